Background: an optimization exercise with open tools, aiming at small area and a short achievable clock period. Do not read the settings as production practice. At most, simulation tests tie the RTL to the original design; equivalence was not proved. The runs stand in the order in which they began. Some may have run side by side, so a run need not build on the results above it, and the first need not be the original design. The series may have gaps, and a smaller design here may also do less where the tests do not look. For runs 2, 9, 10 and 15, only the layout was checked, not whether the RTL still works. Power is estimated from default activity; no workload was simulated.

==> design.v <==
`timescale 1ns/1ns
module bc_pe(
  input         clock,
  input         reset,
  input  [7:0]  io_ho_input,
  input  [31:0] io_ve_input,
  input         io_input_valid,
  input         io_iormac,
  output [31:0] io_ve_out,
  output [7:0]  io_ho_out
);
  reg [31:0] mac;  
  reg [7:0] ho_reg;  
  reg [31:0] ve_reg;  
  wire [39:0] _mac_T = $signed(io_ho_input) * $signed(io_ve_input);  
  wire [39:0] _GEN_1 = {{8{mac[31]}},mac};  
  wire [39:0] _mac_T_3 = $signed(_GEN_1) + $signed(_mac_T);  
  wire [32:0] _mac_T_4 = {{1{mac[31]}},mac};  
  wire [31:0] _mac_T_6 = _mac_T_4[31:0];  
  wire [39:0] _GEN_0 = io_input_valid ? $signed(_mac_T_3) : $signed({{8{_mac_T_6[31]}},_mac_T_6});  
  wire [39:0] _GEN_2 = reset ? $signed(40'sh0) : $signed(_GEN_0);  
  assign io_ve_out = io_iormac ? $signed(ve_reg) : $signed(mac);  
  assign io_ho_out = ho_reg;  
  always @(posedge clock) begin
    mac <= _GEN_2[31:0];  
    if (reset) begin  
      ho_reg <= 8'sh0;  
    end else begin
      ho_reg <= io_ho_input;  
    end
    if (reset) begin  
      ve_reg <= 32'sh0;  
    end else begin
      ve_reg <= io_ve_input;  
    end
  end
endmodule
module bc_mmul(
  input         clock,
  input         reset,
  input  [7:0]  io_x_input_0,
  input  [7:0]  io_x_input_1,
  input  [7:0]  io_x_input_2,
  input  [7:0]  io_x_input_3,
  input  [7:0]  io_w_input_0,
  input  [7:0]  io_w_input_1,
  input  [7:0]  io_w_input_2,
  input  [7:0]  io_w_input_3,
  input         io_input_valid_0,
  input         io_input_valid_1,
  input         io_input_valid_2,
  input         io_input_valid_3,
  input         io_input_valid_4,
  input         io_input_valid_5,
  input         io_input_valid_6,
  input         io_input_valid_7,
  input         io_input_valid_8,
  input         io_input_valid_9,
  input         io_input_valid_10,
  input         io_input_valid_11,
  input         io_input_valid_12,
  input         io_input_valid_13,
  input         io_input_valid_14,
  input         io_input_valid_15,
  input         io_iormac_0,
  input         io_iormac_1,
  input         io_iormac_2,
  input         io_iormac_3,
  input         io_iormac_4,
  input         io_iormac_5,
  input         io_iormac_6,
  input         io_iormac_7,
  input         io_iormac_8,
  input         io_iormac_9,
  input         io_iormac_10,
  input         io_iormac_11,
  input         io_iormac_12,
  input         io_iormac_13,
  input         io_iormac_14,
  input         io_iormac_15,
  output [31:0] io_out_0,
  output [31:0] io_out_1,
  output [31:0] io_out_2,
  output [31:0] io_out_3
);
  wire  bc_pe_clock;  
  wire  bc_pe_reset;  
  wire [7:0] bc_pe_io_ho_input;  
  wire [31:0] bc_pe_io_ve_input;  
  wire  bc_pe_io_input_valid;  
  wire  bc_pe_io_iormac;  
  wire [31:0] bc_pe_io_ve_out;  
  wire [7:0] bc_pe_io_ho_out;  
  wire  bc_pe_1_clock;  
  wire  bc_pe_1_reset;  
  wire [7:0] bc_pe_1_io_ho_input;  
  wire [31:0] bc_pe_1_io_ve_input;  
  wire  bc_pe_1_io_input_valid;  
  wire  bc_pe_1_io_iormac;  
  wire [31:0] bc_pe_1_io_ve_out;  
  wire [7:0] bc_pe_1_io_ho_out;  
  wire  bc_pe_2_clock;  
  wire  bc_pe_2_reset;  
  wire [7:0] bc_pe_2_io_ho_input;  
  wire [31:0] bc_pe_2_io_ve_input;  
  wire  bc_pe_2_io_input_valid;  
  wire  bc_pe_2_io_iormac;  
  wire [31:0] bc_pe_2_io_ve_out;  
  wire [7:0] bc_pe_2_io_ho_out;  
  wire  bc_pe_3_clock;  
  wire  bc_pe_3_reset;  
  wire [7:0] bc_pe_3_io_ho_input;  
  wire [31:0] bc_pe_3_io_ve_input;  
  wire  bc_pe_3_io_input_valid;  
  wire  bc_pe_3_io_iormac;  
  wire [31:0] bc_pe_3_io_ve_out;  
  wire [7:0] bc_pe_3_io_ho_out;  
  wire  bc_pe_4_clock;  
  wire  bc_pe_4_reset;  
  wire [7:0] bc_pe_4_io_ho_input;  
  wire [31:0] bc_pe_4_io_ve_input;  
  wire  bc_pe_4_io_input_valid;  
  wire  bc_pe_4_io_iormac;  
  wire [31:0] bc_pe_4_io_ve_out;  
  wire [7:0] bc_pe_4_io_ho_out;  
  wire  bc_pe_5_clock;  
  wire  bc_pe_5_reset;  
  wire [7:0] bc_pe_5_io_ho_input;  
  wire [31:0] bc_pe_5_io_ve_input;  
  wire  bc_pe_5_io_input_valid;  
  wire  bc_pe_5_io_iormac;  
  wire [31:0] bc_pe_5_io_ve_out;  
  wire [7:0] bc_pe_5_io_ho_out;  
  wire  bc_pe_6_clock;  
  wire  bc_pe_6_reset;  
  wire [7:0] bc_pe_6_io_ho_input;  
  wire [31:0] bc_pe_6_io_ve_input;  
  wire  bc_pe_6_io_input_valid;  
  wire  bc_pe_6_io_iormac;  
  wire [31:0] bc_pe_6_io_ve_out;  
  wire [7:0] bc_pe_6_io_ho_out;  
  wire  bc_pe_7_clock;  
  wire  bc_pe_7_reset;  
  wire [7:0] bc_pe_7_io_ho_input;  
  wire [31:0] bc_pe_7_io_ve_input;  
  wire  bc_pe_7_io_input_valid;  
  wire  bc_pe_7_io_iormac;  
  wire [31:0] bc_pe_7_io_ve_out;  
  wire [7:0] bc_pe_7_io_ho_out;  
  wire  bc_pe_8_clock;  
  wire  bc_pe_8_reset;  
  wire [7:0] bc_pe_8_io_ho_input;  
  wire [31:0] bc_pe_8_io_ve_input;  
  wire  bc_pe_8_io_input_valid;  
  wire  bc_pe_8_io_iormac;  
  wire [31:0] bc_pe_8_io_ve_out;  
  wire [7:0] bc_pe_8_io_ho_out;  
  wire  bc_pe_9_clock;  
  wire  bc_pe_9_reset;  
  wire [7:0] bc_pe_9_io_ho_input;  
  wire [31:0] bc_pe_9_io_ve_input;  
  wire  bc_pe_9_io_input_valid;  
  wire  bc_pe_9_io_iormac;  
  wire [31:0] bc_pe_9_io_ve_out;  
  wire [7:0] bc_pe_9_io_ho_out;  
  wire  bc_pe_10_clock;  
  wire  bc_pe_10_reset;  
  wire [7:0] bc_pe_10_io_ho_input;  
  wire [31:0] bc_pe_10_io_ve_input;  
  wire  bc_pe_10_io_input_valid;  
  wire  bc_pe_10_io_iormac;  
  wire [31:0] bc_pe_10_io_ve_out;  
  wire [7:0] bc_pe_10_io_ho_out;  
  wire  bc_pe_11_clock;  
  wire  bc_pe_11_reset;  
  wire [7:0] bc_pe_11_io_ho_input;  
  wire [31:0] bc_pe_11_io_ve_input;  
  wire  bc_pe_11_io_input_valid;  
  wire  bc_pe_11_io_iormac;  
  wire [31:0] bc_pe_11_io_ve_out;  
  wire [7:0] bc_pe_11_io_ho_out;  
  wire  bc_pe_12_clock;  
  wire  bc_pe_12_reset;  
  wire [7:0] bc_pe_12_io_ho_input;  
  wire [31:0] bc_pe_12_io_ve_input;  
  wire  bc_pe_12_io_input_valid;  
  wire  bc_pe_12_io_iormac;  
  wire [31:0] bc_pe_12_io_ve_out;  
  wire [7:0] bc_pe_12_io_ho_out;  
  wire  bc_pe_13_clock;  
  wire  bc_pe_13_reset;  
  wire [7:0] bc_pe_13_io_ho_input;  
  wire [31:0] bc_pe_13_io_ve_input;  
  wire  bc_pe_13_io_input_valid;  
  wire  bc_pe_13_io_iormac;  
  wire [31:0] bc_pe_13_io_ve_out;  
  wire [7:0] bc_pe_13_io_ho_out;  
  wire  bc_pe_14_clock;  
  wire  bc_pe_14_reset;  
  wire [7:0] bc_pe_14_io_ho_input;  
  wire [31:0] bc_pe_14_io_ve_input;  
  wire  bc_pe_14_io_input_valid;  
  wire  bc_pe_14_io_iormac;  
  wire [31:0] bc_pe_14_io_ve_out;  
  wire [7:0] bc_pe_14_io_ho_out;  
  wire  bc_pe_15_clock;  
  wire  bc_pe_15_reset;  
  wire [7:0] bc_pe_15_io_ho_input;  
  wire [31:0] bc_pe_15_io_ve_input;  
  wire  bc_pe_15_io_input_valid;  
  wire  bc_pe_15_io_iormac;  
  wire [31:0] bc_pe_15_io_ve_out;  
  wire [7:0] bc_pe_15_io_ho_out;  
  bc_pe bc_pe (  
    .clock(bc_pe_clock),
    .reset(bc_pe_reset),
    .io_ho_input(bc_pe_io_ho_input),
    .io_ve_input(bc_pe_io_ve_input),
    .io_input_valid(bc_pe_io_input_valid),
    .io_iormac(bc_pe_io_iormac),
    .io_ve_out(bc_pe_io_ve_out),
    .io_ho_out(bc_pe_io_ho_out)
  );
  bc_pe bc_pe_1 (  
    .clock(bc_pe_1_clock),
    .reset(bc_pe_1_reset),
    .io_ho_input(bc_pe_1_io_ho_input),
    .io_ve_input(bc_pe_1_io_ve_input),
    .io_input_valid(bc_pe_1_io_input_valid),
    .io_iormac(bc_pe_1_io_iormac),
    .io_ve_out(bc_pe_1_io_ve_out),
    .io_ho_out(bc_pe_1_io_ho_out)
  );
  bc_pe bc_pe_2 (  
    .clock(bc_pe_2_clock),
    .reset(bc_pe_2_reset),
    .io_ho_input(bc_pe_2_io_ho_input),
    .io_ve_input(bc_pe_2_io_ve_input),
    .io_input_valid(bc_pe_2_io_input_valid),
    .io_iormac(bc_pe_2_io_iormac),
    .io_ve_out(bc_pe_2_io_ve_out),
    .io_ho_out(bc_pe_2_io_ho_out)
  );
  bc_pe bc_pe_3 (  
    .clock(bc_pe_3_clock),
    .reset(bc_pe_3_reset),
    .io_ho_input(bc_pe_3_io_ho_input),
    .io_ve_input(bc_pe_3_io_ve_input),
    .io_input_valid(bc_pe_3_io_input_valid),
    .io_iormac(bc_pe_3_io_iormac),
    .io_ve_out(bc_pe_3_io_ve_out),
    .io_ho_out(bc_pe_3_io_ho_out)
  );
  bc_pe bc_pe_4 (  
    .clock(bc_pe_4_clock),
    .reset(bc_pe_4_reset),
    .io_ho_input(bc_pe_4_io_ho_input),
    .io_ve_input(bc_pe_4_io_ve_input),
    .io_input_valid(bc_pe_4_io_input_valid),
    .io_iormac(bc_pe_4_io_iormac),
    .io_ve_out(bc_pe_4_io_ve_out),
    .io_ho_out(bc_pe_4_io_ho_out)
  );
  bc_pe bc_pe_5 (  
    .clock(bc_pe_5_clock),
    .reset(bc_pe_5_reset),
    .io_ho_input(bc_pe_5_io_ho_input),
    .io_ve_input(bc_pe_5_io_ve_input),
    .io_input_valid(bc_pe_5_io_input_valid),
    .io_iormac(bc_pe_5_io_iormac),
    .io_ve_out(bc_pe_5_io_ve_out),
    .io_ho_out(bc_pe_5_io_ho_out)
  );
  bc_pe bc_pe_6 (  
    .clock(bc_pe_6_clock),
    .reset(bc_pe_6_reset),
    .io_ho_input(bc_pe_6_io_ho_input),
    .io_ve_input(bc_pe_6_io_ve_input),
    .io_input_valid(bc_pe_6_io_input_valid),
    .io_iormac(bc_pe_6_io_iormac),
    .io_ve_out(bc_pe_6_io_ve_out),
    .io_ho_out(bc_pe_6_io_ho_out)
  );
  bc_pe bc_pe_7 (  
    .clock(bc_pe_7_clock),
    .reset(bc_pe_7_reset),
    .io_ho_input(bc_pe_7_io_ho_input),
    .io_ve_input(bc_pe_7_io_ve_input),
    .io_input_valid(bc_pe_7_io_input_valid),
    .io_iormac(bc_pe_7_io_iormac),
    .io_ve_out(bc_pe_7_io_ve_out),
    .io_ho_out(bc_pe_7_io_ho_out)
  );
  bc_pe bc_pe_8 (  
    .clock(bc_pe_8_clock),
    .reset(bc_pe_8_reset),
    .io_ho_input(bc_pe_8_io_ho_input),
    .io_ve_input(bc_pe_8_io_ve_input),
    .io_input_valid(bc_pe_8_io_input_valid),
    .io_iormac(bc_pe_8_io_iormac),
    .io_ve_out(bc_pe_8_io_ve_out),
    .io_ho_out(bc_pe_8_io_ho_out)
  );
  bc_pe bc_pe_9 (  
    .clock(bc_pe_9_clock),
    .reset(bc_pe_9_reset),
    .io_ho_input(bc_pe_9_io_ho_input),
    .io_ve_input(bc_pe_9_io_ve_input),
    .io_input_valid(bc_pe_9_io_input_valid),
    .io_iormac(bc_pe_9_io_iormac),
    .io_ve_out(bc_pe_9_io_ve_out),
    .io_ho_out(bc_pe_9_io_ho_out)
  );
  bc_pe bc_pe_10 (  
    .clock(bc_pe_10_clock),
    .reset(bc_pe_10_reset),
    .io_ho_input(bc_pe_10_io_ho_input),
    .io_ve_input(bc_pe_10_io_ve_input),
    .io_input_valid(bc_pe_10_io_input_valid),
    .io_iormac(bc_pe_10_io_iormac),
    .io_ve_out(bc_pe_10_io_ve_out),
    .io_ho_out(bc_pe_10_io_ho_out)
  );
  bc_pe bc_pe_11 (  
    .clock(bc_pe_11_clock),
    .reset(bc_pe_11_reset),
    .io_ho_input(bc_pe_11_io_ho_input),
    .io_ve_input(bc_pe_11_io_ve_input),
    .io_input_valid(bc_pe_11_io_input_valid),
    .io_iormac(bc_pe_11_io_iormac),
    .io_ve_out(bc_pe_11_io_ve_out),
    .io_ho_out(bc_pe_11_io_ho_out)
  );
  bc_pe bc_pe_12 (  
    .clock(bc_pe_12_clock),
    .reset(bc_pe_12_reset),
    .io_ho_input(bc_pe_12_io_ho_input),
    .io_ve_input(bc_pe_12_io_ve_input),
    .io_input_valid(bc_pe_12_io_input_valid),
    .io_iormac(bc_pe_12_io_iormac),
    .io_ve_out(bc_pe_12_io_ve_out),
    .io_ho_out(bc_pe_12_io_ho_out)
  );
  bc_pe bc_pe_13 (  
    .clock(bc_pe_13_clock),
    .reset(bc_pe_13_reset),
    .io_ho_input(bc_pe_13_io_ho_input),
    .io_ve_input(bc_pe_13_io_ve_input),
    .io_input_valid(bc_pe_13_io_input_valid),
    .io_iormac(bc_pe_13_io_iormac),
    .io_ve_out(bc_pe_13_io_ve_out),
    .io_ho_out(bc_pe_13_io_ho_out)
  );
  bc_pe bc_pe_14 (  
    .clock(bc_pe_14_clock),
    .reset(bc_pe_14_reset),
    .io_ho_input(bc_pe_14_io_ho_input),
    .io_ve_input(bc_pe_14_io_ve_input),
    .io_input_valid(bc_pe_14_io_input_valid),
    .io_iormac(bc_pe_14_io_iormac),
    .io_ve_out(bc_pe_14_io_ve_out),
    .io_ho_out(bc_pe_14_io_ho_out)
  );
  bc_pe bc_pe_15 (  
    .clock(bc_pe_15_clock),
    .reset(bc_pe_15_reset),
    .io_ho_input(bc_pe_15_io_ho_input),
    .io_ve_input(bc_pe_15_io_ve_input),
    .io_input_valid(bc_pe_15_io_input_valid),
    .io_iormac(bc_pe_15_io_iormac),
    .io_ve_out(bc_pe_15_io_ve_out),
    .io_ho_out(bc_pe_15_io_ho_out)
  );
  assign io_out_0 = bc_pe_12_io_ve_out;  
  assign io_out_1 = bc_pe_13_io_ve_out;  
  assign io_out_2 = bc_pe_14_io_ve_out;  
  assign io_out_3 = bc_pe_15_io_ve_out;  
  assign bc_pe_clock = clock;
  assign bc_pe_reset = reset;
  assign bc_pe_io_ho_input = io_x_input_0;  
  assign bc_pe_io_ve_input = {{24{io_w_input_0[7]}},io_w_input_0};  
  assign bc_pe_io_input_valid = io_input_valid_0;  
  assign bc_pe_io_iormac = io_iormac_0;  
  assign bc_pe_1_clock = clock;
  assign bc_pe_1_reset = reset;
  assign bc_pe_1_io_ho_input = bc_pe_io_ho_out;  
  assign bc_pe_1_io_ve_input = {{24{io_w_input_1[7]}},io_w_input_1};  
  assign bc_pe_1_io_input_valid = io_input_valid_1;  
  assign bc_pe_1_io_iormac = io_iormac_1;  
  assign bc_pe_2_clock = clock;
  assign bc_pe_2_reset = reset;
  assign bc_pe_2_io_ho_input = bc_pe_1_io_ho_out;  
  assign bc_pe_2_io_ve_input = {{24{io_w_input_2[7]}},io_w_input_2};  
  assign bc_pe_2_io_input_valid = io_input_valid_2;  
  assign bc_pe_2_io_iormac = io_iormac_2;  
  assign bc_pe_3_clock = clock;
  assign bc_pe_3_reset = reset;
  assign bc_pe_3_io_ho_input = bc_pe_2_io_ho_out;  
  assign bc_pe_3_io_ve_input = {{24{io_w_input_3[7]}},io_w_input_3};  
  assign bc_pe_3_io_input_valid = io_input_valid_3;  
  assign bc_pe_3_io_iormac = io_iormac_3;  
  assign bc_pe_4_clock = clock;
  assign bc_pe_4_reset = reset;
  assign bc_pe_4_io_ho_input = io_x_input_1;  
  assign bc_pe_4_io_ve_input = bc_pe_io_ve_out;  
  assign bc_pe_4_io_input_valid = io_input_valid_4;  
  assign bc_pe_4_io_iormac = io_iormac_4;  
  assign bc_pe_5_clock = clock;
  assign bc_pe_5_reset = reset;
  assign bc_pe_5_io_ho_input = bc_pe_4_io_ho_out;  
  assign bc_pe_5_io_ve_input = bc_pe_1_io_ve_out;  
  assign bc_pe_5_io_input_valid = io_input_valid_5;  
  assign bc_pe_5_io_iormac = io_iormac_5;  
  assign bc_pe_6_clock = clock;
  assign bc_pe_6_reset = reset;
  assign bc_pe_6_io_ho_input = bc_pe_5_io_ho_out;  
  assign bc_pe_6_io_ve_input = bc_pe_2_io_ve_out;  
  assign bc_pe_6_io_input_valid = io_input_valid_6;  
  assign bc_pe_6_io_iormac = io_iormac_6;  
  assign bc_pe_7_clock = clock;
  assign bc_pe_7_reset = reset;
  assign bc_pe_7_io_ho_input = bc_pe_6_io_ho_out;  
  assign bc_pe_7_io_ve_input = bc_pe_3_io_ve_out;  
  assign bc_pe_7_io_input_valid = io_input_valid_7;  
  assign bc_pe_7_io_iormac = io_iormac_7;  
  assign bc_pe_8_clock = clock;
  assign bc_pe_8_reset = reset;
  assign bc_pe_8_io_ho_input = io_x_input_2;  
  assign bc_pe_8_io_ve_input = bc_pe_4_io_ve_out;  
  assign bc_pe_8_io_input_valid = io_input_valid_8;  
  assign bc_pe_8_io_iormac = io_iormac_8;  
  assign bc_pe_9_clock = clock;
  assign bc_pe_9_reset = reset;
  assign bc_pe_9_io_ho_input = bc_pe_8_io_ho_out;  
  assign bc_pe_9_io_ve_input = bc_pe_5_io_ve_out;  
  assign bc_pe_9_io_input_valid = io_input_valid_9;  
  assign bc_pe_9_io_iormac = io_iormac_9;  
  assign bc_pe_10_clock = clock;
  assign bc_pe_10_reset = reset;
  assign bc_pe_10_io_ho_input = bc_pe_9_io_ho_out;  
  assign bc_pe_10_io_ve_input = bc_pe_6_io_ve_out;  
  assign bc_pe_10_io_input_valid = io_input_valid_10;  
  assign bc_pe_10_io_iormac = io_iormac_10;  
  assign bc_pe_11_clock = clock;
  assign bc_pe_11_reset = reset;
  assign bc_pe_11_io_ho_input = bc_pe_10_io_ho_out;  
  assign bc_pe_11_io_ve_input = bc_pe_7_io_ve_out;  
  assign bc_pe_11_io_input_valid = io_input_valid_11;  
  assign bc_pe_11_io_iormac = io_iormac_11;  
  assign bc_pe_12_clock = clock;
  assign bc_pe_12_reset = reset;
  assign bc_pe_12_io_ho_input = io_x_input_3;  
  assign bc_pe_12_io_ve_input = bc_pe_8_io_ve_out;  
  assign bc_pe_12_io_input_valid = io_input_valid_12;  
  assign bc_pe_12_io_iormac = io_iormac_12;  
  assign bc_pe_13_clock = clock;
  assign bc_pe_13_reset = reset;
  assign bc_pe_13_io_ho_input = bc_pe_12_io_ho_out;  
  assign bc_pe_13_io_ve_input = bc_pe_9_io_ve_out;  
  assign bc_pe_13_io_input_valid = io_input_valid_13;  
  assign bc_pe_13_io_iormac = io_iormac_13;  
  assign bc_pe_14_clock = clock;
  assign bc_pe_14_reset = reset;
  assign bc_pe_14_io_ho_input = bc_pe_13_io_ho_out;  
  assign bc_pe_14_io_ve_input = bc_pe_10_io_ve_out;  
  assign bc_pe_14_io_input_valid = io_input_valid_14;  
  assign bc_pe_14_io_iormac = io_iormac_14;  
  assign bc_pe_15_clock = clock;
  assign bc_pe_15_reset = reset;
  assign bc_pe_15_io_ho_input = bc_pe_14_io_ho_out;  
  assign bc_pe_15_io_ve_input = bc_pe_11_io_ve_out;  
  assign bc_pe_15_io_input_valid = io_input_valid_15;  
  assign bc_pe_15_io_iormac = io_iormac_15;  
endmodule
module demux4to1(
  input        io_in,
  input  [1:0] io_sel,
  output       io_out0,
  output       io_out1,
  output       io_out2,
  output       io_out3
);
  assign io_out0 = io_sel == 2'h0 & io_in;  
  assign io_out1 = io_sel == 2'h1 & io_in;  
  assign io_out2 = io_sel == 2'h2 & io_in;  
  assign io_out3 = io_sel == 2'h3 & io_in;  
endmodule
module regfile(
  input          clock,
  input          reset,
  input  [31:0] io_din,
  input  [4:0]   io_addrs,
  input          io_en,
  input          io_load,
  output [31:0] io_regout
);
  reg [31:0] buffer_0;  
  reg [31:0] buffer_1;  
  reg [31:0] buffer_2;  
  reg [31:0] buffer_3;  
  reg [31:0] buffer_4;  
  reg [31:0] buffer_5;  
  reg [31:0] buffer_6;  
  reg [31:0] buffer_7;  
  reg [31:0] buffer_8;  
  reg [31:0] buffer_9;  
  reg [31:0] buffer_10;  
  reg [31:0] buffer_11;  
  reg [31:0] buffer_12;  
  reg [31:0] buffer_13;  
  reg [31:0] buffer_14;  
  reg [31:0] buffer_15;  
  reg [31:0] buffer_16;  
  reg [31:0] buffer_17;  
  reg [31:0] buffer_18;  
  reg [31:0] buffer_19;  
  reg [31:0] buffer_20;  
  reg [31:0] buffer_21;  
  reg [31:0] buffer_22;  
  reg [31:0] buffer_23;  
  reg [31:0] buffer_24;  
  reg [31:0] buffer_25;  
  reg [31:0] buffer_26;  
  reg [31:0] buffer_27;  
  reg [31:0] buffer_28;  
  reg [31:0] buffer_29;  
  reg [31:0] buffer_30;  
  reg [31:0] buffer_31;  
  wire [31:0] _GEN_33 = 5'h1 == io_addrs ? buffer_1 : buffer_0;  
  wire [31:0] _GEN_34 = 5'h2 == io_addrs ? buffer_2 : _GEN_33;  
  wire [31:0] _GEN_35 = 5'h3 == io_addrs ? buffer_3 : _GEN_34;  
  wire [31:0] _GEN_36 = 5'h4 == io_addrs ? buffer_4 : _GEN_35;  
  wire [31:0] _GEN_37 = 5'h5 == io_addrs ? buffer_5 : _GEN_36;  
  wire [31:0] _GEN_38 = 5'h6 == io_addrs ? buffer_6 : _GEN_37;  
  wire [31:0] _GEN_39 = 5'h7 == io_addrs ? buffer_7 : _GEN_38;  
  wire [31:0] _GEN_40 = 5'h8 == io_addrs ? buffer_8 : _GEN_39;  
  wire [31:0] _GEN_41 = 5'h9 == io_addrs ? buffer_9 : _GEN_40;  
  wire [31:0] _GEN_42 = 5'ha == io_addrs ? buffer_10 : _GEN_41;  
  wire [31:0] _GEN_43 = 5'hb == io_addrs ? buffer_11 : _GEN_42;  
  wire [31:0] _GEN_44 = 5'hc == io_addrs ? buffer_12 : _GEN_43;  
  wire [31:0] _GEN_45 = 5'hd == io_addrs ? buffer_13 : _GEN_44;  
  wire [31:0] _GEN_46 = 5'he == io_addrs ? buffer_14 : _GEN_45;  
  wire [31:0] _GEN_47 = 5'hf == io_addrs ? buffer_15 : _GEN_46;  
  wire [31:0] _GEN_48 = 5'h10 == io_addrs ? buffer_16 : _GEN_47;  
  wire [31:0] _GEN_49 = 5'h11 == io_addrs ? buffer_17 : _GEN_48;  
  wire [31:0] _GEN_50 = 5'h12 == io_addrs ? buffer_18 : _GEN_49;  
  wire [31:0] _GEN_51 = 5'h13 == io_addrs ? buffer_19 : _GEN_50;  
  wire [31:0] _GEN_52 = 5'h14 == io_addrs ? buffer_20 : _GEN_51;  
  wire [31:0] _GEN_53 = 5'h15 == io_addrs ? buffer_21 : _GEN_52;  
  wire [31:0] _GEN_54 = 5'h16 == io_addrs ? buffer_22 : _GEN_53;  
  wire [31:0] _GEN_55 = 5'h17 == io_addrs ? buffer_23 : _GEN_54;  
  wire [31:0] _GEN_56 = 5'h18 == io_addrs ? buffer_24 : _GEN_55;  
  wire [31:0] _GEN_57 = 5'h19 == io_addrs ? buffer_25 : _GEN_56;  
  wire [31:0] _GEN_58 = 5'h1a == io_addrs ? buffer_26 : _GEN_57;  
  wire [31:0] _GEN_59 = 5'h1b == io_addrs ? buffer_27 : _GEN_58;  
  wire [31:0] _GEN_60 = 5'h1c == io_addrs ? buffer_28 : _GEN_59;  
  wire [31:0] _GEN_61 = 5'h1d == io_addrs ? buffer_29 : _GEN_60;  
  wire [31:0] _GEN_62 = 5'h1e == io_addrs ? buffer_30 : _GEN_61;  
  wire [31:0] _GEN_63 = 5'h1f == io_addrs ? buffer_31 : _GEN_62;  
  assign io_regout = ~io_load & io_en ? _GEN_63 : 32'h0;  
  always @(posedge clock) begin
    if (reset) begin  
      buffer_0 <= 32'h0;  
    end else if (io_load & io_en) begin  
      if (5'h0 == io_addrs) begin  
        buffer_0 <= io_din;  
      end
    end
    if (reset) begin  
      buffer_1 <= 32'h0;  
    end else if (io_load & io_en) begin  
      if (5'h1 == io_addrs) begin  
        buffer_1 <= io_din;  
      end
    end
    if (reset) begin  
      buffer_2 <= 32'h0;  
    end else if (io_load & io_en) begin  
      if (5'h2 == io_addrs) begin  
        buffer_2 <= io_din;  
      end
    end
    if (reset) begin  
      buffer_3 <= 32'h0;  
    end else if (io_load & io_en) begin  
      if (5'h3 == io_addrs) begin  
        buffer_3 <= io_din;  
      end
    end
    if (reset) begin  
      buffer_4 <= 32'h0;  
    end else if (io_load & io_en) begin  
      if (5'h4 == io_addrs) begin  
        buffer_4 <= io_din;  
      end
    end
    if (reset) begin  
      buffer_5 <= 32'h0;  
    end else if (io_load & io_en) begin  
      if (5'h5 == io_addrs) begin  
        buffer_5 <= io_din;  
      end
    end
    if (reset) begin  
      buffer_6 <= 32'h0;  
    end else if (io_load & io_en) begin  
      if (5'h6 == io_addrs) begin  
        buffer_6 <= io_din;  
      end
    end
    if (reset) begin  
      buffer_7 <= 32'h0;  
    end else if (io_load & io_en) begin  
      if (5'h7 == io_addrs) begin  
        buffer_7 <= io_din;  
      end
    end
    if (reset) begin  
      buffer_8 <= 32'h0;  
    end else if (io_load & io_en) begin  
      if (5'h8 == io_addrs) begin  
        buffer_8 <= io_din;  
      end
    end
    if (reset) begin  
      buffer_9 <= 32'h0;  
    end else if (io_load & io_en) begin  
      if (5'h9 == io_addrs) begin  
        buffer_9 <= io_din;  
      end
    end
    if (reset) begin  
      buffer_10 <= 32'h0;  
    end else if (io_load & io_en) begin  
      if (5'ha == io_addrs) begin  
        buffer_10 <= io_din;  
      end
    end
    if (reset) begin  
      buffer_11 <= 32'h0;  
    end else if (io_load & io_en) begin  
      if (5'hb == io_addrs) begin  
        buffer_11 <= io_din;  
      end
    end
    if (reset) begin  
      buffer_12 <= 32'h0;  
    end else if (io_load & io_en) begin  
      if (5'hc == io_addrs) begin  
        buffer_12 <= io_din;  
      end
    end
    if (reset) begin  
      buffer_13 <= 32'h0;  
    end else if (io_load & io_en) begin  
      if (5'hd == io_addrs) begin  
        buffer_13 <= io_din;  
      end
    end
    if (reset) begin  
      buffer_14 <= 32'h0;  
    end else if (io_load & io_en) begin  
      if (5'he == io_addrs) begin  
        buffer_14 <= io_din;  
      end
    end
    if (reset) begin  
      buffer_15 <= 32'h0;  
    end else if (io_load & io_en) begin  
      if (5'hf == io_addrs) begin  
        buffer_15 <= io_din;  
      end
    end
    if (reset) begin  
      buffer_16 <= 32'h0;  
    end else if (io_load & io_en) begin  
      if (5'h10 == io_addrs) begin  
        buffer_16 <= io_din;  
      end
    end
    if (reset) begin  
      buffer_17 <= 32'h0;  
    end else if (io_load & io_en) begin  
      if (5'h11 == io_addrs) begin  
        buffer_17 <= io_din;  
      end
    end
    if (reset) begin  
      buffer_18 <= 32'h0;  
    end else if (io_load & io_en) begin  
      if (5'h12 == io_addrs) begin  
        buffer_18 <= io_din;  
      end
    end
    if (reset) begin  
      buffer_19 <= 32'h0;  
    end else if (io_load & io_en) begin  
      if (5'h13 == io_addrs) begin  
        buffer_19 <= io_din;  
      end
    end
    if (reset) begin  
      buffer_20 <= 32'h0;  
    end else if (io_load & io_en) begin  
      if (5'h14 == io_addrs) begin  
        buffer_20 <= io_din;  
      end
    end
    if (reset) begin  
      buffer_21 <= 32'h0;  
    end else if (io_load & io_en) begin  
      if (5'h15 == io_addrs) begin  
        buffer_21 <= io_din;  
      end
    end
    if (reset) begin  
      buffer_22 <= 32'h0;  
    end else if (io_load & io_en) begin  
      if (5'h16 == io_addrs) begin  
        buffer_22 <= io_din;  
      end
    end
    if (reset) begin  
      buffer_23 <= 32'h0;  
    end else if (io_load & io_en) begin  
      if (5'h17 == io_addrs) begin  
        buffer_23 <= io_din;  
      end
    end
    if (reset) begin  
      buffer_24 <= 32'h0;  
    end else if (io_load & io_en) begin  
      if (5'h18 == io_addrs) begin  
        buffer_24 <= io_din;  
      end
    end
    if (reset) begin  
      buffer_25 <= 32'h0;  
    end else if (io_load & io_en) begin  
      if (5'h19 == io_addrs) begin  
        buffer_25 <= io_din;  
      end
    end
    if (reset) begin  
      buffer_26 <= 32'h0;  
    end else if (io_load & io_en) begin  
      if (5'h1a == io_addrs) begin  
        buffer_26 <= io_din;  
      end
    end
    if (reset) begin  
      buffer_27 <= 32'h0;  
    end else if (io_load & io_en) begin  
      if (5'h1b == io_addrs) begin  
        buffer_27 <= io_din;  
      end
    end
    if (reset) begin  
      buffer_28 <= 32'h0;  
    end else if (io_load & io_en) begin  
      if (5'h1c == io_addrs) begin  
        buffer_28 <= io_din;  
      end
    end
    if (reset) begin  
      buffer_29 <= 32'h0;  
    end else if (io_load & io_en) begin  
      if (5'h1d == io_addrs) begin  
        buffer_29 <= io_din;  
      end
    end
    if (reset) begin  
      buffer_30 <= 32'h0;  
    end else if (io_load & io_en) begin  
      if (5'h1e == io_addrs) begin  
        buffer_30 <= io_din;  
      end
    end
    if (reset) begin  
      buffer_31 <= 32'h0;  
    end else if (io_load & io_en) begin  
      if (5'h1f == io_addrs) begin  
        buffer_31 <= io_din;  
      end
    end
  end
endmodule
module regfile_4(
  input         clock,
  input         reset,
  input  [31:0] io_din,
  input  [4:0]  io_addrs,
  input         io_en,
  input         io_load,
  output [31:0] io_regout
);
  reg [31:0] buffer_0;  
  reg [31:0] buffer_1;  
  reg [31:0] buffer_2;  
  reg [31:0] buffer_3;  
  reg [31:0] buffer_4;  
  reg [31:0] buffer_5;  
  reg [31:0] buffer_6;  
  reg [31:0] buffer_7;  
  reg [31:0] buffer_8;  
  reg [31:0] buffer_9;  
  reg [31:0] buffer_10;  
  reg [31:0] buffer_11;  
  reg [31:0] buffer_12;  
  reg [31:0] buffer_13;  
  reg [31:0] buffer_14;  
  reg [31:0] buffer_15;  
  reg [31:0] buffer_16;  
  reg [31:0] buffer_17;  
  reg [31:0] buffer_18;  
  reg [31:0] buffer_19;  
  reg [31:0] buffer_20;  
  reg [31:0] buffer_21;  
  reg [31:0] buffer_22;  
  reg [31:0] buffer_23;  
  reg [31:0] buffer_24;  
  reg [31:0] buffer_25;  
  reg [31:0] buffer_26;  
  reg [31:0] buffer_27;  
  reg [31:0] buffer_28;  
  reg [31:0] buffer_29;  
  reg [31:0] buffer_30;  
  reg [31:0] buffer_31;  
  wire [31:0] _GEN_33 = 5'h1 == io_addrs ? buffer_1 : buffer_0;  
  wire [31:0] _GEN_34 = 5'h2 == io_addrs ? buffer_2 : _GEN_33;  
  wire [31:0] _GEN_35 = 5'h3 == io_addrs ? buffer_3 : _GEN_34;  
  wire [31:0] _GEN_36 = 5'h4 == io_addrs ? buffer_4 : _GEN_35;  
  wire [31:0] _GEN_37 = 5'h5 == io_addrs ? buffer_5 : _GEN_36;  
  wire [31:0] _GEN_38 = 5'h6 == io_addrs ? buffer_6 : _GEN_37;  
  wire [31:0] _GEN_39 = 5'h7 == io_addrs ? buffer_7 : _GEN_38;  
  wire [31:0] _GEN_40 = 5'h8 == io_addrs ? buffer_8 : _GEN_39;  
  wire [31:0] _GEN_41 = 5'h9 == io_addrs ? buffer_9 : _GEN_40;  
  wire [31:0] _GEN_42 = 5'ha == io_addrs ? buffer_10 : _GEN_41;  
  wire [31:0] _GEN_43 = 5'hb == io_addrs ? buffer_11 : _GEN_42;  
  wire [31:0] _GEN_44 = 5'hc == io_addrs ? buffer_12 : _GEN_43;  
  wire [31:0] _GEN_45 = 5'hd == io_addrs ? buffer_13 : _GEN_44;  
  wire [31:0] _GEN_46 = 5'he == io_addrs ? buffer_14 : _GEN_45;  
  wire [31:0] _GEN_47 = 5'hf == io_addrs ? buffer_15 : _GEN_46;  
  wire [31:0] _GEN_48 = 5'h10 == io_addrs ? buffer_16 : _GEN_47;  
  wire [31:0] _GEN_49 = 5'h11 == io_addrs ? buffer_17 : _GEN_48;  
  wire [31:0] _GEN_50 = 5'h12 == io_addrs ? buffer_18 : _GEN_49;  
  wire [31:0] _GEN_51 = 5'h13 == io_addrs ? buffer_19 : _GEN_50;  
  wire [31:0] _GEN_52 = 5'h14 == io_addrs ? buffer_20 : _GEN_51;  
  wire [31:0] _GEN_53 = 5'h15 == io_addrs ? buffer_21 : _GEN_52;  
  wire [31:0] _GEN_54 = 5'h16 == io_addrs ? buffer_22 : _GEN_53;  
  wire [31:0] _GEN_55 = 5'h17 == io_addrs ? buffer_23 : _GEN_54;  
  wire [31:0] _GEN_56 = 5'h18 == io_addrs ? buffer_24 : _GEN_55;  
  wire [31:0] _GEN_57 = 5'h19 == io_addrs ? buffer_25 : _GEN_56;  
  wire [31:0] _GEN_58 = 5'h1a == io_addrs ? buffer_26 : _GEN_57;  
  wire [31:0] _GEN_59 = 5'h1b == io_addrs ? buffer_27 : _GEN_58;  
  wire [31:0] _GEN_60 = 5'h1c == io_addrs ? buffer_28 : _GEN_59;  
  wire [31:0] _GEN_61 = 5'h1d == io_addrs ? buffer_29 : _GEN_60;  
  wire [31:0] _GEN_62 = 5'h1e == io_addrs ? buffer_30 : _GEN_61;  
  wire [31:0] _GEN_63 = 5'h1f == io_addrs ? buffer_31 : _GEN_62;  
  assign io_regout = ~io_load & io_en ? _GEN_63 : 32'h0;  
  always @(posedge clock) begin
    if (reset) begin  
      buffer_0 <= 32'h0;  
    end else if (io_load & io_en) begin  
      if (5'h0 == io_addrs) begin  
        buffer_0 <= io_din;  
      end
    end
    if (reset) begin  
      buffer_1 <= 32'h0;  
    end else if (io_load & io_en) begin  
      if (5'h1 == io_addrs) begin  
        buffer_1 <= io_din;  
      end
    end
    if (reset) begin  
      buffer_2 <= 32'h0;  
    end else if (io_load & io_en) begin  
      if (5'h2 == io_addrs) begin  
        buffer_2 <= io_din;  
      end
    end
    if (reset) begin  
      buffer_3 <= 32'h0;  
    end else if (io_load & io_en) begin  
      if (5'h3 == io_addrs) begin  
        buffer_3 <= io_din;  
      end
    end
    if (reset) begin  
      buffer_4 <= 32'h0;  
    end else if (io_load & io_en) begin  
      if (5'h4 == io_addrs) begin  
        buffer_4 <= io_din;  
      end
    end
    if (reset) begin  
      buffer_5 <= 32'h0;  
    end else if (io_load & io_en) begin  
      if (5'h5 == io_addrs) begin  
        buffer_5 <= io_din;  
      end
    end
    if (reset) begin  
      buffer_6 <= 32'h0;  
    end else if (io_load & io_en) begin  
      if (5'h6 == io_addrs) begin  
        buffer_6 <= io_din;  
      end
    end
    if (reset) begin  
      buffer_7 <= 32'h0;  
    end else if (io_load & io_en) begin  
      if (5'h7 == io_addrs) begin  
        buffer_7 <= io_din;  
      end
    end
    if (reset) begin  
      buffer_8 <= 32'h0;  
    end else if (io_load & io_en) begin  
      if (5'h8 == io_addrs) begin  
        buffer_8 <= io_din;  
      end
    end
    if (reset) begin  
      buffer_9 <= 32'h0;  
    end else if (io_load & io_en) begin  
      if (5'h9 == io_addrs) begin  
        buffer_9 <= io_din;  
      end
    end
    if (reset) begin  
      buffer_10 <= 32'h0;  
    end else if (io_load & io_en) begin  
      if (5'ha == io_addrs) begin  
        buffer_10 <= io_din;  
      end
    end
    if (reset) begin  
      buffer_11 <= 32'h0;  
    end else if (io_load & io_en) begin  
      if (5'hb == io_addrs) begin  
        buffer_11 <= io_din;  
      end
    end
    if (reset) begin  
      buffer_12 <= 32'h0;  
    end else if (io_load & io_en) begin  
      if (5'hc == io_addrs) begin  
        buffer_12 <= io_din;  
      end
    end
    if (reset) begin  
      buffer_13 <= 32'h0;  
    end else if (io_load & io_en) begin  
      if (5'hd == io_addrs) begin  
        buffer_13 <= io_din;  
      end
    end
    if (reset) begin  
      buffer_14 <= 32'h0;  
    end else if (io_load & io_en) begin  
      if (5'he == io_addrs) begin  
        buffer_14 <= io_din;  
      end
    end
    if (reset) begin  
      buffer_15 <= 32'h0;  
    end else if (io_load & io_en) begin  
      if (5'hf == io_addrs) begin  
        buffer_15 <= io_din;  
      end
    end
    if (reset) begin  
      buffer_16 <= 32'h0;  
    end else if (io_load & io_en) begin  
      if (5'h10 == io_addrs) begin  
        buffer_16 <= io_din;  
      end
    end
    if (reset) begin  
      buffer_17 <= 32'h0;  
    end else if (io_load & io_en) begin  
      if (5'h11 == io_addrs) begin  
        buffer_17 <= io_din;  
      end
    end
    if (reset) begin  
      buffer_18 <= 32'h0;  
    end else if (io_load & io_en) begin  
      if (5'h12 == io_addrs) begin  
        buffer_18 <= io_din;  
      end
    end
    if (reset) begin  
      buffer_19 <= 32'h0;  
    end else if (io_load & io_en) begin  
      if (5'h13 == io_addrs) begin  
        buffer_19 <= io_din;  
      end
    end
    if (reset) begin  
      buffer_20 <= 32'h0;  
    end else if (io_load & io_en) begin  
      if (5'h14 == io_addrs) begin  
        buffer_20 <= io_din;  
      end
    end
    if (reset) begin  
      buffer_21 <= 32'h0;  
    end else if (io_load & io_en) begin  
      if (5'h15 == io_addrs) begin  
        buffer_21 <= io_din;  
      end
    end
    if (reset) begin  
      buffer_22 <= 32'h0;  
    end else if (io_load & io_en) begin  
      if (5'h16 == io_addrs) begin  
        buffer_22 <= io_din;  
      end
    end
    if (reset) begin  
      buffer_23 <= 32'h0;  
    end else if (io_load & io_en) begin  
      if (5'h17 == io_addrs) begin  
        buffer_23 <= io_din;  
      end
    end
    if (reset) begin  
      buffer_24 <= 32'h0;  
    end else if (io_load & io_en) begin  
      if (5'h18 == io_addrs) begin  
        buffer_24 <= io_din;  
      end
    end
    if (reset) begin  
      buffer_25 <= 32'h0;  
    end else if (io_load & io_en) begin  
      if (5'h19 == io_addrs) begin  
        buffer_25 <= io_din;  
      end
    end
    if (reset) begin  
      buffer_26 <= 32'h0;  
    end else if (io_load & io_en) begin  
      if (5'h1a == io_addrs) begin  
        buffer_26 <= io_din;  
      end
    end
    if (reset) begin  
      buffer_27 <= 32'h0;  
    end else if (io_load & io_en) begin  
      if (5'h1b == io_addrs) begin  
        buffer_27 <= io_din;  
      end
    end
    if (reset) begin  
      buffer_28 <= 32'h0;  
    end else if (io_load & io_en) begin  
      if (5'h1c == io_addrs) begin  
        buffer_28 <= io_din;  
      end
    end
    if (reset) begin  
      buffer_29 <= 32'h0;  
    end else if (io_load & io_en) begin  
      if (5'h1d == io_addrs) begin  
        buffer_29 <= io_din;  
      end
    end
    if (reset) begin  
      buffer_30 <= 32'h0;  
    end else if (io_load & io_en) begin  
      if (5'h1e == io_addrs) begin  
        buffer_30 <= io_din;  
      end
    end
    if (reset) begin  
      buffer_31 <= 32'h0;  
    end else if (io_load & io_en) begin  
      if (5'h1f == io_addrs) begin  
        buffer_31 <= io_din;  
      end
    end
  end
endmodule
module top_2dsys(
  input          clock,
  input          reset,
  input  [127:0] io_in,
  input          io_rw_co,
  input          io_ping_pong_wr,
  input          io_ping_pong_rd,
  input          io_wr_input,
  output         io_wr_ready,
  input          io_start,
  input          io_iormac,
  output         io_sys_busy,
  input          io_rd_output,
  output         io_rd_ready,
  output [127:0] io_out
);
  wire  bc_mmul_clock;  
  wire  bc_mmul_reset;  
  wire [7:0] bc_mmul_io_x_input_0;  
  wire [7:0] bc_mmul_io_x_input_1;  
  wire [7:0] bc_mmul_io_x_input_2;  
  wire [7:0] bc_mmul_io_x_input_3;  
  wire [7:0] bc_mmul_io_w_input_0;  
  wire [7:0] bc_mmul_io_w_input_1;  
  wire [7:0] bc_mmul_io_w_input_2;  
  wire [7:0] bc_mmul_io_w_input_3;  
  wire  bc_mmul_io_input_valid_0;  
  wire  bc_mmul_io_input_valid_1;  
  wire  bc_mmul_io_input_valid_2;  
  wire  bc_mmul_io_input_valid_3;  
  wire  bc_mmul_io_input_valid_4;  
  wire  bc_mmul_io_input_valid_5;  
  wire  bc_mmul_io_input_valid_6;  
  wire  bc_mmul_io_input_valid_7;  
  wire  bc_mmul_io_input_valid_8;  
  wire  bc_mmul_io_input_valid_9;  
  wire  bc_mmul_io_input_valid_10;  
  wire  bc_mmul_io_input_valid_11;  
  wire  bc_mmul_io_input_valid_12;  
  wire  bc_mmul_io_input_valid_13;  
  wire  bc_mmul_io_input_valid_14;  
  wire  bc_mmul_io_input_valid_15;  
  wire  bc_mmul_io_iormac_0;  
  wire  bc_mmul_io_iormac_1;  
  wire  bc_mmul_io_iormac_2;  
  wire  bc_mmul_io_iormac_3;  
  wire  bc_mmul_io_iormac_4;  
  wire  bc_mmul_io_iormac_5;  
  wire  bc_mmul_io_iormac_6;  
  wire  bc_mmul_io_iormac_7;  
  wire  bc_mmul_io_iormac_8;  
  wire  bc_mmul_io_iormac_9;  
  wire  bc_mmul_io_iormac_10;  
  wire  bc_mmul_io_iormac_11;  
  wire  bc_mmul_io_iormac_12;  
  wire  bc_mmul_io_iormac_13;  
  wire  bc_mmul_io_iormac_14;  
  wire  bc_mmul_io_iormac_15;  
  wire [31:0] bc_mmul_io_out_0;  
  wire [31:0] bc_mmul_io_out_1;  
  wire [31:0] bc_mmul_io_out_2;  
  wire [31:0] bc_mmul_io_out_3;  
  wire  demux4to1_io_in;  
  wire [1:0] demux4to1_io_sel;  
  wire  demux4to1_io_out0;  
  wire  demux4to1_io_out1;  
  wire  demux4to1_io_out2;  
  wire  demux4to1_io_out3;  
  wire  regfile_clock;  
  wire  regfile_reset;  
  wire [31:0] regfile_io_din;  
  wire [4:0] regfile_io_addrs;  
  wire  regfile_io_en;  
  wire  regfile_io_load;  
  wire [31:0] regfile_io_regout;  
  wire  regfile_1_clock;  
  wire  regfile_1_reset;  
  wire [31:0] regfile_1_io_din;  
  wire [4:0] regfile_1_io_addrs;  
  wire  regfile_1_io_en;  
  wire  regfile_1_io_load;  
  wire [31:0] regfile_1_io_regout;  
  wire  regfile_2_clock;  
  wire  regfile_2_reset;  
  wire [31:0] regfile_2_io_din;  
  wire [4:0] regfile_2_io_addrs;  
  wire  regfile_2_io_en;  
  wire  regfile_2_io_load;  
  wire [31:0] regfile_2_io_regout;  
  wire  regfile_3_clock;  
  wire  regfile_3_reset;  
  wire [31:0] regfile_3_io_din;  
  wire [4:0] regfile_3_io_addrs;  
  wire  regfile_3_io_en;  
  wire  regfile_3_io_load;  
  wire [31:0] regfile_3_io_regout;  
  wire  regfile_4_clock;  
  wire  regfile_4_reset;  
  wire [31:0] regfile_4_io_din;  
  wire [4:0] regfile_4_io_addrs;  
  wire  regfile_4_io_en;  
  wire  regfile_4_io_load;  
  wire [31:0] regfile_4_io_regout;  
  wire  regfile_5_clock;  
  wire  regfile_5_reset;  
  wire [31:0] regfile_5_io_din;  
  wire [4:0] regfile_5_io_addrs;  
  wire  regfile_5_io_en;  
  wire  regfile_5_io_load;  
  wire [31:0] regfile_5_io_regout;  
  wire  regfile_6_clock;  
  wire  regfile_6_reset;  
  wire [31:0] regfile_6_io_din;  
  wire [4:0] regfile_6_io_addrs;  
  wire  regfile_6_io_en;  
  wire  regfile_6_io_load;  
  wire [31:0] regfile_6_io_regout;  
  wire  regfile_7_clock;  
  wire  regfile_7_reset;  
  wire [31:0] regfile_7_io_din;  
  wire [4:0] regfile_7_io_addrs;  
  wire  regfile_7_io_en;  
  wire  regfile_7_io_load;  
  wire [31:0] regfile_7_io_regout;  
  reg  wr_fsm;  
  reg [1:0] matmul_fsm;  
  reg  rd_fsm;  
  reg [4:0] addr_count_wr;  
  reg [4:0] addr_count_rd;  
  reg [4:0] addr_count_out;  
  reg  reg_en;  
  reg  reg_load;  
  reg [1:0] demux_sel;  
  reg [31:0] x_input;  
  reg [31:0] w_input;  
  reg  iormac_reg_0;  
  reg  iormac_reg_1;  
  reg  iormac_reg_2;  
  reg  shiftRegister_0;  
  reg  shiftRegister_1;  
  reg  shiftRegister_2;  
  reg  shiftRegister_3;  
  reg  shiftRegister_4;  
  reg  shiftRegister_5;  
  reg  shiftRegister_6;  
  wire  _T = matmul_fsm == 2'h0;  
  wire [7:0] _T_34 = x_input[7:0];  
  wire [7:0] _T_38 = x_input[15:8];  
  wire [7:0] _T_42 = x_input[23:16];  
  wire [7:0] _T_46 = x_input[31:24];  
  wire [7:0] _T_50 = w_input[7:0];  
  wire [7:0] _T_54 = w_input[15:8];  
  wire [7:0] _T_58 = w_input[23:16];  
  wire [7:0] _T_62 = w_input[31:24];  
  wire  _io_rd_ready_T = ~rd_fsm;  
  wire  _io_wr_ready_T = ~wr_fsm;  
  wire [31:0] reg_out_1_regout = regfile_5_io_regout;  
  wire [31:0] reg_out_0_regout = regfile_4_io_regout;  
  wire [63:0] io_out_lo = {reg_out_1_regout,reg_out_0_regout};  
  wire [31:0] reg_out_3_regout = regfile_7_io_regout;  
  wire [31:0] reg_out_2_regout = regfile_6_io_regout;  
  wire [63:0] io_out_hi = {reg_out_3_regout,reg_out_2_regout};  
  wire  _GEN_0 = io_ping_pong_wr ? 1'h0 : 1'h1;  
  wire  _T_103 = io_wr_input & ~io_rw_co;  
  wire [1:0] _GEN_1 = io_ping_pong_wr ? 2'h2 : 2'h3;  
  wire  _GEN_4 = io_wr_input & io_rw_co | _T_103;  
  wire [4:0] _addr_count_wr_T_1 = addr_count_wr + 5'h1;  
  wire  _GEN_7 = io_wr_input & reg_load;  
  wire  _GEN_11 = _io_wr_ready_T | reg_en;  
  wire [4:0] _addr_count_rd_T_1 = addr_count_rd + 5'h1;  
  wire [4:0] _GEN_16 = io_start ? _addr_count_rd_T_1 : 5'h0;  
  wire [1:0] _matmul_fsm_T_1 = ~iormac_reg_2 ? 2'h3 : 2'h2;  
  wire [1:0] _GEN_20 = addr_count_rd >= 5'h3 ? 2'h0 : matmul_fsm;  
  wire [4:0] _GEN_21 = 2'h3 == matmul_fsm ? _addr_count_rd_T_1 : addr_count_rd;  
  wire [1:0] _GEN_22 = 2'h3 == matmul_fsm ? _GEN_20 : matmul_fsm;  
  wire  _GEN_29 = io_rd_output | rd_fsm;  
  wire [4:0] _addr_count_out_T_1 = addr_count_out + 5'h1;  
  bc_mmul bc_mmul (  
    .clock(bc_mmul_clock),
    .reset(bc_mmul_reset),
    .io_x_input_0(bc_mmul_io_x_input_0),
    .io_x_input_1(bc_mmul_io_x_input_1),
    .io_x_input_2(bc_mmul_io_x_input_2),
    .io_x_input_3(bc_mmul_io_x_input_3),
    .io_w_input_0(bc_mmul_io_w_input_0),
    .io_w_input_1(bc_mmul_io_w_input_1),
    .io_w_input_2(bc_mmul_io_w_input_2),
    .io_w_input_3(bc_mmul_io_w_input_3),
    .io_input_valid_0(bc_mmul_io_input_valid_0),
    .io_input_valid_1(bc_mmul_io_input_valid_1),
    .io_input_valid_2(bc_mmul_io_input_valid_2),
    .io_input_valid_3(bc_mmul_io_input_valid_3),
    .io_input_valid_4(bc_mmul_io_input_valid_4),
    .io_input_valid_5(bc_mmul_io_input_valid_5),
    .io_input_valid_6(bc_mmul_io_input_valid_6),
    .io_input_valid_7(bc_mmul_io_input_valid_7),
    .io_input_valid_8(bc_mmul_io_input_valid_8),
    .io_input_valid_9(bc_mmul_io_input_valid_9),
    .io_input_valid_10(bc_mmul_io_input_valid_10),
    .io_input_valid_11(bc_mmul_io_input_valid_11),
    .io_input_valid_12(bc_mmul_io_input_valid_12),
    .io_input_valid_13(bc_mmul_io_input_valid_13),
    .io_input_valid_14(bc_mmul_io_input_valid_14),
    .io_input_valid_15(bc_mmul_io_input_valid_15),
    .io_iormac_0(bc_mmul_io_iormac_0),
    .io_iormac_1(bc_mmul_io_iormac_1),
    .io_iormac_2(bc_mmul_io_iormac_2),
    .io_iormac_3(bc_mmul_io_iormac_3),
    .io_iormac_4(bc_mmul_io_iormac_4),
    .io_iormac_5(bc_mmul_io_iormac_5),
    .io_iormac_6(bc_mmul_io_iormac_6),
    .io_iormac_7(bc_mmul_io_iormac_7),
    .io_iormac_8(bc_mmul_io_iormac_8),
    .io_iormac_9(bc_mmul_io_iormac_9),
    .io_iormac_10(bc_mmul_io_iormac_10),
    .io_iormac_11(bc_mmul_io_iormac_11),
    .io_iormac_12(bc_mmul_io_iormac_12),
    .io_iormac_13(bc_mmul_io_iormac_13),
    .io_iormac_14(bc_mmul_io_iormac_14),
    .io_iormac_15(bc_mmul_io_iormac_15),
    .io_out_0(bc_mmul_io_out_0),
    .io_out_1(bc_mmul_io_out_1),
    .io_out_2(bc_mmul_io_out_2),
    .io_out_3(bc_mmul_io_out_3)
  );
  demux4to1 demux4to1 (  
    .io_in(demux4to1_io_in),
    .io_sel(demux4to1_io_sel),
    .io_out0(demux4to1_io_out0),
    .io_out1(demux4to1_io_out1),
    .io_out2(demux4to1_io_out2),
    .io_out3(demux4to1_io_out3)
  );
  regfile regfile (  
    .clock(regfile_clock),
    .reset(regfile_reset),
    .io_din(regfile_io_din),
    .io_addrs(regfile_io_addrs),
    .io_en(regfile_io_en),
    .io_load(regfile_io_load),
    .io_regout(regfile_io_regout)
  );
  regfile regfile_1 (  
    .clock(regfile_1_clock),
    .reset(regfile_1_reset),
    .io_din(regfile_1_io_din),
    .io_addrs(regfile_1_io_addrs),
    .io_en(regfile_1_io_en),
    .io_load(regfile_1_io_load),
    .io_regout(regfile_1_io_regout)
  );
  regfile regfile_2 (  
    .clock(regfile_2_clock),
    .reset(regfile_2_reset),
    .io_din(regfile_2_io_din),
    .io_addrs(regfile_2_io_addrs),
    .io_en(regfile_2_io_en),
    .io_load(regfile_2_io_load),
    .io_regout(regfile_2_io_regout)
  );
  regfile regfile_3 (  
    .clock(regfile_3_clock),
    .reset(regfile_3_reset),
    .io_din(regfile_3_io_din),
    .io_addrs(regfile_3_io_addrs),
    .io_en(regfile_3_io_en),
    .io_load(regfile_3_io_load),
    .io_regout(regfile_3_io_regout)
  );
  regfile_4 regfile_4 (  
    .clock(regfile_4_clock),
    .reset(regfile_4_reset),
    .io_din(regfile_4_io_din),
    .io_addrs(regfile_4_io_addrs),
    .io_en(regfile_4_io_en),
    .io_load(regfile_4_io_load),
    .io_regout(regfile_4_io_regout)
  );
  regfile_4 regfile_5 (  
    .clock(regfile_5_clock),
    .reset(regfile_5_reset),
    .io_din(regfile_5_io_din),
    .io_addrs(regfile_5_io_addrs),
    .io_en(regfile_5_io_en),
    .io_load(regfile_5_io_load),
    .io_regout(regfile_5_io_regout)
  );
  regfile_4 regfile_6 (  
    .clock(regfile_6_clock),
    .reset(regfile_6_reset),
    .io_din(regfile_6_io_din),
    .io_addrs(regfile_6_io_addrs),
    .io_en(regfile_6_io_en),
    .io_load(regfile_6_io_load),
    .io_regout(regfile_6_io_regout)
  );
  regfile_4 regfile_7 (  
    .clock(regfile_7_clock),
    .reset(regfile_7_reset),
    .io_din(regfile_7_io_din),
    .io_addrs(regfile_7_io_addrs),
    .io_en(regfile_7_io_en),
    .io_load(regfile_7_io_load),
    .io_regout(regfile_7_io_regout)
  );
  assign io_wr_ready = ~wr_fsm ? 1'h0 : 1'h1;  
  assign io_sys_busy = _T ? 1'h0 : 1'h1;  
  assign io_rd_ready = ~rd_fsm ? 1'h0 : 1'h1;  
  assign io_out = {io_out_hi,io_out_lo};  
  assign bc_mmul_clock = clock;
  assign bc_mmul_reset = reset;
  assign bc_mmul_io_x_input_0 = _T ? $signed(8'sh0) : $signed(_T_34);  
  assign bc_mmul_io_x_input_1 = _T ? $signed(8'sh0) : $signed(_T_38);  
  assign bc_mmul_io_x_input_2 = _T ? $signed(8'sh0) : $signed(_T_42);  
  assign bc_mmul_io_x_input_3 = _T ? $signed(8'sh0) : $signed(_T_46);  
  assign bc_mmul_io_w_input_0 = _T ? $signed(8'sh0) : $signed(_T_50);  
  assign bc_mmul_io_w_input_1 = _T ? $signed(8'sh0) : $signed(_T_54);  
  assign bc_mmul_io_w_input_2 = _T ? $signed(8'sh0) : $signed(_T_58);  
  assign bc_mmul_io_w_input_3 = _T ? $signed(8'sh0) : $signed(_T_62);  
  assign bc_mmul_io_input_valid_0 = matmul_fsm == 2'h0 ? 1'h0 : io_start;  
  assign bc_mmul_io_input_valid_1 = matmul_fsm == 2'h0 ? 1'h0 : io_start;  
  assign bc_mmul_io_input_valid_2 = matmul_fsm == 2'h0 ? 1'h0 : io_start;  
  assign bc_mmul_io_input_valid_3 = matmul_fsm == 2'h0 ? 1'h0 : io_start;  
  assign bc_mmul_io_input_valid_4 = matmul_fsm == 2'h0 ? 1'h0 : io_start;  
  assign bc_mmul_io_input_valid_5 = matmul_fsm == 2'h0 ? 1'h0 : io_start;  
  assign bc_mmul_io_input_valid_6 = matmul_fsm == 2'h0 ? 1'h0 : io_start;  
  assign bc_mmul_io_input_valid_7 = matmul_fsm == 2'h0 ? 1'h0 : io_start;  
  assign bc_mmul_io_input_valid_8 = matmul_fsm == 2'h0 ? 1'h0 : io_start;  
  assign bc_mmul_io_input_valid_9 = matmul_fsm == 2'h0 ? 1'h0 : io_start;  
  assign bc_mmul_io_input_valid_10 = matmul_fsm == 2'h0 ? 1'h0 : io_start;  
  assign bc_mmul_io_input_valid_11 = matmul_fsm == 2'h0 ? 1'h0 : io_start;  
  assign bc_mmul_io_input_valid_12 = matmul_fsm == 2'h0 ? 1'h0 : io_start;  
  assign bc_mmul_io_input_valid_13 = matmul_fsm == 2'h0 ? 1'h0 : io_start;  
  assign bc_mmul_io_input_valid_14 = matmul_fsm == 2'h0 ? 1'h0 : io_start;  
  assign bc_mmul_io_input_valid_15 = matmul_fsm == 2'h0 ? 1'h0 : io_start;  
  assign bc_mmul_io_iormac_0 = io_iormac ? io_iormac : shiftRegister_0;  
  assign bc_mmul_io_iormac_1 = io_iormac ? io_iormac : shiftRegister_0;  
  assign bc_mmul_io_iormac_2 = io_iormac ? io_iormac : shiftRegister_0;  
  assign bc_mmul_io_iormac_3 = io_iormac ? io_iormac : shiftRegister_0;  
  assign bc_mmul_io_iormac_4 = io_iormac ? io_iormac : shiftRegister_2;  
  assign bc_mmul_io_iormac_5 = io_iormac ? io_iormac : shiftRegister_2;  
  assign bc_mmul_io_iormac_6 = io_iormac ? io_iormac : shiftRegister_2;  
  assign bc_mmul_io_iormac_7 = io_iormac ? io_iormac : shiftRegister_2;  
  assign bc_mmul_io_iormac_8 = io_iormac ? io_iormac : shiftRegister_4;  
  assign bc_mmul_io_iormac_9 = io_iormac ? io_iormac : shiftRegister_4;  
  assign bc_mmul_io_iormac_10 = io_iormac ? io_iormac : shiftRegister_4;  
  assign bc_mmul_io_iormac_11 = io_iormac ? io_iormac : shiftRegister_4;  
  assign bc_mmul_io_iormac_12 = io_iormac ? io_iormac : shiftRegister_6;  
  assign bc_mmul_io_iormac_13 = io_iormac ? io_iormac : shiftRegister_6;  
  assign bc_mmul_io_iormac_14 = io_iormac ? io_iormac : shiftRegister_6;  
  assign bc_mmul_io_iormac_15 = io_iormac ? io_iormac : shiftRegister_6;  
  assign demux4to1_io_in = reg_load;  
  assign demux4to1_io_sel = demux_sel;  
  assign regfile_clock = clock;
  assign regfile_reset = reset;
  assign regfile_io_din = io_in[31:0];  
  assign regfile_io_addrs = demux_sel == 2'h0 & io_wr_ready ? addr_count_wr : addr_count_rd;  
  assign regfile_io_en = reg_en;  
  assign regfile_io_load = demux4to1_io_out0;  
  assign regfile_1_clock = clock;
  assign regfile_1_reset = reset;
  assign regfile_1_io_din = io_in[31:0];  
  assign regfile_1_io_addrs = demux_sel == 2'h2 & io_wr_ready ? addr_count_wr : addr_count_rd;  
  assign regfile_1_io_en = reg_en;  
  assign regfile_1_io_load = demux4to1_io_out2;  
  assign regfile_2_clock = clock;
  assign regfile_2_reset = reset;
  assign regfile_2_io_din = io_in[31:0];  
  assign regfile_2_io_addrs = demux_sel == 2'h1 & io_wr_ready ? addr_count_wr : addr_count_rd;  
  assign regfile_2_io_en = reg_en;  
  assign regfile_2_io_load = demux4to1_io_out1;  
  assign regfile_3_clock = clock;
  assign regfile_3_reset = reset;
  assign regfile_3_io_din = io_in[31:0];  
  assign regfile_3_io_addrs = demux_sel == 2'h3 & io_wr_ready ? addr_count_wr : addr_count_rd;  
  assign regfile_3_io_en = reg_en;  
  assign regfile_3_io_load = demux4to1_io_out3;  
  assign regfile_4_clock = clock;
  assign regfile_4_reset = reset;
  assign regfile_4_io_din = bc_mmul_io_out_0;  
  assign regfile_4_io_addrs = rd_fsm ? addr_count_out : addr_count_rd;  
  assign regfile_4_io_en = reg_en;  
  assign regfile_4_io_load = matmul_fsm == 2'h3;  
  assign regfile_5_clock = clock;
  assign regfile_5_reset = reset;
  assign regfile_5_io_din = bc_mmul_io_out_1;  
  assign regfile_5_io_addrs = rd_fsm ? addr_count_out : addr_count_rd;  
  assign regfile_5_io_en = reg_en;  
  assign regfile_5_io_load = matmul_fsm == 2'h3;  
  assign regfile_6_clock = clock;
  assign regfile_6_reset = reset;
  assign regfile_6_io_din = bc_mmul_io_out_2;  
  assign regfile_6_io_addrs = rd_fsm ? addr_count_out : addr_count_rd;  
  assign regfile_6_io_en = reg_en;  
  assign regfile_6_io_load = matmul_fsm == 2'h3;  
  assign regfile_7_clock = clock;
  assign regfile_7_reset = reset;
  assign regfile_7_io_din = bc_mmul_io_out_3;  
  assign regfile_7_io_addrs = rd_fsm ? addr_count_out : addr_count_rd;  
  assign regfile_7_io_en = reg_en;  
  assign regfile_7_io_load = matmul_fsm == 2'h3;  
  always @(posedge clock) begin
    if (reset) begin  
      wr_fsm <= 1'h0;  
    end else if (_io_wr_ready_T) begin  
      wr_fsm <= _GEN_4;
    end else if (wr_fsm) begin  
      wr_fsm <= io_wr_input;
    end
    if (reset) begin  
      matmul_fsm <= 2'h0;  
    end else if (2'h0 == matmul_fsm) begin  
      if (io_start) begin  
        matmul_fsm <= 2'h1;  
      end
    end else if (2'h1 == matmul_fsm) begin  
      if (!(io_start)) begin  
        matmul_fsm <= 2'h2;  
      end
    end else if (2'h2 == matmul_fsm) begin  
      matmul_fsm <= _matmul_fsm_T_1;  
    end else begin
      matmul_fsm <= _GEN_22;
    end
    if (reset) begin  
      rd_fsm <= 1'h0;  
    end else if (_io_rd_ready_T) begin  
      rd_fsm <= _GEN_29;
    end else if (rd_fsm) begin  
      if (addr_count_out >= 5'h3) begin  
        rd_fsm <= 1'h0;  
      end
    end
    if (reset) begin  
      addr_count_wr <= 5'h0;  
    end else if (_io_wr_ready_T) begin  
      addr_count_wr <= 5'h0;  
    end else if (wr_fsm) begin  
      addr_count_wr <= _addr_count_wr_T_1;  
    end
    if (reset) begin  
      addr_count_rd <= 5'h0;  
    end else if (2'h0 == matmul_fsm) begin  
      addr_count_rd <= _GEN_16;
    end else if (2'h1 == matmul_fsm) begin  
      addr_count_rd <= _GEN_16;
    end else if (!(2'h2 == matmul_fsm)) begin  
      addr_count_rd <= _GEN_21;
    end
    if (reset) begin  
      addr_count_out <= 5'h0;  
    end else if (_io_rd_ready_T) begin  
      addr_count_out <= 5'h0;  
    end else if (rd_fsm) begin  
      if (addr_count_out >= 5'h3) begin  
        addr_count_out <= 5'h0;  
      end else begin
        addr_count_out <= _addr_count_out_T_1;  
      end
    end
    if (reset) begin  
      reg_en <= 1'h0;  
    end else begin
      reg_en <= _GEN_11;
    end
    if (reset) begin  
      reg_load <= 1'h0;  
    end else if (_io_wr_ready_T) begin  
      reg_load <= _GEN_4;
    end else if (wr_fsm) begin  
      reg_load <= _GEN_7;
    end
    if (reset) begin  
      demux_sel <= 2'h2;  
    end else if (_io_wr_ready_T) begin  
      if (io_wr_input & io_rw_co) begin  
        demux_sel <= {{1'd0}, _GEN_0};
      end else if (io_wr_input & ~io_rw_co) begin  
        demux_sel <= _GEN_1;
      end
    end
    if (reset) begin  
      x_input <= 32'h0;  
    end else if (io_ping_pong_rd) begin  
      x_input <= regfile_io_regout;
    end else begin
      x_input <= regfile_2_io_regout;
    end
    if (reset) begin  
      w_input <= 32'h0;  
    end else if (io_ping_pong_rd) begin  
      w_input <= regfile_1_io_regout;
    end else begin
      w_input <= regfile_3_io_regout;
    end
    iormac_reg_0 <= reset | io_iormac;  
    iormac_reg_1 <= reset | iormac_reg_0;  
    iormac_reg_2 <= reset | iormac_reg_1;  
    shiftRegister_0 <= reset | io_iormac;  
    shiftRegister_1 <= reset | shiftRegister_0;  
    shiftRegister_2 <= reset | shiftRegister_1;  
    shiftRegister_3 <= reset | shiftRegister_2;  
    shiftRegister_4 <= reset | shiftRegister_3;  
    shiftRegister_5 <= reset | shiftRegister_4;  
    shiftRegister_6 <= reset | shiftRegister_5;  
  end
endmodule
==> run.sh <==
#!/bin/bash
# synth_recipe.tcl (not shown) runs the flow's synth.tcl, then flattens the netlist and writes it again
# the make line also repeats each setting of config.mk as NAME=value (left out here)
make -C /OpenROAD-flow-scripts/flow DESIGN_CONFIG=/design/flow/config.mk WORK_HOME=/design/flow/orfs CLKGATE_MAP_FILE= SYNTH_SCRIPT=/design/flow/synth_recipe.tcl finish
==> config.mk <==
export PLATFORM = sky130hd
export DESIGN_NAME = top_2dsys
export DESIGN_NICKNAME = top_2dsys
export VERILOG_FILES = /design/flow/design.v
export SDC_FILE = /design/flow/constraint.sdc
export NUM_CORES = 8
export LEC_CHECK = 0
export CAP_MARGIN = 20
export CORE_MARGIN = 2
export CORE_UTILIZATION = 45
export SLEW_MARGIN = 30
==> constraint.sdc <==
create_clock -name core_clock -period 12.0 [get_ports {clock}]
set_input_delay 2.4000 -clock core_clock [delete_from_list [all_inputs] [get_ports {clock}]]
set_output_delay 2.4000 -clock core_clock [all_outputs]
set_load 0.01 [all_outputs]
==> flow_metrics.py, run 1 <==
metrics = {
    "clocking": {
        "cts-resized-gates": 0,
        "clockBufferDepth": 6,
        "htreeDepth": 7,
        "post_cts_buffers": 0,
        "holdBufCountCts": 0,
        "cts_tree": "built",
        "clk_pin_slew_ns": 0.07,
        "cts.sinks": 9310,
        "cts-root-buf": "clkbuf_16",
        "insertion_delay_ns": 1.27,
        "cts_inserted_buffers": 1118,
    },
    "floorplanning": {
        "dieArea_um2": 1100000,
        "io_pins": 268,
        "core_um2": 1090000,
        "die_h_um": 1050,
        "start_util_pct": 45.1,
        "num_rows": 384,
        "chipWidth_um": 1050,
    },
    "critical_path": {
        "cp-end-kind": "output port",
        "path_max_fanout": 33,
        "cp.arrival_ns": 7.99,
        "required_ns": 9.60,
        "path_class": "reg -> out",
        "start_kind": "register",
        "reg2regPathDepth": 24,
    },
    "finish": {
        "drive_gt1_share_pct": 6.82,
        "fillCellCount": 105393,
        "regArea_um2": 186000,
        "multi_input_area_um2": 277000,
        "fin_nets": 61478,
        "fin_cells": 72853,
        "synthToLayoutAreaGrowth_pct": 10.4,
    },
    "place": {
        "dpl.hpwl_um": 1130000,
        "dpl.cell_count": 70772,
        "io_buffers": 171,
        "place_congestion": 0.903,
    },
    "power": {
        "fin_total_pwr_w": 0.0725,
        "power_density_nw_per_um2": 133,
        "ir_drop_v": 0.000133,
        "p_leak_nw": 195,
    },
    "detailed_routing": {
        "vias": 427431,
        "drc": 0,
        "viasPerCell": 5.87,
        "drt_pass1_iterations": 10,
        "wirelength_um": 1810000,
        "drt-wirelength-per-cell_um": 24.8,
        "drtIter0Drc": 47196,
        "ant_nets": 0,
    },
    "synth": {
        "syn_area_per_cell_um2": 8.17,
        "synth_most_common_cell": "nand2_1",
        "seq_area_frac_synth_pct": 37.9,
        "netlist_area_um2": 492000,
        "ys_warn_count": 4,
        "yosysUniqueCellTypes": 121,
        "synthArstFlopShare_pct": 0,
        "synth_edf_count": 0,
        "ys_top_cells_by_area": "dfxtp_1, fa_1, nand2_1, a211oi_1, a21oi_1",
        "yosys_most_used_dff": "dfxtp_1",
        "synth_seq_cells": 9310,
        "yosys.area.top_type_share_pct": 37.9,
        "syn_inst": 60228,
        "yosys-top-cells-count": "nand2_1, dfxtp_1, nor2_1, a21oi_1, a211oi_1",
        "yosys.area.top_type": "dfxtp_1",
    },
    "global_route": {
        "grt_pass1_vias": 405972,
        "grt_pass1_wl_um": 2690000,
        "grt_overflow": 0,
        "grt_max_degree": 219,
        "antenna_found_initial": 90,
        "grt_use_total_pct": 31.5,
    },
    "timing": {
        "fmaxAchievable_mhz": 96.3,
        "drv_slew": 0,
        "slew_headroom_pct": 19.0,
        "finalSetupViolCount": 0,
        "rsz0062_at_grt": "no",
        "skew_ns": 0.102,
        "hold_viol_final": 0,
        "finalCriticalPeriod_ns": 10.39,
        "worstMarginPinSlew_ns": 1.21,
        "period_share_pct": 86.6,
        "setup_tns_ns": 0,
    },
    "flow_run": {
        "drv_cap": 0,
    },
    "run_status": {
        "status": "no timing/DRC/antenna violations",
    },
    "min_path": {
        "hp-class": "reg -> reg",
        "hold_path_depth": 1,
    },
}
==> cell type report <==
cell class	instances	area share, %
sequential	9310	34.3
multi-input combinational	42338	50.9
inverter	3262	2.25
clock inverter	258	0.531
tap	14475	3.33
clock buffer	1598	5.96
antenna	181	0.0833
timing repair buffer	1431	2.59
==> power by group <==
| part | internal (W) | switching, W | leakage, nW | total, W |
|---|---|---|---|---|
| Sequential | 0.0310 | 0.000170 | 75.0 | 0.0312 |
| Combinational | 0.00192 | 0.00586 | 103 | 0.00778 |
| Clock | 0.0198 | 0.0137 | 17.4 | 0.0336 |
| Total | 0.0528 | 0.0197 | 195 | 0.0725 |
==> per-layer routing <==
metal | vias up | wire length, um | GRT usage, %
li1 | 198392 | - | -
met1 | 207182 | 756000 | 42.5
met2 | 17983 | 800000 | 49.5
met3 | 3824 | 151000 | 5.19
met4 | 50 | 99000 | 15.1
met5 | - | 357 | 0
==> worst max-delay path: stages, from the launching register on <==
cell,delay (ns)
dfxtp_1,0.63
buf_4,0.37
nor3b_1,0.45
or2_0,0.61
nand2_1,0.34
nor2_4,0.84
buf_4,0.71
buf_4,0.50
nand2_1,0.10
a31oi_1,0.19
a211oi_1,0.08
o2111ai_1,0.31
a22o_1,0.18
a21oi_1,0.10
o21ai_1,0.58
clkdlybuf4s50_1,0.71
==> final timing paths <==
check                   from                      end  slack (ns)
min reg2reg  shiftRegister_5          shiftRegister_6        0.41
max                   rd_fsm              io_out[115]        1.61
max reg2reg    matmul_fsm[0]  bc_mmul.bc_pe_1.mac[28]        3.69
min          shiftRegister_5          shiftRegister_6        0.41
==> logic make-up after synthesis <==
logic type | Yosys count | synth area share (%)
xor gates and xnor gates | 576 | 1.03
adders and majority gates | 3880 | 14.1
DFF | 9310 | 37.9
other | 1 | 0.000762
buffers and inverters | 8582 | 6.70
AOI/OAI and AO/OA | 15596 | 20.5
and+or+nand+nor | 21249 | 17.6
muxes | 1034 | 2.18
==> layout by cell type (no fill, tap or decap), drive strengths merged, types with 94 or more instances in the layout <==
cell type | Yosys | final
nand2 | 12279 | 12279
or3 | 229 | 229
nor4 | 112 | 112
a21oi | 5842 | 5842
buf | 775 | 1292
nand2b | 136 | 136
a222oi | 142 | 142
o21a | 94 | 94
ha | 1088 | 1088
mux2i | 777 | 777
a221oi | 317 | 317
dfxtp | 9310 | 9310
clkinv | 0 | 153
a221o | 174 | 174
a22o | 325 | 325
mux2 | 257 | 257
fa | 2792 | 2792
a211oi | 4556 | 4556
clkdlybuf4s50 | 0 | 138
nand3 | 305 | 305
clkbuf | 4545 | 1599
o221ai | 258 | 258
or2 | 179 | 179
diode | 0 | 181
xnor2 | 417 | 417
nor2 | 6209 | 6209
o21ai | 1070 | 1070
xor2 | 157 | 157
o2111ai | 159 | 159
a22oi | 443 | 443
o211ai | 245 | 245
inv | 3262 | 3292
a31oi | 373 | 373
o22ai | 832 | 832
a21o | 243 | 243
nor3 | 263 | 263
and2 | 957 | 957
nor2b | 303 | 303
==> stage by stage <==
step           setup WS [ns]  instance area (um2)  hold slack, ns  util (%)
6_report                1.61               543000           0.406      49.8
5_1_grt                 1.52               543000           0.424      49.8
3_3_place_gp            1.11               505000           0.393      46.2
4_1_cts                 1.73               542000           0.414      49.6
2_1_floorplan           2.32               492000           0.389         -
3_5_place_dp            1.05               507000           0.403      46.4
==> inputs of run 2 (changes only) <==
==> design.v (replaced) <==
`timescale 1ns/1ns
module top_2dsys(
  input          clock,
  input          reset,
  input  [127:0] io_in,
  input          io_rw_co,
  input          io_ping_pong_wr,
  input          io_ping_pong_rd,
  input          io_wr_input,
  output         io_wr_ready,
  input          io_start,
  input          io_iormac,
  output         io_sys_busy,
  input          io_rd_output,
  output         io_rd_ready,
  output [127:0] io_out
);
  reg rst_q;
  always @(posedge clock) rst_q <= reset;
  reg        wr_fsm;
  reg  [1:0] wsel;    
  reg        we_q;
  reg  [4:0] wa;
  reg [31:0] wd;
  always @(posedge clock) begin
    wr_fsm <= ~reset & io_wr_input;
    if (~wr_fsm & io_wr_input) wsel <= {~io_rw_co, ~io_ping_pong_wr};
    we_q <= ~reset & wr_fsm;
    wa   <= we_q ? wa + 5'd1 : 5'd0;
    wd   <= io_in[31:0];
  end
  wire [6:0]    widx = {wsel, wa};
  wire [4095:0] mem;
  reg  [127:0]  vb;
  genvar g;
  generate
    for (g = 0; g < 128; g = g + 1) begin : word
      reg [31:0] d;
      always @(posedge clock)
        if (we_q && widx == g) d <= wd;
      assign mem[32*g +: 32] = d;
    end
  endgenerate
  always @(posedge clock)
    if (rst_q) vb <= 128'd0;
    else if (we_q) vb[widx] <= 1'b1;
  reg  [1:0] fsm;     
  reg        busy;
  reg  [2:0] im;
  reg  [1:0] dc;
  reg        b_q;
  reg [31:0] rsel;
  reg  [1:0] fsm_n;
  always @* begin
    fsm_n = fsm;
    case (fsm)
      2'd0: if (io_start) fsm_n = 2'd1;
      2'd1: if (!io_start) fsm_n = 2'd2;
      2'd2: if (!im[2]) fsm_n = 2'd3;
      2'd3: if (dc == 2'd3) fsm_n = 2'd0;
    endcase
    if (reset) fsm_n = 2'd0;
  end
  wire comp = fsm == 2'd1;
  always @(posedge clock) begin
    fsm  <= fsm_n;
    busy <= fsm_n != 2'd0;
    im   <= {im[1:0], io_iormac} | {3{reset}};
    dc   <= (fsm == 2'd3) ? dc + 2'd1 : 2'd0;
    if (fsm == 2'd0) b_q <= io_ping_pong_rd;
    rsel <= comp ? {rsel[30:0], rsel[31]} : 32'd1;
  end
  reg [31:0] xrd, wrd;
  reg        xv, wv;
  integer i;
  always @* begin
    xrd = 32'd0; wrd = 32'd0; xv = 1'b0; wv = 1'b0;
    for (i = 0; i < 32; i = i + 1) begin
      xrd = xrd | ({32{rsel[i] &  b_q}} & mem[32*i +: 32])
                | ({32{rsel[i] & ~b_q}} & mem[32*(32+i) +: 32]);
      wrd = wrd | ({32{rsel[i] &  b_q}} & mem[32*(64+i) +: 32])
                | ({32{rsel[i] & ~b_q}} & mem[32*(96+i) +: 32]);
      xv  = xv | (rsel[i] & (b_q ? vb[i] : vb[32+i]));
      wv  = wv | (rsel[i] & (b_q ? vb[64+i] : vb[96+i]));
    end
  end
  reg [31:0] xr, wr;
  reg        fx, fw, v1;
  always @(posedge clock) begin
    xr <= xrd;
    wr <= wrd;
    fx <= ~reset & comp & xv;
    fw <= ~reset & comp & wv;
    v1 <= ~reset & comp & io_start;
  end
  reg [7:0] xd [0:3][1:3];
  reg [7:0] wdl [0:3][1:3];
  reg [3:1] fxd, fwd;
  integer r, c;
  always @(posedge clock) begin
    for (r = 0; r < 4; r = r + 1) begin
      xd[r][1] <= xr[8*r +: 8];
      xd[r][2] <= xd[r][1];
      xd[r][3] <= xd[r][2];
      wdl[r][1] <= wr[8*r +: 8];
      wdl[r][2] <= wdl[r][1];
      wdl[r][3] <= wdl[r][2];
    end
    fxd <= reset ? 3'd0 : {fxd[2:1], fx};
    fwd <= reset ? 3'd0 : {fwd[2:1], fw};
  end
  wire [3:0] fxa = {fxd, fx};
  wire [3:0] fwa = {fwd, fw};
  wire [511:0] accs;
  genvar gr, gc;
  generate
    for (gr = 0; gr < 4; gr = gr + 1) begin : row
      for (gc = 0; gc < 4; gc = gc + 1) begin : col
        wire [7:0] xo = (gc == 0) ? xr[8*gr +: 8] : xd[gr][gc];
        wire [7:0] wo = (gr == 0) ? wr[8*gc +: 8] : wdl[gc][gr];
        wire       en = v1 & fxa[gc] & fwa[gr];
        wire [7:0] xg = en ? xo : 8'd0;
        reg [17:0] pp [0:7];
        integer i, j;
        always @* begin
          for (i = 0; i < 8; i = i + 1) begin
            pp[i] = 18'd0;
            for (j = 0; j < 8; j = j + 1)
              pp[i][i+j] = ((i == 7) ^ (j == 7)) ? ~(xg[i] & wo[j]) : (xg[i] & wo[j]);
          end
        end
        reg  [15:0] lo, hi;
        reg   [1:0] cq;    
        wire [17:0] t = {2'b00, lo} + pp[0] + pp[1] + pp[2] + pp[3]
                        + pp[4] + pp[5] + pp[6] + pp[7] + 18'h38100;
        always @(posedge clock) begin
          lo <= rst_q ? 16'd0 : t[15:0];
          cq <= t[17:16];
          hi <= rst_q ? 16'd0 : hi + {{14{cq[1]}}, cq};
        end
        wire [31:0] acc = {hi, lo};
        assign accs[128*gr + 32*gc +: 32] = acc;
      end
    end
  endgenerate
  reg         rd_fsm;
  reg   [1:0] aco;
  reg [127:0] out_q;
  wire  [1:0] nrow = rd_fsm ? aco + 2'd1 : 2'd0;
  always @(posedge clock) begin
    if (reset) begin
      rd_fsm <= 1'b0;
      aco    <= 2'd0;
    end else if (!rd_fsm) begin
      rd_fsm <= io_rd_output;
      aco    <= 2'd0;
    end else if (aco == 2'd3) begin
      rd_fsm <= 1'b0;
      aco    <= 2'd0;
    end else begin
      aco    <= aco + 2'd1;
    end
    out_q <= rst_q ? 128'd0 : accs[128*nrow +: 128];
  end
  assign io_wr_ready = wr_fsm;
  assign io_sys_busy = busy;
  assign io_rd_ready = rd_fsm;
  assign io_out      = out_q;
endmodule
==> flow_metrics.py, run 2 <==
metrics = {
    "run_status": {
        "status": "no timing/DRC/antenna violations",
    },
    "critical_path": {
        "path_delay_family": "adder cells",
        "startpoint": "v1",
        "reg2regPathDepth": 17,
        "path_class": "reg -> reg",
        "required_ns": 12.92,
        "cp-end-kind": "register",
        "r2r-start": "v1",
        "cp_slowest_cell": "dfxtp_1",
        "cp.arrival_ns": 7.31,
        "path_cells": "and3_1, buf_4, and2_1, nand2_1, fa_1, fa_1, fa_1, inv_1, fa_1, ha_1, o21a_1, a21oi_1, o21ai_0, and4_1, a2111oi_2, a21oi_1, xor2_1",
        "crit_end": "row[1].col[0].cq[1]",
        "r2r_end": "row[1].col[0].cq[1]",
        "reg2reg_slack_ns": 5.61,
        "crit_top_cell": "fa_1",
        "start_kind": "register",
        "cp_slowest_stage_delay_ns": 0.75,
        "path_depth": 17,
        "path_max_fanout": 60,
        "crit_buf_inv": 2,
    },
    "finish": {
        "largest_registers": "word.d (4096), row.col.hi (256), row.col.lo (256)",
        "drive_gt1_share_pct": 8.95,
        "finalCoreUtilization_pct": 51.1,
        "multi_input_area_um2": 76900,
        "fillCellCount": 42710,
        "final_common_cell": "edfxtp_1",
        "fin_nets": 18488,
        "synthToLayoutAreaGrowth_pct": 12.9,
        "fin_cells": 23857,
        "top_register": "word.d",
        "regArea_um2": 146000,
        "final_cell_mix": "edfxtp_1, dfxtp_1, inv_1, a22oi_1, ha_1",
        "largest_reg_flops": 4096,
    },
    "clocking": {
        "insertion_delay_ns": 1.12,
        "cts-resized-gates": 0,
        "post_cts_buffers": 0,
        "cts.sinks": 5247,
        "clockBufferDepth": 4,
        "cts_tree": "built",
        "cts-root-buf": "clkbuf_16",
        "htreeDepth": 6,
        "holdBufCountCts": 0,
        "clk_pin_slew_ns": 0.06,
        "cts_inserted_buffers": 561,
    },
    "global_route": {
        "grt_overflow": 0,
        "grt_max_degree": 158,
        "antenna_found_initial": 59,
        "grt_pass1_vias": 145933,
        "grt_use_total_pct": 29.9,
        "grt_pass1_wl_um": 1100000,
    },
    "detailed_routing": {
        "vias": 152011,
        "drt-wirelength-per-cell_um": 32.9,
        "drtIter0Drc": 22348,
        "drc": 0,
        "viasPerCell": 6.37,
        "wirelength_um": 786000,
        "drt_pass1_iterations": 10,
        "ant_nets": 0,
    },
    "timing": {
        "fmaxAchievable_mhz": 156,
        "worstMarginPinSlew_ns": 1.30,
        "fin_ws_ns": 5.61,
        "finalCriticalPeriod_ns": 6.39,
        "slew_headroom_pct": 12.6,
        "setup_tns_ns": 0,
        "drv_slew": 0,
        "finalSetupViolCount": 0,
        "skew_ns": 0.106,
        "rsz0062_at_grt": "no",
        "period_share_pct": 53.3,
        "hold_viol_final": 0,
    },
    "floorplanning": {
        "io_pins": 268,
        "start_util_pct": 45.3,
        "num_rows": 261,
        "dieArea_um2": 514000,
        "core_um2": 506000,
        "die_h_um": 717,
        "chipWidth_um": 717,
    },
    "min_path": {
        "worstHoldStart": "im[1]",
        "hp-class": "reg -> reg",
    },
    "synth": {
        "yosys.area.top_type_share_pct": 53.8,
        "yosys-top-cells-count": "edfxtp_1, dfxtp_1, inv_1, a22oi_1, ha_1",
        "synthArstFlopShare_pct": 0,
        "syn_area_per_cell_um2": 14.0,
        "netlist_area_um2": 229000,
        "synth_edf_count": 4099,
        "yosys_most_used_dff": "edfxtp_1",
        "synth_most_common_cell": "edfxtp_1",
        "synth_seq_cells": 5247,
        "seq_area_frac_synth_pct": 63.8,
        "yosys.area.top_type": "edfxtp_1",
        "syn_inst": 16388,
        "ys_warn_count": 19,
        "ys_top_cells_by_area": "edfxtp_1, dfxtp_1, fa_1, ha_1, a22oi_1",
        "yosysUniqueCellTypes": 77,
    },
    "place": {
        "place_congestion": 0.844,
        "io_buffers": 171,
        "dpl.hpwl_um": 452000,
        "dpl.cell_count": 22803,
        "dp_slack_ns": 5.57,
    },
    "power": {
        "ir_drop_v": 0.000198,
        "power_density_nw_per_um2": 185,
        "p_leak_nw": 94.2,
    },
    "flow_run": {
        "drv_cap": 0,
    },
}
==> run 2: cell count changes after synthesis, sizes merged, moves of 890 or more <==
cell    change
fa       -1976
dfxtp    -8162
nor2     -5408
clkbuf   -3911
edfxtp   +4099
a21oi    -5224
nand2   -11627
inv      -2206
a211oi   -4305
and2      -890
==> run 2: worst min-delay path by stage <==
stage	endpoint	slack [ns]	depth (start not counted)
2_1_floorplan	xd[0][6]	0.35	0
3_3_place_gp	im[1]	0.39	1
3_5_place_dp	im[2]	0.39	1
4_1_cts	im[2]	0.41	1
5_1_grt	im[2]	0.41	1
6_report	im[2]	0.41	1
==> run 2: area by class of cell <==
cell class	instances	area share (%)
diodes	42	0.0407
clock inverters	260	0.895
flip-flops and latches	5247	56.6
clock buffers	748	5.94
inverters	1056	1.53
well taps	6706	3.25
repair buffers	551	1.97
multi-input cells	9247	29.8
==> run 2: cells by family after synthesis <==
family                   Yosys count  share of synthesized area (%)
adder cells (fa/ha/maj)         1687                           11.9
buffers and inverters           1894                           3.12
flip-flops                      5247                           63.8
XOR/XNOR                         341                           1.32
AND/OR/NAND/NOR                 3596                           7.98
multiplexers                      67                          0.328
AO/OA/AOI/OAI                   3556                           11.5
==> run 2: metal layers <==
metal | up-vias | share of wire [%] | global-route usage (%)
met4 | 34 | 4.5 | 11.3
met1 | 77329 | 37 | 39.6
met3 | 1900 | 12 | 6.81
li1 | 62963 | - | -
met2 | 9785 | 46 | 48.2
met5 | - | 0.027 | 0
==> run 2: worst reg2reg max path, delay by kind of cell, from the launching register on <==
kind | cells | cell delay [ns]
AOI/OAI and AO/OA | 5 | 1.23
adders and majority gates | 5 | 2.28
xor gates and xnor gates | 1 | 0.46
buffers and inverters | 2 | 0.46
DFF | 1 | 0.75
and+or+nand+nor | 4 | 1.09
==> run 2: through the flow <==
| stage | area [um2] | hold slack (ns) | power, W |
|---|---|---|---|
| global placement | 240000 | 0.392 | 0.0311 |
| floorplan | 229000 | 0.348 | 0.0287 |
| detailed placement | 241000 | 0.395 | 0.0312 |
| CTS | 258000 | 0.408 | 0.0480 |
| finish | 258000 | 0.406 | 0.0479 |
| global route | 258000 | 0.413 | 0.0501 |
==> run 2: report_power, final <==
part / internal (W) / leakage, nW / total, W / switching (W)
logic: 0.00432 / 39.2 / 0.00962 / 0.00530
registers: 0.0204 / 46.3 / 0.0213 / 0.000952
clock network: 0.00959 / 8.62 / 0.0170 / 0.00739
==> inputs of run 3 (changes only) <==
==> design.v (replaced) <==
`timescale 1ns/1ns
module top_2dsys(
  input          clock,
  input          reset,
  input  [127:0] io_in,
  input          io_rw_co,
  input          io_ping_pong_wr,
  input          io_ping_pong_rd,
  input          io_wr_input,
  output         io_wr_ready,
  input          io_start,
  input          io_iormac,
  output         io_sys_busy,
  input          io_rd_output,
  output         io_rd_ready,
  output [127:0] io_out
);
  reg rst_q;
  always @(posedge clock) rst_q <= reset;
  reg        wr_rdy, wr_idle;
  reg  [1:0] wsel;    
  reg  [4:0] waddr;
  wire       wr_fsm = ~wr_idle;
  always @(posedge clock) begin
    wr_rdy  <= ~reset & io_wr_input;
    wr_idle <= reset | ~io_wr_input;
    if (wr_idle & io_wr_input) wsel <= {~io_rw_co, ~io_ping_pong_wr};
    waddr   <= wr_fsm ? waddr + 5'd1 : 5'd0;
  end
  wire  [6:0]   widx = {wsel, waddr};
  wire [31:0]   din  = rst_q ? 32'd0 : io_in[31:0];
  wire [4095:0] mem;
  genvar g;
  generate
    for (g = 0; g < 128; g = g + 1) begin : word
      reg [31:0] d;
      always @(posedge clock)
        if (rst_q | (wr_fsm & (widx == g))) d <= din;
      assign mem[32*g +: 32] = d;
    end
  endgenerate
  reg  [1:0] fsm;     
  reg        busy;
  reg  [2:0] im;
  reg  [1:0] dc;
  reg [31:0] selp, selq;    
  reg  [1:0] fsm_n;
  always @* begin
    fsm_n = fsm;
    case (fsm)
      2'd0: if (io_start) fsm_n = 2'd1;
      2'd1: if (!io_start) fsm_n = 2'd2;
      2'd2: if (!im[2]) fsm_n = 2'd3;
      2'd3: if (dc == 2'd3) fsm_n = 2'd0;
    endcase
    if (reset) fsm_n = 2'd0;
  end
  wire comp = fsm == 2'd1;
  always @(posedge clock) begin
    fsm  <= fsm_n;
    busy <= fsm_n != 2'd0;
    im   <= {im[1:0], io_iormac} | {3{reset}};
    dc   <= (fsm == 2'd3) ? dc + 2'd1 : 2'd0;
    if (comp) begin
      selp <= {selp[30:0], selp[31]};
      selq <= {selq[30:0], selq[31]};
    end else begin
      selp <= {31'd0,  io_ping_pong_rd};
      selq <= {31'd0, ~io_ping_pong_rd};
    end
  end
  reg [31:0] xrd, wrd;
  integer i;
  always @* begin
    xrd = 32'd0;
    wrd = 32'd0;
    for (i = 0; i < 32; i = i + 1) begin
      xrd = xrd | ({32{selp[i]}} & mem[32*i +: 32])
                | ({32{selq[i]}} & mem[32*(32+i) +: 32]);
      wrd = wrd | ({32{selp[i]}} & mem[32*(64+i) +: 32])
                | ({32{selq[i]}} & mem[32*(96+i) +: 32]);
    end
  end
  wire [47:0] wrdg;
  genvar gb;
  generate
    for (gb = 0; gb < 4; gb = gb + 1) begin : benc
      booth_enc enc (.w(wrd[8*gb +: 8]), .dg(wrdg[12*gb +: 12]));
    end
  endgenerate
  wire       go   = ~reset & comp & io_start;
  wire       kill = reset | (comp & ~io_start);
  reg [31:0] xr;
  reg [47:0] wr;
  reg  [7:0] xd [0:3][1:3];
  reg [11:0] wdl [0:3][1:3];
  integer r;
  always @(posedge clock) begin
    xr <= go ? xrd : 32'd0;
    wr <= go ? wrdg : 48'd0;
    for (r = 0; r < 4; r = r + 1) begin
      xd[r][1]  <= kill ? 8'd0 : xr[8*r +: 8];
      xd[r][2]  <= kill ? 8'd0 : xd[r][1];
      xd[r][3]  <= kill ? 8'd0 : xd[r][2];
      wdl[r][1] <= kill ? 12'd0 : wr[12*r +: 12];
      wdl[r][2] <= kill ? 12'd0 : wdl[r][1];
      wdl[r][3] <= kill ? 12'd0 : wdl[r][2];
    end
  end
  wire [511:0] accs;
  genvar gr, gc;
  generate
    for (gr = 0; gr < 4; gr = gr + 1) begin : row
      for (gc = 0; gc < 4; gc = gc + 1) begin : col
        wire [7:0] xo = (gc == 0) ? xr[8*gr +: 8] : xd[gr][gc];
        wire [11:0] wo = (gr == 0) ? wr[12*gc +: 12] : wdl[gc][gr];
        reg  [15:0] lo, hi;
        reg   [2:0] pc;    
        reg   [1:0] cq;    
        wire  [2:0] pco;
        wire [17:0] t;     
        pe_mac mac (.x(xo), .dg(wo), .lo(lo), .pc(pc), .pco(pco), .t(t));
        always @(posedge clock) begin
          lo <= reset ? 16'd0 : t[15:0];
          pc <= reset ? 3'd0 : pco;
          cq <= reset ? 2'd0 : t[17:16];
          hi <= reset ? 16'd0 : hi + {{14{cq[1]}}, cq};
        end
        assign accs[128*gr + 32*gc +: 32] = {hi, lo};
      end
    end
  endgenerate
  reg         rd_rdy, rd_idle;
  reg   [1:0] aco;
  reg [127:0] out_q;
  wire        rd_fsm = ~rd_idle;
  wire  [1:0] nrow = rd_fsm ? aco + 2'd1 : 2'd0;
  wire        rd_n = ~reset & (rd_fsm ? (aco != 2'd3) : io_rd_output);
  always @(posedge clock) begin
    rd_rdy  <= rd_n;
    rd_idle <= ~(~reset & (rd_fsm ? (aco != 2'd3) : io_rd_output));
    aco     <= (reset | ~rd_fsm | (aco == 2'd3)) ? 2'd0 : aco + 2'd1;
    out_q   <= accs[128*nrow +: 128];
  end
  assign io_wr_ready = wr_rdy;
  assign io_sys_busy = busy;
  assign io_rd_ready = rd_rdy;
  assign io_out      = out_q;
endmodule
module pe_mac(
  input  [7:0]  x,
  input  [11:0] dg,
  input  [15:0] lo,
  input  [2:0]  pc,
  output [2:0]  pco,
  output [17:0] t
);
  wire [8:0] xe = {x[7], x};
  wire one0 = dg[0], two0 = dg[1], neg0 = dg[2];
  wire b_0_0 = (one0 & xe[0]) ^ neg0;
  wire b_0_1 = ((one0 & xe[1]) | (two0 & xe[0])) ^ neg0;
  wire b_0_2 = ((one0 & xe[2]) | (two0 & xe[1])) ^ neg0;
  wire b_0_3 = ((one0 & xe[3]) | (two0 & xe[2])) ^ neg0;
  wire b_0_4 = ((one0 & xe[4]) | (two0 & xe[3])) ^ neg0;
  wire b_0_5 = ((one0 & xe[5]) | (two0 & xe[4])) ^ neg0;
  wire b_0_6 = ((one0 & xe[6]) | (two0 & xe[5])) ^ neg0;
  wire b_0_7 = ((one0 & xe[7]) | (two0 & xe[6])) ^ neg0;
  wire b_0_8 = ((one0 & xe[8]) | (two0 & xe[7])) ^ neg0;
  wire one1 = dg[3], two1 = dg[4], neg1 = dg[5];
  wire b_1_0 = (one1 & xe[0]) ^ neg1;
  wire b_1_1 = ((one1 & xe[1]) | (two1 & xe[0])) ^ neg1;
  wire b_1_2 = ((one1 & xe[2]) | (two1 & xe[1])) ^ neg1;
  wire b_1_3 = ((one1 & xe[3]) | (two1 & xe[2])) ^ neg1;
  wire b_1_4 = ((one1 & xe[4]) | (two1 & xe[3])) ^ neg1;
  wire b_1_5 = ((one1 & xe[5]) | (two1 & xe[4])) ^ neg1;
  wire b_1_6 = ((one1 & xe[6]) | (two1 & xe[5])) ^ neg1;
  wire b_1_7 = ((one1 & xe[7]) | (two1 & xe[6])) ^ neg1;
  wire b_1_8 = ((one1 & xe[8]) | (two1 & xe[7])) ^ neg1;
  wire one2 = dg[6], two2 = dg[7], neg2 = dg[8];
  wire b_2_0 = (one2 & xe[0]) ^ neg2;
  wire b_2_1 = ((one2 & xe[1]) | (two2 & xe[0])) ^ neg2;
  wire b_2_2 = ((one2 & xe[2]) | (two2 & xe[1])) ^ neg2;
  wire b_2_3 = ((one2 & xe[3]) | (two2 & xe[2])) ^ neg2;
  wire b_2_4 = ((one2 & xe[4]) | (two2 & xe[3])) ^ neg2;
  wire b_2_5 = ((one2 & xe[5]) | (two2 & xe[4])) ^ neg2;
  wire b_2_6 = ((one2 & xe[6]) | (two2 & xe[5])) ^ neg2;
  wire b_2_7 = ((one2 & xe[7]) | (two2 & xe[6])) ^ neg2;
  wire b_2_8 = ((one2 & xe[8]) | (two2 & xe[7])) ^ neg2;
  wire one3 = dg[9], two3 = dg[10], neg3 = dg[11];
  wire b_3_0 = (one3 & xe[0]) ^ neg3;
  wire b_3_1 = ((one3 & xe[1]) | (two3 & xe[0])) ^ neg3;
  wire b_3_2 = ((one3 & xe[2]) | (two3 & xe[1])) ^ neg3;
  wire b_3_3 = ((one3 & xe[3]) | (two3 & xe[2])) ^ neg3;
  wire b_3_4 = ((one3 & xe[4]) | (two3 & xe[3])) ^ neg3;
  wire b_3_5 = ((one3 & xe[5]) | (two3 & xe[4])) ^ neg3;
  wire b_3_6 = ((one3 & xe[6]) | (two3 & xe[5])) ^ neg3;
  wire b_3_7 = ((one3 & xe[7]) | (two3 & xe[6])) ^ neg3;
  wire b_3_8 = ((one3 & xe[8]) | (two3 & xe[7])) ^ neg3;
  wire ss12 = ~b_0_8 ^ ~b_1_8 ^ ~b_2_8;
  wire sc12 = (~b_0_8 & ~b_1_8) | (~b_0_8 & ~b_2_8) | (~b_1_8 & ~b_2_8);
  wire s1 = lo[4] ^ pc[0] ^ neg2;
  wire c2 = (lo[4] & pc[0]) | (lo[4] & neg2) | (pc[0] & neg2);
  wire s3 = lo[5] ^ b_0_5;
  wire c4 = lo[5] & b_0_5;
  wire s5 = lo[6] ^ neg3 ^ b_0_6;
  wire c6 = (lo[6] & neg3) | (lo[6] & b_0_6) | (neg3 & b_0_6);
  wire s7 = b_1_4 ^ b_2_2;
  wire c8 = b_1_4 & b_2_2;
  wire s9 = lo[7] ^ b_0_7 ^ b_1_5;
  wire c10 = (lo[7] & b_0_7) | (lo[7] & b_1_5) | (b_0_7 & b_1_5);
  wire s11 = b_2_3 ^ b_3_1;
  wire c12 = b_2_3 & b_3_1;
  wire s13 = lo[8] ^ pc[1] ^ b_0_8;
  wire c14 = (lo[8] & pc[1]) | (lo[8] & b_0_8) | (pc[1] & b_0_8);
  wire s15 = b_1_6 ^ b_2_4 ^ b_3_2;
  wire c16 = (b_1_6 & b_2_4) | (b_1_6 & b_3_2) | (b_2_4 & b_3_2);
  wire s17 = lo[9] ^ b_0_8 ^ b_1_7;
  wire c18 = (lo[9] & b_0_8) | (lo[9] & b_1_7) | (b_0_8 & b_1_7);
  wire s19 = b_2_5 ^ b_3_3;
  wire c20 = b_2_5 & b_3_3;
  wire s21 = lo[10] ^ b_0_8 ^ b_1_8;
  wire c22 = (lo[10] & b_0_8) | (lo[10] & b_1_8) | (b_0_8 & b_1_8);
  wire s23 = b_2_6 ^ b_3_4;
  wire c24 = b_2_6 & b_3_4;
  wire s25 = lo[11] ^ b_0_8 ^ b_1_8;
  wire c26 = (lo[11] & b_0_8) | (lo[11] & b_1_8) | (b_0_8 & b_1_8);
  wire s27 = b_2_7 ^ b_3_5;
  wire c28 = b_2_7 & b_3_5;
  wire s29 = 1'b1 ^ lo[12] ^ pc[2];
  wire c30 = (1'b1 & lo[12]) | (1'b1 & pc[2]) | (lo[12] & pc[2]);
  wire s31 = b_3_6 ^ ss12;
  wire c32 = b_3_6 & ss12;
  wire s33 = lo[13] ^ b_3_7;
  wire c34 = lo[13] & b_3_7;
  wire s35 = lo[2] ^ neg1;
  wire c36 = lo[2] & neg1;
  wire s37 = lo[3] ^ b_0_3;
  wire c38 = lo[3] & b_0_3;
  wire s39 = b_0_4 ^ b_1_2 ^ b_2_0;
  wire c40 = (b_0_4 & b_1_2) | (b_0_4 & b_2_0) | (b_1_2 & b_2_0);
  wire s41 = b_1_3 ^ b_2_1 ^ c2;
  wire c42 = (b_1_3 & b_2_1) | (b_1_3 & c2) | (b_2_1 & c2);
  wire s43 = b_3_0 ^ c4 ^ s7;
  wire c44 = (b_3_0 & c4) | (b_3_0 & s7) | (c4 & s7);
  wire s45 = c8 ^ s11 ^ c6;
  wire c46 = (c8 & s11) | (c8 & c6) | (s11 & c6);
  wire s47 = c12 ^ c10 ^ s13;
  wire c48 = (c12 & c10) | (c12 & s13) | (c10 & s13);
  wire s49 = s19 ^ c14 ^ c16;
  wire c50 = (s19 & c14) | (s19 & c16) | (c14 & c16);
  wire s51 = c20 ^ s23 ^ c18;
  wire c52 = (c20 & s23) | (c20 & c18) | (s23 & c18);
  wire s53 = c24 ^ s27 ^ c22;
  wire c54 = (c24 & s27) | (c24 & c22) | (s27 & c22);
  wire s55 = s29 ^ c28 ^ c26;
  wire c56 = (s29 & c28) | (s29 & c26) | (c28 & c26);
  wire s57 = c30 ^ s33 ^ sc12;
  wire c58 = (c30 & s33) | (c30 & sc12) | (s33 & sc12);
  wire s59 = lo[14] ^ ~b_3_8;
  wire c60 = lo[14] & ~b_3_8;
  wire s61 = lo[0] ^ neg0;
  wire c62 = lo[0] & neg0;
  wire s63 = lo[1] ^ b_0_1;
  wire c64 = lo[1] & b_0_1;
  wire s65 = s35 ^ b_0_2 ^ b_1_0;
  wire c66 = (s35 & b_0_2) | (s35 & b_1_0) | (b_0_2 & b_1_0);
  wire s67 = c36 ^ b_1_1 ^ s37;
  wire c68 = (c36 & b_1_1) | (c36 & s37) | (b_1_1 & s37);
  wire s69 = s1 ^ c38 ^ s39;
  wire c70 = (s1 & c38) | (s1 & s39) | (c38 & s39);
  wire s71 = s3 ^ c40 ^ s41;
  wire c72 = (s3 & c40) | (s3 & s41) | (c40 & s41);
  wire s73 = c42 ^ s5 ^ s43;
  wire c74 = (c42 & s5) | (c42 & s43) | (s5 & s43);
  wire s75 = s9 ^ c44 ^ s45;
  wire c76 = (s9 & c44) | (s9 & s45) | (c44 & s45);
  wire s77 = s15 ^ c46 ^ s47;
  wire c78 = (s15 & c46) | (s15 & s47) | (c46 & s47);
  wire s79 = s17 ^ c48 ^ s49;
  wire c80 = (s17 & c48) | (s17 & s49) | (c48 & s49);
  wire s81 = s21 ^ c50 ^ s51;
  wire c82 = (s21 & c50) | (s21 & s51) | (c50 & s51);
  wire s83 = s25 ^ c52 ^ s53;
  wire c84 = (s25 & c52) | (s25 & s53) | (c52 & s53);
  wire s85 = c54 ^ s55 ^ s31;
  wire c86 = (c54 & s55) | (c54 & s31) | (s55 & s31);
  wire s87 = c32 ^ c56 ^ s57;
  wire c88 = (c32 & c56) | (c32 & s57) | (c56 & s57);
  wire s89 = c34 ^ s59 ^ c58;
  wire c90 = (c34 & s59) | (c34 & c58) | (s59 & c58);
  wire s91 = 1'b1 ^ lo[15] ^ c60;
  wire c92 = (1'b1 & lo[15]) | (1'b1 & c60) | (lo[15] & c60);
  wire [17:0] ra = {1'b1, 1'b1, s91, c88, c86, c84, c82, c80, c78, c76, c74, c72, c70, c68, c66, c64, c62, s61};
  wire [17:0] rb = {1'b0, c92, c90, s89, s87, s85, s83, s81, s79, s77, s75, s73, s71, s69, s67, s65, s63, b_0_0};
  wire [4:0] sg0 = ra[3:0] + rb[3:0];
  assign pco[0] = sg0[4];
  wire [4:0] sg1 = ra[7:4] + rb[7:4];
  assign pco[1] = sg1[4];
  wire [4:0] sg2 = ra[11:8] + rb[11:8];
  assign pco[2] = sg2[4];
  wire [6:0] sg3 = ra[17:12] + rb[17:12];
  assign t = {sg3[5:0], sg2[3:0], sg1[3:0], sg0[3:0]};
endmodule
module booth_enc(
  input  [7:0]  w,
  output [11:0] dg
);
  wire [8:0] we = {w, 1'b0};
  genvar i;
  generate
    for (i = 0; i < 4; i = i + 1) begin : d
      wire a = we[2*i+2], b = we[2*i+1], c = we[2*i];
      assign dg[3*i]   = b ^ c;
      assign dg[3*i+1] = (a & ~b & ~c) | (~a & b & c);
      assign dg[3*i+2] = a;
    end
  endgenerate
endmodule
==> flow_metrics.py, run 3 <==
metrics = {
    "synth": {
        "yosysUniqueCellTypes": 60,
        "yosys.area.top_type_share_pct": 55.0,
        "ys_warn_count": 3,
        "synth_most_common_cell": "edfxtp_1",
        "synthArstFlopShare_pct": 0,
        "synth_edf_count": 4098,
        "seq_area_frac_synth_pct": 65.0,
        "yosys.area.top_type": "edfxtp_1",
        "syn_area_per_cell_um2": 14.3,
        "syn_inst": 15655,
        "synth_seq_cells": 5222,
        "yosys_most_used_dff": "edfxtp_1",
        "ys_top_cells_by_area": "edfxtp_1, dfxtp_1, fa_1, ha_1, a22o_1",
        "yosys-top-cells-count": "edfxtp_1, dfxtp_1, inv_1, a22o_1, a221oi_1",
        "netlist_area_um2": 224000,
    },
    "detailed_routing": {
        "vias": 150021,
        "drt_pass1_iterations": 6,
        "drc": 0,
        "wirelength_um": 840000,
        "drtIter0Drc": 25923,
        "ant_nets": 0,
        "viasPerCell": 6.54,
        "drt-wirelength-per-cell_um": 36.6,
    },
    "timing": {
        "period_share_pct": 37.3,
        "worstMarginPinSlew_ns": 1.21,
        "fin_ws_ns": 7.52,
        "hold_viol_final": 0,
        "finalSetupViolCount": 0,
        "drv_slew": 0,
        "skew_ns": 0.0829,
        "fmaxAchievable_mhz": 223,
        "setup_tns_ns": 0,
        "finalCriticalPeriod_ns": 4.48,
        "fin_hold_ws_ns": 0.407,
        "slew_headroom_pct": 19.2,
        "rsz0062_at_grt": "no",
    },
    "clocking": {
        "clk_pin_slew_ns": 0.06,
        "cts-resized-gates": 0,
        "clockBufferDepth": 4,
        "cts-root-buf": "clkbuf_16",
        "post_cts_buffers": 0,
        "cts_tree": "built",
        "cts.sinks": 5222,
        "insertion_delay_ns": 1.14,
        "htreeDepth": 6,
        "holdBufCountCts": 0,
        "cts_inserted_buffers": 558,
    },
    "floorplanning": {
        "chipWidth_um": 709,
        "core_um2": 496000,
        "io_pins": 268,
        "dieArea_um2": 503000,
        "die_h_um": 709,
        "start_util_pct": 45.1,
        "num_rows": 259,
    },
    "critical_path": {
        "path_class": "reg -> out",
        "path_max_fanout": 1,
        "required_ns": 9.60,
        "path_cells": "clkdlybuf4s50_1",
        "r2r-start": "xr[15]",
        "path_delay_family": "buffers and inverters",
        "r2r_end": "row[1].col[0].cq[1]",
        "cp-end-kind": "output port",
        "reg2reg_slack_ns": 7.52,
        "startpoint": "out_q[13]",
        "path_depth": 1,
        "reg2regPathDepth": 13,
        "crit_buf_inv": 1,
        "cp_slowest_cell": "clkdlybuf4s50_1",
        "crit_end": "io_out[13]",
        "start_kind": "register",
        "cp.arrival_ns": 2.08,
        "cp_slowest_stage_delay_ns": 0.57,
    },
    "min_path": {
        "hp-class": "reg -> reg",
    },
    "global_route": {
        "grt_pass1_vias": 139875,
        "grt_pass1_wl_um": 1140000,
        "grt_max_degree": 183,
        "grt_use_total_pct": 32.6,
        "grt_overflow": 0,
        "antenna_found_initial": 51,
    },
    "finish": {
        "synthToLayoutAreaGrowth_pct": 13.2,
        "top_register": "word.d",
        "final_cell_mix": "edfxtp_1, inv_1, dfxtp_1, a22o_1, a221oi_1",
        "postLayoutCellArea_um2": 253000,
        "regArea_um2": 146000,
        "fillCellCount": 41913,
        "fin_cells": 22935,
        "largest_reg_flops": 4096,
        "drive_gt1_share_pct": 9.15,
        "multi_input_area_um2": 71600,
        "largest_registers": "word.d (4096), row.col.hi (256), row.col.lo (256)",
        "final_common_cell": "edfxtp_1",
        "fin_nets": 17260,
    },
    "place": {
        "dpl.cell_count": 21881,
        "place_area_um2": 236000,
        "dp_slack_ns": 6.72,
        "place_congestion": 0.856,
        "io_buffers": 171,
        "dpl.hpwl_um": 472000,
    },
    "power": {
        "seq_power_share_pct": 48.8,
        "p_leak_nw": 94.6,
        "p_clk_share_pct": 37.9,
        "pwr-share-comb_pct": 13.3,
        "ir_drop_v": 0.000154,
        "p_switching_w": 0.0118,
        "swShare_pct": 26.5,
        "intPower_w": 0.0329,
        "power_density_nw_per_um2": 176,
    },
    "flow_run": {
        "drv_cap": 0,
    },
    "run_status": {
        "status": "no timing/DRC/antenna violations",
    },
}
## run 3: how the worst min path moves through the flow
stage | from | end | slack, ns | cells past startpoint
2_1_floorplan | im[0] | im[1] | 0.39 | 1
3_3_place_gp | im[0] | im[1] | 0.39 | 1
3_5_place_dp | im[1] | im[2] | 0.39 | 1
4_1_cts | im[1] | im[2] | 0.41 | 1
5_1_grt | im[1] | im[2] | 0.43 | 1
6_report | im[1] | im[2] | 0.41 | 1
## run 3: per-layer routing
layer,up-vias,GRT usage [%],share of wire (%),routed length (um)
li1,59632,-,-,-
met1,75627,42.8,36,300000
met2,12040,49.4,44,367000
met3,2702,9.98,15,124000
met4,20,15.6,5.9,49400
met5,-,0,0.017,143
## run 3: through the flow
| step | util [%] | power [W] |
|---|---|---|
| global placement | 47.2 | 0.0278 |
| detailed placement | 47.4 | 0.0280 |
| floorplan | - | 0.0258 |
| finish | 51.0 | 0.0447 |
| global route | 51.0 | 0.0461 |
| CTS | 51.0 | 0.0446 |
## run 3: cell type report
cell class,count,share of cell area (%)
antenna,45,0.0444
clock buffer,745,6.00
clock inverter,261,0.955
inverter,1103,1.63
multi-input combinational,8331,28.3
sequential,5222,57.5
tap,6655,3.29
timing repair buffer,573,2.28
## run 3: cells by family (layout without fill, tap and decap cells)
group	after synthesis	after routing	share of synthesized area, %
AND/OR/NAND/NOR	2475	2475	5.75
flip-flops	5222	5222	65.0
buffers and inverters	2102	2682	3.59
multiplexers	14	14	0.0699
AO/OA/AOI/OAI	3664	3664	12.8
adder cells (fa/ha/maj)	1334	1334	9.44
other	0	45	0
XOR/XNOR	844	844	3.30
## run 3: power groups by stage
stage | combinational [W] | sequential (W) | clock (W)
floorplan | 0.00378 | 0.0220 | 0
global placement | 0.00569 | 0.0222 | 0
detailed placement | 0.00582 | 0.0222 | 0
CTS | 0.00585 | 0.0218 | 0.0170
global route | 0.00650 | 0.0220 | 0.0177
finish | 0.00594 | 0.0218 | 0.0169
## run 3: worst reg2reg max path, stage by stage, from the launching register on
cell and delay, ns:
dfxtp_1 0.55, o21ai_0 0.19, xnor2_1 0.44, inv_1 0.19, fa_1 0.39, inv_1 0.09
fa_1 0.38, inv_1 0.09, fa_1 0.41, ha_1 0.29, a21o_1 0.17, a21oi_1 0.31
nor2b_1 0.12, nor4b_1 0.68
==> inputs of run 4 (changes only) <==
==> flow/run.sh (new file) <==
#!/bin/bash
# Layout: the standard flow (standard.sh) with two changes to how the
# layout is made: the port buffers are buf_4 cells instead of the flow's
# default choice (a delay buffer), and setup repair aims at a larger slack
# margin.  Synthesis, floorplan, power grid, CTS and routing are the
# standard steps.  make's full output goes to standard_flow.log here; the
# ORFS step logs stay under orfs/logs/.
set -euo pipefail
bash standard.sh finish \
  "BUFFER_PORTS_ARGS=-buffer_cell sky130_fd_sc_hd__buf_4" \
  SETUP_SLACK_MARGIN=8 > standard_flow.log 2>&1
==> standard.sh (new file) <==
#!/bin/bash
# synth_recipe.tcl (not shown) runs the flow's synth.tcl, then flattens the netlist and writes it again
# the make line also repeats each setting of config.mk as NAME=value (left out here)
make -C /OpenROAD-flow-scripts/flow DESIGN_CONFIG=/design/flow/config.mk WORK_HOME=/design/flow/orfs CLKGATE_MAP_FILE= SYNTH_SCRIPT=/design/flow/synth_recipe.tcl "${@:-finish}"
--- a/config.mk
+++ b/config.mk
@@ -10,2 +10,4 @@
 export CORE_UTILIZATION = 45
+export CTS_CLUSTER_DIAMETER = 100
+export CTS_CLUSTER_SIZE = 20
 export SLEW_MARGIN = 30
removed: run.sh
==> flow_metrics.py, run 4 <==
metrics = {
    "synth": {
        "synthAdderAreaFrac_pct": 9.44,
        "synth_edf_count": 4098,
        "syn_inst": 15655,
        "yosys.area.top_type_share_pct": 55.0,
        "synth_top_family_by_area": "compound AO/OA/AOI/OAI gates",
        "synth_compound_area_share_pct": 12.8,
        "ys_top_cells_by_area": "edfxtp_1, dfxtp_1, fa_1, ha_1, a22o_1",
        "synth_mux_area_share_pct": 0.0699,
        "yosysUniqueCellTypes": 60,
        "yosys_most_used_dff": "edfxtp_1",
        "ys_warn_count": 3,
        "synthArstFlopShare_pct": 0,
        "synth-simple-area-share_pct": 5.75,
        "synth_seq_cells": 5222,
        "netlist_area_um2": 224000,
        "syn_area_per_cell_um2": 14.3,
        "yosys-top-cells-count": "edfxtp_1, dfxtp_1, inv_1, a22o_1, a221oi_1",
        "synth_most_common_cell": "edfxtp_1",
        "yosys.area.top_type": "edfxtp_1",
        "seq_area_frac_synth_pct": 65.0,
        "synth_xor_area_share_pct": 3.30,
    },
    "global_route": {
        "grt_pass1_vias": 136402,
        "grt_overflow": 0,
        "grt_pass1_wl_um": 1120000,
        "antenna_found_initial": 63,
        "grt_max_degree": 177,
        "grt_use_total_pct": 32.2,
    },
    "run_status": {
        "status": "no timing/DRC/antenna violations",
    },
    "timing": {
        "finalCriticalPeriod_ns": 4.28,
        "drv_slew": 0,
        "finalSetupViolCount": 0,
        "skew_ns": 0.104,
        "slew_headroom_pct": 20.9,
        "setup_tns_ns": 0,
        "worstMarginPinSlew_ns": 1.19,
        "period_share_pct": 35.7,
        "fmaxAchievable_mhz": 234,
        "rsz0062_at_grt": "no",
        "fin_ws_ns": 7.72,
        "hold_viol_final": 0,
    },
    "critical_path": {
        "cp-end-kind": "register",
        "required_ns": 12.91,
        "path_delay_family": "simple AND/OR/NAND/NOR gates",
        "start_kind": "register",
        "crit_top_cell": "buf_4",
        "path_max_fanout": 23,
        "cp_slowest_cell": "or4_1",
        "crit_buf_inv": 2,
        "r2r-start": "selp[6]",
        "reg2regPathDepth": 7,
        "cp_slowest_stage_delay_ns": 0.79,
        "cp.arrival_ns": 5.19,
        "path_cells": "buf_4, buf_4, a221oi_1, nand4_1, or4_1, nand4b_1, a21oi_1",
        "path_class": "reg -> reg",
        "path_depth": 7,
        "r2r_end": "wr[4]",
        "reg2reg_slack_ns": 7.72,
    },
    "floorplanning": {
        "dieArea_um2": 503000,
        "start_util_pct": 45.1,
        "io_pins": 268,
        "num_rows": 259,
        "die_h_um": 709,
        "core_um2": 496000,
        "chipWidth_um": 709,
    },
    "finish": {
        "final_cell_mix": "edfxtp_1, inv_1, dfxtp_1, a22o_1, a221oi_1",
        "top_register": "word.d",
        "largest_reg_flops": 4096,
        "fillCellCount": 42396,
        "synthToLayoutAreaGrowth_pct": 9.46,
        "largest_registers": "word.d (4096), row.col.hi (256), row.col.lo (256)",
        "final_common_cell": "edfxtp_1",
        "fin_cells": 22376,
        "fin_nets": 17020,
        "multi_input_area_um2": 72000,
        "drive_gt1_share_pct": 9.16,
        "regArea_um2": 146000,
    },
    "detailed_routing": {
        "viasPerCell": 6.61,
        "drt-wirelength-per-cell_um": 37.2,
        "drt_pass1_iterations": 6,
        "ant_nets": 0,
        "drc": 0,
        "vias": 147944,
        "drtIter0Drc": 25672,
        "wirelength_um": 833000,
    },
    "min_path": {
        "hold_end": "im[1]",
        "worstHoldStart": "im[0]",
        "hold_path_depth": 1,
        "hp-class": "reg -> reg",
    },
    "clocking": {
        "cts-root-buf": "clkbuf_16",
        "cts_tree": "built",
        "cts_inserted_buffers": 309,
        "holdBufCountCts": 0,
        "clockBufferDepth": 4,
        "htreeDepth": 5,
        "cts.sinks": 5222,
        "insertion_delay_ns": 1.05,
        "clk_pin_slew_ns": 0.09,
    },
    "power": {
        "power_density_nw_per_um2": 159,
        "ir_drop_v": 0.000149,
        "p_leak_nw": 91.1,
    },
    "flow_run": {
        "drv_cap": 0,
    },
    "place": {
        "dpl.cell_count": 21872,
        "place_congestion": 0.846,
        "dp_slack_ns": 6.75,
        "dpl.hpwl_um": 470000,
        "io_buffers": 171,
    },
}
[run 4: layer usage]
| layer | part of all wire, % | vias up | global-route usage, % |
|---|---|---|---|
| met5 | 0.033 | - | 0.183 |
| met4 | 5.9 | 24 | 14.4 |
| met3 | 15 | 2559 | 9.53 |
| met2 | 43 | 11394 | 48.8 |
| met1 | 36 | 75198 | 43.0 |
| li1 | - | 58769 | - |
[run 4: worst max-delay path by stage]
stage	start	endpoint	slack (ns)
after floorplan	io_in[29]	word[0].d[29]	8.09
after global placement	reset	row[1].col[3].hi[14]	6.74
after detailed placement	reset	row[0].col[3].hi[14]	6.75
after CTS	wr[27]	row[0].col[2].cq[1]	7.94
after global routing	wdl[0][3]	row[1].col[0].cq[1]	7.97
final	selp[6]	wr[4]	7.72
[run 4: cells by family (layout without fill, tap and decap cells)]
| group | after synthesis | count (layout) |
|---|---|---|
| flip-flops | 5222 | 5222 |
| adder cells (fa/ha/maj) | 1334 | 1334 |
| buffers and inverters | 2102 | 2141 |
| AO/OA/AOI/OAI | 3664 | 3664 |
| XOR/XNOR | 844 | 844 |
| multiplexers | 14 | 14 |
| other | 0 | 27 |
| AND/OR/NAND/NOR | 2475 | 2475 |
[run 4: repair_timing]
action,4_1_cts,5_1_grt
pin swaps,10,12
resized for setup,84,144
setup buffers,9,7
endpoints found under the setup margin,455,80
[run 4: cell type report]
type / count / area share (%)
antenna: 27 / 0.0276
clock buffer: 412 / 3.39
tap: 6655 / 3.40
timing repair buffer: 582 / 2.25
multi-input combinational: 8331 / 29.4
sequential: 5222 / 59.6
clock inverter: 44 / 0.246
inverter: 1103 / 1.69
[run 4: per-stage QoR]
stage	cell area [um2]	power (W)	utilization [%]	hold WS [ns]
after global placement	234000	0.0278	47.1	0.398
after CTS	244000	0.0388	49.2	0.414
after detailed placement	235000	0.0280	47.4	0.396
after global routing	245000	0.0402	49.3	0.428
final	245000	0.0389	49.3	0.410
after floorplan	224000	0.0258	-	0.389
[run 4: power breakdown]
group	leakage (nW)	switching [W]	internal (W)	total, W
registers	51.3	0.000744	0.0210	0.0218
clock network	4.31	0.00617	0.00504	0.0112
logic	35.4	0.00369	0.00222	0.00591
==> inputs of run 5 (changes only) <==
==> run.sh (new file) <==
#!/bin/bash
# synth_recipe.tcl (not shown) runs the flow's synth.tcl, then flattens the netlist and writes it again
# the make line also repeats each setting of config.mk as NAME=value (left out here)
make -C /OpenROAD-flow-scripts/flow DESIGN_CONFIG=/design/flow/config.mk WORK_HOME=/design/flow/orfs CLKGATE_MAP_FILE= SYNTH_SCRIPT=/design/flow/synth_recipe.tcl finish
removed: flow/run.sh
removed: standard.sh
==> flow_metrics.py, run 5 <==
metrics = {
    "critical_path": {
        "crit_buf_inv": 3,
        "path_delay_family": "adder cells",
        "r2r_end": "row[1].col[0].cq[1]",
        "r2r-start": "xr[15]",
        "path_depth": 13,
        "cp_slowest_cell": "nor4b_1",
        "cp-end-kind": "register",
        "cp_slowest_stage_delay_ns": 0.67,
        "cp.arrival_ns": 5.31,
        "reg2regPathDepth": 13,
        "reg2reg_slack_ns": 7.52,
        "start_kind": "register",
        "path_class": "reg -> reg",
        "path_max_fanout": 9,
        "path_cells": "o21ai_0, xnor2_1, inv_1, fa_1, inv_1, fa_1, inv_1, fa_1, ha_1, a21o_1, a21oi_1, nor2b_1, nor4b_1",
        "required_ns": 12.83,
    },
    "clocking": {
        "post_cts_buffers": 0,
        "cts.sinks": 5222,
        "clk_pin_slew_ns": 0.08,
        "clockBufferDepth": 4,
        "cts_tree": "built",
        "cts_inserted_buffers": 310,
        "cts-root-buf": "clkbuf_16",
        "insertion_delay_ns": 1.05,
        "htreeDepth": 5,
        "holdBufCountCts": 0,
        "cts-resized-gates": 0,
    },
    "finish": {
        "final_common_cell": "edfxtp_1",
        "top_register": "word.d",
        "fillCellCount": 42732,
        "synthToLayoutAreaGrowth_pct": 9.37,
        "fin_nets": 17011,
        "final_cell_mix": "edfxtp_1, inv_1, dfxtp_1, a22o_1, a221oi_1",
        "multi_input_area_um2": 71600,
        "largest_registers": "word.d (4096), row.col.hi (256), row.col.lo (256)",
        "postLayoutCellArea_um2": 245000,
        "regArea_um2": 146000,
        "drive_gt1_share_pct": 7.01,
        "largest_reg_flops": 4096,
    },
    "timing": {
        "finalSetupViolCount": 0,
        "fmaxAchievable_mhz": 223,
        "setup_tns_ns": 0,
        "drv_slew": 0,
        "finalCriticalPeriod_ns": 4.48,
        "slew_headroom_pct": 22.5,
        "worstMarginPinSlew_ns": 1.16,
        "skew_ns": 0.0777,
        "hold_viol_final": 0,
        "period_share_pct": 37.3,
        "rsz0062_at_grt": "no",
        "fin_ws_ns": 7.52,
    },
    "global_route": {
        "grt_pass1_wl_um": 1130000,
        "grt_overflow": 0,
        "grt_max_degree": 183,
        "grt_pass1_vias": 136888,
        "antenna_found_initial": 61,
        "grt_use_total_pct": 32.3,
    },
    "floorplanning": {
        "io_pins": 268,
        "die_h_um": 709,
        "chipWidth_um": 709,
        "core_um2": 496000,
        "start_util_pct": 45.1,
        "dieArea_um2": 503000,
        "num_rows": 259,
    },
    "run_status": {
        "status": "no timing/DRC/antenna violations",
    },
    "detailed_routing": {
        "drtIter0Drc": 25932,
        "drt-wirelength-per-cell_um": 37.2,
        "ant_nets": 0,
        "vias": 147675,
        "wirelength_um": 833000,
        "drc": 0,
        "drt_pass1_iterations": 6,
        "viasPerCell": 6.59,
    },
    "power": {
        "power_density_nw_per_um2": 159,
        "fin_total_pwr_w": 0.0389,
        "ir_drop_v": 0.000148,
        "p_leak_nw": 90.4,
    },
    "synth": {
        "ys_top_cells_by_area": "edfxtp_1, dfxtp_1, fa_1, ha_1, a22o_1",
        "synth_edf_count": 4098,
        "synth_seq_cells": 5222,
        "ys_warn_count": 3,
        "seq_area_frac_synth_pct": 65.0,
        "synth_most_common_cell": "edfxtp_1",
        "syn_area_per_cell_um2": 14.3,
        "synthArstFlopShare_pct": 0,
        "yosys-top-cells-count": "edfxtp_1, dfxtp_1, inv_1, a22o_1, a221oi_1",
        "syn_inst": 15655,
        "yosys.area.top_type": "edfxtp_1",
        "yosys_most_used_dff": "edfxtp_1",
        "netlist_area_um2": 224000,
        "yosys.area.top_type_share_pct": 55.0,
        "yosysUniqueCellTypes": 60,
    },
    "place": {
        "place_congestion": 0.856,
        "dp_slack_ns": 6.72,
        "io_buffers": 171,
        "dpl.hpwl_um": 472000,
        "place_area_um2": 236000,
    },
    "min_path": {
        "hp-class": "reg -> reg",
        "worstHoldStart": "im[1]",
        "hold_path_depth": 1,
        "hold_end": "im[2]",
    },
    "flow_run": {
        "drv_cap": 0,
    },
}
==> run 5: worst reg2reg max path: stages, from the launching register on <==
cell     delay [ns]
dfxtp_1        0.56
o21ai_0        0.19
xnor2_1        0.44
inv_1          0.19
fa_1           0.39
inv_1          0.09
fa_1           0.38
inv_1          0.09
fa_1           0.41
ha_1           0.29
a21o_1         0.17
a21oi_1        0.31
nor2b_1        0.12
nor4b_1        0.67
==> run 5: cell type report <==
| cell class | count | area share [%] |
|---|---|---|
| clock inverters | 53 | 0.265 |
| diodes | 39 | 0.0399 |
| clock buffers | 426 | 3.42 |
| repair buffers | 572 | 2.35 |
| flip-flops and latches | 5222 | 59.6 |
| well taps | 6655 | 3.40 |
| inverters | 1103 | 1.69 |
| multi-input cells | 8331 | 29.3 |
==> run 5: metrics by stage <==
| step | hold slack [ns] | cells | utilization (%) |
|---|---|---|---|
| detailed placement | 0.395 | 21881 | 47.4 |
| CTS | 0.415 | 22360 | 49.3 |
| global placement | 0.392 | 21842 | 47.2 |
| global route | 0.435 | 22364 | 49.3 |
| floorplan | 0.389 | 15655 | - |
| finish | 0.413 | 22401 | 49.3 |
==> run 5: kinds of logic (layout without fill, tap and decap cells) <==
group	Yosys count	in the layout	share of synthesized area, %
AND/OR/NAND/NOR	2475	2475	5.75
other	0	39	0
multiplexers	14	14	0.0699
flip-flops	5222	5222	65.0
XOR/XNOR	844	844	3.30
adder cells (fa/ha/maj)	1334	1334	9.44
AO/OA/AOI/OAI	3664	3664	12.8
buffers and inverters	2102	2154	3.59
==> run 5: layer usage <==
| layer | GRT usage, % | wire, um |
|---|---|---|
| met1 | 42.9 | 299000 |
| met2 | 49.2 | 364000 |
| met3 | 9.52 | 122000 |
| met4 | 14.6 | 47800 |
| met5 | 0 | 220 |
==> run 5: report_power, final <==
part / total, W / switching [W] / internal [W]
logic: 0.00593 / 0.00367 / 0.00226
registers: 0.0218 / 0.000743 / 0.0210
clock network: 0.0112 / 0.00620 / 0.00502
total: 0.0389 / 0.0106 / 0.0283
==> run 5: worst max path at each step <==
stage	slack [ns]	endpoint	start
4_1_cts	7.47	row[1].col[0].cq[1]	xr[15]
3_5_place_dp	6.72	row[3].col[2].hi[14]	reset
5_1_grt	7.17	row[1].col[0].cq[1]	xr[15]
3_3_place_gp	6.70	row[2].col[2].hi[14]	reset
6_report	7.52	row[1].col[0].cq[1]	xr[15]
2_1_floorplan	5.66	word[0].d[0]	io_in[0]
==> inputs of run 6 (changes only) <==
--- a/design.v
+++ b/design.v
@@ -20,4 +20,4 @@
   reg        wr_rdy, wr_idle;
-  reg  [1:0] wsel;    
-  reg  [4:0] waddr;
+  reg  [3:0] wbuf;
+  reg [31:0] wptr;
   wire       wr_fsm = ~wr_idle;
@@ -26,7 +26,9 @@
     wr_idle <= reset | ~io_wr_input;
-    if (wr_idle & io_wr_input) wsel <= {~io_rw_co, ~io_ping_pong_wr};
-    waddr   <= wr_fsm ? waddr + 5'd1 : 5'd0;
+    if (wr_idle & io_wr_input)
+      wbuf <= 4'd1 << {~io_rw_co, ~io_ping_pong_wr};
+    if (reset | ~io_wr_input) wptr <= 32'd0;
+    else if (wr_fsm)          wptr <= {wptr[30:0], wptr[31]};
+    else                      wptr <= 32'd1;
   end
-  wire  [6:0]   widx = {wsel, waddr};
-  wire [31:0]   din  = rst_q ? 32'd0 : io_in[31:0];
+  wire [31:0]   din = rst_q ? 32'd0 : io_in[31:0];
   wire [4095:0] mem;
@@ -37,3 +39,3 @@
       always @(posedge clock)
-        if (rst_q | (wr_fsm & (widx == g))) d <= din;
+        if (rst_q | (wbuf[g / 32] & wptr[g % 32])) d <= din;
       assign mem[32*g +: 32] = d;
@@ -45,3 +47,3 @@
   reg  [1:0] dc;
-  reg [31:0] selp, selq;    
+  reg [31:0] sxp, sxq, swp, swq;
   reg  [1:0] fsm_n;
@@ -64,7 +66,11 @@
     if (comp) begin
-      selp <= {selp[30:0], selp[31]};
-      selq <= {selq[30:0], selq[31]};
+      sxp <= {sxp[30:0], sxp[31]};
+      sxq <= {sxq[30:0], sxq[31]};
+      swp <= {swp[30:0], swp[31]};
+      swq <= {swq[30:0], swq[31]};
     end else begin
-      selp <= {31'd0,  io_ping_pong_rd};
-      selq <= {31'd0, ~io_ping_pong_rd};
+      sxp <= {31'd0,  io_ping_pong_rd};
+      sxq <= {31'd0, ~io_ping_pong_rd};
+      swp <= {31'd0,  io_ping_pong_rd};
+      swq <= {31'd0, ~io_ping_pong_rd};
     end
@@ -77,9 +83,18 @@
     for (i = 0; i < 32; i = i + 1) begin
-      xrd = xrd | ({32{selp[i]}} & mem[32*i +: 32])
-                | ({32{selq[i]}} & mem[32*(32+i) +: 32]);
-      wrd = wrd | ({32{selp[i]}} & mem[32*(64+i) +: 32])
-                | ({32{selq[i]}} & mem[32*(96+i) +: 32]);
+      xrd = xrd | ({32{sxp[i]}} & mem[32*i +: 32])
+                | ({32{sxq[i]}} & mem[32*(32+i) +: 32]);
+      wrd = wrd | ({32{swp[i]}} & mem[32*(64+i) +: 32])
+                | ({32{swq[i]}} & mem[32*(96+i) +: 32]);
     end
   end
-  wire [47:0] wrdg;
+  wire       go = ~reset & comp & io_start;
+  reg        kill_q;
+  wire       clr = reset | kill_q;
+  reg [31:0] xa, wa;
+  always @(posedge clock) begin
+    kill_q <= comp & ~io_start;
+    xa     <= go ? xrd : 32'd0;
+    wa     <= go ? wrd : 32'd0;
+  end
+  wire [47:0] wadg;
   genvar gb;
@@ -87,7 +102,5 @@
     for (gb = 0; gb < 4; gb = gb + 1) begin : benc
-      booth_enc enc (.w(wrd[8*gb +: 8]), .dg(wrdg[12*gb +: 12]));
+      booth_enc enc (.w(wa[8*gb +: 8]), .dg(wadg[12*gb +: 12]));
     end
   endgenerate
-  wire       go   = ~reset & comp & io_start;
-  wire       kill = reset | (comp & ~io_start);
   reg [31:0] xr;
@@ -98,11 +111,11 @@
   always @(posedge clock) begin
-    xr <= go ? xrd : 32'd0;
-    wr <= go ? wrdg : 48'd0;
+    xr <= clr ? 32'd0 : xa;
+    wr <= clr ? 48'd0 : wadg;
     for (r = 0; r < 4; r = r + 1) begin
-      xd[r][1]  <= kill ? 8'd0 : xr[8*r +: 8];
-      xd[r][2]  <= kill ? 8'd0 : xd[r][1];
-      xd[r][3]  <= kill ? 8'd0 : xd[r][2];
-      wdl[r][1] <= kill ? 12'd0 : wr[12*r +: 12];
-      wdl[r][2] <= kill ? 12'd0 : wdl[r][1];
-      wdl[r][3] <= kill ? 12'd0 : wdl[r][2];
+      xd[r][1]  <= clr ? 8'd0 : xr[8*r +: 8];
+      xd[r][2]  <= clr ? 8'd0 : xd[r][1];
+      xd[r][3]  <= clr ? 8'd0 : xd[r][2];
+      wdl[r][1] <= clr ? 12'd0 : wr[12*r +: 12];
+      wdl[r][2] <= clr ? 12'd0 : wdl[r][1];
+      wdl[r][3] <= clr ? 12'd0 : wdl[r][2];
     end
@@ -123,6 +136,6 @@
         always @(posedge clock) begin
-          lo <= reset ? 16'd0 : t[15:0];
-          pc <= reset ? 3'd0 : pco;
-          cq <= reset ? 2'd0 : t[17:16];
-          hi <= reset ? 16'd0 : hi + {{14{cq[1]}}, cq};
+          lo <= rst_q ? 16'd0 : t[15:0];
+          pc <= rst_q ? 3'd0 : pco;
+          cq <= rst_q ? 2'd0 : t[17:16];
+          hi <= rst_q ? 16'd0 : hi + {{14{cq[1]}}, cq};
         end
@@ -134,12 +147,22 @@
   reg   [1:0] aco;
+  reg   [3:0] rsel;
   reg [127:0] out_q;
   wire        rd_fsm = ~rd_idle;
-  wire  [1:0] nrow = rd_fsm ? aco + 2'd1 : 2'd0;
-  wire        rd_n = ~reset & (rd_fsm ? (aco != 2'd3) : io_rd_output);
+  wire        rd_n   = ~reset & (rd_fsm ? (aco != 2'd3) : io_rd_output);
+  wire  [1:0] aco_n  = (reset | ~rd_fsm | (aco == 2'd3)) ? 2'd0 : aco + 2'd1;
+  wire  [1:0] nrow_n = rd_n ? aco_n + 2'd1 : 2'd0;
   always @(posedge clock) begin
     rd_rdy  <= rd_n;
-    rd_idle <= ~(~reset & (rd_fsm ? (aco != 2'd3) : io_rd_output));
-    aco     <= (reset | ~rd_fsm | (aco == 2'd3)) ? 2'd0 : aco + 2'd1;
-    out_q   <= accs[128*nrow +: 128];
+    rd_idle <= ~rd_n;
+    aco     <= aco_n;
+    rsel    <= reset ? 4'd0 : 4'd1 << nrow_n;
+  end
+  reg [127:0] orow;
+  integer q;
+  always @* begin
+    orow = 128'd0;
+    for (q = 0; q < 4; q = q + 1)
+      orow = orow | ({128{rsel[q]}} & accs[128*q +: 128]);
   end
+  always @(posedge clock) out_q <= orow;
   assign io_wr_ready = wr_rdy;
==> flow/run.sh (new file) <==
#!/bin/bash
# Layout: the standard flow (standard.sh) with two changes to how the
# layout is made: the port buffers are buf_4 cells instead of the flow's
# default choice (a delay buffer), and setup repair aims at a larger slack
# margin.  Synthesis, floorplan, power grid, CTS and routing are the
# standard steps.  make's full output goes to standard_flow.log here; the
# ORFS step logs stay under orfs/logs/.
set -euo pipefail
bash standard.sh finish \
  "BUFFER_PORTS_ARGS=-buffer_cell sky130_fd_sc_hd__buf_4" \
  SETUP_SLACK_MARGIN=8 > standard_flow.log 2>&1
==> standard.sh (new file) <==
#!/bin/bash
# synth_recipe.tcl (not shown) runs the flow's synth.tcl, then flattens the netlist and writes it again
# the make line also repeats each setting of config.mk as NAME=value (left out here)
make -C /OpenROAD-flow-scripts/flow DESIGN_CONFIG=/design/flow/config.mk WORK_HOME=/design/flow/orfs CLKGATE_MAP_FILE= SYNTH_SCRIPT=/design/flow/synth_recipe.tcl "${@:-finish}"
removed: run.sh
==> flow_metrics.py, run 6 <==
metrics = {
    "critical_path": {
        "path_class": "reg -> reg",
        "path_max_fanout": 74,
        "reg2reg_slack_ns": 8.00,
        "r2r-start": "rst_q",
        "cp.arrival_ns": 4.62,
        "r2r_end": "word[28].d[7]",
        "required_ns": 12.62,
        "start_kind": "register",
        "reg2regPathDepth": 4,
        "cp-end-kind": "register",
    },
    "global_route": {
        "grt_use_total_pct": 31.5,
        "grt_overflow": 0,
        "grt_pass1_wl_um": 1120000,
        "grt_pass1_vias": 136507,
        "grt_max_degree": 137,
        "antenna_found_initial": 58,
    },
    "detailed_routing": {
        "vias": 146994,
        "wirelength_um": 823000,
        "drc": 0,
        "drt_pass1_iterations": 6,
        "viasPerCell": 6.50,
        "ant_nets": 0,
        "drtIter0Drc": 25769,
        "drt-wirelength-per-cell_um": 36.4,
    },
    "floorplanning": {
        "start_util_pct": 45.1,
        "die_h_um": 713,
        "core_um2": 501000,
        "chipWidth_um": 713,
        "dieArea_um2": 508000,
        "num_rows": 260,
        "io_pins": 268,
    },
    "clocking": {
        "insertion_delay_ns": 1.05,
        "clk_pin_slew_ns": 0.08,
        "cts-root-buf": "clkbuf_16",
        "htreeDepth": 5,
        "clockBufferDepth": 4,
        "cts.sinks": 5384,
        "cts_tree": "built",
        "cts_inserted_buffers": 313,
    },
    "place": {
        "place_area_um2": 236000,
        "io_buffers": 171,
        "dpl.hpwl_um": 461000,
        "dp_slack_ns": 7.27,
        "place_congestion": 0.854,
        "dpl.cell_count": 22015,
    },
    "timing": {
        "fin_ws_ns": 8.00,
        "drv_slew": 0,
        "finalCriticalPeriod_ns": 4.00,
        "setup_tns_ns": 0,
        "skew_ns": 0.0847,
        "slew_headroom_pct": 18.7,
        "hold_viol_final": 0,
        "finalSetupViolCount": 0,
        "period_share_pct": 33.4,
        "worstMarginPinSlew_ns": 1.22,
        "fmaxAchievable_mhz": 250,
        "rsz0062_at_grt": "yes",
    },
    "synth": {
        "ys_warn_count": 3,
        "synth_edf_count": 4100,
        "yosys-top-cells-count": "edfxtp_1, a22oi_1, dfxtp_1, inv_1, clkbuf_1",
        "yosys.area.top_type": "edfxtp_1",
        "yosys_most_used_dff": "edfxtp_1",
        "yosys.area.top_type_share_pct": 54.4,
        "syn_area_per_cell_um2": 14.4,
        "ys_top_cells_by_area": "edfxtp_1, dfxtp_1, a22oi_1, fa_1, ha_1",
        "yosysUniqueCellTypes": 62,
        "synth_most_common_cell": "edfxtp_1",
        "synthArstFlopShare_pct": 0,
        "seq_area_frac_synth_pct": 65.8,
        "syn_inst": 15696,
        "netlist_area_um2": 226000,
        "synth_seq_cells": 5384,
    },
    "min_path": {
        "hp-class": "reg -> reg",
        "worstHoldStart": "dc[0]",
        "hold_end": "dc[0]",
        "hold_path_depth": 1,
    },
    "power": {
        "p_leak_nw": 92.0,
        "ir_drop_v": 0.000111,
        "power_density_nw_per_um2": 154,
        "fin_total_pwr_w": 0.0380,
    },
    "flow_run": {
        "drv_cap": 0,
    },
    "finish": {
        "fillCellCount": 42850,
        "fin_nets": 17149,
        "largest_registers": "word.d (4096), row.col.hi (256), row.col.lo (256)",
        "final_common_cell": "edfxtp_1",
        "top_register": "word.d",
        "final_cell_mix": "edfxtp_1, a22oi_1, inv_1, dfxtp_1, ha_1",
        "drive_gt1_share_pct": 9.36,
        "largest_reg_flops": 4096,
        "fin_cells": 22620,
        "synthToLayoutAreaGrowth_pct": 9.03,
        "postLayoutCellArea_um2": 247000,
    },
    "run_status": {
        "status": "no timing/DRC/antenna violations",
    },
}
[run 6: worst max path at each step]
stage / from / endpoint / slack [ns] / depth (start not counted)
after floorplan: io_in[10] / word[0].d[10] / 8.09 / 1
after global placement: reset / wa[9] / 7.14 / 5
after detailed placement: xd[1][7] / row[0].col[2].cq[1] / 7.27 / 13
after CTS: busy / io_sys_busy / 7.98 / 1
after global routing: xd[0][7] / row[0].col[1].pc[2] / 7.96 / 15
final: rst_q / word[28].d[7] / 8.00 / 4
[run 6: stage by stage]
| step | utilization [%] | hold WS, ns |
|---|---|---|
| after CTS | 49.1 | 0.425 |
| after global placement | 47.1 | 0.397 |
| after global routing | 49.2 | 0.439 |
| after floorplan | - | 0.383 |
| final | 49.2 | 0.424 |
| after detailed placement | 47.2 | 0.411 |
[run 6: area by class of cell]
class	instances	area, um2	share of cell area [%]
diodes	17	42.5	0.0173
clock buffers	516	8720	3.54
clock inverters	39	477	0.193
inverters	1116	4190	1.70
multi-input cells	8273	70500	28.6
flip-flops and latches	5384	149000	60.5
well taps	6681	8360	3.39
repair buffers	594	5060	2.05
[run 6: power breakdown]
part / internal (W) / total [W] / switching, W
sequential: 0.0214 / 0.0221 / 0.000646
combinational: 0.00159 / 0.00450 / 0.00291
clock: 0.00510 / 0.0114 / 0.00631
[run 6: cells by family (layout without fill, tap and decap cells)]
kind of cell	count (synthesis)	in the layout	synth area share [%]
DFF	5384	5384	65.8
AOI/OAI and AO/OA	3814	3814	12.8
and+or+nand+nor	2246	2246	5.27
buffers and inverters	2039	2265	3.38
adders and majority gates	1330	1330	9.32
xor gates and xnor gates	862	862	3.34
muxes	21	21	0.108
other	0	17	0
[run 6: routing by layer]
metal  track usage (%)  routed length (um)  vias up
met5                 0                 373        -
met2              49.3              368000    11216
met3              7.58              116000     2303
li1                  -                   -    58932
met4              13.6               46500       54
met1              42.1              292000    74489
[run 6: worst max-delay path: stages (launching register included)]
cell,delay (ns)
dfxtp_4,0.80
buf_6,0.55
buf_6,0.55
a21o_2,0.76
buf_4,0.73
[run 6: what timing repair did]
item                                    in CTS  in global routing
endpoints found under the setup margin     460                 71
pin swaps                                   13                 12
resized for setup                           89                147
endpoints found under the hold margin        0                  0
hold buffers                                 0                  0
cloned                                       0                  0
setup buffers                               13                 16
==> inputs of run 7 (changes only) <==
--- a/design.v
+++ b/design.v
@@ -17,4 +17,7 @@
 );
-  reg rst_q;
-  always @(posedge clock) rst_q <= reset;
+  reg rst_q, rst_nq;
+  always @(posedge clock) begin
+    rst_q  <= reset;
+    rst_nq <= ~reset;
+  end
   reg        wr_rdy, wr_idle;
@@ -90,9 +93,9 @@
   wire       go = ~reset & comp & io_start;
-  reg        kill_q;
-  wire       clr = reset | kill_q;
+  reg        go_q, clr_q;
   reg [31:0] xa, wa;
   always @(posedge clock) begin
-    kill_q <= comp & ~io_start;
-    xa     <= go ? xrd : 32'd0;
-    wa     <= go ? wrd : 32'd0;
+    go_q  <= go;
+    clr_q <= reset | (comp & ~io_start);
+    xa    <= xrd;
+    wa    <= wrd;
   end
@@ -111,11 +114,11 @@
   always @(posedge clock) begin
-    xr <= clr ? 32'd0 : xa;
-    wr <= clr ? 48'd0 : wadg;
+    xr <= go_q ? xa : 32'd0;
+    wr <= go_q ? wadg : 48'd0;
     for (r = 0; r < 4; r = r + 1) begin
-      xd[r][1]  <= clr ? 8'd0 : xr[8*r +: 8];
-      xd[r][2]  <= clr ? 8'd0 : xd[r][1];
-      xd[r][3]  <= clr ? 8'd0 : xd[r][2];
-      wdl[r][1] <= clr ? 12'd0 : wr[12*r +: 12];
-      wdl[r][2] <= clr ? 12'd0 : wdl[r][1];
-      wdl[r][3] <= clr ? 12'd0 : wdl[r][2];
+      xd[r][1]  <= clr_q ? 8'd0 : xr[8*r +: 8];
+      xd[r][2]  <= clr_q ? 8'd0 : xd[r][1];
+      xd[r][3]  <= clr_q ? 8'd0 : xd[r][2];
+      wdl[r][1] <= clr_q ? 12'd0 : wr[12*r +: 12];
+      wdl[r][2] <= clr_q ? 12'd0 : wdl[r][1];
+      wdl[r][3] <= clr_q ? 12'd0 : wdl[r][2];
     end
@@ -136,6 +139,6 @@
         always @(posedge clock) begin
-          lo <= rst_q ? 16'd0 : t[15:0];
-          pc <= rst_q ? 3'd0 : pco;
-          cq <= rst_q ? 2'd0 : t[17:16];
-          hi <= rst_q ? 16'd0 : hi + {{14{cq[1]}}, cq};
+          lo <= rst_nq ? t[15:0] : 16'd0;
+          pc <= rst_nq ? pco : 3'd0;
+          cq <= rst_nq ? t[17:16] : 2'd0;
+          hi <= rst_nq ? hi + {{14{cq[1]}}, cq} : 16'd0;
         end
--- a/config.mk
+++ b/config.mk
@@ -9,3 +9,3 @@
 export CORE_MARGIN = 2
-export CORE_UTILIZATION = 45
+export CORE_UTILIZATION = 60
 export CTS_CLUSTER_DIAMETER = 100
==> flow_metrics.py, run 7 <==
metrics = {
    "run_status": {
        "status": "no timing/DRC/antenna violations",
    },
    "global_route": {
        "grt_pass1_wl_um": 1110000,
        "grt_max_degree": 154,
        "grt_use_total_pct": 41.9,
        "grt_pass1_vias": 141060,
        "antenna_found_initial": 62,
        "grt_overflow": 0,
    },
    "critical_path": {
        "cp.arrival_ns": 4.54,
        "required_ns": 12.57,
        "cp-end-kind": "register",
        "reg2reg_slack_ns": 8.03,
        "startpoint": "rst_q",
        "start_kind": "register",
        "path_class": "reg -> reg",
        "path_max_fanout": 56,
        "cp_slowest_cell": "dfxtp_4",
        "r2r_end": "word[47].d[10]",
        "r2r-start": "rst_q",
        "path_cells": "buf_4, buf_6, a21o_2, buf_4",
        "reg2regPathDepth": 4,
        "cp_slowest_stage_delay_ns": 0.86,
        "crit_top_cell": "buf_4",
    },
    "synth": {
        "synthArstFlopShare_pct": 0,
        "yosys.area.top_type": "edfxtp_1",
        "yosysUniqueCellTypes": 71,
        "netlist_area_um2": 227000,
        "seq_area_frac_synth_pct": 65.5,
        "yosys_most_used_dff": "edfxtp_1",
        "syn_area_per_cell_um2": 14.5,
        "syn_inst": 15645,
        "ys_warn_count": 3,
        "yosys-top-cells-count": "edfxtp_1, dfxtp_1, inv_1, a221oi_1, a22o_1",
        "synth_seq_cells": 5386,
        "ys_top_cells_by_area": "edfxtp_1, dfxtp_1, fa_1, ha_1, a221oi_1",
        "synth_most_common_cell": "edfxtp_1",
        "yosys.area.top_type_share_pct": 54.2,
        "synth_edf_count": 4100,
    },
    "detailed_routing": {
        "vias": 149862,
        "ant_nets": 0,
        "wirelength_um": 814000,
        "drt_pass1_iterations": 9,
        "drc": 0,
        "drtIter0Drc": 26612,
        "viasPerCell": 7.19,
        "drt-wirelength-per-cell_um": 39.1,
    },
    "power": {
        "swShare_pct": 26.8,
        "p_clk_share_pct": 28.8,
        "intPower_w": 0.0285,
        "power_density_nw_per_um2": 159,
        "p_leak_nw": 92.9,
        "seq_power_share_pct": 57.4,
        "pwr-share-comb_pct": 13.8,
        "ir_drop_v": 0.000159,
        "p_switching_w": 0.0105,
    },
    "min_path": {
        "hold_path_depth": 1,
        "hp-class": "reg -> reg",
        "worstHoldStart": "wa[8]",
        "hold_end": "wr[13]",
    },
    "finish": {
        "largest_registers": "word.d (4096), row.col.hi (256), row.col.lo (256)",
        "final_common_cell": "edfxtp_1",
        "postLayoutCellArea_um2": 245000,
        "fin_cells": 20830,
        "regArea_um2": 149000,
        "fin_nets": 16965,
        "synthToLayoutAreaGrowth_pct": 7.71,
        "drive_gt1_share_pct": 8.84,
        "final_cell_mix": "edfxtp_1, inv_1, dfxtp_1, a221oi_1, a22o_1",
        "multi_input_area_um2": 70800,
        "top_register": "word.d",
        "largest_reg_flops": 4096,
        "fillCellCount": 27113,
    },
    "clocking": {
        "cts_inserted_buffers": 311,
        "htreeDepth": 5,
        "cts-root-buf": "clkbuf_16",
        "clk_pin_slew_ns": 0.08,
        "insertion_delay_ns": 1.03,
        "holdBufCountCts": 0,
        "cts.sinks": 5386,
        "clockBufferDepth": 4,
        "cts_tree": "built",
    },
    "floorplanning": {
        "core_um2": 378000,
        "dieArea_um2": 384000,
        "io_pins": 268,
        "num_rows": 226,
        "chipWidth_um": 620,
        "die_h_um": 620,
        "start_util_pct": 60.1,
    },
    "timing": {
        "fin_hold_ws_ns": 0.402,
        "worstMarginPinSlew_ns": 1.22,
        "finalSetupViolCount": 0,
        "slew_headroom_pct": 18.6,
        "fmaxAchievable_mhz": 252,
        "rsz0062_at_grt": "yes",
        "period_share_pct": 33.1,
        "setup_tns_ns": 0,
        "hold_viol_final": 0,
        "skew_ns": 0.120,
        "drv_slew": 0,
        "finalCriticalPeriod_ns": 3.97,
    },
    "place": {
        "dpl.hpwl_um": 442000,
        "place_area_um2": 234000,
        "io_buffers": 171,
        "dpl.cell_count": 20163,
        "place_congestion": 0.874,
    },
    "flow_run": {
        "drv_cap": 0,
    },
}
==> run 7: cell count changes in the layout (fill, tap and decap cells not counted), moves of 65 or more <==
| cell | delta |
|---|---|
| a221oi_1 | +438 |
| a22o_1 | +444 |
| a22oi_1 | -887 |
| and2_1 | -112 |
| buf_4 | -87 |
| dfxtp_2 | -88 |
| dfxtp_4 | +76 |
| diode_2 | +65 |
| nand2_1 | +67 |
| nor2_1 | -83 |
| nor2b_1 | +117 |
| nor3_1 | -69 |
| or4_1 | +65 |
| xnor2_1 | -86 |
==> run 7: metal layers <==
metal	GRT usage (%)	vias up	share of wire, %
met3	12.8	2841	16
met2	62.6	12706	43
met4	21.7	38	6.6
met5	0	-	0.034
met1	55.6	75320	34
li1	-	58957	-
==> run 7: worst max-delay path by stage <==
| stage | to | slack, ns | cells past startpoint |
|---|---|---|---|
| final | word[47].d[10] | 8.03 | 4 |
| after global routing | row[1].col[2].pc[2] | 7.92 | 15 |
| after CTS | row[1].col[2].pc[2] | 7.96 | 15 |
| after detailed placement | word[11].d[27] | 7.46 | 3 |
| after global placement | word[19].d[21] | 7.46 | 3 |
| after floorplan | word[0].d[29] | 8.09 | 1 |
==> run 7: power by group through the flow <==
| stage | sequential (W) | combinational (W) | clock [W] |
|---|---|---|---|
| finish | 0.0224 | 0.00538 | 0.0112 |
| global route | 0.0225 | 0.00585 | 0.0118 |
| detailed placement | 0.0228 | 0.00520 | 0 |
| floorplan | 0.0225 | 0.00353 | 0 |
| CTS | 0.0224 | 0.00523 | 0.0112 |
| global placement | 0.0227 | 0.00491 | 0 |
==> run 7: cells by family (layout without fill, tap and decap cells) <==
group           count (synthesis)  after routing  synth area share (%)
other cells                     0             82                     0
compound gates               3751           3751                  13.0
buf+inv                      2115           2202                  3.68
mux                            18             18                0.0792
flops                        5386           5386                  65.5
xor+xnor                      803            803                  3.09
fa+ha+maj                    1330           1330                  9.27
simple gates                 2242           2242                  5.34
==> run 7: area by class of cell <==
cell class | instances | area share [%]
inverter | 1133 | 1.74
clock inverter | 30 | 0.172
sequential | 5386 | 61.0
tap | 5016 | 2.56
clock buffer | 517 | 3.57
multi-input combinational | 8144 | 28.9
timing repair buffer | 522 | 1.92
antenna | 82 | 0.0838
==> run 7: critical path, delay by kind of cell, from the launching register on <==
family	cells	cell delay (ns)
buffers and inverters	3	1.89
flip-flops	1	0.86
AO/OA/AOI/OAI	1	0.66
==> run 7: timing repair <==
action / CTS / global route
setup endpoints to repair: 106 / 122
buffers inserted: 13 / 12
pin swaps: 12 / 11
gates resized for setup: 61 / 137
==> run 7: through the flow <==
stage	setup WS [ns]	utilization, %	power [W]
after floorplan	8.09	-	0.0260
after global placement	7.46	61.8	0.0276
after detailed placement	7.46	62.0	0.0280
after CTS	7.96	64.5	0.0388
after global routing	7.92	64.7	0.0402
final	8.03	64.8	0.0390
==> inputs of run 8 (changes only) <==
--- a/config.mk
+++ b/config.mk
@@ -9,3 +9,3 @@
 export CORE_MARGIN = 2
-export CORE_UTILIZATION = 60
+export CORE_UTILIZATION = 45
 export CTS_CLUSTER_DIAMETER = 100
==> flow_metrics.py, run 8 <==
metrics = {
    "floorplanning": {
        "start_util_pct": 45.1,
        "dieArea_um2": 511000,
        "io_pins": 268,
        "num_rows": 261,
        "core_um2": 504000,
        "chipWidth_um": 715,
        "die_h_um": 715,
    },
    "clocking": {
        "clk_pin_slew_ns": 0.08,
        "cts_inserted_buffers": 317,
        "holdBufCountCts": 0,
        "cts-root-buf": "clkbuf_16",
        "cts.sinks": 5386,
        "cts_tree": "built",
        "htreeDepth": 5,
        "clockBufferDepth": 4,
        "insertion_delay_ns": 1.03,
    },
    "global_route": {
        "grt_overflow": 0,
        "grt_max_degree": 182,
        "antenna_found_initial": 59,
        "grt_pass1_wl_um": 1110000,
        "grt_pass1_vias": 136390,
        "grt_use_total_pct": 31.3,
    },
    "critical_path": {
        "path_class": "reg -> out",
        "required_ns": 9.60,
        "path_delay_family": "flip-flops",
        "cp_slowest_stage_delay_ns": 0.40,
        "reg2regPathDepth": 15,
        "cp.arrival_ns": 1.54,
        "path_max_fanout": 1,
        "cp_slowest_cell": "dfxtp_2",
        "r2r-start": "wr[0]",
        "crit_buf_inv": 1,
        "path_cells": "buf_4",
        "r2r_end": "row[0].col[0].pc[2]",
        "start_kind": "register",
        "reg2reg_slack_ns": 8.18,
        "cp-end-kind": "output port",
    },
    "timing": {
        "skew_ns": 0.0895,
        "fmaxAchievable_mhz": 254,
        "period_share_pct": 32.8,
        "slew_headroom_pct": 19.6,
        "setup_tns_ns": 0,
        "worstMarginPinSlew_ns": 1.21,
        "drv_slew": 0,
        "finalSetupViolCount": 0,
        "rsz0062_at_grt": "yes",
        "fin_ws_ns": 8.06,
        "finalCriticalPeriod_ns": 3.94,
        "hold_viol_final": 0,
    },
    "power": {
        "ir_drop_v": 0.000113,
        "p_leak_nw": 93.2,
        "power_density_nw_per_um2": 159,
    },
    "finish": {
        "top_register": "word.d",
        "final_common_cell": "edfxtp_1",
        "fin_nets": 17017,
        "largest_registers": "word.d (4096), row.col.hi (256), row.col.lo (256)",
        "largest_reg_flops": 4096,
        "fillCellCount": 43360,
        "postLayoutCellArea_um2": 247000,
        "drive_gt1_share_pct": 9.33,
        "final_cell_mix": "edfxtp_1, inv_1, dfxtp_1, a221oi_1, a22o_1",
        "synthToLayoutAreaGrowth_pct": 8.71,
    },
    "synth": {
        "synth_edf_count": 4100,
        "synth_most_common_cell": "edfxtp_1",
        "yosys_most_used_dff": "edfxtp_1",
        "yosys.area.top_type": "edfxtp_1",
        "ys_warn_count": 3,
        "synthArstFlopShare_pct": 0,
        "synth_seq_cells": 5386,
        "yosysUniqueCellTypes": 71,
        "syn_inst": 15645,
        "seq_area_frac_synth_pct": 65.5,
        "ys_top_cells_by_area": "edfxtp_1, dfxtp_1, fa_1, ha_1, a221oi_1",
        "yosys-top-cells-count": "edfxtp_1, dfxtp_1, inv_1, a221oi_1, a22o_1",
        "syn_area_per_cell_um2": 14.5,
        "netlist_area_um2": 227000,
        "yosys.area.top_type_share_pct": 54.2,
    },
    "detailed_routing": {
        "ant_nets": 0,
        "drtIter0Drc": 25447,
        "wirelength_um": 823000,
        "drc": 0,
        "drt-wirelength-per-cell_um": 36.5,
        "vias": 147327,
        "viasPerCell": 6.54,
        "drt_pass1_iterations": 8,
    },
    "place": {
        "io_buffers": 171,
        "place_area_um2": 237000,
        "dpl.hpwl_um": 460000,
        "place_congestion": 0.848,
        "dp_slack_ns": 7.42,
    },
    "min_path": {
        "hold_path_depth": 1,
        "hold_end": "wr[13]",
        "worstHoldStart": "wa[8]",
        "hp-class": "reg -> reg",
    },
    "run_status": {
        "status": "no timing/DRC/antenna violations",
    },
    "flow_run": {
        "drv_cap": 0,
    },
}
[run 8: final cells by class]
class                           count  area (um2)  area share [%]
Antenna cell                       41         103          0.0415
Clock buffer                      523        8960            3.63
Clock inverter                     38         493           0.199
Inverter                         1133        4260            1.72
Multi-Input combinational cell   8144       70900            28.7
Sequential cell                  5386      149000            60.4
Tap cell                         6706        8390            3.39
Timing Repair Buffer              568        4760            1.93
[run 8: per-layer routing]
layer	up-vias	wire length (um)	GRT usage [%]
met1	75160	299000	42.3
met4	40	43000	12.6
li1	59001	-	-
met5	-	603	0.132
met3	2211	117000	8.33
met2	10915	363000	48.0
[run 8: power by group]
group	switching (W)	leakage [nW]	internal [W]
Sequential	0.000815	52.9	0.0215
Clock	0.00638	4.51	0.00526
Combinational	0.00340	35.8	0.00191
Total	0.0106	93.2	0.0287
[run 8: logic make-up (layout without fill, tap and decap cells)]
group	count (synthesis)	count (layout)	share of synthesized area (%)
other cells	0	41	0
flops	5386	5386	65.5
compound gates	3751	3751	13.0
fa+ha+maj	1330	1330	9.27
xor+xnor	803	803	3.09
simple gates	2242	2242	5.34
mux	18	18	0.0792
buf+inv	2115	2262	3.68
[run 8: stage by stage]
stage / std cells / hold WS (ns) / util, % / total power [W]
final: 22539 / 0.400 / 49.0 / 0.0393
after CTS: 22475 / 0.408 / 48.9 / 0.0392
after floorplan: 15645 / 0.383 / - / 0.0260
after detailed placement: 21906 / 0.396 / 47.0 / 0.0280
after global routing: 22504 / 0.423 / 49.0 / 0.0406
after global placement: 21891 / 0.396 / 46.8 / 0.0278
[run 8: worst max-delay path by stage]
stage          slack [ns]  cells after the start                   to  startpoint
2_1_floorplan        8.09                      1        word[0].d[29]   io_in[29]
3_3_place_gp         7.48                      3      word[114].d[16]   io_in[16]
3_5_place_dp         7.42                      3      word[101].d[16]   io_in[16]
4_1_cts              7.99                     15  row[1].col[0].pc[2]   wdl[0][1]
5_1_grt              7.94                     15  row[3].col[3].pc[2]   xd[11][7]
6_report             8.06                      1           io_out[48]   out_q[48]
[run 8: what timing repair did]
action / CTS / global route
pin swaps: 8 / 13
buffers inserted: 8 / 20
setup endpoints to repair: 114 / 75
gates resized for setup: 88 / 142
==> inputs of run 9 (changes only) <==
--- a/design.v
+++ b/design.v
@@ -133,5 +133,5 @@
         reg  [15:0] lo, hi;
-        reg   [2:0] pc;    
+        reg   [3:0] pc;    
         reg   [1:0] cq;    
-        wire  [2:0] pco;
+        wire  [3:0] pco;
         wire [17:0] t;     
@@ -140,3 +140,3 @@
           lo <= rst_nq ? t[15:0] : 16'd0;
-          pc <= rst_nq ? pco : 3'd0;
+          pc <= rst_nq ? pco : 4'd0;
           cq <= rst_nq ? t[17:16] : 2'd0;
@@ -179,4 +179,4 @@
   input  [15:0] lo,
-  input  [2:0]  pc,
-  output [2:0]  pco,
+  input  [3:0]  pc,
+  output [3:0]  pco,
   output [17:0] t
@@ -234,10 +234,10 @@
   wire c8 = b_1_4 & b_2_2;
-  wire s9 = lo[7] ^ b_0_7 ^ b_1_5;
-  wire c10 = (lo[7] & b_0_7) | (lo[7] & b_1_5) | (b_0_7 & b_1_5);
-  wire s11 = b_2_3 ^ b_3_1;
-  wire c12 = b_2_3 & b_3_1;
-  wire s13 = lo[8] ^ pc[1] ^ b_0_8;
-  wire c14 = (lo[8] & pc[1]) | (lo[8] & b_0_8) | (pc[1] & b_0_8);
-  wire s15 = b_1_6 ^ b_2_4 ^ b_3_2;
-  wire c16 = (b_1_6 & b_2_4) | (b_1_6 & b_3_2) | (b_2_4 & b_3_2);
+  wire s9 = lo[7] ^ pc[1] ^ b_0_7;
+  wire c10 = (lo[7] & pc[1]) | (lo[7] & b_0_7) | (pc[1] & b_0_7);
+  wire s11 = b_1_5 ^ b_2_3 ^ b_3_1;
+  wire c12 = (b_1_5 & b_2_3) | (b_1_5 & b_3_1) | (b_2_3 & b_3_1);
+  wire s13 = lo[8] ^ b_0_8 ^ b_1_6;
+  wire c14 = (lo[8] & b_0_8) | (lo[8] & b_1_6) | (b_0_8 & b_1_6);
+  wire s15 = b_2_4 ^ b_3_2;
+  wire c16 = b_2_4 & b_3_2;
   wire s17 = lo[9] ^ b_0_8 ^ b_1_7;
@@ -246,6 +246,6 @@
   wire c20 = b_2_5 & b_3_3;
-  wire s21 = lo[10] ^ b_0_8 ^ b_1_8;
-  wire c22 = (lo[10] & b_0_8) | (lo[10] & b_1_8) | (b_0_8 & b_1_8);
-  wire s23 = b_2_6 ^ b_3_4;
-  wire c24 = b_2_6 & b_3_4;
+  wire s21 = lo[10] ^ pc[2] ^ b_0_8;
+  wire c22 = (lo[10] & pc[2]) | (lo[10] & b_0_8) | (pc[2] & b_0_8);
+  wire s23 = b_1_8 ^ b_2_6 ^ b_3_4;
+  wire c24 = (b_1_8 & b_2_6) | (b_1_8 & b_3_4) | (b_2_6 & b_3_4);
   wire s25 = lo[11] ^ b_0_8 ^ b_1_8;
@@ -254,4 +254,4 @@
   wire c28 = b_2_7 & b_3_5;
-  wire s29 = 1'b1 ^ lo[12] ^ pc[2];
-  wire c30 = (1'b1 & lo[12]) | (1'b1 & pc[2]) | (lo[12] & pc[2]);
+  wire s29 = 1'b1 ^ lo[12] ^ pc[3];
+  wire c30 = (1'b1 & lo[12]) | (1'b1 & pc[3]) | (lo[12] & pc[3]);
   wire s31 = b_3_6 ^ ss12;
@@ -270,12 +270,12 @@
   wire c44 = (b_3_0 & c4) | (b_3_0 & s7) | (c4 & s7);
-  wire s45 = c8 ^ s11 ^ c6;
-  wire c46 = (c8 & s11) | (c8 & c6) | (s11 & c6);
-  wire s47 = c12 ^ c10 ^ s13;
-  wire c48 = (c12 & c10) | (c12 & s13) | (c10 & s13);
-  wire s49 = s19 ^ c14 ^ c16;
-  wire c50 = (s19 & c14) | (s19 & c16) | (c14 & c16);
-  wire s51 = c20 ^ s23 ^ c18;
-  wire c52 = (c20 & s23) | (c20 & c18) | (s23 & c18);
-  wire s53 = c24 ^ s27 ^ c22;
-  wire c54 = (c24 & s27) | (c24 & c22) | (s27 & c22);
+  wire s45 = c8 ^ c6 ^ s11;
+  wire c46 = (c8 & c6) | (c8 & s11) | (c6 & s11);
+  wire s47 = s15 ^ c10 ^ c12;
+  wire c48 = (s15 & c10) | (s15 & c12) | (c10 & c12);
+  wire s49 = c16 ^ s19 ^ c14;
+  wire c50 = (c16 & s19) | (c16 & c14) | (s19 & c14);
+  wire s51 = c20 ^ c18 ^ s21;
+  wire c52 = (c20 & c18) | (c20 & s21) | (c18 & s21);
+  wire s53 = s27 ^ c22 ^ c24;
+  wire c54 = (s27 & c22) | (s27 & c24) | (c22 & c24);
   wire s55 = s29 ^ c28 ^ c26;
@@ -302,8 +302,8 @@
   wire c76 = (s9 & c44) | (s9 & s45) | (c44 & s45);
-  wire s77 = s15 ^ c46 ^ s47;
-  wire c78 = (s15 & c46) | (s15 & s47) | (c46 & s47);
+  wire s77 = s13 ^ c46 ^ s47;
+  wire c78 = (s13 & c46) | (s13 & s47) | (c46 & s47);
   wire s79 = s17 ^ c48 ^ s49;
   wire c80 = (s17 & c48) | (s17 & s49) | (c48 & s49);
-  wire s81 = s21 ^ c50 ^ s51;
-  wire c82 = (s21 & c50) | (s21 & s51) | (c50 & s51);
+  wire s81 = s23 ^ c50 ^ s51;
+  wire c82 = (s23 & c50) | (s23 & s51) | (c50 & s51);
   wire s83 = s25 ^ c52 ^ s53;
@@ -322,8 +322,10 @@
   assign pco[0] = sg0[4];
-  wire [4:0] sg1 = ra[7:4] + rb[7:4];
-  assign pco[1] = sg1[4];
-  wire [4:0] sg2 = ra[11:8] + rb[11:8];
-  assign pco[2] = sg2[4];
-  wire [6:0] sg3 = ra[17:12] + rb[17:12];
-  assign t = {sg3[5:0], sg2[3:0], sg1[3:0], sg0[3:0]};
+  wire [3:0] sg1 = ra[6:4] + rb[6:4];
+  assign pco[1] = sg1[3];
+  wire [3:0] sg2 = ra[9:7] + rb[9:7];
+  assign pco[2] = sg2[3];
+  wire [2:0] sg3 = ra[11:10] + rb[11:10];
+  assign pco[3] = sg3[2];
+  wire [6:0] sg4 = ra[17:12] + rb[17:12];
+  assign t = {sg4[5:0], sg3[1:0], sg2[2:0], sg1[2:0], sg0[3:0]};
 endmodule
==> flow/run.sh (replaced) <==
#!/bin/bash
# Layout: the standard flow (standard.sh) with three changes to how the
# layout is made: the port buffers are buf_4 cells instead of the flow's
# default choice (a delay buffer); setup repair aims at a larger slack
# margin; and after placement each flip-flop that drives an output buffer is
# moved next to that buffer (flow/outflops.tcl) before CTS.  Synthesis,
# floorplan, power grid, CTS and routing are the standard steps.  Each
# tool's full output goes to a log file here (standard_place.log,
# outflops.log, standard_finish.log); the ORFS step logs stay in orfs/logs/.
set -euo pipefail
VARS=("BUFFER_PORTS_ARGS=-buffer_cell sky130_fd_sc_hd__buf_4" "SETUP_SLACK_MARGIN=8")
bash standard.sh place "${VARS[@]}" > standard_place.log 2>&1
PLACE_ODB="$PWD/orfs/results/$FLOW_PLATFORM/top_2dsys/base/3_place.odb" \
  openroad -no_init -exit flow/outflops.tcl > outflops.log 2>&1
bash standard.sh finish "${VARS[@]}" > standard_finish.log 2>&1
==> flow/outflops.tcl (new file) <==
# Place each flip-flop that drives an output port's buffer right beside that
# buffer (the buffer sits at the port), then legalize.  Nothing else changes:
# the output buffers stay where the standard flow put them.
read_db $::env(PLACE_ODB)
set block [ord::get_db_block]
set moved 0
foreach bterm [$block getBTerms] {
  if {[$bterm getIoType] ne "OUTPUT"} { continue }
  set net [$bterm getNet]
  if {$net eq "NULL"} { continue }
  set buf ""
  foreach it [$net getITerms] {
    if {[$it isOutputSignal]} { set buf [$it getInst] }
  }
  if {$buf eq ""} { continue }
  set innet ""
  foreach it [$buf getITerms] {
    if {[$it isInputSignal] && [$it getNet] ne "NULL"} { set innet [$it getNet] }
  }
  if {$innet eq ""} { continue }
  set ff ""
  set loads 0
  foreach it [$innet getITerms] {
    if {[$it isOutputSignal]} { set ff [$it getInst] } else { incr loads }
  }
  if {$ff eq "" || $loads != 1} { continue }
  if {![[$ff getMaster] isSequential]} { continue }
  set loc [$buf getLocation]
  $ff setLocation [lindex $loc 0] [lindex $loc 1]
  incr moved
}
puts "outflops: moved $moved flip-flops next to their output buffers"
detailed_placement
check_placement
write_db $::env(PLACE_ODB)
==> flow_metrics.py, run 9 <==
metrics = {
    "synth": {
        "syn_inst": 15549,
        "synth_edf_count": 4100,
        "ys_top_cells_by_area": "edfxtp_1, dfxtp_1, fa_1, a221oi_1, a22o_1",
        "yosys.area.top_type": "edfxtp_1",
        "synthArstFlopShare_pct": 0,
        "syn_area_per_cell_um2": 14.6,
        "yosys.area.top_type_share_pct": 54.3,
        "yosysUniqueCellTypes": 61,
        "yosys_most_used_dff": "edfxtp_1",
        "synth_most_common_cell": "edfxtp_1",
        "seq_area_frac_synth_pct": 65.8,
        "ys_warn_count": 3,
        "netlist_area_um2": 227000,
        "yosys-top-cells-count": "edfxtp_1, dfxtp_1, inv_1, a221oi_1, a22o_1",
        "synth_seq_cells": 5402,
    },
    "power": {
        "swShare_pct": 26.9,
        "p_clk_share_pct": 29.6,
        "seq_power_share_pct": 56.9,
        "pwr-share-comb_pct": 13.5,
        "power_density_nw_per_um2": 159,
        "ir_drop_v": 0.000115,
        "fin_total_pwr_w": 0.0393,
        "p_switching_w": 0.0106,
        "intPower_w": 0.0287,
        "p_leak_nw": 93.8,
    },
    "timing": {
        "period_share_pct": 32.5,
        "finalSetupViolCount": 0,
        "setup_tns_ns": 0,
        "fmaxAchievable_mhz": 256,
        "rsz0062_at_grt": "yes",
        "worstMarginPinSlew_ns": 1.18,
        "finalCriticalPeriod_ns": 3.90,
        "slew_headroom_pct": 21.0,
        "hold_viol_final": 0,
        "fin_hold_ws_ns": 0.400,
        "drv_slew": 0,
        "skew_ns": 0.0990,
    },
    "critical_path": {
        "required_ns": 9.60,
        "r2r-start": "xd[3][5]",
        "r2r_end": "row[1].col[1].cq[0]",
        "path_class": "reg -> out",
        "cp-end-kind": "output port",
        "reg2regPathDepth": 14,
        "path_cells": "buf_4",
        "path_delay_family": "flip-flops",
        "cp_slowest_stage_delay_ns": 0.31,
        "path_max_fanout": 1,
        "cp.arrival_ns": 1.50,
        "start_kind": "register",
        "cp_slowest_cell": "dfxtp_1",
        "crit_buf_inv": 1,
        "reg2reg_slack_ns": 8.15,
    },
    "detailed_routing": {
        "drt-wirelength-per-cell_um": 36.9,
        "vias": 146844,
        "wirelength_um": 826000,
        "ant_nets": 0,
        "drtIter0Drc": 24676,
        "drt_pass1_iterations": 6,
        "drc": 0,
        "viasPerCell": 6.55,
    },
    "global_route": {
        "grt_max_degree": 182,
        "grt_pass1_wl_um": 1120000,
        "grt_pass1_vias": 136413,
        "grt_overflow": 0,
        "antenna_found_initial": 55,
        "grt_use_total_pct": 31.5,
    },
    "clocking": {
        "insertion_delay_ns": 1.05,
        "clockBufferDepth": 4,
        "cts_inserted_buffers": 317,
        "cts-root-buf": "clkbuf_16",
        "cts.sinks": 5402,
        "cts_tree": "built",
        "clk_pin_slew_ns": 0.09,
        "htreeDepth": 5,
    },
    "min_path": {
        "hp-class": "reg -> reg",
        "worstHoldStart": "wa[16]",
        "hold_end": "wr[25]",
        "hold_path_depth": 1,
    },
    "finish": {
        "fin_nets": 16940,
        "drive_gt1_share_pct": 9.45,
        "largest_registers": "word.d (4096), row.col.hi (256), row.col.lo (256)",
        "final_cell_mix": "edfxtp_1, inv_1, dfxtp_1, a221oi_1, a22o_1",
        "largest_reg_flops": 4096,
        "finalCoreUtilization_pct": 49.3,
        "top_register": "word.d",
        "regArea_um2": 150000,
        "fillCellCount": 42677,
        "fin_cells": 22422,
        "multi_input_area_um2": 70400,
        "synthToLayoutAreaGrowth_pct": 8.96,
        "final_common_cell": "edfxtp_1",
    },
    "place": {
        "dpl.cell_count": 21794,
        "place_congestion": 0.839,
        "io_buffers": 171,
        "dpl.hpwl_um": 460000,
    },
    "floorplanning": {
        "core_um2": 502000,
        "num_rows": 260,
        "start_util_pct": 45.2,
        "chipWidth_um": 714,
        "die_h_um": 714,
        "dieArea_um2": 510000,
        "io_pins": 268,
    },
    "run_status": {
        "status": "no timing/DRC/antenna violations",
    },
    "flow_run": {
        "drv_cap": 0,
    },
}
run 9: power groups by stage:
| stage | Sequential [W] | Combinational [W] | Clock [W] |
|---|---|---|---|
| after floorplan | 0.0225 | 0.00346 | 0 |
| after global placement | 0.0228 | 0.00503 | 0 |
| after detailed placement | 0.0228 | 0.00515 | 0 |
| after CTS | 0.0224 | 0.00521 | 0.0117 |
| after global routing | 0.0225 | 0.00580 | 0.0123 |
| final | 0.0224 | 0.00531 | 0.0116 |
run 9: timing repair:
item,in CTS,in global routing
endpoints found under the setup margin,69,48
endpoints found under the hold margin,0,0
hold buffers,0,0
setup buffers,9,30
gates resized for setup,76,136
pin swaps,7,27
run 9: how the worst max path moves through the flow:
stage                     depth (start not counted)  slack, ns      start             endpoint
after floorplan                                   1       8.09  io_in[29]        word[0].d[29]
after global placement                            3       7.39   io_in[0]        word[27].d[0]
after detailed placement                         13       7.41   xd[6][7]  row[2].col[1].cq[1]
after CTS                                        13       7.95  wdl[4][0]  row[2].col[1].cq[1]
after global routing                             15       7.91      xr[7]  row[0].col[0].cq[0]
final                                             1       8.10     wr_rdy          io_wr_ready
run 9: layout make-up:
type / count / area share, %
flip-flops and latches: 5402 / 60.5
multi-input cells: 8029 / 28.5
clock buffers: 509 / 3.59
well taps: 6681 / 3.38
repair buffers: 581 / 2.00
inverters: 1142 / 1.75
clock inverters: 42 / 0.233
diodes: 36 / 0.0364
run 9: per-stage QoR:
stage | setup slack [ns] | cell area (um2)
3_3_place_gp | 7.39 | 236000
5_1_grt | 7.91 | 247000
4_1_cts | 7.95 | 247000
3_5_place_dp | 7.41 | 237000
6_report | 8.10 | 247000
2_1_floorplan | 8.09 | 227000
run 9: cells by family (layout without fill, tap and decap cells):
family | count (synthesis) | after routing | share of synthesized area, %
buf+inv | 2118 | 2274 | 3.50
other cells | 0 | 36 | 0
fa+ha+maj | 1330 | 1330 | 9.40
xor+xnor | 821 | 821 | 3.17
simple gates | 2135 | 2135 | 5.04
compound gates | 3715 | 3715 | 13.0
flops | 5402 | 5402 | 65.8
mux | 28 | 28 | 0.125
run 9: layer usage:
layer / part of all wire, % / track usage [%] / up-vias
li1: - / - / 58572
met1: 36 / 42.2 / 75106
met2: 44 / 48.8 / 10907
met3: 14 / 8.19 / 2229
met4: 5.3 / 13.5 / 30
met5: 0.026 / 0 / -
run 9: worst reg2reg max path, cell delays in order, from the launching register on:
cell and delay [ns]:
dfxtp_1 0.63, a22oi_1 0.16, xor2_1 0.19, fa_1 0.46
fa_1 0.52, fa_1 0.42, inv_1 0.07, ha_1 0.16
inv_1 0.06, fa_1 0.45, inv_1 0.07, a21o_1 0.13
a21oi_2 0.07, xor2_2 0.27, nor2_1 0.07
==> inputs of run 10 (changes only) <==
--- a/design.v
+++ b/design.v
@@ -138,2 +138,11 @@
         pe_mac mac (.x(xo), .dg(wo), .lo(lo), .pc(pc), .pco(pco), .t(t));
+        wire [15:0] ht;
+        genvar gi;
+        for (gi = 0; gi < 16; gi = gi + 1) begin : tg
+          if (gi == 0) begin : b0
+            assign ht[gi] = cq[0];
+          end else begin : bn
+            assign ht[gi] = cq[0] & (cq[1] ? ~|hi[gi-1:0] : &hi[gi-1:0]);
+          end
+        end
         always @(posedge clock) begin
@@ -142,3 +151,3 @@
           cq <= rst_nq ? t[17:16] : 2'd0;
-          hi <= rst_nq ? hi + {{14{cq[1]}}, cq} : 16'd0;
+          hi <= rst_nq ? hi ^ ht : 16'd0;
         end
==> flow_metrics.py, run 10 <==
metrics = {
    "timing": {
        "skew_ns": 0.0930,
        "worstMarginPinSlew_ns": 1.17,
        "fmaxAchievable_mhz": 254,
        "setup_tns_ns": 0,
        "hold_viol_final": 0,
        "finalSetupViolCount": 0,
        "finalCriticalPeriod_ns": 3.94,
        "drv_slew": 0,
        "slew_headroom_pct": 22.0,
        "period_share_pct": 32.8,
        "rsz0062_at_grt": "yes",
    },
    "synth": {
        "yosys.area.top_type": "edfxtp_1",
        "yosys-top-cells-count": "edfxtp_1, dfxtp_1, inv_1, clkbuf_1, a22o_1",
        "ys_warn_count": 3,
        "yosys.area.top_type_share_pct": 54.8,
        "synth_seq_cells": 5402,
        "netlist_area_um2": 225000,
        "synth_most_common_cell": "edfxtp_1",
        "ys_top_cells_by_area": "edfxtp_1, dfxtp_1, fa_1, a22o_1, a221oi_1",
        "yosysUniqueCellTypes": 71,
        "yosys_most_used_dff": "edfxtp_1",
        "synthArstFlopShare_pct": 0,
        "syn_inst": 15460,
        "seq_area_frac_synth_pct": 66.4,
        "synth_edf_count": 4100,
        "syn_area_per_cell_um2": 14.5,
    },
    "floorplanning": {
        "die_h_um": 710,
        "start_util_pct": 45.1,
        "chipWidth_um": 710,
        "dieArea_um2": 505000,
        "io_pins": 268,
        "core_um2": 497000,
        "num_rows": 259,
    },
    "detailed_routing": {
        "drtIter0Drc": 26850,
        "wirelength_um": 812000,
        "ant_nets": 0,
        "drc": 0,
        "vias": 145090,
        "wl_met1_um": 299000,
        "met2_length_um": 355000,
        "drt_pass1_iterations": 8,
        "wl_met3_um": 117000,
        "drt-wirelength-per-cell_um": 36.6,
        "viasPerCell": 6.53,
        "top_layer": "met5",
    },
    "clocking": {
        "cts_inserted_buffers": 316,
        "cts_tree": "built",
        "htreeDepth": 5,
        "cts.sinks": 5402,
        "clockBufferDepth": 4,
        "holdBufCountCts": 0,
        "insertion_delay_ns": 1.06,
        "cts-root-buf": "clkbuf_16",
        "clk_pin_slew_ns": 0.09,
    },
    "finish": {
        "drive_gt1_share_pct": 9.70,
        "finalCoreUtilization_pct": 49.2,
        "final_cell_mix": "edfxtp_1, inv_1, a22o_1, a221oi_1, dfxtp_1",
        "fin_nets": 16524,
        "largest_registers": "word.d (4096), row.col.hi (256), row.col.lo (256)",
        "synthToLayoutAreaGrowth_pct": 8.89,
        "final_common_cell": "edfxtp_1",
        "top_register": "word.d",
        "largest_reg_flops": 4096,
        "postLayoutCellArea_um2": 245000,
    },
    "place": {
        "place_area_um2": 234000,
        "dpl.hpwl_um": 445000,
        "io_buffers": 171,
        "place_congestion": 0.828,
    },
    "power": {
        "power_density_nw_per_um2": 152,
        "ir_drop_v": 0.000122,
        "p_leak_nw": 90.4,
        "fin_total_pwr_w": 0.0372,
    },
    "critical_path": {
        "path_class": "reg -> reg",
        "cp_slowest_stage_delay_ns": 0.72,
        "cp_slowest_cell": "dfxtp_1",
        "start_kind": "register",
        "required_ns": 12.90,
        "cp.arrival_ns": 4.84,
        "path_cells": "xnor2_1, inv_1, fa_1, fa_1, fa_1, inv_1, ha_1, inv_1, fa_1, inv_1, a21o_1, a21oi_1, xor2_1, nor2_2",
        "cp-end-kind": "register",
        "path_max_fanout": 11,
    },
    "global_route": {
        "grt_max_degree": 189,
        "grt_pass1_vias": 133480,
        "grt_use_total_pct": 31.3,
        "grt_pass1_wl_um": 1100000,
        "grt_overflow": 0,
        "antenna_found_initial": 65,
    },
    "run_status": {
        "status": "no timing/DRC/antenna violations",
    },
    "min_path": {
        "hp-class": "reg -> reg",
    },
    "flow_run": {
        "drv_cap": 0,
    },
}
## run 10: critical path, delay by kind of cell, from the launching register on
family / cells / cell delay, ns
AO/OA/AOI/OAI: 2 / 0.18
XOR/XNOR: 2 / 0.43
adder cells (fa/ha/maj): 5 / 1.97
buffers and inverters: 4 / 0.34
flip-flops: 1 / 0.72
AND/OR/NAND/NOR: 1 / 0.18
## run 10: final timing paths
check / startpoint / end / slack, ns / cells after the start
worst max-delay path: wdl[3][5] / row[1].col[1].cq[0] / 8.06 / 14
worst min-delay path: im[1] / im[2] / 0.41 / 1
worst max register to register: wdl[3][5] / row[1].col[1].cq[0] / 8.06 / 14
worst min register to register: im[1] / im[2] / 0.41 / 1
## run 10: per-layer routing
metal,global-route usage (%),vias to the layer above
li1,-,57910
met1,43.1,74050
met2,47.8,11019
met3,7.89,2091
met4,12.3,20
met5,0.181,-
## run 10: per-stage QoR
stage | worst slack [ns] | hold WS [ns] | instances
finish | 8.06 | 0.412 | 22212
global route | 7.83 | 0.426 | 22183
CTS | 7.87 | 0.412 | 22133
detailed placement | 7.52 | 0.394 | 21591
global placement | 7.41 | 0.392 | 21570
floorplan | 8.09 | 0.383 | 15460
## run 10: power breakdown
group	switching, W	internal [W]
combinational	0.00245	0.00115
clock	0.00634	0.00515
sequential	0.000833	0.0213
## run 10: logic make-up (layout without fill, tap and decap cells)
| kind of cell | Yosys count | count (layout) | synth area share, % |
|---|---|---|---|
| adder cells (fa/ha/maj) | 1074 | 1074 | 8.02 |
| buffers and inverters | 2177 | 2243 | 3.65 |
| multiplexers | 34 | 34 | 0.155 |
| AND/OR/NAND/NOR | 2376 | 2376 | 5.79 |
| other | 0 | 31 | 0 |
| XOR/XNOR | 885 | 885 | 3.45 |
| flip-flops | 5402 | 5402 | 66.4 |
| AO/OA/AOI/OAI | 3512 | 3512 | 12.5 |
## run 10: cell type report
| class | instances | area, um2 |
|---|---|---|
| fillers | 42223 | 253000 |
| flip-flops and latches | 5402 | 150000 |
| multi-input cells | 7881 | 67800 |
| clock buffers | 493 | 8680 |
| well taps | 6655 | 8330 |
| repair buffers | 619 | 5300 |
| inverters | 1093 | 4140 |
| clock inverters | 38 | 589 |
| diodes | 31 | 77.6 |
## run 10: what timing repair did
action / in CTS / in global routing
resized for setup: 65 / 161
endpoints found under the setup margin: 71 / 51
pin swaps: 8 / 28
buffers inserted: 11 / 42
endpoints found under the hold margin: 0 / 0
==> inputs of run 11 (changes only) <==
--- a/design.v
+++ b/design.v
@@ -133,5 +133,5 @@
         reg  [15:0] lo, hi;
-        reg   [3:0] pc;    
+        reg   [2:0] pc;    
         reg   [1:0] cq;    
-        wire  [3:0] pco;
+        wire  [2:0] pco;
         wire [17:0] t;     
@@ -149,3 +149,3 @@
           lo <= rst_nq ? t[15:0] : 16'd0;
-          pc <= rst_nq ? pco : 4'd0;
+          pc <= rst_nq ? pco : 3'd0;
           cq <= rst_nq ? t[17:16] : 2'd0;
@@ -188,4 +188,4 @@
   input  [15:0] lo,
-  input  [3:0]  pc,
-  output [3:0]  pco,
+  input  [2:0]  pc,
+  output [2:0]  pco,
   output [17:0] t
@@ -243,10 +243,10 @@
   wire c8 = b_1_4 & b_2_2;
-  wire s9 = lo[7] ^ pc[1] ^ b_0_7;
-  wire c10 = (lo[7] & pc[1]) | (lo[7] & b_0_7) | (pc[1] & b_0_7);
-  wire s11 = b_1_5 ^ b_2_3 ^ b_3_1;
-  wire c12 = (b_1_5 & b_2_3) | (b_1_5 & b_3_1) | (b_2_3 & b_3_1);
-  wire s13 = lo[8] ^ b_0_8 ^ b_1_6;
-  wire c14 = (lo[8] & b_0_8) | (lo[8] & b_1_6) | (b_0_8 & b_1_6);
-  wire s15 = b_2_4 ^ b_3_2;
-  wire c16 = b_2_4 & b_3_2;
+  wire s9 = lo[7] ^ b_0_7 ^ b_1_5;
+  wire c10 = (lo[7] & b_0_7) | (lo[7] & b_1_5) | (b_0_7 & b_1_5);
+  wire s11 = b_2_3 ^ b_3_1;
+  wire c12 = b_2_3 & b_3_1;
+  wire s13 = lo[8] ^ pc[1] ^ b_0_8;
+  wire c14 = (lo[8] & pc[1]) | (lo[8] & b_0_8) | (pc[1] & b_0_8);
+  wire s15 = b_1_6 ^ b_2_4 ^ b_3_2;
+  wire c16 = (b_1_6 & b_2_4) | (b_1_6 & b_3_2) | (b_2_4 & b_3_2);
   wire s17 = lo[9] ^ b_0_8 ^ b_1_7;
@@ -255,6 +255,6 @@
   wire c20 = b_2_5 & b_3_3;
-  wire s21 = lo[10] ^ pc[2] ^ b_0_8;
-  wire c22 = (lo[10] & pc[2]) | (lo[10] & b_0_8) | (pc[2] & b_0_8);
-  wire s23 = b_1_8 ^ b_2_6 ^ b_3_4;
-  wire c24 = (b_1_8 & b_2_6) | (b_1_8 & b_3_4) | (b_2_6 & b_3_4);
+  wire s21 = lo[10] ^ b_0_8 ^ b_1_8;
+  wire c22 = (lo[10] & b_0_8) | (lo[10] & b_1_8) | (b_0_8 & b_1_8);
+  wire s23 = b_2_6 ^ b_3_4;
+  wire c24 = b_2_6 & b_3_4;
   wire s25 = lo[11] ^ b_0_8 ^ b_1_8;
@@ -263,4 +263,4 @@
   wire c28 = b_2_7 & b_3_5;
-  wire s29 = 1'b1 ^ lo[12] ^ pc[3];
-  wire c30 = (1'b1 & lo[12]) | (1'b1 & pc[3]) | (lo[12] & pc[3]);
+  wire s29 = 1'b1 ^ lo[12] ^ pc[2];
+  wire c30 = (1'b1 & lo[12]) | (1'b1 & pc[2]) | (lo[12] & pc[2]);
   wire s31 = b_3_6 ^ ss12;
@@ -279,12 +279,12 @@
   wire c44 = (b_3_0 & c4) | (b_3_0 & s7) | (c4 & s7);
-  wire s45 = c8 ^ c6 ^ s11;
-  wire c46 = (c8 & c6) | (c8 & s11) | (c6 & s11);
-  wire s47 = s15 ^ c10 ^ c12;
-  wire c48 = (s15 & c10) | (s15 & c12) | (c10 & c12);
-  wire s49 = c16 ^ s19 ^ c14;
-  wire c50 = (c16 & s19) | (c16 & c14) | (s19 & c14);
-  wire s51 = c20 ^ c18 ^ s21;
-  wire c52 = (c20 & c18) | (c20 & s21) | (c18 & s21);
-  wire s53 = s27 ^ c22 ^ c24;
-  wire c54 = (s27 & c22) | (s27 & c24) | (c22 & c24);
+  wire s45 = c8 ^ s11 ^ c6;
+  wire c46 = (c8 & s11) | (c8 & c6) | (s11 & c6);
+  wire s47 = c12 ^ c10 ^ s13;
+  wire c48 = (c12 & c10) | (c12 & s13) | (c10 & s13);
+  wire s49 = s19 ^ c14 ^ c16;
+  wire c50 = (s19 & c14) | (s19 & c16) | (c14 & c16);
+  wire s51 = c20 ^ s23 ^ c18;
+  wire c52 = (c20 & s23) | (c20 & c18) | (s23 & c18);
+  wire s53 = c24 ^ s27 ^ c22;
+  wire c54 = (c24 & s27) | (c24 & c22) | (s27 & c22);
   wire s55 = s29 ^ c28 ^ c26;
@@ -311,8 +311,8 @@
   wire c76 = (s9 & c44) | (s9 & s45) | (c44 & s45);
-  wire s77 = s13 ^ c46 ^ s47;
-  wire c78 = (s13 & c46) | (s13 & s47) | (c46 & s47);
+  wire s77 = s15 ^ c46 ^ s47;
+  wire c78 = (s15 & c46) | (s15 & s47) | (c46 & s47);
   wire s79 = s17 ^ c48 ^ s49;
   wire c80 = (s17 & c48) | (s17 & s49) | (c48 & s49);
-  wire s81 = s23 ^ c50 ^ s51;
-  wire c82 = (s23 & c50) | (s23 & s51) | (c50 & s51);
+  wire s81 = s21 ^ c50 ^ s51;
+  wire c82 = (s21 & c50) | (s21 & s51) | (c50 & s51);
   wire s83 = s25 ^ c52 ^ s53;
@@ -331,10 +331,8 @@
   assign pco[0] = sg0[4];
-  wire [3:0] sg1 = ra[6:4] + rb[6:4];
-  assign pco[1] = sg1[3];
-  wire [3:0] sg2 = ra[9:7] + rb[9:7];
-  assign pco[2] = sg2[3];
-  wire [2:0] sg3 = ra[11:10] + rb[11:10];
-  assign pco[3] = sg3[2];
-  wire [6:0] sg4 = ra[17:12] + rb[17:12];
-  assign t = {sg4[5:0], sg3[1:0], sg2[2:0], sg1[2:0], sg0[3:0]};
+  wire [4:0] sg1 = ra[7:4] + rb[7:4];
+  assign pco[1] = sg1[4];
+  wire [4:0] sg2 = ra[11:8] + rb[11:8];
+  assign pco[2] = sg2[4];
+  wire [6:0] sg3 = ra[17:12] + rb[17:12];
+  assign t = {sg3[5:0], sg2[3:0], sg1[3:0], sg0[3:0]};
 endmodule
==> flow_metrics.py, run 11 <==
metrics = {
    "detailed_routing": {
        "viasPerCell": 6.57,
        "wirelength_um": 820000,
        "drtIter0Drc": 26039,
        "vias": 145857,
        "ant_nets": 0,
        "drt_pass1_iterations": 6,
        "drc": 0,
        "drt-wirelength-per-cell_um": 37.0,
    },
    "finish": {
        "fin_nets": 16489,
        "drive_gt1_share_pct": 9.34,
        "top_register": "word.d",
        "final_common_cell": "edfxtp_1",
        "synthToLayoutAreaGrowth_pct": 8.81,
        "final_cell_mix": "edfxtp_1, inv_1, dfxtp_1, a22o_1, a221oi_1",
        "largest_reg_flops": 4096,
        "largest_registers": "word.d (4096), row.col.hi (256), row.col.lo (256)",
        "fin_cells": 22194,
    },
    "timing": {
        "setup_tns_ns": 0,
        "finalCriticalPeriod_ns": 3.88,
        "fmaxAchievable_mhz": 257,
        "rsz0062_at_grt": "no",
        "worstMarginPinSlew_ns": 1.19,
        "slew_headroom_pct": 20.6,
        "finalSetupViolCount": 0,
        "drv_slew": 0,
        "period_share_pct": 32.4,
        "hold_viol_final": 0,
        "skew_ns": 0.0841,
    },
    "place": {
        "io_buffers": 171,
        "dpl.cell_count": 21583,
        "place_congestion": 0.853,
        "dpl.hpwl_um": 455000,
    },
    "clocking": {
        "insertion_delay_ns": 1.06,
        "cts_inserted_buffers": 316,
        "cts_tree": "built",
        "clockBufferDepth": 4,
        "cts-root-buf": "clkbuf_16",
        "cts.sinks": 5386,
        "clk_pin_slew_ns": 0.09,
        "htreeDepth": 5,
    },
    "global_route": {
        "grt_max_degree": 136,
        "grt_pass1_wl_um": 1110000,
        "grt_pass1_vias": 133842,
        "antenna_found_initial": 80,
        "grt_use_total_pct": 31.7,
        "grt_overflow": 0,
    },
    "floorplanning": {
        "core_um2": 497000,
        "start_util_pct": 45.1,
        "chipWidth_um": 710,
        "num_rows": 259,
        "dieArea_um2": 504000,
        "io_pins": 268,
        "die_h_um": 710,
    },
    "critical_path": {
        "cp.arrival_ns": 1.48,
        "path_max_fanout": 1,
        "path_delay_family": "flip-flops",
        "path_cells": "buf_4",
        "required_ns": 9.60,
        "path_class": "reg -> out",
        "start_kind": "register",
        "crit_buf_inv": 1,
        "cp_slowest_stage_delay_ns": 0.31,
        "cp-end-kind": "output port",
        "cp_slowest_cell": "dfxtp_1",
    },
    "synth": {
        "netlist_area_um2": 224000,
        "syn_inst": 15450,
        "yosysUniqueCellTypes": 70,
        "synth_edf_count": 4100,
        "synth_most_common_cell": "edfxtp_1",
        "syn_area_per_cell_um2": 14.5,
        "ys_warn_count": 3,
        "synth_seq_cells": 5386,
        "ys_top_cells_by_area": "edfxtp_1, dfxtp_1, fa_1, a22o_1, a221oi_1",
        "yosys.area.top_type": "edfxtp_1",
        "yosys.area.top_type_share_pct": 54.9,
        "seq_area_frac_synth_pct": 66.4,
        "yosys_most_used_dff": "edfxtp_1",
        "yosys-top-cells-count": "edfxtp_1, dfxtp_1, inv_1, clkbuf_1, a22o_1",
        "synthArstFlopShare_pct": 0,
    },
    "min_path": {
        "hp-class": "reg -> reg",
    },
    "power": {
        "p_leak_nw": 90.0,
        "power_density_nw_per_um2": 152,
        "ir_drop_v": 0.000147,
    },
    "run_status": {
        "status": "no timing/DRC/antenna violations",
    },
    "flow_run": {
        "drv_cap": 0,
    },
}
==> run 11: kinds of logic (layout without fill, tap and decap cells) <==
kind of cell | after synthesis | after routing | share of synthesized area (%)
compound gates | 3558 | 3558 | 12.6
xor+xnor | 891 | 891 | 3.48
fa+ha+maj | 1074 | 1074 | 7.92
buf+inv | 2138 | 2184 | 3.59
flops | 5386 | 5386 | 66.4
mux | 37 | 37 | 0.167
other cells | 0 | 43 | 0
simple gates | 2366 | 2366 | 5.82
==> run 11: layout make-up <==
type	instances	area, um2
Sequential cell	5386	149000
Fill cell	42286	253000
Clock inverter	35	448
Tap cell	6655	8330
Inverter	1062	3990
Multi-Input combinational cell	7926	68000
Clock buffer	501	8820
Antenna cell	43	108
Timing Repair Buffer	586	4960
==> run 11: power by group <==
group | leakage, nW | switching [W] | internal [W] | total (W)
Clock | 4.44 | 0.00631 | 0.00519 | 0.0115
Combinational | 32.7 | 0.00249 | 0.00114 | 0.00363
Sequential | 52.8 | 0.000810 | 0.0212 | 0.0221
==> run 11: stage by stage <==
| stage | util [%] | hold slack, ns | instance area, um2 | power, W | setup slack (ns) |
|---|---|---|---|---|---|
| 2_1_floorplan | - | 0.383 | 224000 | 0.0244 | 8.09 |
| 3_3_place_gp | 46.9 | 0.391 | 233000 | 0.0258 | 7.48 |
| 3_5_place_dp | 47.1 | 0.393 | 234000 | 0.0260 | 7.41 |
| 4_1_cts | 49.0 | 0.374 | 243000 | 0.0371 | 7.96 |
| 5_1_grt | 49.1 | 0.380 | 244000 | 0.0382 | 7.98 |
| 6_report | 49.1 | 0.375 | 244000 | 0.0372 | 8.12 |
==> run 11: path summary, 6_finish.rpt <==
kind,start,end,slack [ns],cells after the start
worst max register to register,wr[24],row[0].col[2].cq[0],8.16,16
worst max-delay path,wr_rdy,io_wr_ready,8.12,1
worst min-delay path,wa[16],wr[25],0.37,1
worst min register to register,wa[16],wr[25],0.37,1
==> run 11: routing by layer <==
layer / vias to the layer above / share of wire, % / global-route usage (%)
met5: - / 0.037 / 0
met4: 44 / 5.1 / 12.7
met3: 2215 / 15 / 8.77
met2: 11212 / 44 / 48.3
met1: 74455 / 36 / 42.9
li1: 57931 / - / -
==> run 11: repair_timing <==
item,CTS,global route
pin swaps,8,15
resized for setup,72,127
endpoints found under the setup margin,85,61
setup buffers,11,18
hold buffers,0,0
==> inputs of run 12 (changes only) <==
--- a/flow/run.sh
+++ b/flow/run.sh
@@ -10,3 +10,3 @@
 set -euo pipefail
-VARS=("BUFFER_PORTS_ARGS=-buffer_cell sky130_fd_sc_hd__buf_4" "SETUP_SLACK_MARGIN=8")
+VARS=("BUFFER_PORTS_ARGS=-buffer_cell sky130_fd_sc_hd__buf_4" "SETUP_SLACK_MARGIN=8.2")
 bash standard.sh place "${VARS[@]}" > standard_place.log 2>&1
==> flow_metrics.py, run 12 <==
metrics = {
    "timing": {
        "hold_viol_final": 0,
        "drv_slew": 0,
        "fin_hold_ws_ns": 0.399,
        "setup_tns_ns": 0,
        "worstMarginPinSlew_ns": 1.24,
        "skew_ns": 0.0935,
        "period_share_pct": 32.4,
        "finalSetupViolCount": 0,
        "fmaxAchievable_mhz": 258,
        "slew_headroom_pct": 17.0,
        "rsz0062_at_grt": "yes",
        "finalCriticalPeriod_ns": 3.88,
    },
    "run_status": {
        "status": "no timing/DRC/antenna violations",
    },
    "synth": {
        "synth_seq_cells": 5386,
        "yosys.area.top_type": "edfxtp_1",
        "syn_inst": 15450,
        "yosys.area.top_type_share_pct": 54.9,
        "netlist_area_um2": 224000,
        "yosys-top-cells-count": "edfxtp_1, dfxtp_1, inv_1, clkbuf_1, a22o_1",
        "seq_area_frac_synth_pct": 66.4,
        "yosysUniqueCellTypes": 70,
        "yosys_most_used_dff": "edfxtp_1",
        "synth_edf_count": 4100,
        "synthArstFlopShare_pct": 0,
        "ys_warn_count": 3,
        "synth_most_common_cell": "edfxtp_1",
        "ys_top_cells_by_area": "edfxtp_1, dfxtp_1, fa_1, a22o_1, a221oi_1",
        "syn_area_per_cell_um2": 14.5,
    },
    "floorplanning": {
        "num_rows": 259,
        "core_um2": 497000,
        "chipWidth_um": 710,
        "io_pins": 268,
        "dieArea_um2": 504000,
        "start_util_pct": 45.1,
        "die_h_um": 710,
    },
    "power": {
        "p_leak_nw": 90.3,
        "power_density_nw_per_um2": 152,
        "ir_drop_v": 0.000147,
        "fin_total_pwr_w": 0.0372,
    },
    "critical_path": {
        "path_depth": 1,
        "path_delay_family": "flip-flops",
        "path_class": "reg -> out",
        "crit_buf_inv": 1,
        "cp.arrival_ns": 1.48,
        "cp_slowest_stage_delay_ns": 0.33,
        "cp_slowest_cell": "dfxtp_2",
        "required_ns": 9.60,
        "cp-end-kind": "output port",
        "start_kind": "register",
        "reg2regPathDepth": 14,
        "path_cells": "buf_6",
        "path_max_fanout": 1,
    },
    "detailed_routing": {
        "drt-wirelength-per-cell_um": 36.8,
        "ant_nets": 0,
        "wirelength_um": 818000,
        "drc": 0,
        "drt_pass1_iterations": 6,
        "viasPerCell": 6.57,
        "drtIter0Drc": 25993,
        "vias": 146090,
    },
    "clocking": {
        "cts_tree": "built",
        "clockBufferDepth": 4,
        "cts_inserted_buffers": 315,
        "htreeDepth": 5,
        "clk_pin_slew_ns": 0.09,
        "cts-root-buf": "clkbuf_16",
        "cts.sinks": 5386,
        "insertion_delay_ns": 1.04,
        "holdBufCountCts": 0,
    },
    "finish": {
        "largest_registers": "word.d (4096), row.col.hi (256), row.col.lo (256)",
        "finalCoreUtilization_pct": 49.4,
        "top_register": "word.d",
        "final_common_cell": "edfxtp_1",
        "final_cell_mix": "edfxtp_1, inv_1, a22o_1, a221oi_1, dfxtp_1",
        "fillCellCount": 42238,
        "multi_input_area_um2": 68400,
        "regArea_um2": 150000,
        "synthToLayoutAreaGrowth_pct": 9.45,
        "drive_gt1_share_pct": 11.5,
        "fin_nets": 16519,
        "fin_cells": 22230,
        "largest_reg_flops": 4096,
    },
    "min_path": {
        "hp-class": "reg -> reg",
        "hold_path_depth": 1,
    },
    "place": {
        "io_buffers": 171,
        "dpl.cell_count": 21578,
        "dpl.hpwl_um": 453000,
        "place_congestion": 0.842,
    },
    "global_route": {
        "grt_overflow": 0,
        "grt_max_degree": 179,
        "grt_use_total_pct": 31.6,
        "grt_pass1_vias": 134290,
        "grt_pass1_wl_um": 1110000,
        "antenna_found_initial": 63,
    },
    "flow_run": {
        "drv_cap": 0,
    },
}
run 12: cell counts after synthesis:
Identical to the previous run, type by type.
run 12: timing repair:
item	CTS	global route
resized for setup	478	249
pin swaps	16	41
buffers inserted	24	41
endpoints found under the hold margin	0	0
endpoints found under the setup margin	263	199
cloned	0	0
run 12: final cells by class:
cell class | count | share of cell area (%)
diodes | 46 | 0.0469
clock buffers | 502 | 3.59
clock inverters | 36 | 0.179
inverters | 1062 | 1.63
multi-input cells | 7926 | 27.9
flip-flops and latches | 5386 | 61.0
well taps | 6655 | 3.39
repair buffers | 617 | 2.28
run 12: path summary, 6_finish.rpt:
| path | start | to | slack, ns |
|---|---|---|---|
| setup reg to reg | wr[17] | row[0].col[1].cq[0] | 8.24 |
| hold reg to reg | wa[16] | wr[25] | 0.40 |
| setup / recovery | wr_rdy | io_wr_ready | 8.12 |
| hold / removal | wa[16] | wr[25] | 0.40 |
run 12: worst reg2reg max path, delay by kind of cell, from the launching register on:
kind | cells | cell delay, ns
xor+xnor | 2 | 0.38
flops | 1 | 0.56
compound gates | 2 | 0.20
fa+ha+maj | 5 | 2.08
simple gates | 1 | 0.20
buf+inv | 4 | 0.25
run 12: cell families after synthesis:
kind of cell / share of synthesized area [%]
AO/OA/AOI/OAI: 12.6
XOR/XNOR: 3.48
adder cells (fa/ha/maj): 7.92
buffers and inverters: 3.59
flip-flops: 66.4
multiplexers: 0.167
AND/OR/NAND/NOR: 5.82
run 12: per-stage QoR:
step                      instance area [um2]  setup slack (ns)
after floorplan                        224000              8.09
after global placement                 233000              7.45
after detailed placement               234000              7.43
after CTS                              244000              8.06
after global routing                   245000              8.10
final                                  245000              8.12
run 12: routing by layer:
layer  global-route usage (%)  part of all wire (%)  vias up
met5                        0                 0.036        -
met4                     12.4                   5.2       40
met3                     8.98                    15     2211
met2                     47.8                    43    11299
met1                     43.2                    37    74497
li1                         -                     -    58043
run 12: power breakdown:
group | leakage [nW] | internal [W] | switching, W
Sequential | 52.9 | 0.0212 | 0.000815
Combinational | 33.0 | 0.00118 | 0.00251
Clock | 4.42 | 0.00515 | 0.00632
Total | 90.3 | 0.0276 | 0.00964
==> inputs of run 13 (changes only) <==
--- a/config.mk
+++ b/config.mk
@@ -7,3 +7,3 @@
 export LEC_CHECK = 0
-export CAP_MARGIN = 20
+export CAP_MARGIN = 10
 export CORE_MARGIN = 2
@@ -12,2 +12,2 @@
 export CTS_CLUSTER_SIZE = 20
-export SLEW_MARGIN = 30
+export SLEW_MARGIN = 10
==> flow_metrics.py, run 13 <==
metrics = {
    "timing": {
        "worstMarginPinSlew_ns": 1.29,
        "skew_ns": 0.102,
        "setup_tns_ns": 0,
        "finalSetupViolCount": 0,
        "slew_headroom_pct": 14.2,
        "fin_hold_ws_ns": 0.400,
        "hold_viol_final": 0,
        "drv_slew": 0,
        "finalCriticalPeriod_ns": 3.88,
        "fmaxAchievable_mhz": 258,
        "period_share_pct": 32.4,
        "rsz0062_at_grt": "yes",
    },
    "detailed_routing": {
        "vias": 145659,
        "drt_pass1_iterations": 6,
        "top_layer": "met5",
        "wirelength_um": 818000,
        "wl_met1_um": 299000,
        "drtIter0Drc": 25869,
        "viasPerCell": 6.56,
        "drt-wirelength-per-cell_um": 36.8,
        "met2_length_um": 356000,
        "ant_nets": 0,
        "wl_met3_um": 120000,
        "drc": 0,
    },
    "floorplanning": {
        "start_util_pct": 45.1,
        "io_pins": 268,
        "num_rows": 259,
        "chipWidth_um": 710,
        "core_um2": 497000,
        "die_h_um": 710,
        "dieArea_um2": 504000,
    },
    "synth": {
        "ys_top_cells_by_area": "edfxtp_1, dfxtp_1, fa_1, a22o_1, a221oi_1",
        "syn_inst": 15450,
        "yosys.area.top_type": "edfxtp_1",
        "yosys_most_used_dff": "edfxtp_1",
        "netlist_area_um2": 224000,
        "synth_most_common_cell": "edfxtp_1",
        "synthArstFlopShare_pct": 0,
        "yosysUniqueCellTypes": 70,
        "yosys-top-cells-count": "edfxtp_1, dfxtp_1, inv_1, clkbuf_1, a22o_1",
        "seq_area_frac_synth_pct": 66.4,
        "ys_warn_count": 3,
        "syn_area_per_cell_um2": 14.5,
        "yosys.area.top_type_share_pct": 54.9,
        "synth_seq_cells": 5386,
        "synth_edf_count": 4100,
    },
    "finish": {
        "largest_reg_flops": 4096,
        "top_register": "word.d",
        "final_common_cell": "edfxtp_1",
        "largest_registers": "word.d (4096), row.col.hi (256), row.col.lo (256)",
        "postLayoutCellArea_um2": 245000,
        "fin_nets": 16515,
        "synthToLayoutAreaGrowth_pct": 9.26,
        "drive_gt1_share_pct": 11.6,
        "final_cell_mix": "edfxtp_1, inv_1, a22o_1, a221oi_1, dfxtp_1",
        "fillCellCount": 42359,
        "finalCoreUtilization_pct": 49.3,
    },
    "clocking": {
        "cts_tree": "built",
        "clockBufferDepth": 4,
        "cts_inserted_buffers": 315,
        "insertion_delay_ns": 1.05,
        "holdBufCountCts": 0,
        "cts.sinks": 5386,
        "htreeDepth": 5,
        "cts-root-buf": "clkbuf_16",
        "clk_pin_slew_ns": 0.09,
    },
    "critical_path": {
        "path_cells": "buf_6",
        "path_max_fanout": 1,
        "cp_slowest_stage_delay_ns": 0.33,
        "cp_slowest_cell": "dfxtp_2",
        "path_delay_family": "flip-flops",
        "reg2reg_slack_ns": 8.29,
        "start_kind": "register",
        "crit_buf_inv": 1,
        "cp.arrival_ns": 1.48,
        "path_class": "reg -> out",
        "required_ns": 9.60,
        "cp-end-kind": "output port",
    },
    "global_route": {
        "grt_max_degree": 179,
        "grt_overflow": 0,
        "grt_pass1_vias": 134539,
        "grt_use_total_pct": 31.6,
        "grt_pass1_wl_um": 1110000,
        "antenna_found_initial": 75,
    },
    "place": {
        "place_congestion": 0.842,
        "dpl.hpwl_um": 448000,
        "io_buffers": 171,
        "place_area_um2": 233000,
    },
    "power": {
        "power_density_nw_per_um2": 152,
        "p_leak_nw": 90.2,
        "ir_drop_v": 0.000143,
    },
    "min_path": {
        "hp-class": "reg -> reg",
    },
    "run_status": {
        "status": "no timing/DRC/antenna violations",
    },
    "flow_run": {
        "drv_cap": 0,
    },
}
## run 13: area by class of cell
| type | count | area (um2) | share of cell area (%) |
|---|---|---|---|
| clock buffer | 496 | 8710 | 3.56 |
| inverter | 1062 | 3990 | 1.63 |
| clock inverter | 44 | 568 | 0.232 |
| multi-input combinational | 7926 | 68400 | 27.9 |
| antenna | 27 | 67.6 | 0.0276 |
| tap | 6655 | 8330 | 3.40 |
| sequential | 5386 | 150000 | 61.1 |
| timing repair buffer | 613 | 5160 | 2.11 |
## run 13: logic make-up after synthesis
kind of cell | Yosys count | share of synthesized area, %
compound gates | 3558 | 12.6
xor+xnor | 891 | 3.48
fa+ha+maj | 1074 | 7.92
buf+inv | 2138 | 3.59
flops | 5386 | 66.4
mux | 37 | 0.167
simple gates | 2366 | 5.82
## run 13: metal layers
layer	up-vias	GRT usage, %
li1	57998	-
met1	74448	43.0
met2	11040	47.8
met3	2127	8.92
met4	46	12.7
met5	-	0.209
## run 13: final timing paths
path                  from                   to  cells after the start
setup / recovery    wr_rdy          io_wr_ready                      1
hold reg to reg     wa[16]               wr[25]                      1
setup reg to reg  xd[4][7]  row[1].col[2].pc[2]                     16
hold / removal      wa[16]               wr[25]                      1
## run 13: timing repair
item,in CTS,in global routing
endpoints found under the setup margin,266,204
resized for setup,482,268
buffers inserted,23,54
pin swaps,17,43
## run 13: where the power goes
group	switching, W	total, W	leakage (nW)	internal, W
clock	0.00635	0.0115	4.44	0.00514
sequential	0.000813	0.0221	52.9	0.0212
combinational	0.00251	0.00368	32.8	0.00117
total	0.00967	0.0372	90.2	0.0276
## run 13: per-stage QoR
step / total power (W) / std cells / worst slack (ns)
after floorplan: 0.0244 / 15450 / 8.09
after global placement: 0.0258 / 21563 / 7.45
after detailed placement: 0.0259 / 21563 / 7.42
after CTS: 0.0371 / 22126 / 8.08
after global routing: 0.0382 / 22191 / 8.10
final: 0.0372 / 22209 / 8.12
==> inputs of run 14 (changes only) <==
--- a/config.mk
+++ b/config.mk
@@ -7,3 +7,3 @@
 export LEC_CHECK = 0
-export CAP_MARGIN = 10
+export CAP_MARGIN = 20
 export CORE_MARGIN = 2
@@ -12,2 +12,3 @@
 export CTS_CLUSTER_SIZE = 20
-export SLEW_MARGIN = 10
+export PLACE_DENSITY = 0.75
+export SLEW_MARGIN = 30
==> flow_metrics.py, run 14 <==
metrics = {
    "run_status": {
        "status": "no timing/DRC/antenna violations",
    },
    "power": {
        "fin_total_pwr_w": 0.0370,
        "power_density_nw_per_um2": 151,
        "p_leak_nw": 89.9,
        "ir_drop_v": 0.000151,
    },
    "place": {
        "io_buffers": 171,
        "dpl.hpwl_um": 408000,
        "place_congestion": 0.857,
    },
    "clocking": {
        "cts.sinks": 5386,
        "clk_pin_slew_ns": 0.09,
        "cts_tree": "built",
        "cts_inserted_buffers": 314,
        "clockBufferDepth": 4,
        "insertion_delay_ns": 1.07,
        "htreeDepth": 5,
        "cts-root-buf": "clkbuf_16",
    },
    "synth": {
        "yosys-top-cells-count": "edfxtp_1, dfxtp_1, inv_1, clkbuf_1, a22o_1",
        "syn_inst": 15450,
        "ys_warn_count": 3,
        "seq_area_frac_synth_pct": 66.4,
        "syn_area_per_cell_um2": 14.5,
        "yosys.area.top_type_share_pct": 54.9,
        "synth_most_common_cell": "edfxtp_1",
        "yosysUniqueCellTypes": 70,
        "synth_edf_count": 4100,
        "ys_top_cells_by_area": "edfxtp_1, dfxtp_1, fa_1, a22o_1, a221oi_1",
        "synth_seq_cells": 5386,
        "yosys_most_used_dff": "edfxtp_1",
        "synthArstFlopShare_pct": 0,
        "yosys.area.top_type": "edfxtp_1",
        "netlist_area_um2": 224000,
    },
    "critical_path": {
        "start_kind": "register",
        "cp.arrival_ns": 1.51,
        "cp_slowest_cell": "dfxtp_2",
        "path_delay_family": "flip-flops",
        "path_max_fanout": 1,
        "crit_buf_inv": 1,
        "path_class": "reg -> out",
        "path_cells": "buf_6",
        "cp_slowest_stage_delay_ns": 0.33,
        "cp-end-kind": "output port",
        "required_ns": 9.60,
    },
    "detailed_routing": {
        "wirelength_um": 767000,
        "vias": 148488,
        "drt_pass1_iterations": 9,
        "ant_nets": 0,
        "drc": 0,
        "drt-wirelength-per-cell_um": 34.5,
        "viasPerCell": 6.69,
        "drtIter0Drc": 29350,
    },
    "finish": {
        "multi_input_area_um2": 68300,
        "synthToLayoutAreaGrowth_pct": 9.28,
        "largest_reg_flops": 4096,
        "fin_nets": 16446,
        "largest_registers": "word.d (4096), row.col.hi (256), row.col.lo (256)",
        "drive_gt1_share_pct": 10.8,
        "final_cell_mix": "edfxtp_1, inv_1, a22o_1, a221oi_1, dfxtp_1",
        "fillCellCount": 40647,
        "regArea_um2": 150000,
        "top_register": "word.d",
        "final_common_cell": "edfxtp_1",
    },
    "global_route": {
        "use_met2_pct": 43.2,
        "antenna_found_initial": 71,
        "grt_pass1_vias": 137743,
        "grt_use_total_pct": 29.5,
        "gr-max-usage-layer": "met2",
        "grt_overflow": 0,
        "grt_pass1_wl_um": 1050000,
        "grt_max_degree": 191,
        "use_met1_pct": 36.8,
        "use_met3_pct": 12.4,
    },
    "timing": {
        "setup_tns_ns": 0,
        "fmaxAchievable_mhz": 256,
        "rsz0062_at_grt": "yes",
        "finalSetupViolCount": 0,
        "finalCriticalPeriod_ns": 3.91,
        "drv_slew": 0,
        "slew_headroom_pct": 19.6,
        "period_share_pct": 32.6,
        "hold_viol_final": 0,
        "skew_ns": 0.116,
        "worstMarginPinSlew_ns": 1.21,
    },
    "floorplanning": {
        "start_util_pct": 45.1,
        "dieArea_um2": 504000,
        "core_um2": 497000,
        "io_pins": 268,
        "num_rows": 259,
        "chipWidth_um": 710,
        "die_h_um": 710,
    },
    "min_path": {
        "hp-class": "reg -> reg",
    },
    "flow_run": {
        "drv_cap": 0,
    },
}
## run 14: cell counts after synthesis
No cell type changed its count.
## run 14: per-stage QoR
stage	setup WS [ns]	utilization, %	hold WS (ns)	std cells	instance area, um2
final	8.09	49.3	0.401	22195	245000
after global routing	8.09	49.3	0.425	22138	245000
after CTS	8.07	49.0	0.405	22068	243000
after detailed placement	7.49	46.9	0.397	21498	233000
after global placement	7.61	46.8	0.392	21484	233000
after floorplan	8.09	-	0.383	15450	224000
## run 14: cell families (layout without fill, tap and decap cells)
kind of cell | Yosys count | in the layout | synth area share (%)
buffers and inverters | 2138 | 2157 | 3.59
other | 0 | 71 | 0
AO/OA/AOI/OAI | 3558 | 3558 | 12.6
XOR/XNOR | 891 | 891 | 3.48
AND/OR/NAND/NOR | 2366 | 2366 | 5.82
flip-flops | 5386 | 5386 | 66.4
adder cells (fa/ha/maj) | 1074 | 1074 | 7.92
multiplexers | 37 | 37 | 0.167
## run 14: what timing repair did
action	CTS	global route
setup endpoints to repair	283	285
pin swaps	22	25
buffers inserted	20	47
resized for setup	427	274
cloned	0	0
hold buffers	0	0
hold endpoints to repair	0	0
## run 14: power by group
group,leakage (nW),switching [W],internal (W),total [W]
combinational,32.6,0.00246,0.00117,0.00363
clock,4.42,0.00618,0.00512,0.0113
sequential,52.9,0.000835,0.0212,0.0221
total,89.9,0.00947,0.0275,0.0370
## run 14: path summary, 6_finish.rpt
path | start | endpoint | slack (ns) | cells after the start
worst max-delay path | rd_rdy | io_rd_ready | 8.09 | 1
worst min-delay path | wa[24] | wr[37] | 0.40 | 1
worst max register to register | rst_q | word[41].d[8] | 8.23 | 4
worst min register to register | wa[24] | wr[37] | 0.40 | 1
## run 14: final cells by class
cell class	count	area share (%)
multi-input combinational	7926	27.9
tap	6655	3.40
timing repair buffer	545	2.08
inverter	1062	1.63
antenna	71	0.0725
clock inverter	36	0.199
sequential	5386	61.1
clock buffer	514	3.58
## run 14: per-layer routing
layer | vias to the layer above | routed length (um)
met3 | 3509 | 143000
met4 | 53 | 55600
li1 | 57891 | -
met1 | 72495 | 246000
met2 | 14540 | 322000
met5 | - | 660
## run 14: worst register-to-register path: stages (launching register included)
cell and delay [ns]:
dfxtp_4 0.86, buf_4 0.69, buf_6 0.54, a21o_4 0.57, buf_4 0.70
==> inputs of run 15 (changes only) <==
--- a/design.v
+++ b/design.v
@@ -50,3 +50,3 @@
   reg  [1:0] dc;
-  reg [31:0] sxp, sxq, swp, swq;
+  reg [31:0] selp, selq;
   reg  [1:0] fsm_n;
@@ -69,11 +69,7 @@
     if (comp) begin
-      sxp <= {sxp[30:0], sxp[31]};
-      sxq <= {sxq[30:0], sxq[31]};
-      swp <= {swp[30:0], swp[31]};
-      swq <= {swq[30:0], swq[31]};
+      selp <= {selp[30:0], selp[31]};
+      selq <= {selq[30:0], selq[31]};
     end else begin
-      sxp <= {31'd0,  io_ping_pong_rd};
-      sxq <= {31'd0, ~io_ping_pong_rd};
-      swp <= {31'd0,  io_ping_pong_rd};
-      swq <= {31'd0, ~io_ping_pong_rd};
+      selp <= {31'd0,  io_ping_pong_rd};
+      selq <= {31'd0, ~io_ping_pong_rd};
     end
@@ -86,6 +82,6 @@
     for (i = 0; i < 32; i = i + 1) begin
-      xrd = xrd | ({32{sxp[i]}} & mem[32*i +: 32])
-                | ({32{sxq[i]}} & mem[32*(32+i) +: 32]);
-      wrd = wrd | ({32{swp[i]}} & mem[32*(64+i) +: 32])
-                | ({32{swq[i]}} & mem[32*(96+i) +: 32]);
+      xrd = xrd | ({32{selp[i]}} & mem[32*i +: 32])
+                | ({32{selq[i]}} & mem[32*(32+i) +: 32]);
+      wrd = wrd | ({32{selp[i]}} & mem[32*(64+i) +: 32])
+                | ({32{selq[i]}} & mem[32*(96+i) +: 32]);
     end
--- a/config.mk
+++ b/config.mk
@@ -11,4 +11,3 @@
 export CTS_CLUSTER_DIAMETER = 100
-export CTS_CLUSTER_SIZE = 20
-export PLACE_DENSITY = 0.75
+export CTS_CLUSTER_SIZE = 25
 export SLEW_MARGIN = 30
==> flow_metrics.py, run 15 <==
metrics = {
    "min_path": {
        "hp-class": "reg -> reg",
    },
    "synth": {
        "yosys-top-cells-count": "edfxtp_1, dfxtp_1, inv_1, a221oi_1, a22o_1",
        "yosysUniqueCellTypes": 70,
        "yosys_most_used_dff": "edfxtp_1",
        "synthArstFlopShare_pct": 0,
        "ys_top_cells_by_area": "edfxtp_1, dfxtp_1, fa_1, a221oi_1, a22o_1",
        "yosys.area.top_type_share_pct": 55.3,
        "netlist_area_um2": 223000,
        "syn_inst": 15368,
        "ys_warn_count": 3,
        "synth_edf_count": 4100,
        "syn_area_per_cell_um2": 14.5,
        "seq_area_frac_synth_pct": 66.3,
        "yosys.area.top_type": "edfxtp_1",
        "synth_seq_cells": 5322,
        "synth_most_common_cell": "edfxtp_1",
    },
    "detailed_routing": {
        "ant_nets": 0,
        "viasPerCell": 6.65,
        "vias": 146029,
        "drtIter0Drc": 24808,
        "drt-wirelength-per-cell_um": 38.1,
        "drt_pass1_iterations": 8,
        "wirelength_um": 837000,
        "drc": 0,
    },
    "timing": {
        "hold_viol_final": 0,
        "drv_slew": 0,
        "rsz0062_at_grt": "yes",
        "period_share_pct": 32.6,
        "setup_tns_ns": 0,
        "finalCriticalPeriod_ns": 3.92,
        "fin_ws_ns": 8.08,
        "finalSetupViolCount": 0,
        "skew_ns": 0.145,
        "slew_headroom_pct": 16.1,
        "worstMarginPinSlew_ns": 1.26,
        "fmaxAchievable_mhz": 255,
    },
    "floorplanning": {
        "chipWidth_um": 707,
        "dieArea_um2": 500000,
        "start_util_pct": 45.1,
        "io_pins": 268,
        "core_um2": 493000,
        "num_rows": 258,
        "die_h_um": 707,
    },
    "finish": {
        "fin_nets": 16364,
        "largest_registers": "word.d (4096), row.col.hi (256), row.col.lo (256)",
        "final_common_cell": "edfxtp_1",
        "fillCellCount": 41782,
        "multi_input_area_um2": 68800,
        "drive_gt1_share_pct": 10.9,
        "largest_reg_flops": 4096,
        "regArea_um2": 149000,
        "synthToLayoutAreaGrowth_pct": 9.32,
        "top_register": "word.d",
        "final_cell_mix": "edfxtp_1, inv_1, a221oi_1, a22o_1, dfxtp_1",
    },
    "critical_path": {
        "start_kind": "register",
        "crit_buf_inv": 1,
        "path_class": "reg -> out",
        "cp_slowest_cell": "dfxtp_2",
        "path_max_fanout": 1,
        "cp_slowest_stage_delay_ns": 0.33,
        "required_ns": 9.60,
        "path_cells": "buf_6",
        "cp.arrival_ns": 1.52,
        "cp-end-kind": "output port",
        "path_delay_family": "flip-flops",
    },
    "place": {
        "io_buffers": 171,
        "place_congestion": 0.848,
        "dp_slack_ns": 7.39,
        "dpl.hpwl_um": 474000,
    },
    "clocking": {
        "clk_pin_slew_ns": 0.10,
        "clockBufferDepth": 4,
        "insertion_delay_ns": 1.07,
        "holdBufCountCts": 0,
        "cts-root-buf": "clkbuf_16",
        "cts_tree": "built",
        "htreeDepth": 4,
        "cts_inserted_buffers": 245,
        "cts.sinks": 5322,
    },
    "global_route": {
        "grt_pass1_vias": 133377,
        "grt_overflow": 0,
        "antenna_found_initial": 69,
        "grt_max_degree": 196,
        "grt_pass1_wl_um": 1130000,
        "grt_use_total_pct": 32.5,
    },
    "power": {
        "p_leak_nw": 88.9,
        "ir_drop_v": 0.000141,
        "power_density_nw_per_um2": 146,
        "fin_total_pwr_w": 0.0356,
    },
    "flow_run": {
        "drv_cap": 0,
    },
    "run_status": {
        "status": "no timing/DRC/antenna violations",
    },
}
==> run 15: cell type report <==
cell class	count	share of cell area, %
inverter	1073	1.66
clock inverter	36	0.177
tap	6500	3.34
sequential	5322	61.0
clock buffer	383	2.79
multi-input combinational	7897	28.3
antenna	130	0.134
timing repair buffer	614	2.60
==> run 15: routing by layer <==
layer  part of all wire [%]  track usage, %
met4                    6.2            15.7
met1                     36            42.9
met5                  0.026               0
met3                     14            8.15
met2                     45            50.3
==> run 15: final timing paths <==
| check | startpoint | endpoint | slack (ns) | cells after the start |
|---|---|---|---|---|
| setup / recovery | wr_rdy | io_wr_ready | 8.08 | 1 |
| hold / removal | wa[0] | wr[1] | 0.41 | 1 |
| setup reg to reg | rst_q | word[46].d[29] | 8.09 | 4 |
| hold reg to reg | wa[0] | wr[1] | 0.41 | 1 |
==> run 15: repair_timing <==
item	4_1_cts	5_1_grt
setup endpoints to repair	336	262
setup buffers	18	87
resized for setup	516	274
pin swaps	32	47
==> run 15: stage by stage <==
step	hold WS (ns)	cell area [um2]	cells	utilization [%]
after detailed placement	0.395	233000	21296	47.2
after CTS	0.419	241000	21733	48.9
after global routing	0.437	243000	21893	49.3
final	0.415	243000	21955	49.3
after floorplan	0.383	223000	15368	-
after global placement	0.393	232000	21247	46.9
==> run 15: cells by family (layout without fill, tap and decap cells) <==
family | Yosys count | in the layout | synth area share (%)
flops | 5322 | 5322 | 66.3
compound gates | 3578 | 3578 | 12.8
simple gates | 2327 | 2327 | 5.69
buf+inv | 2149 | 2106 | 3.63
fa+ha+maj | 1074 | 1074 | 7.98
xor+xnor | 874 | 874 | 3.44
mux | 44 | 44 | 0.200
other cells | 0 | 130 | 0
==> run 15: report_power, final <==
group	leakage (nW)	internal, W	switching (W)
Clock	3.45	0.00400	0.00597
Sequential	52.4	0.0210	0.000827
Combinational	33.0	0.00122	0.00260
Total	88.9	0.0262	0.00940
==> inputs of run 16 (changes only) <==
--- a/design.v
+++ b/design.v
@@ -50,3 +50,3 @@
   reg  [1:0] dc;
-  reg [31:0] selp, selq;
+  reg [31:0] sxp, sxq, swp, swq;
   reg  [1:0] fsm_n;
@@ -69,7 +69,11 @@
     if (comp) begin
-      selp <= {selp[30:0], selp[31]};
-      selq <= {selq[30:0], selq[31]};
+      sxp <= {sxp[30:0], sxp[31]};
+      sxq <= {sxq[30:0], sxq[31]};
+      swp <= {swp[30:0], swp[31]};
+      swq <= {swq[30:0], swq[31]};
     end else begin
-      selp <= {31'd0,  io_ping_pong_rd};
-      selq <= {31'd0, ~io_ping_pong_rd};
+      sxp <= {31'd0,  io_ping_pong_rd};
+      sxq <= {31'd0, ~io_ping_pong_rd};
+      swp <= {31'd0,  io_ping_pong_rd};
+      swq <= {31'd0, ~io_ping_pong_rd};
     end
@@ -82,6 +86,6 @@
     for (i = 0; i < 32; i = i + 1) begin
-      xrd = xrd | ({32{selp[i]}} & mem[32*i +: 32])
-                | ({32{selq[i]}} & mem[32*(32+i) +: 32]);
-      wrd = wrd | ({32{selp[i]}} & mem[32*(64+i) +: 32])
-                | ({32{selq[i]}} & mem[32*(96+i) +: 32]);
+      xrd = xrd | ({32{sxp[i]}} & mem[32*i +: 32])
+                | ({32{sxq[i]}} & mem[32*(32+i) +: 32]);
+      wrd = wrd | ({32{swp[i]}} & mem[32*(64+i) +: 32])
+                | ({32{swq[i]}} & mem[32*(96+i) +: 32]);
     end
--- a/flow/run.sh
+++ b/flow/run.sh
@@ -10,3 +10,3 @@
 set -euo pipefail
-VARS=("BUFFER_PORTS_ARGS=-buffer_cell sky130_fd_sc_hd__buf_4" "SETUP_SLACK_MARGIN=8.2")
+VARS=("BUFFER_PORTS_ARGS=-buffer_cell sky130_fd_sc_hd__buf_4" "SETUP_SLACK_MARGIN=8.3")
 bash standard.sh place "${VARS[@]}" > standard_place.log 2>&1
==> flow_metrics.py, run 16 <==
metrics = {
    "floorplanning": {
        "dieArea_um2": 504000,
        "num_rows": 259,
        "die_h_um": 710,
        "core_um2": 497000,
        "chipWidth_um": 710,
        "io_pins": 268,
        "start_util_pct": 45.1,
    },
    "critical_path": {
        "startpoint": "wr_rdy",
        "cp.arrival_ns": 1.51,
        "cp_slowest_stage_delay_ns": 0.33,
        "path_class": "reg -> out",
        "path_depth": 1,
        "cp_slowest_cell": "dfxtp_2",
        "reg2regPathDepth": 16,
        "crit_end": "io_wr_ready",
        "crit_buf_inv": 1,
        "path_cells": "buf_6",
        "path_max_fanout": 1,
        "cp-end-kind": "output port",
        "reg2reg_slack_ns": 8.29,
        "path_delay_family": "flip-flops",
        "r2r_end": "row[0].col[2].cq[0]",
        "start_kind": "register",
        "r2r-start": "xd[1][7]",
        "required_ns": 9.60,
    },
    "power": {
        "p_leak_nw": 90.0,
        "power_density_nw_per_um2": 149,
        "p_clk_share_pct": 29.4,
        "pwr-share-comb_pct": 10.2,
        "intPower_w": 0.0270,
        "swShare_pct": 26.1,
        "p_switching_w": 0.00953,
        "seq_power_share_pct": 60.4,
        "ir_drop_v": 0.000143,
        "fin_total_pwr_w": 0.0365,
    },
    "synth": {
        "ys_top_cells_by_area": "edfxtp_1, dfxtp_1, fa_1, a22o_1, a221oi_1",
        "yosys.area.top_type": "edfxtp_1",
        "synthArstFlopShare_pct": 0,
        "ys_warn_count": 3,
        "synth_compound_area_share_pct": 12.6,
        "netlist_area_um2": 224000,
        "syn_inst": 15450,
        "yosys_most_used_dff": "edfxtp_1",
        "synth_mux_area_share_pct": 0.167,
        "synthAdderAreaFrac_pct": 7.92,
        "synth_xor_area_share_pct": 3.48,
        "synth-simple-area-share_pct": 5.82,
        "synth_edf_count": 4100,
        "yosys-top-cells-count": "edfxtp_1, dfxtp_1, inv_1, clkbuf_1, a22o_1",
        "yosys.area.top_type_share_pct": 54.9,
        "syn_area_per_cell_um2": 14.5,
        "synth_seq_cells": 5386,
        "synth_most_common_cell": "edfxtp_1",
        "seq_area_frac_synth_pct": 66.4,
        "yosysUniqueCellTypes": 70,
        "synth_top_family_by_area": "compound AO/OA/AOI/OAI gates",
    },
    "min_path": {
        "hold_path_depth": 1,
        "hp-class": "reg -> reg",
    },
    "finish": {
        "final_common_cell": "edfxtp_1",
        "top_register": "word.d",
        "final_cell_mix": "edfxtp_1, inv_1, a22o_1, a221oi_1, dfxtp_1",
        "largest_reg_flops": 4096,
        "finalCoreUtilization_pct": 49.3,
        "fin_cells": 22201,
        "fin_nets": 16506,
        "fillCellCount": 42096,
        "drive_gt1_share_pct": 12.4,
        "largest_registers": "word.d (4096), row.col.hi (256), row.col.lo (256)",
        "synthToLayoutAreaGrowth_pct": 9.27,
    },
    "timing": {
        "drv_slew": 0,
        "fin_ws_ns": 8.09,
        "skew_ns": 0.0819,
        "setup_tns_ns": 0,
        "slew_headroom_pct": 20.8,
        "finalCriticalPeriod_ns": 3.91,
        "fmaxAchievable_mhz": 256,
        "hold_viol_final": 0,
        "period_share_pct": 32.6,
        "finalSetupViolCount": 0,
        "worstMarginPinSlew_ns": 1.19,
        "rsz0062_at_grt": "yes",
    },
    "clocking": {
        "clockBufferDepth": 4,
        "cts.sinks": 5386,
        "holdBufCountCts": 0,
        "cts-root-buf": "clkbuf_16",
        "htreeDepth": 5,
        "cts_inserted_buffers": 266,
        "insertion_delay_ns": 1.07,
        "cts_tree": "built",
        "clk_pin_slew_ns": 0.10,
    },
    "detailed_routing": {
        "vias": 145717,
        "ant_nets": 0,
        "drtIter0Drc": 25665,
        "wirelength_um": 821000,
        "drt-wirelength-per-cell_um": 37.0,
        "drc": 0,
        "drt_pass1_iterations": 6,
        "viasPerCell": 6.56,
    },
    "global_route": {
        "grt_pass1_vias": 133666,
        "grt_max_degree": 131,
        "grt_use_total_pct": 31.7,
        "grt_pass1_wl_um": 1110000,
        "antenna_found_initial": 59,
        "grt_overflow": 0,
    },
    "place": {
        "io_buffers": 171,
        "place_congestion": 0.841,
        "dpl.hpwl_um": 452000,
        "dpl.cell_count": 21574,
        "dp_slack_ns": 7.51,
    },
    "run_status": {
        "status": "no timing/DRC/antenna violations",
    },
    "flow_run": {
        "drv_cap": 0,
    },
}
-- run 16: cell type report --
type | instances | area (um2) | area share (%)
tap | 6655 | 8330 | 3.40
clock buffer | 426 | 7540 | 3.08
timing repair buffer | 653 | 5880 | 2.40
inverter | 1062 | 3990 | 1.63
clock inverter | 48 | 667 | 0.272
antenna | 45 | 113 | 0.0460
multi-input combinational | 7926 | 68700 | 28.0
sequential | 5386 | 150000 | 61.1
-- run 16: cells by family (layout without fill, tap and decap cells) --
family | Yosys count | count (layout)
mux | 37 | 37
simple gates | 2366 | 2366
compound gates | 3558 | 3558
flops | 5386 | 5386
xor+xnor | 891 | 891
other cells | 0 | 45
fa+ha+maj | 1074 | 1074
buf+inv | 2138 | 2189
-- run 16: worst min-delay path by stage --
stage | slack (ns) | to | startpoint
floorplan | 0.38 | wr[13] | wa[8]
global placement | 0.39 | wr[13] | wa[8]
detailed placement | 0.40 | im[2] | im[1]
CTS | 0.40 | wr[25] | wa[16]
global route | 0.43 | wr[25] | wa[16]
finish | 0.40 | wr[25] | wa[16]
-- run 16: power groups by stage --
stage | combinational, W | sequential, W | clock [W]
finish | 0.00374 | 0.0220 | 0.0107
global route | 0.00400 | 0.0222 | 0.0113
CTS | 0.00359 | 0.0220 | 0.0107
detailed placement | 0.00350 | 0.0225 | 0
global placement | 0.00344 | 0.0224 | 0
floorplan | 0.00240 | 0.0220 | 0
-- run 16: per-layer routing --
metal	global-route usage (%)	part of all wire [%]	up-vias
li1	-	-	57957
met1	43.1	36	74586
met2	48.3	44	11028
met3	9.00	15	2104
met4	12.2	4.9	42
met5	0	0.042	-
-- run 16: what timing repair did --
| item | 4_1_cts | 5_1_grt |
|---|---|---|
| resized for setup | 578 | 308 |
| pin swaps | 30 | 88 |
| endpoints found under the setup margin | 315 | 219 |
| hold endpoints to repair | 0 | 0 |
| setup buffers | 43 | 62 |
-- run 16: metrics by stage --
| stage | instance area, um2 | hold WS [ns] |
|---|---|---|
| 6_report | 245000 | 0.405 |
| 5_1_grt | 245000 | 0.425 |
| 4_1_cts | 244000 | 0.402 |
| 3_5_place_dp | 234000 | 0.402 |
| 3_3_place_gp | 233000 | 0.394 |
| 2_1_floorplan | 225000 | 0.383 |
==> inputs of run 17 (changes only) <==
--- a/flow/run.sh
+++ b/flow/run.sh
@@ -10,3 +10,3 @@
 set -euo pipefail
-VARS=("BUFFER_PORTS_ARGS=-buffer_cell sky130_fd_sc_hd__buf_4" "SETUP_SLACK_MARGIN=8.3")
+VARS=("BUFFER_PORTS_ARGS=-buffer_cell sky130_fd_sc_hd__buf_4" "SETUP_SLACK_MARGIN=8.2")
 bash standard.sh place "${VARS[@]}" > standard_place.log 2>&1
==> flow_metrics.py, run 17 <==
metrics = {
    "critical_path": {
        "path_class": "reg -> out",
        "cp_slowest_cell": "dfxtp_2",
        "cp-end-kind": "output port",
        "path_delay_family": "flip-flops",
        "path_max_fanout": 1,
        "crit_buf_inv": 1,
        "start_kind": "register",
        "cp.arrival_ns": 1.47,
        "required_ns": 9.60,
        "path_cells": "buf_6",
        "cp_slowest_stage_delay_ns": 0.33,
    },
    "timing": {
        "worstMarginPinSlew_ns": 1.21,
        "fmaxAchievable_mhz": 259,
        "rsz0062_at_grt": "yes",
        "slew_headroom_pct": 19.5,
        "hold_viol_final": 0,
        "setup_tns_ns": 0,
        "finalSetupViolCount": 0,
        "finalCriticalPeriod_ns": 3.87,
        "fin_ws_ns": 8.13,
        "drv_slew": 0,
        "skew_ns": 0.0851,
        "period_share_pct": 32.2,
    },
    "place": {
        "dpl.hpwl_um": 453000,
        "place_congestion": 0.842,
        "dp_slack_ns": 7.43,
        "io_buffers": 171,
    },
    "synth": {
        "seq_area_frac_synth_pct": 66.4,
        "synth_seq_cells": 5386,
        "syn_area_per_cell_um2": 14.5,
        "yosys.area.top_type_share_pct": 54.9,
        "syn_inst": 15450,
        "yosys.area.top_type": "edfxtp_1",
        "netlist_area_um2": 224000,
        "yosysUniqueCellTypes": 70,
        "synth_edf_count": 4100,
        "synthArstFlopShare_pct": 0,
        "yosys_most_used_dff": "edfxtp_1",
        "synth_most_common_cell": "edfxtp_1",
        "ys_warn_count": 3,
        "ys_top_cells_by_area": "edfxtp_1, dfxtp_1, fa_1, a22o_1, a221oi_1",
        "yosys-top-cells-count": "edfxtp_1, dfxtp_1, inv_1, clkbuf_1, a22o_1",
    },
    "detailed_routing": {
        "drt_pass1_iterations": 6,
        "viasPerCell": 6.56,
        "drt-wirelength-per-cell_um": 36.9,
        "wirelength_um": 816000,
        "ant_nets": 0,
        "drtIter0Drc": 26214,
        "drc": 0,
        "vias": 145298,
    },
    "global_route": {
        "grt_use_total_pct": 31.5,
        "grt_overflow": 0,
        "grt_max_degree": 179,
        "grt_pass1_wl_um": 1100000,
        "antenna_found_initial": 67,
        "grt_pass1_vias": 133504,
    },
    "floorplanning": {
        "dieArea_um2": 504000,
        "start_util_pct": 45.1,
        "chipWidth_um": 710,
        "io_pins": 268,
        "num_rows": 259,
        "die_h_um": 710,
        "core_um2": 497000,
    },
    "flow_run": {
        "drv_cap": 0,
    },
    "run_status": {
        "status": "no timing/DRC/antenna violations",
    },
    "clocking": {
        "cts.sinks": 5386,
        "insertion_delay_ns": 1.03,
        "clockBufferDepth": 4,
        "cts-root-buf": "clkbuf_16",
        "clk_pin_slew_ns": 0.10,
        "htreeDepth": 5,
        "holdBufCountCts": 0,
        "cts_tree": "built",
        "cts_inserted_buffers": 265,
    },
    "finish": {
        "fin_nets": 16476,
        "fillCellCount": 42358,
        "synthToLayoutAreaGrowth_pct": 8.93,
        "final_common_cell": "edfxtp_1",
        "largest_registers": "word.d (4096), row.col.hi (256), row.col.lo (256)",
        "drive_gt1_share_pct": 11.3,
        "largest_reg_flops": 4096,
        "top_register": "word.d",
        "final_cell_mix": "edfxtp_1, inv_1, a22o_1, a221oi_1, dfxtp_1",
    },
    "power": {
        "ir_drop_v": 0.000155,
        "power_density_nw_per_um2": 149,
        "p_leak_nw": 89.8,
    },
    "min_path": {
        "hp-class": "reg -> reg",
    },
}
==> run 17: cell counts after synthesis <==
Identical to the previous run, type by type.
==> run 17: worst paths after layout <==
check / start / endpoint / slack, ns / cells after the start
setup / recovery: wr_rdy / io_wr_ready / 8.13 / 1
setup reg to reg: wr[20] / row[0].col[1].cq[0] / 8.21 / 14
hold reg to reg: wa[16] / wr[25] / 0.40 / 1
hold / removal: wa[16] / wr[25] / 0.40 / 1
==> run 17: cell families after synthesis <==
family / count (synthesis) / share of synthesized area, %
DFF: 5386 / 66.4
and+or+nand+nor: 2366 / 5.82
muxes: 37 / 0.167
buffers and inverters: 2138 / 3.59
xor gates and xnor gates: 891 / 3.48
AOI/OAI and AO/OA: 3558 / 12.6
adders and majority gates: 1074 / 7.92
==> run 17: cell type report <==
| type | count | area [um2] | area share, % |
|---|---|---|---|
| repair buffers | 624 | 5670 | 2.32 |
| inverters | 1062 | 3990 | 1.64 |
| clock buffers | 419 | 7540 | 3.09 |
| well taps | 6655 | 8330 | 3.41 |
| multi-input cells | 7926 | 68400 | 28.0 |
| clock inverters | 38 | 573 | 0.235 |
| flip-flops and latches | 5386 | 150000 | 61.3 |
| diodes | 23 | 57.6 | 0.0236 |
==> run 17: through the flow <==
| stage | area, um2 | hold WS, ns | std cells | total power (W) | util [%] |
|---|---|---|---|---|---|
| 5_1_grt | 244000 | 0.425 | 22121 | 0.0374 | 49.2 |
| 3_5_place_dp | 234000 | 0.396 | 21578 | 0.0260 | 47.0 |
| 3_3_place_gp | 233000 | 0.392 | 21563 | 0.0258 | 46.9 |
| 6_report | 244000 | 0.399 | 22133 | 0.0364 | 49.2 |
| 4_1_cts | 243000 | 0.400 | 22060 | 0.0363 | 48.9 |
| 2_1_floorplan | 224000 | 0.383 | 15450 | 0.0244 | - |
==> run 17: what timing repair did <==
item / in CTS / in global routing
resized for setup: 474 / 252
cloned: 0 / 0
setup buffers: 25 / 46
pin swaps: 17 / 46
endpoints found under the setup margin: 268 / 199
==> run 17: where the power goes <==
group,internal [W],total (W),switching [W]
sequential,0.0212,0.0221,0.000811
clock,0.00459,0.0107,0.00612
combinational,0.00118,0.00369,0.00251
total,0.0270,0.0364,0.00943
==> run 17: per-layer routing <==
layer  share of wire (%)  track usage, %  routed length, um
met1                  37            43.3             300000
met4                 5.1            12.6              41700
met3                  15            8.71             120000
met2                  43            47.5             354000
met5               0.044           0.105                356

## afterwards: timing with drivers on the ports
No port has a modelled driver above. Below, the same layouts with a new extraction and two added sets of constraints. Step 1, drivers: a clkbuf_16 drives clock and a buf_2 each remaining input, both assumed. Step 2 also shifts input and output timing later by t, the mid clock arrival at the registers, as if the neighbouring blocks saw the same clock. Three values: ideal ports, drivers, drivers and shift; two values: the first two.
| run | t, ns | setup slack, ns | hold WS [ns] | clock arrival spread, ns |
|---|---|---|---|---|
| run 1 | 1.374 | 1.611 / 1.448 / 0.725 | 0.406 / 0.406 / 0.406 | 0.121 / 0.122 |
| run 2 | 1.186 | 5.607 / 5.607 / 5.607 | 0.406 / 0.406 / 0.406 | 0.110 / 0.110 |
| run 3 | 1.223 | 7.523 / 7.405 / 6.719 | 0.407 / 0.407 / 0.407 | 0.087 / 0.088 |
| run 4 | 1.119 | 7.720 / 7.720 / 7.123 | 0.410 / 0.410 / 0.410 | 0.109 / 0.110 |
| run 5 | 1.135 | 7.525 / 7.459 / 6.748 | 0.413 / 0.413 / 0.413 | 0.081 / 0.081 |
| run 6 | 1.117 | 7.998 / 7.913 / 7.134 | 0.424 / 0.424 / 0.424 | 0.113 / 0.113 |
| run 7 | 1.081 | 8.029 / 7.972 / 7.357 | 0.402 / 0.402 / 0.402 | 0.133 / 0.133 |
| run 8 | 1.120 | 8.062 / 7.933 / 7.546 | 0.400 / 0.400 / 0.400 | 0.096 / 0.096 |
| run 9 | 1.123 | 8.095 / 7.967 / 7.456 | 0.400 / 0.400 / 0.400 | 0.109 / 0.108 |
| run 10 | 1.140 | 8.062 / 7.977 / 7.470 | 0.412 / 0.412 / 0.412 | 0.099 / 0.099 |
| run 11 | 1.118 | 8.115 / 7.997 / 7.491 | 0.375 / 0.375 / 0.375 | 0.112 / 0.112 |
| run 12 | 1.119 | 8.117 / 7.997 / 7.506 | 0.399 / 0.399 / 0.399 | 0.105 / 0.105 |
| run 13 | 1.118 | 8.118 / 7.997 / 7.214 | 0.400 / 0.400 / 0.400 | 0.116 / 0.116 |
| run 14 | 1.126 | 8.092 / 7.976 / 7.341 | 0.401 / 0.401 / 0.401 | 0.118 / 0.119 |
| run 15 | 1.126 | 8.084 / 7.966 / 7.432 | 0.415 / 0.415 / 0.415 | 0.158 / 0.158 |
| run 16 | 1.117 | 8.090 / 7.988 / 7.552 | 0.405 / 0.405 / 0.405 | 0.112 / 0.112 |
| run 17 | 1.104 | 8.135 / 8.015 / 7.510 | 0.399 / 0.399 / 0.399 | 0.095 / 0.096 |
After both steps every run listed still meets setup and hold. The setup slack of run 13, which loses most, moves by -0.121 ns with the drivers and by -0.904 ns with both steps.
